This is an optimization exercise on Yosys and OpenROAD, whose aim is small area and a short achievable clock period, not a production implementation. Where RTL was checked, it was by simulation tests only, not by an equivalence proof against the original. Runs are listed by start time; runs that overlapped did not see each other's results, and the first one shown may already differ from the original design. Not every run is shown, and edits may drop behaviour that the tests do not exercise. Function not checked in runs 2 to 4, 6 to 9 and 21 to 23: the RTL went through the layout flow alone.

--- flow/run.sh ---
#!/bin/bash
# synth_recipe.tcl (not shown) runs the flow's synth.tcl, then flattens the netlist and writes it again
# the make line also repeats each setting of config.mk as NAME=value (left out here)
make -C /OpenROAD-flow-scripts/flow DESIGN_CONFIG=/design/flow/config.mk WORK_HOME=/design/flow/orfs CLKGATE_MAP_FILE= SYNTH_SCRIPT=/design/flow/synth_recipe.tcl finish
--- flow/config.mk ---
export PLATFORM = sky130hd
export DESIGN_NAME = qrs
export DESIGN_NICKNAME = qrs
export VERILOG_FILES = /design/flow/design.v
export SDC_FILE = /design/flow/constraint.sdc
export NUM_CORES = 4
export LEC_CHECK = 0
export CAP_MARGIN = 20
export CORE_MARGIN = 2
export CORE_UTILIZATION = 40
export SLEW_MARGIN = 20
--- flow/constraint.sdc ---
create_clock -name core_clock -period 25.0 [get_ports {clk}]
set_input_delay 5.0000 -clock core_clock [delete_from_list [all_inputs] [get_ports {clk}]]
set_output_delay 5.0000 -clock core_clock [all_outputs]
set_load 0.01 [all_outputs]
--- flow/design.v ---
module dfl(clk,reset,up_out,d1
    );
input clk,reset;
input [15:0] up_out;
output reg [15:0] d1;
always @(posedge clk,posedge reset)
begin
if(reset)
begin
    d1<=0;
end
else 
begin
  d1<=up_out;
end	 
end
endmodule
module dflo(clk,reset,low,d13
    );
input clk,reset;
input [15:0] low;
output reg [15:0] d13;
always @(posedge clk,posedge reset)
begin
if(reset)
begin
    d13<=0;
end
else 
begin
  d13<=low;
end	 
end
endmodule
module dfh(clk,reset,low_out,d15
    );
input clk,reset;
input [15:0] low_out;
output reg [15:0] d15;
always @(posedge clk,posedge reset)
begin
if(reset)
begin
    d15<=0;
end
else 
begin
  d15<=low_out;
end	 
end
endmodule
module dfho(clk,reset,high,d47
    );
input clk,reset;
input [15:0] high;
output reg [15:0] d47;
always @(posedge clk,posedge reset)
begin
if(reset)
begin
    d47<=0;
end
else 
begin
  d47<=high;
end	 
end
endmodule
module dfd(clk,reset,high_out,d48
    );
input clk,reset;
input [15:0] high_out;
output reg [15:0] d48;
always @(posedge clk,posedge reset)
begin
if(reset)
begin
    d48<=0;
end
else 
begin
  d48<=high_out;
end	 
end
endmodule
module dfa(clk,reset,sqr_out,d52
    );
input clk,reset;
input [15:0] sqr_out;
output reg [15:0] d52;
always @(posedge clk,posedge reset)
begin
if(reset)
begin
    d52<=0;
end
else 
begin
  d52<=sqr_out;
end	 
end
endmodule
module qrs(
input clk,
input reset,
input signed [15:0] data_in,
output  signed [15:0] up,
output  signed [15:0] low,
output  signed [15:0] low_out,
output  signed [15:0] high,
output  signed [15:0] high_out,
output  signed [15:0] deri_out,
output  signed [15:0] sqr_out,
output  signed [15:0] avg_out,
output  signed [15:0] data_out
    );
reg signed [15:0] up_out;
wire [15:0] d1,d2,d3,d4,d5,d6,d7,d8,d9,d10,d11,d12,d13,d14,d15,d16,d17,d18,d19,d20,d21,d22,d23,d24,d25,d26,d27,d28,d29,d30,d31,d32,d33 ,d34,d35,d36,d37,d38,d39,d40,d41,d42,d43,d44,d45,d46,d47,d48,d49,d50,d51,d52,d53;
reg signed [15:0] down_out;
reg signed [15:0] data_wait;
reg i;
always @ (posedge clk, posedge reset) 
begin 
	if(reset)
	begin
          up_out <= 16'd0;
          i <= 1'b0;
	end
	else
	begin
       if (i==1'b0) 
		  begin
           up_out <= data_in;
			  i <= 1'b1;
        end
       else 
		  begin
          up_out <= 24'd0;
          i <= 1'b0;
        end
	 end
end
assign up = up_out; 
dfl A1(clk,reset,up_out,d1);
dfl A2(clk,reset,d1,d2);
dfl A3(clk,reset,d2,d3);
dfl A4(clk,reset,d3,d4);
dfl A5(clk,reset,d4,d5);
dfl A6(clk,reset,d5,d6);
dfl A7(clk,reset,d6,d7);
dfl A8(clk,reset,d7,d8);
dfl A9(clk,reset,d8,d9);
dfl A10(clk,reset,d9,d10);
dfl A11(clk,reset,d10,d11);
dfl A12(clk,reset,d11,d12);
 assign low=( up_out-(2*d6)+ d12 )/32;
dflo B1(clk,reset,low,d13);
dflo B2(clk,reset,d13,d14);
assign low_out=( ( up_out-(2*d6)+d12 )/32 )+(2*d13)-d14;
dfh A15(clk,reset,low_out,d15);
dfh A16(clk,reset,d15,d16);
dfh A17(clk,reset,d16,d17);
dfh A18(clk,reset,d17,d18);
dfh A19(clk,reset,d18,d19);
dfh A20(clk,reset,d19,d20);
dfh A21(clk,reset,d20,d21);
dfh A22(clk,reset,d21,d22);
dfh A23(clk,reset,d22,d23);
dfh A24(clk,reset,d23,d24);
dfh A25(clk,reset,d24,d25);
dfh A26(clk,reset,d25,d26);
dfh A27(clk,reset,d26,d27);
dfh A28(clk,reset,d27,d28);
dfh A29(clk,reset,d28,d29);
dfh A30(clk,reset,d29,d30);
dfh A31(clk,reset,d30,d31);
dfh A32(clk,reset,d31,d32);
dfh A33(clk,reset,d32,d33);
dfh A34(clk,reset,d33,d34);
dfh A35(clk,reset,d34,d35);
dfh A36(clk,reset,d35,d36);
dfh A37(clk,reset,d36,d37);
dfh A38(clk,reset,d37,d38);
dfh A39(clk,reset,d38,d39);
dfh A40(clk,reset,d39,d40);
dfh A41(clk,reset,d40,d41);
dfh A42(clk,reset,d41,d42);
dfh A43(clk,reset,d42,d43);
dfh A44(clk,reset,d43,d44);
dfh A45(clk,reset,d44,d45);
dfh A46(clk,reset,d45,d46);
 assign high=(low_out)-(d46);
dfho B3(clk,reset,high,d47);
assign high_out=(low_out)-(d46)+(d47);
dfd A47(clk,reset,high_out,d48);
dfd A48(clk,reset,d48,d49);
dfd A49(clk,reset,d49,d50);
dfd A50(clk,reset,d50,d51);
assign deri_out=( (2*high_out)+d48-d50-(2*d51) )/8;
assign sqr_out=( (deri_out)*(deri_out) );
dfa A51(clk,reset,sqr_out,d52);
dfa A52(clk,reset,d52,d53);
assign avg_out=( (sqr_out)+d52+d53 )/3;
reg j;
always @ (posedge clk, posedge reset)
begin
 if (reset)
		  begin
           down_out <= 16'd0;
           data_wait <= 16'd0;
           j <= 1'b0;
        end
 else if (j==1'b0) 
		  begin
           down_out <= avg_out;
			  j <= 1'b1;
        end
   else 
		 begin
         data_wait<= avg_out;
          j <= 1'b0;
       end     
end
assign data_out = down_out;
endmodule
==> flow_summary_export.csv, run 1 <==
group,metric,value,unit
drt,wl,57890,µm
synth,synthDistinctLibCells,89,
clock_network,cts_made_buffers,87,
clock_network,clockBufferDepth,3,
placed_design,routabilityCongestion,0.8284,
synth,synth_top_family_by_area,"adder cells",
clock_network,clk_pin_slew,0.06,ns
placed_design,buffer_ports.inserted,160,
grt,grt_usage,13.99,%
finish,fillers,7068,
floorplanning,dieHeight,293.1,µm
drt,drtIter0Drc,927,
setup_path,criticalPathCategory,"flop to primary output",
synth,synthMuxAreaShare,0.6776,%
setup_path,arrival,19.02,ns
clock_network,cts_max_level,3,
synth,async_flop_share,100.0,%
synth,ys.flop_type,"dfrtp_1",
synth,yosysTopAreaCell,"dfrtp_1",
synth,synth_seq_area_share,65.89,%
timing,relSlewSlack,29.23,%
grt,antenna_found_initial,0,
timing,finalSetupViolCount,0,
synth,synth_adder_area_share,14.20,%
setup_path,slowest_delay,0.57,ns
finish,syn_to_final_growth,20.18,%
setup_path,r2r_start,"up_out[2]",
synth,synth.top_cell.area_share,65.89,%
synth,synth-simple-area-share,4.766,%
synth,ys_seq_elements,880,
synth,ys_warn_count,7,
grt,grt_pass1_vias,19040,
synth,synth_compound_area_share,6.361,%
clock_network,root_buffer,"clkbuf_16",
drt,ant_nets,0,
timing,worst_slack,0.9839,ns
synth,syn_area,0.03342,mm²
timing,fin_skew,0.05256,ns
timing,drv_slew,0,
synth,syn_inst,2395,
floorplanning,die-area,0.08588,mm²
drt,drc_errors,0,
timing,worst_pin_slew,1.054,ns
finish,drive_gt1_share,10.95,%
synth,synthXorXnorAreaFrac,3.036,%
synth,synth.most_common_cell,"dfrtp_1",
setup_path,worstRegToRegCells,74,
hold_path,hold_class,"flop to flop",
clock_network,cts_tree,"done",
finish,nets,2986,
placed_design,dpl.hpwl,39660,µm
floorplanning,pin_count,162,
timing,fin_setup_tns,0,ns
clock_network,postCtsHoldBufs,0,
timing,period_minus_slack,24.02,ns
setup_path,cp-start-kind,"flop",
timing,grt_setup_unrepaired,"true",
setup_path,critical_path.endpoint_type,"primary output",
clock_network,numClockSinks,880,
setup_path,ff2ff_setup_slack,6.64,ns
hold_path,hold_depth,0,
setup_path,cp_slowest_cell,"fa_1",
floorplanning,rows,106,
flow_run,max_cap_viol_count,0,
synth,syn_area_per_cell,13.95,µm²
clock_network,clkLatencyLatePin,0.64,ns
drt,wl_per_cell,15.15,µm
timing,min_period_over_period,96.06,%
synth,synthTopCellsByCount,"dfrtp_1 (880), inv_1 (412), ha_1 (169)",
synth,synth-edff-count,0,
drt,dr.pass1.iters,8,
outcome,outcome,"no timing/DRC/antenna violations",
hold_path,hold_path_startpoint,"A2.d1[12]",
timing,final_hold_viol_count,0,
setup_path,cp_max_fo,20,
floorplanning,start_util,40.19,%
timing,max_freq,0.04164,GHz
placed_design,post-place-ws,-0.6126,ns
floorplanning,die_w,293.1,µm
drt,num_vias,17690,
synth,synth.area.top_cells,"dfrtp_1 (66%), fa_1 (7.8%), ha_1 (6.3%)",
grt,grt_pass1_wl,96760,µm
drt,via_per_inst,4.630,
grt,grt_max_degree,193,
setup_path,cp_data_required_time,20.00,ns
grt,grt_overflow,0,
hold_path,hold_end,"A3.d1[12]",
floorplanning,core_area,0.08316,mm²
setup_path,reg2reg_to,"down_out[0]",
## per-layer routing
metal / vias up / wire (µm) / track usage, %
met5: - / 0 / 0
met1: 8997 / 26180 / 18.75
li1: 8127 / - / -
met3: 132 / 2813 / 2.844
met2: 434 / 27080 / 22.67
met4: 0 / 1814 / 5.153
## worst max-delay path by stage
| stage | slack, ns | start | to | depth (start not counted) |
|---|---|---|---|---|
| floorplan | 2.69 | up_out[1] | avg_out[0] | 79 |
| global placement | -0.03 | up_out[1] | avg_out[0] | 75 |
| detailed placement | -0.61 | A6.d1[1] | avg_out[0] | 74 |
| CTS | 0.08 | up_out[1] | avg_out[0] | 74 |
| global route | -0.16 | up_out[1] | avg_out[0] | 76 |
| finish | 0.98 | up_out[2] | avg_out[0] | 75 |
## final cells by class
cell class | count | area (µm²) | share of cell area [%]
Sequential cell | 880 | 22020 | 54.83
Multi-Input combinational cell | 1080 | 10260 | 25.55
Clock buffer | 125 | 2520 | 6.274
Timing Repair Buffer | 203 | 1962 | 4.885
Inverter | 416 | 1565 | 3.897
Tap cell | 1080 | 1351 | 3.364
Clock inverter | 36 | 479.2 | 1.193
Antenna cell | 1 | 2.502 | 0.006231
## layout by cell type (no fill, tap or decap), types with 23 or more instances in the layout
master / n
a21o_1: 29
a21oi_1: 63
buf_4: 39
clkbuf_16: 87
clkdlybuf4s50_1: 158
dfrtp_1: 880
fa_1: 131
ha_1: 167
inv_1: 410
nand2_1: 91
nor2_1: 108
nor2b_1: 28
nor3_1: 23
o21ai_0: 48
o21bai_1: 28
xnor2_1: 61
xor2_1: 24
## worst max-delay path: cells and delay by family, from the launching register on
| kind | cells | cell delay [ns] |
|---|---|---|
| simple gates | 13 | 2.24 |
| compound gates | 26 | 5.58 |
| mux | 1 | 0.30 |
| flops | 1 | 0.42 |
| fa+ha+maj | 18 | 7.53 |
| xor+xnor | 5 | 1.15 |
| buf+inv | 12 | 1.19 |
## stage by stage
step | cells | hold slack (ns) | cell area [µm²] | utilization (%)
2_1_floorplan | 2396 | 0.3312 | 33430 | -
3_3_place_gp | 3633 | 0.3313 | 36420 | 43.79
3_5_place_dp | 3633 | 0.3347 | 36420 | 43.79
4_1_cts | 3802 | 0.3053 | 39690 | 47.72
5_1_grt | 3820 | 0.3222 | 40160 | 48.30
6_report | 3821 | 0.3093 | 40160 | 48.30
## timing repair
action / in CTS / in global routing
setup endpoints to repair: 5 / 5
pin swaps: 3 / 20
cloned: 2 / 1
gates resized for setup: 31 / 73
setup buffers: 6 / 17
## logic make-up after synthesis
kind of cell | after synthesis
AOI/OAI and AO/OA | 301
adders and majority gates | 301
xor gates and xnor gates | 115
buffers and inverters | 439
other | 1
and+or+nand+nor | 337
muxes | 21
DFF | 880
Power of run 1 is not shown: default switching activity piles up to over one toggle a cycle in this logic, so the estimate is an artifact.
==> run 2: changes to the inputs <==
==> flow/design.v (replaced) <==
module qrs(
input clk,
input reset,
input signed [15:0] data_in,
output  signed [15:0] up,
output  signed [15:0] low,
output  signed [15:0] low_out,
output  signed [15:0] high,
output  signed [15:0] high_out,
output  signed [15:0] deri_out,
output  signed [15:0] sqr_out,
output  signed [15:0] avg_out,
output  signed [15:0] data_out
    );
integer t;
reg ph;
reg [4:0] cnt;               
always @(posedge clk, posedge reset)
  if (reset) begin
    ph <= 1'b0;
    cnt <= 5'd0;
  end else begin
    ph <= ~ph;
    if (!ph && !cnt[4]) cnt <= cnt + 5'd1;
  end
reg [15:0] up_r;
always @(posedge clk, posedge reset)
  if (reset) up_r <= 16'd0;
  else up_r <= ph ? 16'd0 : data_in;
assign up = up_r;
reg [7:0] xq [0:10];
always @(posedge clk) begin
  xq[0] <= ph ? up_r[15:8] : data_in[7:0];
  for (t = 1; t < 11; t = t + 1) xq[t] <= xq[t-1];
end
reg [6:0] lq [0:30];
reg [6:0] laux;
wire [12:0] lnew;
always @(posedge clk, posedge reset)
  if (reset) begin
    lq[0] <= 7'd0;
    lq[1] <= 7'd0;
    lq[2] <= 7'd0;
  end else begin
    lq[0] <= ph ? laux : {1'b0, lnew[12:7]};
    lq[1] <= lq[0];
    lq[2] <= lq[1];
  end
always @(posedge clk) begin
  laux <= lnew[6:0];
  for (t = 3; t < 31; t = t + 1) lq[t] <= lq[t-1];
end
reg signed [13:0] m0, m1;    
reg [15:0] h1, h2, h3;       
wire [15:0] m0x = {{2{m0[13]}}, m0};
wire [15:0] m1x = {{2{m1[13]}}, m1};
wire [15:0] hsum, hdif, h3m;
wire co_hs, co_hd, co_h3;
ks_add #(16) a_hsum(.a(m0x), .b(m1x), .ci(1'b0), .s(hsum), .co(co_hs));    
ks_add #(16) a_hdif(.a(m0x), .b(~m1x), .ci(1'b1), .s(hdif), .co(co_hd));   
wire [15:0] h3s, h3y;
csa3 #(16) c_h3(.a({m0x[14:0], 1'b0}), .b(m0x), .c(~m1x), .s(h3s), .y(h3y));
ks_add #(16) a_h3m(.a(h3s), .b({h3y[14:0], 1'b1}), .ci(1'b0), .s(h3m), .co(co_h3));  
wire v3 = (cnt >= 5'd3);
wire v6 = (cnt >= 5'd6);
wire v16 = cnt[4];
wire [15:0] mx3 = v3 ? {xq[3], xq[4]} : 16'd0;
wire [15:0] mx6 = v6 ? {xq[9], xq[10]} : 16'd0;
wire [12:0] ml16 = v16 ? {lq[30][5:0], lq[29]} : 13'd0;
wire [17:0] cc;
wire co_cc;
rc_add #(18) a_cc(.a({2'b0, mx6}), .b(~{1'b0, mx3, 1'b0}), .ci(1'b1), .s(cc), .co(co_cc));
wire [14:0] md;
wire co_md;
rc_add #(15) a_md(.a({m0[13], m0}), .b(~{{2{ml16[12]}}, ml16}), .ci(1'b1), .s(md), .co(co_md));
wire [20:0] c2a;
wire co_c2;
assign c2a[4:0] = cc[4:0];
rc_add #(16) a_c2(.a({{3{cc[17]}}, cc[17:5]}), .b({md[14], md}), .ci(1'b0), .s(c2a[20:5]), .co(co_c2));
wire [18:0] es, ey, ea;
wire co_ea;
csa3 #(19) c_ea(.a({3'b0, h3m}), .b(~{3'b0, h1}), .c(~{2'b0, h2, 1'b0}), .s(es), .y(ey));
rc_add #(19) a_ea(.a(es), .b({ey[17:0], 1'b1}), .ci(1'b1), .s(ea), .co(co_ea));
wire [22:0] ka;
wire co_ka;
assign ka[4:0] = c2a[4:0];
rc_add #(18) a_ka(.a({2'b0, c2a[20:5]}), .b(ea[18:1]), .ci(1'b0), .s(ka[22:5]), .co(co_ka));
wire [6:0] kahi1;
wire co_k1;
rc_add #(7) a_k1(.a(ka[22:16]), .b(7'd0), .ci(1'b1), .s(kahi1), .co(co_k1));
reg [17:0] cc_r;
reg [12:0] ml16_r;
reg [15:0] klo_r;
reg [6:0] khi_r, khi1_r;
reg c2hi_r;                  
reg [15:0] c2lo_r;           
always @(posedge clk) begin
  cc_r <= cc;
  ml16_r <= ml16;
  klo_r <= ka[15:0];
  khi_r <= ka[22:16];
  khi1_r <= kahi1;
  c2hi_r <= &c2a[20:16];
  c2lo_r <= c2a[15:0];
end
wire [15:0] sl;
wire co_sl;
ks_add #(16) a_sl(.a(data_in), .b(cc_r[15:0]), .ci(1'b0), .s(sl), .co(co_sl));
assign lnew = {cc_r[17] ^ (cc_r[16] & co_sl), cc_r[16] ^ co_sl, sl[15:5]};
wire [13:0] mnew;
wire co_mn;
ks_add #(14) a_mn(.a({lnew[12], lnew}), .b(~{ml16_r[12], ml16_r}), .ci(1'b1), .s(mnew), .co(co_mn));
wire [15:0] sk;
wire co_sk;
ks_add #(16) a_sk(.a(data_in), .b(klo_r), .ci(1'b0), .s(sk), .co(co_sk));
wire [15:0] sc;
wire co_sc;
ks_add #(16) a_sc(.a(data_in), .b(c2lo_r), .ci(1'b0), .s(sc), .co(co_sc));
wire c21 = co_sc & c2hi_r;
wire [6:0] khi = co_sk ? khi1_r : khi_r;
wire [15:0] dna = {khi[6:5] - {1'b0, c21}, khi[4:0], sk[15:7]};
wire [18:0] t1s, t1y, t2s, t2y, tb;
wire co_tb;
csa3 #(19) c_t1(.a({2'b0, h3m, 1'b0}), .b({3'b0, hsum}), .c(~{3'b0, h2}), .s(t1s), .y(t1y));
csa3 #(19) c_t2(.a(t1s), .b({t1y[17:0], 1'b1}), .c(~{2'b0, h3, 1'b0}), .s(t2s), .y(t2y));
ks_add #(19) a_tb(.a(t2s), .b({t2y[17:0], 1'b1}), .ci(1'b0), .s(tb), .co(co_tb));
wire [15:0] dnb = tb[18:3];
wire [15:0] dn = ph ? dnb : dna;
wire [15:0] sn;
sq16 u_sq(.d(dn), .q(sn));
always @(posedge clk, posedge reset)
  if (reset) begin
    m0 <= 14'd0;
    m1 <= 14'd0;
  end else if (!ph) begin
    m0 <= mnew;
    m1 <= m0;
  end
wire [12:0] lA  = {lq[0][5:0], laux};
wire [12:0] lA1 = {lq[2][5:0], lq[1]};
wire [12:0] lB  = {lq[1][5:0], lq[0]};
wire [13:0] lod;
wire co_lo;
ks_add #(14) a_lo(.a({lA[12], lA}), .b(~{lA1[12], lA1}), .ci(1'b1), .s(lod), .co(co_lo));
assign low = ph ? {{3{lA[12]}}, lA} : 16'd0;
assign low_out = ph ? {{2{lod[13]}}, lod} : {{2{lB[12]}}, lB, 1'b0};
assign high = ph ? hdif : {m0x[14:0], 1'b0};
wire [15:0] hcur = ph ? hsum : h3m;
assign high_out = hcur;
always @(posedge clk, posedge reset)
  if (reset) begin
    h1 <= 16'd0; h2 <= 16'd0; h3 <= 16'd0;
  end else begin
    h1 <= hcur; h2 <= h1; h3 <= h2;
  end
reg [15:0] deri_r, sqr_r, s1;
reg [16:0] pp;               
wire [16:0] ppn;
wire co_pp;
rc_add #(17) a_pp(.a({1'b0, sqr_r}), .b({1'b0, s1}), .ci(1'b0), .s(ppn), .co(co_pp));
always @(posedge clk, posedge reset)
  if (reset) begin
    deri_r <= 16'd0; sqr_r <= 16'd0; s1 <= 16'd0; pp <= 17'd0;
  end else begin
    deri_r <= dn; sqr_r <= sn; s1 <= sqr_r; pp <= ppn;
  end
assign deri_out = deri_r;
assign sqr_out = sqr_r;
wire [17:0] ysum, avg;
wire co_y;
ks_add #(18) a_y(.a({2'b0, sqr_r}), .b({1'b0, pp}), .ci(1'b0), .s(ysum), .co(co_y));
div3_18 u_div(.y(ysum), .q(avg));
assign avg_out = avg[15:0];
reg [15:0] dout;
always @(posedge clk, posedge reset)
  if (reset) dout <= 16'd0;
  else if (!ph) dout <= avg[15:0];
assign data_out = dout;
endmodule
module ks_add #(parameter N = 16) (input [N-1:0] a, input [N-1:0] b, input ci, output [N-1:0] s, output co);
  localparam L = $clog2(N);
  wire [N-1:0] g [0:L];
  wire [N-1:0] p [0:L];
  genvar i, l;
  generate
    for (i = 0; i < N; i = i + 1) begin : pg
      if (i == 0) begin : b0
        assign g[0][0] = (a[0] & b[0]) | ((a[0] ^ b[0]) & ci);
      end else begin : bi
        assign g[0][i] = a[i] & b[i];
      end
      assign p[0][i] = a[i] ^ b[i];
    end
    for (l = 0; l < L; l = l + 1) begin : lv
      for (i = 0; i < N; i = i + 1) begin : nd
        if (i >= (1 << l)) begin : m
          assign g[l+1][i] = g[l][i] | (p[l][i] & g[l][i - (1 << l)]);
          assign p[l+1][i] = p[l][i] & p[l][i - (1 << l)];
        end else begin : k
          assign g[l+1][i] = g[l][i];
          assign p[l+1][i] = p[l][i];
        end
      end
    end
    assign s[0] = p[0][0] ^ ci;
    for (i = 1; i < N; i = i + 1) begin : sm
      assign s[i] = p[0][i] ^ g[L][i-1];
    end
  endgenerate
  assign co = g[L][N-1];
endmodule
module rc_add #(parameter N = 16) (input [N-1:0] a, input [N-1:0] b, input ci, output [N-1:0] s, output co);
  wire [N:0] c;
  assign c[0] = ci;
  genvar i;
  generate for (i = 0; i < N; i = i + 1) begin : fa
    assign s[i] = a[i] ^ b[i] ^ c[i];
    assign c[i+1] = (a[i] & b[i]) | (a[i] & c[i]) | (b[i] & c[i]);
  end endgenerate
  assign co = c[N];
endmodule
module csa3 #(parameter N = 16) (input [N-1:0] a, input [N-1:0] b, input [N-1:0] c, output [N-1:0] s, output [N-1:0] y);
  assign s = a ^ b ^ c;
  assign y = (a & b) | (a & c) | (b & c);
endmodule
module div3_18(input [17:0] y, output [17:0] q);
  wire [9:0] r1, r0;
  assign r1[9] = 1'b0;
  assign r0[9] = 1'b0;
  genvar i;
  generate for (i = 8; i >= 0; i = i - 1) begin : st
    wire d1 = y[2*i+1], d0 = y[2*i];
    wire a1 = r1[i+1], a0 = r0[i+1];
    assign q[2*i+1] = a1 | (a0 & d1);
    assign q[2*i]   = (~a1 & ~a0 & d1 & d0) | (a0 & ~d1) | (a1 & (d1 | d0));
    assign r1[i] = (~a1 & ~a0 & d1 & ~d0) | (a0 & ~d1 & d0) | (a1 & (d1 ~^ d0));
    assign r0[i] = (~a1 & ~a0 & ~d1 & d0) | (a0 & (d1 ~^ d0)) | (a1 & d1 & ~d0);
  end endgenerate
endmodule
module sq16(input [15:0] d, output [15:0] q);
  wire sq_1 = d[0] & d[1];
  wire sq_2 = d[0] & d[2];
  wire sq_3 = d[0] & d[3];
  wire sq_4 = d[0] & d[4];
  wire sq_5 = d[0] & d[5];
  wire sq_6 = d[0] & d[6];
  wire sq_7 = d[0] & d[7];
  wire sq_8 = d[0] & d[8];
  wire sq_9 = d[0] & d[9];
  wire sq_10 = d[0] & d[10];
  wire sq_11 = d[0] & d[11];
  wire sq_12 = d[0] & d[12];
  wire sq_13 = d[0] & d[13];
  wire sq_14 = d[0] & d[14];
  wire sq_15 = d[1] & d[2];
  wire sq_16 = d[1] & d[3];
  wire sq_17 = d[1] & d[4];
  wire sq_18 = d[1] & d[5];
  wire sq_19 = d[1] & d[6];
  wire sq_20 = d[1] & d[7];
  wire sq_21 = d[1] & d[8];
  wire sq_22 = d[1] & d[9];
  wire sq_23 = d[1] & d[10];
  wire sq_24 = d[1] & d[11];
  wire sq_25 = d[1] & d[12];
  wire sq_26 = d[1] & d[13];
  wire sq_27 = d[2] & d[3];
  wire sq_28 = d[2] & d[4];
  wire sq_29 = d[2] & d[5];
  wire sq_30 = d[2] & d[6];
  wire sq_31 = d[2] & d[7];
  wire sq_32 = d[2] & d[8];
  wire sq_33 = d[2] & d[9];
  wire sq_34 = d[2] & d[10];
  wire sq_35 = d[2] & d[11];
  wire sq_36 = d[2] & d[12];
  wire sq_37 = d[3] & d[4];
  wire sq_38 = d[3] & d[5];
  wire sq_39 = d[3] & d[6];
  wire sq_40 = d[3] & d[7];
  wire sq_41 = d[3] & d[8];
  wire sq_42 = d[3] & d[9];
  wire sq_43 = d[3] & d[10];
  wire sq_44 = d[3] & d[11];
  wire sq_45 = d[4] & d[5];
  wire sq_46 = d[4] & d[6];
  wire sq_47 = d[4] & d[7];
  wire sq_48 = d[4] & d[8];
  wire sq_49 = d[4] & d[9];
  wire sq_50 = d[4] & d[10];
  wire sq_51 = d[5] & d[6];
  wire sq_52 = d[5] & d[7];
  wire sq_53 = d[5] & d[8];
  wire sq_54 = d[5] & d[9];
  wire sq_55 = d[6] & d[7];
  wire sq_56 = d[6] & d[8];
  wire sq_57 = sq_3 ^ sq_15 ^ d[2];
  wire sq_58 = (sq_3 & sq_15) | (sq_3 & d[2]) | (sq_15 & d[2]);
  wire sq_59 = sq_4 ^ sq_16;
  wire sq_60 = sq_4 & sq_16;
  wire sq_61 = sq_5 ^ sq_17 ^ sq_27;
  wire sq_62 = (sq_5 & sq_17) | (sq_5 & sq_27) | (sq_17 & sq_27);
  wire sq_63 = sq_6 ^ sq_18 ^ sq_28;
  wire sq_64 = (sq_6 & sq_18) | (sq_6 & sq_28) | (sq_18 & sq_28);
  wire sq_65 = sq_7 ^ sq_19 ^ sq_29;
  wire sq_66 = (sq_7 & sq_19) | (sq_7 & sq_29) | (sq_19 & sq_29);
  wire sq_67 = sq_37 ^ d[4];
  wire sq_68 = sq_37 & d[4];
  wire sq_69 = sq_8 ^ sq_20 ^ sq_30;
  wire sq_70 = (sq_8 & sq_20) | (sq_8 & sq_30) | (sq_20 & sq_30);
  wire sq_71 = sq_9 ^ sq_21 ^ sq_31;
  wire sq_72 = (sq_9 & sq_21) | (sq_9 & sq_31) | (sq_21 & sq_31);
  wire sq_73 = sq_39 ^ sq_45 ^ d[5];
  wire sq_74 = (sq_39 & sq_45) | (sq_39 & d[5]) | (sq_45 & d[5]);
  wire sq_75 = sq_10 ^ sq_22 ^ sq_32;
  wire sq_76 = (sq_10 & sq_22) | (sq_10 & sq_32) | (sq_22 & sq_32);
  wire sq_77 = sq_40 ^ sq_46;
  wire sq_78 = sq_40 & sq_46;
  wire sq_79 = sq_11 ^ sq_23 ^ sq_33;
  wire sq_80 = (sq_11 & sq_23) | (sq_11 & sq_33) | (sq_23 & sq_33);
  wire sq_81 = sq_41 ^ sq_47 ^ sq_51;
  wire sq_82 = (sq_41 & sq_47) | (sq_41 & sq_51) | (sq_47 & sq_51);
  wire sq_83 = sq_12 ^ sq_24 ^ sq_34;
  wire sq_84 = (sq_12 & sq_24) | (sq_12 & sq_34) | (sq_24 & sq_34);
  wire sq_85 = sq_42 ^ sq_48 ^ sq_52;
  wire sq_86 = (sq_42 & sq_48) | (sq_42 & sq_52) | (sq_48 & sq_52);
  wire sq_87 = sq_13 ^ sq_25 ^ sq_35;
  wire sq_88 = (sq_13 & sq_25) | (sq_13 & sq_35) | (sq_25 & sq_35);
  wire sq_89 = sq_43 ^ sq_49 ^ sq_53;
  wire sq_90 = (sq_43 & sq_49) | (sq_43 & sq_53) | (sq_49 & sq_53);
  wire sq_91 = sq_55 ^ d[7];
  wire sq_92 = sq_55 & d[7];
  wire sq_93 = sq_14 ^ sq_26 ^ sq_36;
  wire sq_94 = sq_44 ^ sq_50 ^ sq_54;
  wire sq_95 = sq_60 ^ sq_61 ^ d[3];
  wire sq_96 = (sq_60 & sq_61) | (sq_60 & d[3]) | (sq_61 & d[3]);
  wire sq_97 = sq_62 ^ sq_63;
  wire sq_98 = sq_62 & sq_63;
  wire sq_99 = sq_64 ^ sq_65 ^ sq_67;
  wire sq_100 = (sq_64 & sq_65) | (sq_64 & sq_67) | (sq_65 & sq_67);
  wire sq_101 = sq_66 ^ sq_68 ^ sq_69;
  wire sq_102 = (sq_66 & sq_68) | (sq_66 & sq_69) | (sq_68 & sq_69);
  wire sq_103 = sq_70 ^ sq_71 ^ sq_73;
  wire sq_104 = (sq_70 & sq_71) | (sq_70 & sq_73) | (sq_71 & sq_73);
  wire sq_105 = sq_72 ^ sq_74 ^ sq_75;
  wire sq_106 = (sq_72 & sq_74) | (sq_72 & sq_75) | (sq_74 & sq_75);
  wire sq_107 = sq_76 ^ sq_78 ^ sq_79;
  wire sq_108 = (sq_76 & sq_78) | (sq_76 & sq_79) | (sq_78 & sq_79);
  wire sq_109 = sq_81 ^ d[6];
  wire sq_110 = sq_81 & d[6];
  wire sq_111 = sq_80 ^ sq_82 ^ sq_83;
  wire sq_112 = (sq_80 & sq_82) | (sq_80 & sq_83) | (sq_82 & sq_83);
  wire sq_113 = sq_84 ^ sq_86 ^ sq_87;
  wire sq_114 = (sq_84 & sq_86) | (sq_84 & sq_87) | (sq_86 & sq_87);
  wire sq_115 = sq_89 ^ sq_91;
  wire sq_116 = sq_89 & sq_91;
  wire sq_117 = sq_88 ^ sq_90 ^ sq_92;
  wire sq_118 = sq_93 ^ sq_94 ^ sq_56;
  wire sq_119 = sq_100 ^ sq_101 ^ sq_38;
  wire sq_120 = (sq_100 & sq_101) | (sq_100 & sq_38) | (sq_101 & sq_38);
  wire sq_121 = sq_102 ^ sq_103;
  wire sq_122 = sq_102 & sq_103;
  wire sq_123 = sq_104 ^ sq_105 ^ sq_77;
  wire sq_124 = (sq_104 & sq_105) | (sq_104 & sq_77) | (sq_105 & sq_77);
  wire sq_125 = sq_106 ^ sq_107 ^ sq_109;
  wire sq_126 = (sq_106 & sq_107) | (sq_106 & sq_109) | (sq_107 & sq_109);
  wire sq_127 = sq_108 ^ sq_110 ^ sq_111;
  wire sq_128 = (sq_108 & sq_110) | (sq_108 & sq_111) | (sq_110 & sq_111);
  wire sq_129 = sq_112 ^ sq_113 ^ sq_115;
  wire sq_130 = (sq_112 & sq_113) | (sq_112 & sq_115) | (sq_113 & sq_115);
  wire sq_131 = sq_114 ^ sq_116 ^ sq_117;
  wire sq_132 = sq_126 ^ sq_127 ^ sq_85;
  wire sq_133 = (sq_126 & sq_127) | (sq_126 & sq_85) | (sq_127 & sq_85);
  wire sq_134 = sq_128 ^ sq_129;
  wire sq_135 = sq_128 & sq_129;
  wire sq_136 = sq_130 ^ sq_131 ^ sq_118;
  wire [15:0] sq_ra = {sq_135, sq_133, sq_132, sq_124, sq_122, sq_120, sq_119, sq_98, sq_96, sq_95, sq_58, sq_57, sq_2, sq_1, 1'b0, d[0]};
  wire [15:0] sq_rb = {sq_136, sq_134, 1'b0, sq_125, sq_123, sq_121, 1'b0, sq_99, sq_97, 1'b0, sq_59, 1'b0, 1'b0, d[1], 1'b0, 1'b0};
  wire sq_co;
  ks_add #(.N(16)) sq_add(.a(sq_ra), .b(sq_rb), .ci(1'b0), .s(q), .co(sq_co));
endmodule
==> run 2 against run 1 <==
  * Highest routed layer unchanged
  * Fmax grew 99%
  * Synthesized cell count is 4.1% lower
  * Non-clock buffer count down 36
  * Largest cell class is now multi-input combinational cells
==> flow_summary_export.csv, run 2 <==
group,metric,value,unit
outcome,outcome,"no timing/DRC/antenna violations",
drt,drtIter0Drc,778,
clock_network,clk_pin_slew,0.06,ns
drt,ant_nets,0,
timing,period_minus_slack,12.09,ns
clock_network,cts_tree,"done",
timing,drv_slew,0,
setup_path,cp_slowest_cell,"nor3_4",
drt,drc_errors,0,
grt,grt_usage,17.48,%
setup_path,cp_data_required_time,20.00,ns
synth,yosysTopAreaCell,"dfxtp_1",
timing,max_freq,0.08271,GHz
synth,syn_area_per_cell,11.21,µm²
timing,relSlewSlack,36.68,%
setup_path,ff2ff_setup_slack,13.74,ns
timing,final_hold_viol_count,0,
synth,synth.most_common_cell,"dfxtp_1",
drt,wl_per_cell,16.99,µm
synth,synthTopCellsByCount,"dfxtp_1 (358), inv_1 (319), dfrtp_1 (197)",
finish,top_register,"lq",
timing,fin_setup_tns,0,ns
setup_path,crit_top_cell,"ha_1",
placed_design,routabilityCongestion,0.8617,
floorplanning,dieHeight,257.8,µm
synth,ys_seq_elements,555,
clock_network,numClockSinks,555,
synth,syn_area,0.02576,mm²
finish,drive_gt1_share,6.622,%
floorplanning,die_w,257.8,µm
synth,syn_inst,2297,
grt,grt_pass1_vias,17310,
synth,synth_seq_area_share,46.96,%
synth,synth.area.top_cells,"dfxtp_1 (28%), dfrtp_1 (19%), fa_1 (13%)",
floorplanning,die-area,0.06645,mm²
setup_path,cp_max_fo,19,
grt,grt_overflow,0,
clock_network,clockBufferDepth,3,
finish,nets,2848,
synth,async_flop_share,35.50,%
drt,wl,57380,µm
synth,synth.top_cell.area_share,27.82,%
grt,antenna_found_initial,0,
placed_design,buffer_ports.inserted,160,
setup_path,worst-path-buf-inv,3,
placed_design,dpl.hpwl,43870,µm
finish,fillers,5833,
finish,largest_reg_flops,216,
clock_network,post_cts_buffers,0,
finish,layout_commonest_cell,"dfxtp_1",
setup_path,criticalPathCategory,"flop to primary output",
synth,ys_warn_count,7,
setup_path,critical_path.endpoint_type,"primary output",
setup_path,slowest_delay,0.54,ns
drt,dr.pass1.iters,4,
floorplanning,start_util,40.18,%
timing,finalSetupViolCount,0,
timing,grt_setup_unrepaired,"false",
synth,synth-edff-count,0,
grt,grt_max_degree,87,
clock_network,cts-resized-gates,0,
clock_network,postCtsHoldBufs,0,
timing,min_period_over_period,48.36,%
floorplanning,rows,93,
flow_run,max_cap_viol_count,0,
finish,biggestRegsByFlops,"lq x216, xq x88, pp x17",
synth,ys.flop_type,"dfxtp_1",
floorplanning,core_area,0.06412,mm²
setup_path,crit_family,"compound AO/OA/AOI/OAI gates",
floorplanning,pin_count,162,
setup_path,arrival,7.09,ns
finish,final_cell_mix,"dfxtp_1 (358), inv_1 (317), dfrtp_1 (196)",
hold_path,hold_class,"flop to flop",
clock_network,root_buffer,"clkbuf_16",
drt,num_vias,16300,
drt,via_per_inst,4.826,
timing,worst_pin_slew,0.9498,ns
finish,syn_to_final_growth,17.58,%
synth,synthDistinctLibCells,88,
setup_path,cp-start-kind,"flop",
timing,fin_skew,0.07417,ns
clock_network,cts_made_buffers,57,
grt,grt_pass1_wl,91800,µm
clock_network,cts_max_level,2,
clock_network,clkLatencyLatePin,0.65,ns
==> run 2: cell count changes in the layout (fill, tap and decap cells not counted), sizes merged, moves of 16 or more <==
cell	previous run	this run
clkbuf	125	80
nor2	117	100
and2	15	47
dfrtp	880	197
a21oi	74	106
inv	412	325
a21o	29	56
nand2	92	140
fa	131	171
a21boi	21	5
dfxtp	0	358
o21ai	58	115
buf	43	7
==> run 2: worst paths after layout <==
kind / cells after the start / start / to
max: 25 / deri_r[0] / avg_out[0]
min: 0 / lq[13][0] / lq[14][0]
max reg2reg: 33 / cnt[1] / khi1_r[6]
min reg2reg: 0 / lq[13][0] / lq[14][0]
max in group asynchronous: 3 / reset / s1[8]
min in group asynchronous: 2 / reset / h2[14]
==> run 2: cell families after synthesis <==
| family | Yosys count | share of synthesized area [%] |
|---|---|---|
| fa+ha+maj | 358 | 22.34 |
| compound gates | 432 | 11.19 |
| other cells | 1 | 0.01456 |
| flops | 555 | 46.96 |
| buf+inv | 369 | 5.600 |
| xor+xnor | 121 | 4.167 |
| simple gates | 417 | 7.854 |
| mux | 44 | 1.870 |
==> run 2: through the flow <==
step                      instance area (µm²)  hold slack (ns)  utilization, %  std cells  setup WS, ns
final                                   30290           0.3211           47.24       3378         12.91
after global routing                    30290           0.3240           47.24       3377         12.24
after CTS                               30290           0.3246           47.24       3377         12.79
after detailed placement                28260           0.3121           44.07       3271         12.59
after global placement                  28260           0.3102           44.07       3271         12.67
after floorplan                         25760           0.3096               -       2297         13.87
==> run 2: layout make-up <==
type                    instances  area [µm²]  area share [%]
flip-flops and latches        555       12100           39.95
clock inverters                26       404.1           1.334
diodes                          1       2.502        0.008262
inverters                     321        1212           4.003
well taps                     855        1070           3.532
multi-input cells            1373       12220           40.35
repair buffers                167        1654           5.461
clock buffers                  80        1625           5.366
==> run 2: layer usage <==
layer | global-route usage (%) | wire, µm
met1 | 21.86 | 24960
met2 | 29.79 | 27620
met5 | 0 | 0
met3 | 3.278 | 2551
met4 | 7.097 | 2241
Power of run 2 is left out for the same reason.
==> run 3: changes to the inputs <==
==> flow/flow/run.sh (new file) <==
#!/bin/bash
# Standard layout, with plain buf_1 cells as the port buffers and a clock tree
# of clkbuf_4 cells without dummy loads. Everything else is standard.sh.
set -euo pipefail
export BUFFER_PORTS_ARGS="-buffer_cell sky130_fd_sc_hd__buf_1"
export CTS_ARGS="-sink_clustering_enable -repair_clock_nets -dont_use_dummy_load -buf_list sky130_fd_sc_hd__clkbuf_4"
bash standard.sh finish > standard_flow.log 2>&1
==> flow/standard.sh (new file) <==
#!/bin/bash
# synth_recipe.tcl (not shown) runs the flow's synth.tcl, then flattens the netlist and writes it again
# the make line also repeats each setting of config.mk as NAME=value (left out here)
make -C /OpenROAD-flow-scripts/flow DESIGN_CONFIG=/design/flow/config.mk WORK_HOME=/design/flow/orfs CLKGATE_MAP_FILE= SYNTH_SCRIPT=/design/flow/synth_recipe.tcl "${@:-finish}"
removed: flow/run.sh
==> run 3 against run 2 <==
  * Register-to-register slack better by 0.04 ns
  * Count of clock-buffer cells in the layout is 66 higher
  * Sequential share of layout area is 2.7 points higher
  * Wire length is 0.55% higher
  * Still clean on timing, DRC and antenna
  * Worst hold slack worse by 0.047 ns
  * Worst setup slack worse by 0.047 ns
  * Area after synthesis stayed put
  * Critical path depth stayed put
==> flow_summary_export.csv, run 3 <==
group,metric,value,unit
outcome,outcome,"no timing/DRC/antenna violations",
finish,drive_gt1_share,8.733,%
synth,synthTopCellsByCount,"dfxtp_1 (358), inv_1 (319), dfrtp_1 (197)",
synth,ys_seq_elements,555,
synth,synth.area.top_cells,"dfxtp_1 (28%), dfrtp_1 (19%), fa_1 (13%)",
synth,syn_area_per_cell,11.21,µm²
synth,yosysTopAreaCell,"dfxtp_1",
timing,period_minus_slack,12.14,ns
grt,grt_max_degree,93,
setup_path,cp_slowest_cell,"nor3_4",
flow_run,max_cap_viol_count,0,
synth,async_flop_share,35.50,%
timing,worst_pin_slew,0.9479,ns
clock_network,numClockSinks,555,
floorplanning,die_w,257.8,µm
drt,num_vias,16580,
timing,max_freq,0.08239,GHz
hold_path,hold_depth,0,
synth,synth.top_cell.area_share,27.82,%
grt,grt.busiest_layer,"met2",
setup_path,reg2reg_to,"khi1_r[6]",
hold_path,hold_end,"lq[8][1]",
synth,synth.most_common_cell,"dfxtp_1",
grt,grt_usage,18.02,%
finish,layout_commonest_cell,"dfxtp_1",
grt,grt_overflow,0,
clock_network,cts_tree,"done",
placed_design,place_inst,3274,
finish,largest_reg_flops,216,
timing,final_hold_viol_count,0,
finish,syn_to_final_growth,10.18,%
setup_path,ff2ff_setup_slack,13.78,ns
floorplanning,pin_count,162,
grt,use_met1,21.49,%
hold_path,hold_path_startpoint,"lq[7][1]",
synth,synth_seq_area_share,46.96,%
timing,drv_slew,0,
timing,relSlewSlack,36.81,%
drt,ant_nets,0,
setup_path,critical_path.endpoint_type,"primary output",
grt,antenna_found_initial,5,
finish,biggestRegsByFlops,"lq x216, xq x88, pp x17",
setup_path,arrival,7.14,ns
clock_network,cts_max_level,4,
clock_network,cts_made_buffers,146,
synth,synthDistinctLibCells,88,
finish,fin_util,44.27,%
floorplanning,core_area,0.06412,mm²
synth,syn_area,0.02576,mm²
drt,drc_errors,0,
clock_network,postCtsHoldBufs,0,
finish,nets,2940,
setup_path,cp_data_required_time,20.00,ns
drt,drtIter0Drc,757,
drt,wl,57700,µm
finish,top_register,"lq",
setup_path,r2r_start,"cnt[1]",
setup_path,crit_top_cell,"ha_1",
synth,synth-edff-count,0,
finish,final_cell_mix,"dfxtp_1 (358), inv_1 (317), dfrtp_1 (196)",
finish,fillers,6033,
clock_network,clk_pin_slew,0.07,ns
setup_path,cp_max_fo,19,
setup_path,worstRegToRegCells,33,
drt,wl_per_cell,16.86,µm
synth,ys.flop_type,"dfxtp_1",
clock_network,root_buffer,"clkbuf_4",
placed_design,dpl.hpwl,43660,µm
clock_network,cts-resized-gates,0,
timing,finalSetupViolCount,0,
drt,dr.pass1.iters,5,
hold_path,hold_class,"flop to flop",
setup_path,slowest_delay,0.56,ns
synth,syn_inst,2297,
placed_design,buffer_ports.inserted,160,
floorplanning,die-area,0.06645,mm²
setup_path,crit_path_start,"deri_r[0]",
setup_path,criticalPathCategory,"flop to primary output",
placed_design,placed_area,0.02728,mm²
clock_network,clkLatencyLatePin,0.95,ns
timing,min_period_over_period,48.55,%
floorplanning,start_util,40.18,%
placed_design,routabilityCongestion,0.8444,
floorplanning,rows,93,
finish,finalInstanceArea,0.02838,mm²
finish,stdcell_count,3423,
timing,fin_skew,0.09521,ns
timing,fin_setup_tns,0,ns
synth,ys_warn_count,7,
grt,met3_usage,4.868,%
grt,grt_pass1_vias,18060,
clock_network,clockBufferDepth,3,
grt,met2_usage,30.32,%
grt,grt_pass1_wl,93380,µm
setup_path,cp-start-kind,"flop",
floorplanning,dieHeight,257.8,µm
timing,grt_setup_unrepaired,"false",
drt,via_per_inst,4.843,
clock_network,post_cts_buffers,0,
[run 3: cell counts after synthesis]
Identical to the previous run, type by type.
[run 3: critical path, delay by kind of cell (launching register included)]
family / cells / cell delay [ns]
simple gates: 5 / 1.46
xor+xnor: 1 / 0.23
mux: 1 / 0.34
flops: 1 / 0.46
compound gates: 12 / 2.55
buf+inv: 3 / 0.36
fa+ha+maj: 3 / 0.81
[run 3: cell type report]
class / instances / area, µm² / area share (%)
flip-flops and latches: 555 / 12100 / 42.63
diodes: 3 / 7.507 / 0.02645
multi-input cells: 1373 / 12220 / 43.06
well taps: 855 / 1070 / 3.769
repair buffers: 170 / 675.6 / 2.381
clock buffers: 146 / 1096 / 3.862
inverters: 321 / 1212 / 4.272
[run 3: through the flow]
step	worst slack (ns)	hold slack (ns)
3_5_place_dp	12.95	0.3121
3_3_place_gp	12.99	0.3104
6_report	12.86	0.2745
5_1_grt	12.21	0.2440
4_1_cts	12.80	0.2587
2_1_floorplan	13.87	0.3096
[run 3: layer usage]
metal	vias to the layer above	share of wire [%]
met5	-	0.012
met4	2	3.5
met3	111	5.2
met2	358	48
met1	8056	43
li1	8050	-
[run 3: worst max-delay path by stage]
stage,to,cells after the start
2_1_floorplan,sqr_r[15],26
3_3_place_gp,sqr_r[15],27
3_5_place_dp,sqr_r[15],27
4_1_cts,avg_out[0],25
5_1_grt,avg_out[0],25
6_report,avg_out[0],25
[run 3: kinds of logic after synthesis]
kind of cell               Yosys count  synth area share, %
DFF                                555                46.96
muxes                               44                1.870
xor gates and xnor gates           121                4.167
AOI/OAI and AO/OA                  432                11.19
other                                1              0.01456
adders and majority gates          358                22.34
buffers and inverters              369                5.600
and+or+nand+nor                    417                7.854
Power of run 3 is left out for the same reason.
==> run 4: changes to the inputs <==
==> flow/flow/run.sh (replaced) <==
#!/bin/bash
# Standard layout, with plain buf_2 cells as the port buffers and a clock tree
# of clkbuf_8 cells without dummy loads. Everything else is standard.sh.
set -euo pipefail
export BUFFER_PORTS_ARGS="-buffer_cell sky130_fd_sc_hd__buf_2"
export CTS_ARGS="-sink_clustering_enable -repair_clock_nets -dont_use_dummy_load -buf_list sky130_fd_sc_hd__clkbuf_8"
bash standard.sh finish > standard_flow.log 2>&1
==> run 4 against run 3 <==
  * Wire length shrank 0.85%
  * Clock skew increased by 0.011 ns
  * Final cell count shrank 1.7%
  * Non-clock buffer count is 4 lower
  * Utilization increased by 0.54 points
  * Sequential share of layout area fell by 0.52 points
  * Register-to-register slack is essentially flat
  * Global-route usage decreased by 0.47 points
  * Die area did not move
  * Worst hold slack better by 0.0082 ns
  * Fmax up 3.5%
  * Critical endpoint unchanged
  * Largest cell class unchanged
==> flow_summary_export.csv, run 4 <==
group,metric,value,unit
outcome,outcome,"no timing/DRC/antenna violations",
setup_path,ff2ff_setup_slack,13.78,ns
grt,grt_pass1_vias,17330,
synth,synth_top_family_by_area,"adder cells",
timing,fin_setup_tns,0,ns
synth,ys.flop_type,"dfxtp_1",
finish,final_cell_mix,"dfxtp_1 (358), inv_1 (317), dfrtp_1 (196)",
setup_path,crit_path_start,"deri_r[0]",
synth,synth-simple-area-share,7.854,%
placed_design,routabilityCongestion,0.8548,
clock_network,clkLatencyLatePin,0.68,ns
finish,largest_reg_flops,216,
finish,finalInstanceArea,0.02873,mm²
setup_path,cp-start-kind,"flop",
grt,antenna_found_initial,2,
clock_network,cts_made_buffers,93,
synth,synthMuxAreaShare,1.870,%
drt,wl,57210,µm
clock_network,numClockSinks,555,
synth,synth_seq_area_share,46.96,%
grt,grt_usage,17.54,%
timing,min_period_over_period,46.91,%
clock_network,clk_pin_slew,0.05,ns
synth,synth_compound_area_share,11.19,%
timing,worst_pin_slew,0.9602,ns
timing,fin_skew,0.1065,ns
drt,dr.pass1.iters,5,
placed_design,dpl.hpwl,43840,µm
synth,synth-edff-count,0,
setup_path,arrival,6.73,ns
clock_network,root_buffer,"clkbuf_8",
synth,synth_adder_area_share,22.34,%
setup_path,cp_max_fo,19,
clock_network,post_cts_buffers,0,
drt,wl_per_cell,17.01,µm
hold_path,hold_class,"flop to flop",
drt,drtIter0Drc,673,
timing,drv_slew,0,
finish,multi_input_area,0.01222,mm²
finish,fin_util,44.81,%
grt,grt_pass1_wl,91500,µm
synth,synth.most_common_cell,"dfxtp_1",
synth,async_flop_share,35.50,%
synth,syn_area_per_cell,11.21,µm²
clock_network,postCtsHoldBufs,0,
finish,layout_commonest_cell,"dfxtp_1",
flow_run,max_cap_viol_count,0,
clock_network,cts_tree,"done",
finish,drive_gt1_share,13.04,%
setup_path,worstRegToRegCells,33,
timing,relSlewSlack,35.69,%
floorplanning,start_util,40.18,%
clock_network,cts_max_level,3,
floorplanning,rows,93,
clock_network,cts-resized-gates,0,
synth,syn_inst,2297,
setup_path,cp-endpoint,"avg_out[0]",
grt,grt_max_degree,88,
synth,synth.area.top_cells,"dfxtp_1 (28%), dfrtp_1 (19%), fa_1 (13%)",
synth,syn_area,0.02576,mm²
finish,top_register,"lq",
drt,via_per_inst,4.838,
synth,synth.top_cell.area_share,27.82,%
timing,finalSetupViolCount,0,
setup_path,criticalPathCategory,"flop to primary output",
finish,fillers,5962,
finish,seqCellArea,0.01210,mm²
setup_path,reg2reg_to,"khi1_r[6]",
timing,max_freq,0.08526,GHz
drt,drc_errors,0,
clock_network,clockBufferDepth,3,
setup_path,r2r_start,"cnt[1]",
floorplanning,pin_count,162,
floorplanning,die-area,0.06645,mm²
synth,synthDistinctLibCells,88,
drt,num_vias,16280,
floorplanning,die_w,257.8,µm
setup_path,cp_data_required_time,20.00,ns
synth,synthXorXnorAreaFrac,4.167,%
drt,ant_nets,0,
finish,syn_to_final_growth,11.54,%
timing,period_minus_slack,11.73,ns
timing,grt_setup_unrepaired,"false",
setup_path,critical_path.endpoint_type,"primary output",
floorplanning,dieHeight,257.8,µm
placed_design,placed_area,0.02745,mm²
finish,nets,2883,
floorplanning,core_area,0.06412,mm²
placed_design,buffer_ports.inserted,160,
grt,grt_overflow,0,
synth,ys_seq_elements,555,
synth,yosysTopAreaCell,"dfxtp_1",
timing,final_hold_viol_count,0,
finish,biggestRegsByFlops,"lq x216, xq x88, pp x17",
synth,ys_warn_count,7,
synth,synthTopCellsByCount,"dfxtp_1 (358), inv_1 (319), dfrtp_1 (197)",
## run 4: cell count changes in the layout (fill, tap and decap cells not counted), sizes merged
cell / previous run / this run
buf: 170 / 166
clkbuf: 146 / 93
diode: 3 / 1
## run 4: through the flow
step,setup WS [ns],hold WS [ns],instances
3_5_place_dp,12.91,0.3121,3270
3_3_place_gp,13.02,0.3110,3270
2_1_floorplan,13.87,0.3096,2297
6_report,13.27,0.2827,3364
5_1_grt,12.72,0.2814,3363
4_1_cts,13.21,0.2817,3363
## run 4: routing by layer
layer	vias to the layer above	GRT usage [%]	part of all wire [%]
met5	-	0	0
met4	0	6.647	3.3
met3	104	3.985	4.5
met2	300	30.24	49
met1	7966	21.40	43
li1	7906	-	-
## run 4: kinds of logic after synthesis
kind of cell,count (synthesis)
DFF,555
AOI/OAI and AO/OA,432
and+or+nand+nor,417
buffers and inverters,369
adders and majority gates,358
xor gates and xnor gates,121
muxes,44
other,1
## run 4: cell type report
class                      count  area share [%]
timing repair buffer         166           2.944
antenna                        1        0.008710
clock buffer                  93           4.455
sequential                   555           42.12
multi-input combinational   1373           42.53
inverter                     321           4.220
tap                          855           3.723
## run 4: worst max-delay path: stages (launching register included)
cell	delay (ns)
dfrtp_1	0.45
ha_1	0.24
ha_1	0.24
a211oi_1	0.34
o21ai_1	0.23
a21oi_2	0.30
a21oi_1	0.11
a21oi_1	0.16
o21bai_1	0.08
xor2_1	0.21
inv_1	0.08
ha_1	0.32
inv_1	0.13
a2111oi_4	0.06
nor3_4	0.56
o21ai_0	0.27
nor4b_4	0.23
o31ai_2	0.39
nand3_1	0.29
o21ai_0	0.22
and3_1	0.31
o211ai_2	0.14
o21ai_2	0.18
mux2_4	0.34
nand2_1	0.06
buf_2	0.13
## run 4: how the worst min path moves through the flow
stage / cells after the start / slack, ns / to / startpoint
floorplan: 0 / 0.31 / lq[10][0] / lq[9][0]
global placement: 0 / 0.31 / xq[8][6] / xq[7][6]
detailed placement: 0 / 0.31 / lq[20][0] / lq[19][0]
CTS: 0 / 0.28 / lq[29][3] / lq[28][3]
global route: 0 / 0.28 / lq[29][3] / lq[28][3]
finish: 0 / 0.28 / lq[29][3] / lq[28][3]
Power of run 4 is left out for the same reason.
==> run 5: changes to the inputs <==
--- a/flow/design.v
+++ b/flow/design.v
@@ -179,5 +179,5 @@
 endmodule
 module ks_add #(parameter N = 16) (input [N-1:0] a, input [N-1:0] b, input ci, output [N-1:0] s, output co);
-  localparam L = $clog2(N);
+  localparam L = (N <= 2) ? 1 : (N <= 4) ? 2 : (N <= 8) ? 3 : (N <= 16) ? 4 : (N <= 32) ? 5 : 6;
   wire [N-1:0] g [0:L];
   wire [N-1:0] p [0:L];
==> run 5 against run 4 <==
  * Final cell count unchanged
  * Utilization stayed put
  * Die area unchanged
  * Largest cell class unchanged
  * Cell area unchanged
  * Count of clock-buffer cells in the layout did not move
  * Wire length stayed put
  * Non-clock buffer count is the same
  * Worst setup slack unchanged
  * Clock skew unchanged
  * Sequential share of layout area unchanged
  * Critical path type unchanged
  * Critical path depth unchanged
==> flow_summary_export.csv, run 5 <==
group,metric,value,unit
setup_path,crit_path_start,"deri_r[0]",
finish,largest_reg_flops,216,
clock_network,root_buffer,"clkbuf_8",
finish,syn_to_final_growth,11.54,%
floorplanning,core_area,0.06412,mm²
synth,async_flop_share,35.50,%
synth,yosysTopAreaCell,"dfxtp_1",
hold_path,hold_class,"flop to flop",
drt,drtIter0Drc,673,
synth,synthDistinctLibCells,88,
setup_path,arrival,6.73,ns
clock_network,clk_pin_slew,0.05,ns
outcome,outcome,"no timing/DRC/antenna violations",
timing,min_period_over_period,46.91,%
finish,biggestRegsByFlops,"lq x216, xq x88, pp x17",
grt,grt_pass1_vias,17330,
grt,grt_max_degree,88,
synth,synthTopCellsByCount,"dfxtp_1 (358), inv_1 (319), dfrtp_1 (197)",
drt,num_vias,16280,
floorplanning,start_util,40.18,%
timing,fin_setup_tns,0,ns
setup_path,crit_family,"compound AO/OA/AOI/OAI gates",
drt,drc_errors,0,
grt,grt_overflow,0,
grt,grt_usage,17.54,%
floorplanning,dieHeight,257.8,µm
finish,drive_gt1_share,13.04,%
drt,wl,57210,µm
synth,ys_seq_elements,555,
clock_network,cts_made_buffers,93,
flow_run,max_cap_viol_count,0,
timing,final_hold_viol_count,0,
placed_design,buffer_ports.inserted,160,
setup_path,cp_max_fo,19,
finish,nets,2883,
synth,ys.flop_type,"dfxtp_1",
synth,syn_inst,2297,
drt,via_per_inst,4.838,
finish,top_register,"lq",
clock_network,post_cts_buffers,0,
synth,synth_seq_area_share,46.96,%
floorplanning,rows,93,
synth,synth-edff-count,0,
timing,worst_pin_slew,0.9602,ns
placed_design,routabilityCongestion,0.8548,
drt,wl_met1,24760,µm
clock_network,clockBufferDepth,3,
drt,route.met3.wl,2568,µm
placed_design,place_inst,3270,
setup_path,cp_slowest_cell,"nor3_4",
synth,syn_area_per_cell,11.21,µm²
finish,stdcell_count,3364,
timing,grt_setup_unrepaired,"false",
setup_path,slowest_delay,0.56,ns
clock_network,postCtsHoldBufs,0,
timing,max_freq,0.08526,GHz
synth,synth.top_cell.area_share,27.82,%
clock_network,cts_max_level,3,
grt,grt_pass1_wl,91500,µm
timing,fin_skew,0.1065,ns
synth,synth.area.top_cells,"dfxtp_1 (28%), dfrtp_1 (19%), fa_1 (13%)",
setup_path,criticalPathCategory,"flop to primary output",
clock_network,clkLatencyLatePin,0.68,ns
drt,wl_per_cell,17.01,µm
setup_path,cp-start-kind,"flop",
placed_design,dpl.hpwl,43840,µm
grt,antenna_found_initial,2,
clock_network,numClockSinks,555,
timing,period_minus_slack,11.73,ns
finish,layout_commonest_cell,"dfxtp_1",
drt,dr.pass1.iters,5,
floorplanning,pin_count,162,
setup_path,crit_top_cell,"ha_1",
synth,ys_warn_count,7,
clock_network,cts-resized-gates,0,
setup_path,critical_path.endpoint_type,"primary output",
drt,dr.max_layer_used,"met4",
drt,wl_met2,28020,µm
timing,finalSetupViolCount,0,
timing,holdWs,0.2827,ns
finish,final_cell_mix,"dfxtp_1 (358), inv_1 (317), dfrtp_1 (196)",
drt,ant_nets,0,
setup_path,r2r_start,"cnt[1]",
floorplanning,die_w,257.8,µm
setup_path,worst-path-buf-inv,3,
synth,synth.most_common_cell,"dfxtp_1",
setup_path,cp_data_required_time,20.00,ns
synth,syn_area,0.02576,mm²
clock_network,cts_tree,"done",
timing,drv_slew,0,
timing,relSlewSlack,35.69,%
floorplanning,die-area,0.06645,mm²
hold_path,hold_path_startpoint,"lq[28][3]",
-- run 5: cell counts after synthesis --
No cell type changed its count.
-- run 5: kinds of logic after synthesis --
kind of cell    after synthesis  synth area share (%)
xor+xnor                    121                 4.167
simple gates                417                 7.854
flops                       555                 46.96
compound gates              432                 11.19
other cells                   1               0.01456
fa+ha+maj                   358                 22.34
mux                          44                 1.870
buf+inv                     369                 5.600
-- run 5: metrics by stage --
step           cell area, µm²  utilization (%)  setup WS, ns
2_1_floorplan           25760                -         13.87
3_3_place_gp            27450            42.81         13.02
3_5_place_dp            27450            42.81         12.91
4_1_cts                 28730            44.81         13.21
5_1_grt                 28730            44.81         12.72
6_report                28730            44.81         13.27
-- run 5: area by class of cell --
| class | instances | area, µm² |
|---|---|---|
| diodes | 1 | 2.502 |
| clock buffers | 93 | 1280 |
| fillers | 5962 | 35380 |
| inverters | 321 | 1212 |
| multi-input cells | 1373 | 12220 |
| flip-flops and latches | 555 | 12100 |
| well taps | 855 | 1070 |
| repair buffers | 166 | 845.8 |
-- run 5: final timing paths --
path                               to  slack [ns]  depth (start not counted)
min                         lq[29][3]        0.28                          0
min reg2reg                 lq[29][3]        0.28                          0
max reg2reg                 khi1_r[6]       13.78                         33
max in group asynchronous       s1[8]       19.17                          3
min in group asynchronous  deri_r[15]        4.42                          2
max                        avg_out[0]       13.27                         25
-- run 5: worst register-to-register path: cells and delay by family (launching register included) --
family | cells | cell delay [ns]
flops | 1 | 0.43
compound gates | 2 | 0.43
xor+xnor | 1 | 0.13
simple gates | 2 | 0.61
buf+inv | 4 | 0.27
fa+ha+maj | 24 | 9.22
-- run 5: routing by layer --
metal / global-route usage [%] / up-vias
li1: - / 7906
met1: 21.40 / 7966
met2: 30.24 / 300
met3: 3.985 / 104
met4: 6.647 / 0
met5: 0 / -
Power of run 5 is left out for the same reason.
==> run 6: changes to the inputs <==
--- a/flow/design.v
+++ b/flow/design.v
@@ -70,5 +70,5 @@
 wire [17:0] cc;
 wire co_cc;
-rc_add #(18) a_cc(.a({2'b0, mx6}), .b(~{1'b0, mx3, 1'b0}), .ci(1'b1), .s(cc), .co(co_cc));
+ks_add #(18) a_cc(.a({2'b0, mx6}), .b(~{1'b0, mx3, 1'b0}), .ci(1'b1), .s(cc), .co(co_cc));
 wire [14:0] md;
 wire co_md;
@@ -81,16 +81,13 @@
 wire co_ea;
 csa3 #(19) c_ea(.a({3'b0, h3m}), .b(~{3'b0, h1}), .c(~{2'b0, h2, 1'b0}), .s(es), .y(ey));
-rc_add #(19) a_ea(.a(es), .b({ey[17:0], 1'b1}), .ci(1'b1), .s(ea), .co(co_ea));
+ks_add #(19) a_ea(.a(es), .b({ey[17:0], 1'b1}), .ci(1'b1), .s(ea), .co(co_ea));
 wire [22:0] ka;
 wire co_ka;
 assign ka[4:0] = c2a[4:0];
 rc_add #(18) a_ka(.a({2'b0, c2a[20:5]}), .b(ea[18:1]), .ci(1'b0), .s(ka[22:5]), .co(co_ka));
-wire [6:0] kahi1;
-wire co_k1;
-rc_add #(7) a_k1(.a(ka[22:16]), .b(7'd0), .ci(1'b1), .s(kahi1), .co(co_k1));
 reg [17:0] cc_r;
 reg [12:0] ml16_r;
 reg [15:0] klo_r;
-reg [6:0] khi_r, khi1_r;
+reg [6:0] khi_r;
 reg c2hi_r;                  
 reg [15:0] c2lo_r;           
@@ -100,5 +97,4 @@
   klo_r <= ka[15:0];
   khi_r <= ka[22:16];
-  khi1_r <= kahi1;
   c2hi_r <= &c2a[20:16];
   c2lo_r <= c2a[15:0];
@@ -118,5 +114,6 @@
 ks_add #(16) a_sc(.a(data_in), .b(c2lo_r), .ci(1'b0), .s(sc), .co(co_sc));
 wire c21 = co_sc & c2hi_r;
-wire [6:0] khi = co_sk ? khi1_r : khi_r;
+wire [6:0] khi1 = khi_r + 7'd1;
+wire [6:0] khi = co_sk ? khi1 : khi_r;
 wire [15:0] dna = {khi[6:5] - {1'b0, c21}, khi[4:0], sk[15:7]};
 wire [18:0] t1s, t1y, t2s, t2y, tb;
@@ -167,8 +164,6 @@
 assign deri_out = deri_r;
 assign sqr_out = sqr_r;
-wire [17:0] ysum, avg;
-wire co_y;
-ks_add #(18) a_y(.a({2'b0, sqr_r}), .b({1'b0, pp}), .ci(1'b0), .s(ysum), .co(co_y));
-div3_18 u_div(.y(ysum), .q(avg));
+wire [15:0] avg;
+avg3 u_avg(.a(sqr_r), .b(pp), .q(avg));
 assign avg_out = avg[15:0];
 reg [15:0] dout;
@@ -224,16 +219,59 @@
   assign y = (a & b) | (a & c) | (b & c);
 endmodule
-module div3_18(input [17:0] y, output [17:0] q);
-  wire [9:0] r1, r0;
-  assign r1[9] = 1'b0;
-  assign r0[9] = 1'b0;
-  genvar i;
-  generate for (i = 8; i >= 0; i = i - 1) begin : st
+module m3add(input [1:0] x, input [1:0] y, output [1:0] z);
+  assign z[0] = (~x[1] & ~x[0] & y[0]) | (x[0] & ~y[1] & ~y[0]) | (x[1] & y[1]);
+  assign z[1] = (~x[1] & ~x[0] & y[1]) | (x[0] & y[0]) | (x[1] & ~y[1] & ~y[0]);
+endmodule
+module avg3(input [15:0] a, input [16:0] b, output [15:0] q);
+  wire [17:0] aa = {2'b0, a};
+  wire [17:0] bb = {1'b0, b};
+  wire [17:0] g [0:5];
+  wire [17:0] p [0:5];
+  assign g[0] = aa & bb;
+  assign p[0] = aa ^ bb;
+  genvar i, l;
+  generate
+    for (l = 0; l < 5; l = l + 1) begin : lv
+      for (i = 0; i < 18; i = i + 1) begin : nd
+        if (i >= (1 << l)) begin : m
+          assign g[l+1][i] = g[l][i] | (p[l][i] & g[l][i - (1 << l)]);
+          assign p[l+1][i] = p[l][i] & p[l][i - (1 << l)];
+        end else begin : k
+          assign g[l+1][i] = g[l][i];
+          assign p[l+1][i] = p[l][i];
+        end
+      end
+    end
+  endgenerate
+  wire [17:0] cy = g[5];                      
+  wire [17:0] y = p[0] ^ {cy[16:0], 1'b0};    
+  wire [1:0] e [0:8];
+  generate for (i = 0; i < 9; i = i + 1) begin : dg
+    wire [1:0] ad = aa[2*i +: 2];
+    wire [1:0] bd = bb[2*i +: 2];
+    m3add u(.x({ad[1] & ~ad[0], ad[0] & ~ad[1]}), .y({bd[1] & ~bd[0], bd[0] & ~bd[1]}), .z(e[i]));
+  end endgenerate
+  wire [1:0] s [0:4][0:8];
+  generate
+    for (i = 0; i < 9; i = i + 1) begin : s0
+      assign s[0][i] = e[i];
+    end
+    for (l = 0; l < 4; l = l + 1) begin : sl
+      for (i = 0; i < 9; i = i + 1) begin : sn
+        if ((((8 - i) >> l) & 1) && (((8 - i) >> l) << l) >= 1) begin : m
+          m3add u(.x(s[l][i]), .y(s[l][8 - ((((8 - i) >> l) << l) - 1)]), .z(s[l+1][i]));
+        end else begin : k
+          assign s[l+1][i] = s[l][i];
+        end
+      end
+    end
+  endgenerate
+  generate for (i = 0; i < 8; i = i + 1) begin : qd
+    wire [1:0] rs = s[4][i+1];
+    wire c = cy[2*i+1];
+    wire [1:0] r = c ? {rs[0], ~rs[1] & ~rs[0]} : rs;
     wire d1 = y[2*i+1], d0 = y[2*i];
-    wire a1 = r1[i+1], a0 = r0[i+1];
-    assign q[2*i+1] = a1 | (a0 & d1);
-    assign q[2*i]   = (~a1 & ~a0 & d1 & d0) | (a0 & ~d1) | (a1 & (d1 | d0));
-    assign r1[i] = (~a1 & ~a0 & d1 & ~d0) | (a0 & ~d1 & d0) | (a1 & (d1 ~^ d0));
-    assign r0[i] = (~a1 & ~a0 & ~d1 & d0) | (a0 & (d1 ~^ d0)) | (a1 & d1 & ~d0);
+    assign q[2*i+1] = r[1] | (r[0] & d1);
+    assign q[2*i]   = (~r[1] & ~r[0] & d1 & d0) | (r[0] & ~d1) | (r[1] & (d1 | d0));
   end endgenerate
 endmodule
==> flow/flow/run.sh (replaced) <==
#!/bin/bash
# Standard layout (standard.sh), with plain buf_2 cells as the port
# buffers and a clock tree of clkbuf_8 cells without dummy loads.
set -euo pipefail
export BUFFER_PORTS_ARGS="-buffer_cell sky130_fd_sc_hd__buf_2"
export CTS_ARGS="-sink_clustering_enable -repair_clock_nets -dont_use_dummy_load -buf_list sky130_fd_sc_hd__clkbuf_8"
bash standard.sh finish > standard_flow.log 2>&1
--- a/flow/config.mk
+++ b/flow/config.mk
@@ -6,4 +6,5 @@
 export NUM_CORES = 4
 export LEC_CHECK = 0
+export ABC_AREA = 1
 export CAP_MARGIN = 20
 export CORE_MARGIN = 2
==> run 6 against run 5 <==
  * Via count rose by 27%
  * Clock skew fell by 0.019 ns
  * Critical path depth up 6
  * First-iteration DRC count up 55%
  * Critical path type is now input port to flop
  * Critical endpoint is now sqr_r[15]
  * Highest routed layer unchanged
==> flow_summary_export.csv, run 6 <==
group,metric,value,unit
floorplanning,die-area,0.07287,mm²
hold_path,hold_depth,0,
clock_network,cts-resized-gates,0,
synth,syn_area_per_cell,8.735,µm²
hold_path,hold_path_startpoint,"xq[8][7]",
hold_path,hold_end,"xq[9][7]",
drt,via_per_inst,4.718,
synth,synth_top_family_by_area,"adder cells",
synth,async_flop_share,35.95,%
placed_design,routabilityCongestion,0.9032,
clock_network,clockBufferDepth,3,
drt,num_vias,20710,
finish,top_register,"lq",
clock_network,postCtsHoldBufs,0,
setup_path,crit_top_cell,"nand2_1",
synth,synth_compound_area_share,8.734,%
floorplanning,start_util,40.40,%
setup_path,slowest_delay,0.54,ns
setup_path,criticalPathCategory,"input port to flop",
floorplanning,rows,97,
synth,ys_seq_elements,548,
floorplanning,die_w,270.0,µm
timing,worst_pin_slew,0.9368,ns
drt,ant_nets,0,
timing,grt_setup_unrepaired,"false",
grt,grt_overflow,0,
synth,synth_adder_area_share,19.69,%
drt,drtIter0Drc,1041,
clock_network,numClockSinks,548,
placed_design,dpl.hpwl,50800,µm
synth,ys.flop_type,"dfxtp_1",
synth,syn_inst,3239,
floorplanning,pin_count,162,
drt,wl,64770,µm
finish,final_cell_mix,"nand2_1 (680), inv_1 (557), dfxtp_1 (351)",
setup_path,arrival,9.99,ns
clock_network,clk_pin_slew,0.06,ns
timing,fin_skew,0.08752,ns
finish,largest_reg_flops,216,
synth,synthXorXnorAreaFrac,3.684,%
drt,drc_errors,0,
grt,grt_pass1_vias,20280,
clock_network,root_buffer,"clkbuf_8",
synth,syn_area,0.02829,mm²
synth,synth-edff-count,0,
synth,synthTopCellsByCount,"nand2_1 (680), inv_1 (558), dfxtp_1 (351)",
setup_path,cp_data_required_time,25.53,ns
setup_path,worstRegToRegCells,35,
synth,synthMuxAreaShare,0.03980,%
finish,drive_gt1_share,9.600,%
setup_path,critical_path.endpoint_type,"flop",
grt,grt_max_degree,95,
synth,ys_warn_count,8,
grt,grt_pass1_wl,104700,µm
timing,relSlewSlack,37.55,%
setup_path,reg2reg_to,"khi_r[5]",
grt,grt_usage,17.99,%
placed_design,buffer_ports.inserted,160,
outcome,outcome,"no timing/DRC/antenna violations",
clock_network,cts_max_level,3,
grt,antenna_found_initial,0,
timing,finalSetupViolCount,0,
hold_path,hold_class,"flop to flop",
timing,drv_slew,0,
timing,period_minus_slack,9.459,ns
setup_path,cp_slowest_cell,"fa_1",
timing,min_period_over_period,37.84,%
clock_network,clkLatencyLatePin,0.69,ns
finish,nets,3828,
synth,synth.area.top_cells,"dfxtp_1 (25%), dfrtp_1 (17%), fa_1 (10%)",
setup_path,ff2ff_setup_slack,15.99,ns
flow_run,max_cap_viol_count,0,
timing,fin_setup_tns,0,ns
setup_path,cp-start-kind,"input port",
setup_path,r2r_start,"cnt[4]",
floorplanning,dieHeight,270.0,µm
timing,max_freq,0.1057,GHz
synth,synth.most_common_cell,"nand2_1",
clock_network,cts_tree,"done",
synth,synthDistinctLibCells,57,
setup_path,cp_max_fo,9,
timing,final_hold_viol_count,0,
floorplanning,core_area,0.07003,mm²
drt,wl_per_cell,14.76,µm
drt,dr.pass1.iters,5,
finish,fillers,6875,
clock_network,post_cts_buffers,0,
synth,synth.top_cell.area_share,24.84,%
synth,synth-simple-area-share,17.15,%
clock_network,cts_made_buffers,93,
finish,biggestRegsByFlops,"lq x216, xq x88, pp x17",
synth,yosysTopAreaCell,"dfxtp_1",
finish,syn_to_final_growth,10.92,%
synth,synth_seq_area_share,42.26,%
finish,layout_commonest_cell,"nand2_1",
run 6: cell families (layout without fill, tap and decap cells):
kind of cell | Yosys count | in the layout
flip-flops | 548 | 548
multiplexers | 1 | 1
AND/OR/NAND/NOR | 1152 | 1152
XOR/XNOR | 119 | 119
AO/OA/AOI/OAI | 434 | 434
adder cells (fa/ha/maj) | 360 | 360
other | 1 | 2
buffers and inverters | 624 | 833
run 6: how the worst max path moves through the flow:
stage	start	end	slack, ns
3_5_place_dp	data_in[4]	sqr_r[15]	14.85
5_1_grt	data_in[4]	sqr_r[15]	15.17
2_1_floorplan	reset	cnt[0]	14.63
6_report	data_in[4]	sqr_r[15]	15.54
4_1_cts	data_in[4]	sqr_r[15]	15.56
3_3_place_gp	data_in[4]	sqr_r[15]	14.89
run 6: metrics by stage:
step	setup slack (ns)	instances	area, µm²	utilization, %	hold slack [ns]
floorplan	14.63	3239	28290	-	0.3096
global placement	14.89	4295	30100	42.98	0.3099
detailed placement	14.85	4295	30100	42.98	0.3121
CTS	15.56	4388	31380	44.81	0.2610
global route	15.17	4388	31380	44.81	0.2833
finish	15.54	4389	31380	44.81	0.2623
run 6: routing by layer:
metal,up-vias,track usage (%),part of all wire (%)
li1,10570,-,-
met1,9629,24.04,47
met2,398,29.62,46
met3,112,2.916,3.7
met4,0,6.096,3.1
met5,-,0,0
run 6: cell type report:
class	count	area, µm²	area share (%)
inverters	574	2165	6.898
multi-input cells	2067	13950	44.46
clock buffers	93	1280	4.079
repair buffers	166	845.8	2.695
diodes	1	2.502	0.007974
well taps	940	1176	3.748
flip-flops and latches	548	11960	38.11
run 6: worst max-delay path: cells and delay by family:
family	cells	cell delay, ns
xor gates and xnor gates	1	0.14
adders and majority gates	5	1.86
and+or+nand+nor	15	1.14
AOI/OAI and AO/OA	5	1.21
buffers and inverters	5	0.64
Power of run 6 is left out for the same reason.
==> run 7: changes to the inputs <==
==> flow/flow/run.sh (replaced) <==
#!/bin/bash
# Standard layout (standard.sh), with plain buf_2 cells as the port
# buffers and a clock tree of clkbuf_16 cells in sink clusters of up to 20,
# without dummy loads.
set -euo pipefail
export BUFFER_PORTS_ARGS="-buffer_cell sky130_fd_sc_hd__buf_2"
export CTS_ARGS="-sink_clustering_enable -repair_clock_nets -dont_use_dummy_load -buf_list sky130_fd_sc_hd__clkbuf_16 -sink_clustering_size 20 -sink_clustering_max_diameter 80"
bash standard.sh finish > standard_flow.log 2>&1
==> run 7 against run 6 <==
  * Count of clock-buffer cells in the layout decreased by 54
  * Die area unchanged
  * Final cell count decreased by 1.2%
  * Sequential share of layout area increased by 0.37 points
  * Via count decreased by 1.1%
  * Worst setup slack got worse by 0.076 ns
  * Area after synthesis unchanged
  * Global-route usage decreased by 0.26 points
  * Flip-flop and latch count unchanged
  * Still clean on timing, DRC and antenna
  * Cell area decreased by 0.97%
  * Highest routed layer unchanged
==> flow_summary_export.csv, run 7 <==
group,metric,value,unit
outcome,outcome,"no timing/DRC/antenna violations",
setup_path,crit_top_cell,"nand2_1",
timing,grt_setup_unrepaired,"false",
floorplanning,dieHeight,270.0,µm
setup_path,cp-start-kind,"input port",
drt,wl,64190,µm
synth,async_flop_share,35.95,%
synth,ys_seq_elements,548,
drt,drc_errors,0,
setup_path,critical_path.endpoint_type,"flop",
floorplanning,die-area,0.07287,mm²
setup_path,ff2ff_setup_slack,16.04,ns
finish,largest_reg_flops,216,
timing,fin_skew,0.07786,ns
finish,syn_to_final_growth,9.844,%
clock_network,post_cts_buffers,0,
clock_network,clockBufferDepth,3,
clock_network,clk_pin_slew,0.08,ns
synth,syn_area,0.02829,mm²
synth,synth-edff-count,0,
clock_network,cts_tree,"done",
setup_path,arrival,9.99,ns
drt,num_vias,20470,
synth,synthTopCellsByCount,"nand2_1 (680), inv_1 (558), dfxtp_1 (351)",
placed_design,routabilityCongestion,0.9032,
setup_path,slowest_delay,0.54,ns
grt,grt_pass1_vias,19860,
clock_network,postCtsHoldBufs,0,
drt,wl_per_cell,14.81,µm
synth,yosysTopAreaCell,"dfxtp_1",
synth,synthDistinctLibCells,57,
grt,grt_usage,17.72,%
finish,layout_commonest_cell,"nand2_1",
placed_design,dpl.hpwl,50800,µm
clock_network,cts-resized-gates,0,
timing,drv_slew,0,
clock_network,numClockSinks,548,
drt,dr.pass1.iters,5,
timing,fin_setup_tns,0,ns
timing,final_hold_viol_count,0,
clock_network,cts_max_level,2,
synth,synth_seq_area_share,42.26,%
placed_design,buffer_ports.inserted,160,
flow_run,max_cap_viol_count,0,
grt,antenna_found_initial,0,
synth,ys.flop_type,"dfxtp_1",
timing,finalSetupViolCount,0,
floorplanning,start_util,40.40,%
drt,via_per_inst,4.723,
timing,worst_pin_slew,0.9169,ns
synth,ys_warn_count,8,
timing,period_minus_slack,9.535,ns
hold_path,hold_class,"flop to flop",
setup_path,cp_max_fo,9,
grt,grt_overflow,0,
synth,synth.area.top_cells,"dfxtp_1 (25%), dfrtp_1 (17%), fa_1 (10%)",
synth,synth.top_cell.area_share,24.84,%
timing,min_period_over_period,38.14,%
finish,top_register,"lq",
drt,ant_nets,0,
finish,nets,3774,
clock_network,root_buffer,"clkbuf_16",
floorplanning,rows,97,
clock_network,cts_made_buffers,39,
synth,synth.most_common_cell,"nand2_1",
synth,syn_inst,3239,
setup_path,cp_slowest_cell,"fa_1",
timing,max_freq,0.1049,GHz
timing,relSlewSlack,38.87,%
synth,syn_area_per_cell,8.735,µm²
finish,drive_gt1_share,8.161,%
setup_path,cp_data_required_time,25.45,ns
grt,grt_pass1_wl,103500,µm
floorplanning,pin_count,162,
grt,grt_max_degree,95,
clock_network,clkLatencyLatePin,0.60,ns
floorplanning,core_area,0.07003,mm²
setup_path,criticalPathCategory,"input port to flop",
drt,drtIter0Drc,1055,
finish,fin_util,44.38,%
floorplanning,die_w,270.0,µm
finish,final_cell_mix,"nand2_1 (680), inv_1 (557), dfxtp_1 (351)",
finish,biggestRegsByFlops,"lq x216, xq x88, pp x17",
[run 7: cell counts after synthesis]
No cell type changed its count.
[run 7: final timing paths]
path | start | end | depth (start not counted)
max in group asynchronous | reset | ph | 3
min reg2reg | lq[17][5] | lq[18][5] | 0
max | data_in[4] | sqr_r[15] | 31
min | lq[17][5] | lq[18][5] | 0
max reg2reg | cnt[4] | khi_r[5] | 35
min in group asynchronous | reset | dout[12] | 2
[run 7: kinds of logic after synthesis]
logic type	after synthesis	share of synthesized area (%)
buffers and inverters	624	8.425
AND/OR/NAND/NOR	1152	17.15
adder cells (fa/ha/maj)	360	19.69
XOR/XNOR	119	3.684
multiplexers	1	0.03980
flip-flops	548	42.26
other	1	0.01325
AO/OA/AOI/OAI	434	8.734
[run 7: cell type report]
type | count | area, µm²
clock buffer | 39 | 975.9
multi-input combinational | 2067 | 13950
tap | 940 | 1176
sequential | 548 | 11960
antenna | 1 | 2.502
inverter | 574 | 2165
fill | 6864 | 38950
timing repair buffer | 166 | 845.8
[run 7: layer usage]
metal  vias to the layer above  global-route usage [%]  share of wire, %
met2                       378                   29.49                46
met4                         0                   5.541               2.9
met3                        82                   2.151               3.6
met1                      9544                   24.07                48
li1                      10470                       -                 -
met5                         -                       0                 0
[run 7: worst max-delay path, delay by kind of cell]
family	cells	cell delay (ns)
xor gates and xnor gates	1	0.14
and+or+nand+nor	15	1.14
AOI/OAI and AO/OA	5	1.20
buffers and inverters	5	0.64
adders and majority gates	5	1.86
[run 7: stage by stage]
step	std cells	hold WS, ns	cell area (µm²)	worst slack, ns
final	4335	0.2848	31080	15.46
after global routing	4334	0.2782	31070	15.06
after CTS	4334	0.2808	31070	15.46
after detailed placement	4295	0.3121	30100	14.85
after global placement	4295	0.3099	30100	14.89
after floorplan	3239	0.3096	28290	14.63
Power of run 7 is left out for the same reason.
==> run 8: changes to the inputs <==
--- a/flow/design.v
+++ b/flow/design.v
@@ -57,6 +57,6 @@
 wire [15:0] hsum, hdif, h3m;
 wire co_hs, co_hd, co_h3;
-ks_add #(16) a_hsum(.a(m0x), .b(m1x), .ci(1'b0), .s(hsum), .co(co_hs));    
-ks_add #(16) a_hdif(.a(m0x), .b(~m1x), .ci(1'b1), .s(hdif), .co(co_hd));   
+sk_add #(16) a_hsum(.a(m0x), .b(m1x), .ci(1'b0), .s(hsum), .co(co_hs));    
+sk_add #(16) a_hdif(.a(m0x), .b(~m1x), .ci(1'b1), .s(hdif), .co(co_hd));   
 wire [15:0] h3s, h3y;
 csa3 #(16) c_h3(.a({m0x[14:0], 1'b0}), .b(m0x), .c(~m1x), .s(h3s), .y(h3y));
@@ -85,11 +85,9 @@
 wire co_ka;
 assign ka[4:0] = c2a[4:0];
-rc_add #(18) a_ka(.a({2'b0, c2a[20:5]}), .b(ea[18:1]), .ci(1'b0), .s(ka[22:5]), .co(co_ka));
+rc_add #(18) a_ka(.a({{2{c2a[20]}}, c2a[20:5]}), .b(ea[18:1]), .ci(1'b0), .s(ka[22:5]), .co(co_ka));
 reg [17:0] cc_r;
 reg [12:0] ml16_r;
 reg [15:0] klo_r;
 reg [6:0] khi_r;
-reg c2hi_r;                  
-reg [15:0] c2lo_r;           
 always @(posedge clk) begin
   cc_r <= cc;
@@ -97,6 +95,4 @@
   klo_r <= ka[15:0];
   khi_r <= ka[22:16];
-  c2hi_r <= &c2a[20:16];
-  c2lo_r <= c2a[15:0];
 end
 wire [15:0] sl;
@@ -110,11 +106,11 @@
 wire co_sk;
 ks_add #(16) a_sk(.a(data_in), .b(klo_r), .ci(1'b0), .s(sk), .co(co_sk));
-wire [15:0] sc;
-wire co_sc;
-ks_add #(16) a_sc(.a(data_in), .b(c2lo_r), .ci(1'b0), .s(sc), .co(co_sc));
-wire c21 = co_sc & c2hi_r;
+wire [14:0] hna;
+wire co_hna;
+ks_add #(15) a_hna(.a({mnew[13], mnew}), .b({m0[13], m0}), .ci(1'b0), .s(hna), .co(co_hna));
+wire sa = ~ph & hna[14];
 wire [6:0] khi1 = khi_r + 7'd1;
 wire [6:0] khi = co_sk ? khi1 : khi_r;
-wire [15:0] dna = {khi[6:5] - {1'b0, c21}, khi[4:0], sk[15:7]};
+wire [15:0] dna = {khi[6:0], sk[15:7]};
 wire [18:0] t1s, t1y, t2s, t2y, tb;
 wire co_tb;
@@ -123,7 +119,9 @@
 ks_add #(19) a_tb(.a(t2s), .b({t2y[17:0], 1'b1}), .ci(1'b0), .s(tb), .co(co_tb));
 wire [15:0] dnb = tb[18:3];
-wire [15:0] dn = ph ? dnb : dna;
-wire [15:0] sn;
-sq16 u_sq(.d(dn), .q(sn));
+wire [15:0] dn0 = ph ? dnb : dna;
+wire [15:0] dn = {dn0[15:14] + {1'b0, sa}, dn0[13:0]};
+wire [15:0] sn0, sn;
+sq16 u_sq(.d(dn0), .q(sn0));
+assign sn = {sn0[15] ^ (sa & dn0[0]), sn0[14:0]};
 always @(posedge clk, posedge reset)
   if (reset) begin
@@ -139,5 +137,5 @@
 wire [13:0] lod;
 wire co_lo;
-ks_add #(14) a_lo(.a({lA[12], lA}), .b(~{lA1[12], lA1}), .ci(1'b1), .s(lod), .co(co_lo));
+sk_add #(14) a_lo(.a({lA[12], lA}), .b(~{lA1[12], lA1}), .ci(1'b1), .s(lod), .co(co_lo));
 assign low = ph ? {{3{lA[12]}}, lA} : 16'd0;
 assign low_out = ph ? {{2{lod[13]}}, lod} : {{2{lB[12]}}, lB, 1'b0};
@@ -194,4 +192,36 @@
         end else begin : k
           assign g[l+1][i] = g[l][i];
+          assign p[l+1][i] = p[l][i];
+        end
+      end
+    end
+    assign s[0] = p[0][0] ^ ci;
+    for (i = 1; i < N; i = i + 1) begin : sm
+      assign s[i] = p[0][i] ^ g[L][i-1];
+    end
+  endgenerate
+  assign co = g[L][N-1];
+endmodule
+module sk_add #(parameter N = 16) (input [N-1:0] a, input [N-1:0] b, input ci, output [N-1:0] s, output co);
+  localparam L = (N <= 2) ? 1 : (N <= 4) ? 2 : (N <= 8) ? 3 : (N <= 16) ? 4 : (N <= 32) ? 5 : 6;
+  wire [N-1:0] g [0:L];
+  wire [N-1:0] p [0:L];
+  genvar i, l;
+  generate
+    for (i = 0; i < N; i = i + 1) begin : pg
+      if (i == 0) begin : b0
+        assign g[0][0] = (a[0] & b[0]) | ((a[0] ^ b[0]) & ci);
+      end else begin : bi
+        assign g[0][i] = a[i] & b[i];
+      end
+      assign p[0][i] = a[i] ^ b[i];
+    end
+    for (l = 0; l < L; l = l + 1) begin : lv
+      for (i = 0; i < N; i = i + 1) begin : nd
+        if ((i >> l) & 1) begin : m
+          assign g[l+1][i] = g[l][i] | (p[l][i] & g[l][((i >> l) << l) - 1]);
+          assign p[l+1][i] = p[l][i] & p[l][((i >> l) << l) - 1];
+        end else begin : k
+          assign g[l+1][i] = g[l][i];
           assign p[l+1][i] = p[l][i];
         end
==> run 8 against run 7 <==
  * Cell area shrank 2.7%
  * First-iteration DRC count shrank 15%
  * Utilization shrank 0.13 points
  * Worst setup slack lost 0.52 ns
  * Critical path type is now flop to flop
==> flow_summary_export.csv, run 8 <==
group,metric,value,unit
outcome,outcome,"no timing/DRC/antenna violations",
clock_network,cts_tree,"done",
setup_path,cp_max_fo,16,
setup_path,arrival,10.50,ns
drt,num_vias,19170,
floorplanning,die-area,0.07096,mm²
floorplanning,rows,96,
drt,dr.pass1.iters,5,
placed_design,routabilityCongestion,0.8695,
setup_path,cp_slowest_cell,"dfrtp_1",
clock_network,clkLatencyLatePin,0.58,ns
timing,min_period_over_period,40.23,%
grt,grt_pass1_wl,97920,µm
grt,grt_overflow,0,
setup_path,cp-start-kind,"flop",
timing,period_minus_slack,10.06,ns
setup_path,critical_path.endpoint_type,"flop",
finish,final_cell_mix,"nand2_1 (633), inv_1 (577), dfxtp_1 (339)",
hold_path,hold_class,"flop to flop",
timing,final_hold_viol_count,0,
drt,wl,60490,µm
synth,synthDistinctLibCells,62,
clock_network,cts-resized-gates,0,
drt,drtIter0Drc,898,
drt,via_per_inst,4.657,
drt,wl_per_cell,14.70,µm
timing,fin_setup_tns,0,ns
drt,route.met3.wl,2226,µm
clock_network,numClockSinks,536,
grt,grt_max_degree,83,
timing,fin_skew,0.07065,ns
grt,grt_pass1_vias,18960,
timing,worst_pin_slew,0.9430,ns
synth,yosysTopAreaCell,"dfxtp_1",
finish,drive_gt1_share,8.537,%
setup_path,worst-path-buf-inv,2,
clock_network,cts_max_level,2,
drt,dr.max_layer_used,"met4",
synth,synth-edff-count,0,
setup_path,r2r_start,"cnt[4]",
finish,syn_to_final_growth,9.828,%
finish,biggestRegsByFlops,"lq x216, xq x88, pp x17",
placed_design,dpl.hpwl,47920,µm
timing,drv_slew,0,
synth,synth.top_cell.area_share,24.64,%
drt,wl_met2,28680,µm
grt,antenna_found_initial,0,
floorplanning,pin_count,162,
clock_network,postCtsHoldBufs,0,
clock_network,cts_made_buffers,38,
synth,ys_warn_count,11,
finish,fillers,6646,
clock_network,clockBufferDepth,3,
synth,synth.most_common_cell,"nand2_1",
synth,ys_seq_elements,536,
clock_network,clk_pin_slew,0.08,ns
synth,async_flop_share,36.75,%
setup_path,crit_path_start,"cnt[4]",
synth,syn_area_per_cell,8.961,µm²
drt,ant_nets,0,
synth,synth.area.top_cells,"dfxtp_1 (25%), dfrtp_1 (18%), fa_1 (11%)",
setup_path,cp_data_required_time,25.44,ns
floorplanning,dieHeight,266.4,µm
finish,largest_reg_flops,216,
finish,nets,3621,
floorplanning,core_area,0.06835,mm²
hold_path,hold_path_startpoint,"xq[7][5]",
setup_path,crit_top_cell,"fa_1",
floorplanning,die_w,266.4,µm
floorplanning,start_util,40.29,%
flow_run,max_cap_viol_count,0,
synth,ys.flop_type,"dfxtp_1",
finish,layout_commonest_cell,"nand2_1",
finish,top_register,"lq",
timing,finalSetupViolCount,0,
setup_path,criticalPathCategory,"flop to flop",
synth,syn_inst,3073,
grt,grt_usage,17.40,%
clock_network,root_buffer,"clkbuf_16",
placed_design,buffer_ports.inserted,160,
drt,wl_met1,28260,µm
drt,drc_errors,0,
synth,synth_seq_area_share,42.55,%
setup_path,crit_family,"adder cells",
clock_network,post_cts_buffers,0,
timing,grt_setup_unrepaired,"false",
timing,max_freq,0.09942,GHz
timing,relSlewSlack,37.13,%
setup_path,slowest_delay,0.58,ns
synth,synthTopCellsByCount,"nand2_1 (633), inv_1 (578), dfxtp_1 (339)",
synth,syn_area,0.02754,mm²
run 8: cell count changes after synthesis, moves of 8 or more:
| cell | change |
|---|---|
| nand3_1 | -25 |
| nand2_1 | -47 |
| xor2_1 | +9 |
| fa_1 | +11 |
| clkbuf_1 | -8 |
| dfxtp_1 | -12 |
| inv_1 | +20 |
| a21oi_1 | -33 |
| nand2_2 | +9 |
| nor2_1 | -48 |
run 8: logic make-up after synthesis:
group,Yosys count,synth area share [%]
AND/OR/NAND/NOR,1032,15.91
buffers and inverters,629,8.737
AO/OA/AOI/OAI,379,7.774
adder cells (fa/ha/maj),368,20.89
flip-flops,536,42.55
other,1,0.01362
XOR/XNOR,128,4.126
run 8: worst paths after layout:
path / to / slack [ns] / depth (start not counted)
max: khi_r[6] / 14.94 / 32
min: xq[8][5] / 0.30 / 0
max reg2reg: khi_r[6] / 14.94 / 32
min reg2reg: xq[8][5] / 0.30 / 0
max in group asynchronous: ph / 18.28 / 4
min in group asynchronous: up_r[6] / 4.47 / 2
run 8: layout make-up:
class	instances	area (µm²)	share of cell area, %
diodes	1	2.502	0.008274
clock buffers	38	950.9	3.144
inverters	585	2206	7.294
multi-input cells	1908	13420	44.36
flip-flops and latches	536	11720	38.75
well taps	882	1104	3.649
repair buffers	166	845.8	2.797
run 8: metal layers:
layer	vias up	track usage (%)
met2	265	30.29
met1	8970	22.75
met4	0	4.373
li1	9860	-
met3	73	2.417
met5	-	0
run 8: stage by stage:
stage | cell area, µm² | hold slack, ns | util, % | std cells | setup WS (ns)
after floorplan | 27540 | 0.3096 | - | 3073 | 14.63
after CTS | 30240 | 0.3100 | 44.25 | 4115 | 14.95
final | 30240 | 0.3028 | 44.25 | 4116 | 14.94
after detailed placement | 29290 | 0.3121 | 42.86 | 4077 | 14.59
after global placement | 29290 | 0.3102 | 42.86 | 4077 | 14.66
after global routing | 30240 | 0.3157 | 44.25 | 4115 | 14.41
Power of run 8 is left out for the same reason.
==> run 9: changes to the inputs <==
==> flow/flow/run.sh (replaced) <==
#!/bin/bash
# Standard layout (standard.sh), with plain buf_2 cells as the port
# buffers, a clock tree of clkbuf_16 cells in sink clusters of up to 20
# without dummy loads, and timing repair asked to leave 16 ns of setup slack.
set -euo pipefail
export BUFFER_PORTS_ARGS="-buffer_cell sky130_fd_sc_hd__buf_2"
export CTS_ARGS="-sink_clustering_enable -repair_clock_nets -dont_use_dummy_load -buf_list sky130_fd_sc_hd__clkbuf_16 -sink_clustering_size 20 -sink_clustering_max_diameter 80"
bash standard.sh SETUP_SLACK_MARGIN=16 finish > standard_flow.log 2>&1
==> run 9 against run 8 <==
  * Still clean on timing, DRC and antenna
  * Cell area up 6.2%
  * Worst hold slack better by 0.0024 ns
  * Clock skew up 0.034 ns
  * Worst setup slack better by 0.92 ns
  * Utilization up 2.7 points
  * Non-clock buffer count up 78
  * First-iteration DRC count down 13%
==> flow_summary_export.csv, run 9 <==
group,metric,value,unit
clock_network,clkLatencyLatePin,0.59,ns
synth,async_flop_share,36.75,%
synth,synthDistinctLibCells,62,
synth,syn_inst,3073,
finish,nets,3699,
setup_path,cp_max_fo,3,
floorplanning,rows,96,
setup_path,ff2ff_setup_slack,16.12,ns
floorplanning,die-area,0.07096,mm²
clock_network,clk_pin_slew,0.07,ns
setup_path,crit_top_cell,"nand2_2",
timing,min_period_over_period,36.55,%
timing,period_minus_slack,9.138,ns
finish,biggestRegsByFlops,"lq x216, xq x88, pp x17",
grt,grt_pass1_vias,19550,
clock_network,cts_made_buffers,38,
synth,synth.top_cell.area_share,24.64,%
setup_path,crit_family,"simple AND/OR/NAND/NOR gates",
clock_network,cts_max_level,2,
floorplanning,start_util,40.29,%
timing,max_freq,0.1094,GHz
drt,ant_nets,0,
placed_design,routabilityCongestion,0.8966,
timing,worst_pin_slew,0.8048,ns
setup_path,critical_path.endpoint_type,"flop",
clock_network,postCtsHoldBufs,0,
timing,drv_slew,0,
synth,ys_warn_count,11,
finish,syn_to_final_growth,16.62,%
setup_path,arrival,9.59,ns
setup_path,criticalPathCategory,"input port to flop",
synth,synth.most_common_cell,"nand2_1",
grt,grt_max_degree,81,
finish,fillers,6531,
finish,final_cell_mix,"nand2_1 (583), inv_1 (553), dfxtp_1 (339)",
clock_network,cts_tree,"done",
floorplanning,pin_count,162,
setup_path,cp_data_required_time,25.45,ns
setup_path,slowest_delay,0.30,ns
synth,ys.flop_type,"dfxtp_1",
grt,antenna_found_initial,1,
drt,drc_errors,0,
timing,relSlewSlack,46.35,%
synth,synth-edff-count,0,
clock_network,clockBufferDepth,3,
floorplanning,core_area,0.06835,mm²
synth,synth.area.top_cells,"dfxtp_1 (25%), dfrtp_1 (18%), fa_1 (11%)",
synth,synth_seq_area_share,42.55,%
finish,diodes,0,
synth,syn_area,0.02754,mm²
finish,top_register,"lq",
timing,fin_skew,0.1044,ns
floorplanning,dieHeight,266.4,µm
floorplanning,die_w,266.4,µm
clock_network,root_buffer,"clkbuf_16",
drt,via_per_inst,4.682,
placed_design,dpl.hpwl,49190,µm
finish,largest_reg_flops,216,
finish,layout_commonest_cell,"nand2_1",
timing,grt_setup_unrepaired,"true",
outcome,outcome,"no timing/DRC/antenna violations",
placed_design,buffer_ports.inserted,160,
grt,grt_pass1_wl,102300,µm
finish,drive_gt1_share,17.34,%
drt,drtIter0Drc,783,
grt,grt_usage,18.26,%
timing,final_hold_viol_count,0,
setup_path,cp-start-kind,"input port",
synth,synthTopCellsByCount,"nand2_1 (633), inv_1 (578), dfxtp_1 (339)",
setup_path,cp_slowest_cell,"ha_1",
drt,num_vias,19630,
drt,wl,64170,µm
flow_run,max_cap_viol_count,0,
synth,ys_seq_elements,536,
timing,finalSetupViolCount,0,
timing,fin_setup_tns,0,ns
synth,syn_area_per_cell,8.961,µm²
drt,wl_per_cell,15.30,µm
grt,grt_overflow,0,
setup_path,worst-path-buf-inv,3,
synth,yosysTopAreaCell,"dfxtp_1",
drt,dr.pass1.iters,5,
hold_path,hold_class,"flop to flop",
clock_network,numClockSinks,536,
-- run 9: path summary, 6_finish.rpt --
| check | depth (start not counted) | endpoint | startpoint |
|---|---|---|---|
| setup / recovery | 39 | sqr_r[15] | data_in[1] |
| hold / removal | 0 | lq[24][4] | lq[23][4] |
| setup reg to reg | 35 | khi_r[6] | cnt[0] |
| hold reg to reg | 0 | lq[24][4] | lq[23][4] |
| max in group asynchronous | 4 | h3[14] | reset |
| min in group asynchronous | 2 | up_r[4] | reset |
-- run 9: what timing repair did --
item                       CTS  global route
pin swaps                   53            98
buffers inserted            39            37
setup endpoints to repair   22            24
resized for setup          106           142
-- run 9: stage by stage --
stage,utilization [%],cell area [µm²],instances,hold WS [ns],setup WS [ns]
after floorplan,-,27860,3073,0.3096,15.83
final,46.99,32110,4193,0.3052,15.86
after detailed placement,43.33,29620,4079,0.3121,14.70
after global routing,46.99,32110,4193,0.3116,15.62
after global placement,43.33,29620,4079,0.3099,14.81
after CTS,45.79,31300,4156,0.3061,15.84
-- run 9: routing by layer --
layer,part of all wire [%],GRT usage [%]
met5,0.020,0
met2,48,31.51
met4,2.7,5.557
met3,3.4,2.380
met1,46,23.84
-- run 9: logic make-up after synthesis --
| family | synth area share, % |
|---|---|
| DFF | 42.55 |
| other | 0.01362 |
| adders and majority gates | 20.89 |
| AOI/OAI and AO/OA | 7.774 |
| and+or+nand+nor | 15.91 |
| buffers and inverters | 8.737 |
| xor gates and xnor gates | 4.126 |
-- run 9: layout make-up --
type	instances	area, µm²	area share (%)
timing repair buffer	244	1483	4.617
clock buffer	38	950.9	2.961
tap	882	1104	3.436
inverter	585	2213	6.892
sequential	536	11730	36.53
multi-input combinational	1908	14630	45.56
Power of run 9 is left out for the same reason.
==> run 10: changes to the inputs <==
--- a/flow/design.v
+++ b/flow/design.v
@@ -85,9 +85,11 @@
 wire co_ka;
 assign ka[4:0] = c2a[4:0];
-rc_add #(18) a_ka(.a({{2{c2a[20]}}, c2a[20:5]}), .b(ea[18:1]), .ci(1'b0), .s(ka[22:5]), .co(co_ka));
+rc_add #(18) a_ka(.a({2'b0, c2a[20:5]}), .b(ea[18:1]), .ci(1'b0), .s(ka[22:5]), .co(co_ka));
 reg [17:0] cc_r;
 reg [12:0] ml16_r;
 reg [15:0] klo_r;
 reg [6:0] khi_r;
+reg c2hi_r;                  
+reg [15:0] c2lo_r;           
 always @(posedge clk) begin
   cc_r <= cc;
@@ -95,4 +97,6 @@
   klo_r <= ka[15:0];
   khi_r <= ka[22:16];
+  c2hi_r <= &c2a[20:16];
+  c2lo_r <= c2a[15:0];
 end
 wire [15:0] sl;
@@ -106,11 +110,11 @@
 wire co_sk;
 ks_add #(16) a_sk(.a(data_in), .b(klo_r), .ci(1'b0), .s(sk), .co(co_sk));
-wire [14:0] hna;
-wire co_hna;
-ks_add #(15) a_hna(.a({mnew[13], mnew}), .b({m0[13], m0}), .ci(1'b0), .s(hna), .co(co_hna));
-wire sa = ~ph & hna[14];
+wire [15:0] sc;
+wire co_sc;
+ks_add #(16) a_sc(.a(data_in), .b(c2lo_r), .ci(1'b0), .s(sc), .co(co_sc));
+wire c21 = co_sc & c2hi_r;
 wire [6:0] khi1 = khi_r + 7'd1;
 wire [6:0] khi = co_sk ? khi1 : khi_r;
-wire [15:0] dna = {khi[6:0], sk[15:7]};
+wire [15:0] dna = {khi[6:5] - {1'b0, c21}, khi[4:0], sk[15:7]};
 wire [18:0] t1s, t1y, t2s, t2y, tb;
 wire co_tb;
@@ -119,9 +123,7 @@
 ks_add #(19) a_tb(.a(t2s), .b({t2y[17:0], 1'b1}), .ci(1'b0), .s(tb), .co(co_tb));
 wire [15:0] dnb = tb[18:3];
-wire [15:0] dn0 = ph ? dnb : dna;
-wire [15:0] dn = {dn0[15:14] + {1'b0, sa}, dn0[13:0]};
-wire [15:0] sn0, sn;
-sq16 u_sq(.d(dn0), .q(sn0));
-assign sn = {sn0[15] ^ (sa & dn0[0]), sn0[14:0]};
+wire [15:0] dn = ph ? dnb : dna;
+wire [15:0] sn;
+sq16 u_sq(.d(dn), .q(sn));
 always @(posedge clk, posedge reset)
   if (reset) begin
==> flow/flow/run.sh (replaced) <==
#!/bin/bash
# Standard layout (standard.sh), with plain buf_2 cells as the port
# buffers and a clock tree of clkbuf_16 cells in sink clusters of up to 20,
# without dummy loads.
set -euo pipefail
export BUFFER_PORTS_ARGS="-buffer_cell sky130_fd_sc_hd__buf_2"
export CTS_ARGS="-sink_clustering_enable -repair_clock_nets -dont_use_dummy_load -buf_list sky130_fd_sc_hd__clkbuf_16 -sink_clustering_size 20 -sink_clustering_max_diameter 80"
bash standard.sh finish > standard_flow.log 2>&1
==> run 10 against run 9 <==
  * Still clean on timing, DRC and antenna
  * Clock skew fell by 0.017 ns
  * Non-clock buffer count shrank 78
  * Critical path depth fell by 14
  * Utilization fell by 2.3 points
==> flow_summary_export.csv, run 10 <==
group,metric,value,unit
grt,grt_pass1_vias,19090,
finish,biggestRegsByFlops,"lq x216, xq x88, pp x17",
drt,wl,61860,µm
clock_network,cts_max_level,2,
setup_path,cp_data_required_time,25.42,ns
drt,dr.pass1.iters,5,
timing,grt_setup_unrepaired,"false",
timing,min_period_over_period,38.73,%
floorplanning,core_area,0.06859,mm²
timing,max_freq,0.1033,GHz
hold_path,hold_end,"xq[3][7]",
synth,synth.top_cell.area_share,25.32,%
finish,nets,3673,
floorplanning,die-area,0.07151,mm²
grt,grt_usage,17.84,%
finish,largest_reg_flops,216,
clock_network,root_buffer,"clkbuf_16",
placed_design,routabilityCongestion,0.8622,
drt,via_per_inst,4.592,
setup_path,reg2reg_to,"khi_r[5]",
floorplanning,rows,96,
timing,fin_setup_tns,0,ns
finish,final_cell_mix,"nand2_1 (670), inv_1 (575), dfxtp_1 (351)",
drt,drc_errors,0,
synth,ys_seq_elements,548,
synth,synth-edff-count,0,
drt,drtIter0Drc,934,
setup_path,critical_path.endpoint_type,"flop",
hold_path,hold_class,"flop to flop",
synth,syn_inst,3123,
grt,grt_pass1_wl,100300,µm
synth,synth_compound_area_share,7.452,%
synth,synthTopCellsByCount,"nand2_1 (670), inv_1 (577), dfxtp_1 (351)",
clock_network,cts_made_buffers,42,
clock_network,postCtsHoldBufs,0,
floorplanning,pin_count,162,
setup_path,worstRegToRegCells,34,
placed_design,dpl.hpwl,48880,µm
floorplanning,die_w,267.4,µm
synth,syn_area_per_cell,8.887,µm²
synth,synthXorXnorAreaFrac,3.345,%
timing,drv_slew,0,
clock_network,cts_tree,"done",
setup_path,cp_max_fo,11,
hold_path,hold_path_startpoint,"xq[2][7]",
flow_run,max_cap_viol_count,0,
hold_path,hold_depth,0,
floorplanning,dieHeight,267.4,µm
setup_path,r2r_start,"cnt[4]",
timing,worst_pin_slew,1.002,ns
grt,grt_overflow,0,
synth,synth_seq_area_share,43.08,%
synth,synth_adder_area_share,20.54,%
synth,async_flop_share,35.95,%
finish,layout_commonest_cell,"nand2_1",
clock_network,clockBufferDepth,3,
synth,synth.most_common_cell,"nand2_1",
drt,ant_nets,0,
finish,drive_gt1_share,8.668,%
timing,fin_skew,0.08756,ns
setup_path,arrival,10.10,ns
finish,top_register,"lq",
finish,syn_to_final_growth,10.36,%
clock_network,cts-resized-gates,0,
grt,antenna_found_initial,0,
synth,synth_top_family_by_area,"adder cells",
timing,final_hold_viol_count,0,
grt,grt_max_degree,75,
synth,synthMuxAreaShare,0,%
finish,fillers,6677,
clock_network,numClockSinks,548,
outcome,outcome,"no timing/DRC/antenna violations",
clock_network,post_cts_buffers,0,
synth,syn_area,0.02775,mm²
drt,num_vias,19370,
timing,period_minus_slack,9.683,ns
drt,wl_per_cell,14.66,µm
clock_network,clkLatencyLatePin,0.60,ns
setup_path,criticalPathCategory,"input port to flop",
setup_path,cp-start-kind,"input port",
synth,ys_warn_count,10,
floorplanning,start_util,40.46,%
synth,synthDistinctLibCells,55,
timing,relSlewSlack,33.22,%
synth,yosysTopAreaCell,"dfxtp_1",
setup_path,ff2ff_setup_slack,16.02,ns
clock_network,clk_pin_slew,0.08,ns
finish,diodes,0,
synth,synth-simple-area-share,16.82,%
synth,synth.area.top_cells,"dfxtp_1 (25%), dfrtp_1 (18%), fa_1 (11%)",
synth,ys.flop_type,"dfxtp_1",
placed_design,buffer_ports.inserted,160,
timing,finalSetupViolCount,0,
==> run 10: final cells by class <==
cell class	instances	area, µm²	share of cell area, %
repair buffers	166	845.8	2.761
clock buffers	42	1051	3.431
well taps	931	1165	3.803
multi-input cells	1939	13370	43.65
flip-flops and latches	548	11960	39.05
inverters	593	2238	7.308
==> run 10: worst max-delay path by stage <==
stage / startpoint / to / slack, ns / depth (start not counted)
final: data_in[3] / sqr_r[15] / 15.32 / 25
after global routing: data_in[3] / sqr_r[15] / 14.86 / 25
after detailed placement: data_in[3] / sqr_r[15] / 14.71 / 25
after global placement: data_in[3] / sqr_r[15] / 14.81 / 25
after CTS: data_in[3] / sqr_r[15] / 15.27 / 25
after floorplan: reset / cnt[0] / 14.63 / 1
==> run 10: metal layers <==
| metal | global-route usage, % | wire length (µm) | vias to the layer above |
|---|---|---|---|
| met4 | 5.147 | 1557 | 0 |
| met3 | 2.437 | 2226 | 77 |
| met5 | 0 | 0 | - |
| li1 | - | - | 9998 |
| met1 | 24.29 | 29490 | 9039 |
| met2 | 29.63 | 28580 | 259 |
==> run 10: cells by family (layout without fill, tap and decap cells) <==
family,count (synthesis),count (layout)
and+or+nand+nor,1098,1098
buffers and inverters,636,801
DFF,548,548
AOI/OAI and AO/OA,369,369
adders and majority gates,365,365
xor gates and xnor gates,106,106
other,1,1
==> run 10: through the flow <==
| stage | hold WS [ns] | cell area [µm²] | std cells | worst slack [ns] | util (%) |
|---|---|---|---|---|---|
| floorplan | 0.3096 | 27750 | 3123 | 14.63 | - |
| global placement | 0.3096 | 29580 | 4177 | 14.81 | 43.13 |
| detailed placement | 0.3121 | 29580 | 4177 | 14.71 | 43.13 |
| CTS | 0.3046 | 30630 | 4219 | 15.27 | 44.66 |
| global route | 0.3052 | 30630 | 4219 | 14.86 | 44.66 |
| finish | 0.3034 | 30630 | 4219 | 15.32 | 44.66 |
==> run 10: critical path: stages <==
cell	delay, ns
buf_2	0.12
ha_1	0.32
a21oi_1	0.21
nand2_1	0.10
nand2_1	0.06
nand2_1	0.14
nand2_1	0.10
nand2_1	0.05
o22ai_1	0.76
inv_1	0.35
a21oi_1	0.27
fa_1	0.46
fa_1	0.49
inv_1	0.05
fa_1	0.49
inv_1	0.04
ha_1	0.32
nand2_1	0.09
inv_1	0.05
a31oi_1	0.15
nand2_1	0.10
a31oi_1	0.18
inv_1	0.06
nand3_1	0.08
nand2_1	0.05
Power of run 10 is left out for the same reason.
==> run 11: changes to the inputs <==
==> flow/flow/run.sh (replaced) <==
#!/bin/bash
# Standard layout (standard.sh), with plain buf_2 cells as the port
# buffers, a clock tree of clkbuf_16 cells in sink clusters of up to 20
# without dummy loads, and timing repair asked to leave 16 ns of setup slack.
set -euo pipefail
export BUFFER_PORTS_ARGS="-buffer_cell sky130_fd_sc_hd__buf_2"
export CTS_ARGS="-sink_clustering_enable -repair_clock_nets -dont_use_dummy_load -buf_list sky130_fd_sc_hd__clkbuf_16 -sink_clustering_size 20 -sink_clustering_max_diameter 80"
bash standard.sh SETUP_SLACK_MARGIN=16 finish > standard_flow.log 2>&1
==> run 11 against run 10 <==
  * Still clean on timing, DRC and antenna
  * Count of clock-buffer cells in the layout decreased by 1
  * Final cell count increased by 1.1%
  * Global-route usage decreased by 0.13 points
  * Register-to-register slack improved by 0.41 ns
  * Critical path type unchanged
  * Highest routed layer unchanged
==> flow_summary_export.csv, run 11 <==
group,metric,value,unit
hold_path,hold_path_startpoint,"xq[6][6]",
timing,drv_slew,0,
clock_network,cts_tree,"done",
setup_path,r2r_start,"m1[1]",
finish,fin_util,46.08,%
setup_path,crit_top_cell,"nand2_2",
synth,synth-edff-count,0,
floorplanning,start_util,40.46,%
timing,worst_slack,16.13,ns
hold_path,hold_end,"xq[7][6]",
floorplanning,dieHeight,267.4,µm
timing,final_hold_viol_count,0,
drt,dr.pass1.iters,5,
hold_path,hold_depth,0,
finish,seqCellArea,0.01197,mm²
finish,drive_gt1_share,13.33,%
synth,ys_seq_elements,548,
clock_network,numClockSinks,548,
synth,syn_area,0.02775,mm²
clock_network,clkLatencyLatePin,0.60,ns
synth,async_flop_share,35.95,%
finish,finalInstanceArea,0.03160,mm²
synth,syn_area_per_cell,8.887,µm²
placed_design,routabilityCongestion,0.8725,
setup_path,criticalPathCategory,"input port to flop",
setup_path,critical_path.endpoint_type,"flop",
clock_network,cts_made_buffers,41,
synth,ys.flop_type,"dfxtp_1",
setup_path,cp-start-kind,"input port",
finish,syn_to_final_growth,13.87,%
finish,multi_input_area,0.01399,mm²
setup_path,cp_max_fo,5,
timing,relSlewSlack,36.91,%
hold_path,hold_class,"flop to flop",
drt,num_vias,19590,
timing,max_freq,0.1127,GHz
finish,biggestRegsByFlops,"lq x216, xq x88, pp x17",
finish,largest_reg_flops,216,
placed_design,buffer_ports.inserted,160,
placed_design,post-place-ws,14.72,ns
finish,final_cell_mix,"nand2_1 (645), inv_1 (562), dfxtp_1 (351)",
clock_network,cts_max_level,2,
setup_path,ff2ff_setup_slack,16.43,ns
finish,nets,3717,
drt,wl_per_cell,14.61,µm
floorplanning,die_w,267.4,µm
setup_path,worstRegToRegCells,33,
synth,synth.top_cell.area_share,25.32,%
synth,synth.area.top_cells,"dfxtp_1 (25%), dfrtp_1 (18%), fa_1 (11%)",
setup_path,reg2reg_to,"khi_r[5]",
synth,yosysTopAreaCell,"dfxtp_1",
floorplanning,rows,96,
timing,fin_setup_tns,0,ns
drt,drtIter0Drc,901,
drt,via_per_inst,4.593,
clock_network,clockBufferDepth,3,
timing,finalSetupViolCount,0,
synth,synth_seq_area_share,43.08,%
finish,layout_commonest_cell,"nand2_1",
timing,worst_pin_slew,0.9464,ns
drt,ant_nets,0,
timing,fin_skew,0.07223,ns
synth,ys_warn_count,10,
finish,fillers,6586,
placed_design,placed_area,0.02969,mm²
synth,synth.most_common_cell,"nand2_1",
synth,synthTopCellsByCount,"nand2_1 (670), inv_1 (577), dfxtp_1 (351)",
grt,grt_usage,17.71,%
floorplanning,pin_count,162,
synth,synthDistinctLibCells,55,
grt,grt_max_degree,71,
grt,grt_overflow,0,
flow_run,max_cap_viol_count,0,
placed_design,dpl.hpwl,48580,µm
floorplanning,die-area,0.07151,mm²
grt,grt_pass1_vias,19110,
clock_network,clk_pin_slew,0.08,ns
drt,wl,62310,µm
synth,syn_inst,3123,
timing,period_minus_slack,8.872,ns
outcome,outcome,"no timing/DRC/antenna violations",
finish,top_register,"lq",
setup_path,arrival,9.32,ns
setup_path,cp_slowest_cell,"fa_1",
floorplanning,core_area,0.06859,mm²
timing,grt_setup_unrepaired,"true",
clock_network,postCtsHoldBufs,0,
setup_path,slowest_delay,0.48,ns
grt,grt_pass1_wl,99840,µm
drt,drc_errors,0,
setup_path,cp_data_required_time,25.44,ns
grt,antenna_found_initial,1,
clock_network,root_buffer,"clkbuf_16",
timing,min_period_over_period,35.49,%
==> run 11: cell counts after synthesis <==
Identical to the previous run, type by type.
==> run 11: layout make-up <==
class                   count  area share [%]
diodes                      1        0.007919
clock buffers              41           3.247
inverters                 593           7.135
multi-input cells        1939           44.26
flip-flops and latches    548           37.88
well taps                 931           3.686
repair buffers            211           3.777
==> run 11: metrics by stage <==
| step | std cells | hold WS, ns |
|---|---|---|
| after global routing | 4263 | 0.2984 |
| after floorplan | 3123 | 0.3096 |
| after detailed placement | 4178 | 0.3121 |
| after CTS | 4236 | 0.2824 |
| after global placement | 4178 | 0.3100 |
| final | 4264 | 0.2820 |
==> run 11: critical path, delay by kind of cell <==
family,cells,cell delay (ns)
and+or+nand+nor,18,1.48
AOI/OAI and AO/OA,4,0.55
buffers and inverters,5,0.35
adders and majority gates,5,1.93
==> run 11: per-layer routing <==
| layer | global-route usage [%] | wire [µm] | vias to the layer above | part of all wire [%] |
|---|---|---|---|---|
| met5 | 0 | 0 | - | 0 |
| met1 | 23.89 | 29470 | 9116 | 47 |
| met3 | 2.243 | 2368 | 82 | 3.8 |
| li1 | - | - | 10080 | - |
| met2 | 29.82 | 28950 | 312 | 46 |
| met4 | 5.087 | 1517 | 0 | 2.4 |
==> run 11: timing repair <==
action / 4_1_cts / 5_1_grt
endpoints found under the setup margin: 11 / 17
pin swaps: 6 / 35
buffers inserted: 17 / 27
gates resized for setup: 35 / 106
==> run 11: worst max-delay path by stage <==
stage | start | to | cells after the start
global route | data_in[1] | sqr_r[15] | 32
floorplan | data_in[1] | sqr_r[15] | 32
CTS | m0[7] | high_out[14] | 21
finish | data_in[1] | sqr_r[15] | 32
global placement | data_in[6] | sqr_r[15] | 25
detailed placement | data_in[1] | sqr_r[15] | 27
==> run 11: cell families (layout without fill, tap and decap cells) <==
group	count (synthesis)	in the layout	share of synthesized area, %
and+or+nand+nor	1098	1098	16.82
xor gates and xnor gates	106	106	3.345
other	1	2	0.01351
AOI/OAI and AO/OA	369	369	7.452
adders and majority gates	365	365	20.54
DFF	548	548	43.08
buffers and inverters	636	845	8.746
Power of run 11 is left out for the same reason.
==> run 12: changes to the inputs <==
==> flow/flow/run.sh (replaced) <==
#!/bin/bash
# Standard layout (standard.sh), with plain buf_2 cells as the port
# buffers, a clock tree of clkbuf_16 cells in sink clusters of up to 20
# without dummy loads, and timing repair asked to leave 17 ns of setup slack.
set -euo pipefail
export BUFFER_PORTS_ARGS="-buffer_cell sky130_fd_sc_hd__buf_2"
export CTS_ARGS="-sink_clustering_enable -repair_clock_nets -dont_use_dummy_load -buf_list sky130_fd_sc_hd__clkbuf_16 -sink_clustering_size 20 -sink_clustering_max_diameter 80"
bash standard.sh SETUP_SLACK_MARGIN=17 finish > standard_flow.log 2>&1
==> run 12 against run 11 <==
  * Critical path type unchanged
  * Highest routed layer unchanged
  * First-iteration DRC count increased by 19%
  * Via count increased by 8.0%
  * Critical endpoint unchanged
  * Sequential share of layout area down 4.5 points
  * Largest cell class unchanged
  * Clock skew is 0.014 ns higher
  * Count of clock-buffer cells in the layout is 1 higher
  * Synthesized cell count stayed put
==> flow_summary_export.csv, run 12 <==
group,metric,value,unit
outcome,outcome,"no timing/DRC/antenna violations",
timing,relSlewSlack,40.57,%
synth,synth_adder_area_share,20.54,%
clock_network,cts_made_buffers,42,
finish,top_register,"lq",
synth,synthTopCellsByCount,"nand2_1 (670), inv_1 (577), dfxtp_1 (351)",
synth,ys_warn_count,10,
finish,drive_gt1_share,30.90,%
grt,grt_usage,18.92,%
floorplanning,die-area,0.07151,mm²
setup_path,crit_top_cell,"nand2_1",
clock_network,clkLatencyLatePin,0.61,ns
drt,via_per_inst,4.708,
timing,final_hold_viol_count,0,
synth,synth_top_family_by_area,"adder cells",
finish,syn_to_final_growth,29.66,%
setup_path,critical_path.endpoint_type,"flop",
setup_path,cp_data_required_time,25.47,ns
floorplanning,rows,96,
floorplanning,die_w,267.4,µm
synth,synthDistinctLibCells,55,
synth,ys.flop_type,"dfxtp_1",
floorplanning,pin_count,162,
synth,synthMuxAreaShare,0,%
clock_network,cts_tree,"done",
finish,final_cell_mix,"nand2_1 (532), inv_1 (510), dfxtp_1 (350)",
setup_path,cp_slowest_cell,"fa_1",
drt,dr.pass1.iters,5,
synth,synth-simple-area-share,16.82,%
floorplanning,core_area,0.06859,mm²
grt,grt_pass1_vias,20560,
clock_network,clk_pin_slew,0.07,ns
synth,synth.most_common_cell,"nand2_1",
clock_network,root_buffer,"clkbuf_16",
synth,synth-edff-count,0,
synth,syn_area,0.02775,mm²
drt,drc_errors,0,
clock_network,clockBufferDepth,3,
drt,ant_nets,0,
hold_path,hold_class,"flop to flop",
drt,num_vias,21160,
grt,antenna_found_initial,1,
placed_design,routabilityCongestion,0.8634,
timing,worst_pin_slew,0.8821,ns
setup_path,criticalPathCategory,"input port to flop",
setup_path,arrival,9.28,ns
synth,synthXorXnorAreaFrac,3.345,%
synth,synth.area.top_cells,"dfxtp_1 (25%), dfrtp_1 (18%), fa_1 (11%)",
placed_design,buffer_ports.inserted,160,
placed_design,dpl.hpwl,48380,µm
timing,max_freq,0.1135,GHz
finish,fillers,6102,
clock_network,numClockSinks,548,
synth,synth.top_cell.area_share,25.32,%
drt,wl,70480,µm
flow_run,max_cap_viol_count,0,
drt,wl_per_cell,15.68,µm
clock_network,cts_max_level,2,
timing,fin_setup_tns,0,ns
clock_network,postCtsHoldBufs,0,
floorplanning,start_util,40.46,%
finish,diodes,0,
timing,drv_slew,0,
grt,grt_pass1_wl,107100,µm
finish,multi_input_area,0.01615,mm²
grt,grt_overflow,0,
setup_path,slowest_delay,0.53,ns
synth,synth_seq_area_share,43.08,%
synth,synth_compound_area_share,7.452,%
timing,grt_setup_unrepaired,"true",
synth,syn_area_per_cell,8.887,µm²
floorplanning,dieHeight,267.4,µm
timing,period_minus_slack,8.814,ns
timing,finalSetupViolCount,0,
finish,nets,3948,
timing,fin_skew,0.08671,ns
drt,drtIter0Drc,1074,
setup_path,cp-start-kind,"input port",
synth,ys_seq_elements,548,
timing,min_period_over_period,35.26,%
synth,syn_inst,3123,
grt,grt_max_degree,134,
finish,layout_commonest_cell,"nand2_1",
finish,largest_reg_flops,216,
finish,seqCellArea,0.01200,mm²
setup_path,cp_max_fo,10,
synth,yosysTopAreaCell,"dfxtp_1",
synth,async_flop_share,35.95,%
finish,biggestRegsByFlops,"lq x216, xq x88, pp x17",
[run 12: cells by family after synthesis]
logic type / after synthesis
XOR/XNOR: 106
adder cells (fa/ha/maj): 365
AO/OA/AOI/OAI: 369
buffers and inverters: 636
AND/OR/NAND/NOR: 1098
flip-flops: 548
other: 1
[run 12: routing by layer]
metal,vias to the layer above,share of wire (%),GRT usage [%]
met3,114,3.8,2.409
met4,0,2.8,5.223
met2,419,49,32.48
li1,10540,-,-
met1,10090,45,25.07
met5,-,0,0
[run 12: final timing paths]
check	start	endpoint	slack (ns)	cells past startpoint
worst min register to register	lq[10][1]	lq[11][1]	0.29	0
max in group asynchronous	reset	ph	19.19	4
worst max-delay path	data_in[4]	sqr_r[15]	16.19	26
min in group asynchronous	reset	cnt[1]	4.58	3
worst min-delay path	lq[10][1]	lq[11][1]	0.29	0
worst max register to register	m0[3]	sqr_r[15]	16.66	45
[run 12: per-stage QoR]
stage          util (%)  cells  hold WS [ns]  setup WS, ns  cell area [µm²]
2_1_floorplan         -   3123        0.3096         16.01            28060
3_5_place_dp      43.58   4177        0.3121         14.68            29890
6_report          52.46   4494        0.2903         16.19            35980
3_3_place_gp      43.58   4177        0.3097         14.84            29890
5_1_grt           52.46   4494        0.2915         15.92            35980
4_1_cts           49.27   4404        0.2920         16.31            33790
[run 12: layout make-up]
type	count	share of cell area (%)
clock buffers	42	2.921
inverters	593	6.349
multi-input cells	1940	44.87
flip-flops and latches	548	33.35
well taps	931	3.237
repair buffers	440	9.274
[run 12: timing repair]
action	CTS	global route
gates cloned	1	0
resized for setup	403	380
endpoints found under the hold margin	0	0
buffers inserted	184	89
pin swaps	147	223
endpoints found under the setup margin	71	69
[run 12: critical path, delay by kind of cell]
family | cells | cell delay, ns
buffers and inverters | 6 | 0.52
adders and majority gates | 5 | 2.04
and+or+nand+nor | 10 | 1.11
AOI/OAI and AO/OA | 5 | 0.61
Power of run 12 is left out for the same reason.
==> run 13: changes to the inputs <==
==> flow/flow/run.sh (replaced) <==
#!/bin/bash
# Standard layout (standard.sh), with plain buf_2 cells as the port
# buffers, a clock tree of clkbuf_16 cells in sink clusters of up to 30
# without dummy loads, and timing repair asked to leave 16 ns of setup slack.
set -euo pipefail
export BUFFER_PORTS_ARGS="-buffer_cell sky130_fd_sc_hd__buf_2"
export CTS_ARGS="-sink_clustering_enable -repair_clock_nets -dont_use_dummy_load -buf_list sky130_fd_sc_hd__clkbuf_16 -sink_clustering_size 30 -sink_clustering_max_diameter 100"
bash standard.sh SETUP_SLACK_MARGIN=16 finish > standard_flow.log 2>&1
==> run 13 against run 12 <==
  * Wire length shrank 12%
  * Utilization decreased by 6.8 points
  * Final cell count decreased by 5.4%
  * Still clean on timing, DRC and antenna
  * Synthesized cell count unchanged
  * Cell area decreased by 13%
  * Clock skew increased by 0.040 ns
  * Register-to-register slack lost 0.25 ns
  * Non-clock buffer count fell by 229
  * Count of clock-buffer cells in the layout shrank 14
  * Sequential share of layout area increased by 4.9 points
==> flow_summary_export.csv, run 13 <==
group,metric,value,unit
synth,syn_area,0.02775,mm²
synth,synth-edff-count,0,
synth,synthTopCellsByCount,"nand2_1 (670), inv_1 (577), dfxtp_1 (351)",
finish,layout_commonest_cell,"nand2_1",
finish,final_cell_mix,"nand2_1 (638), inv_1 (559), dfxtp_1 (351)",
floorplanning,pin_count,162,
setup_path,r2r_start,"m0[2]",
setup_path,cp_max_fo,5,
drt,via_per_inst,4.594,
drt,num_vias,19530,
finish,stdcell_count,4251,
drt,drc_errors,0,
timing,grt_setup_unrepaired,"true",
setup_path,crit_path_start,"data_in[9]",
synth,yosysTopAreaCell,"dfxtp_1",
floorplanning,dieHeight,267.4,µm
finish,top_register,"lq",
finish,nets,3704,
outcome,outcome,"no timing/DRC/antenna violations",
clock_network,root_buffer,"clkbuf_16",
grt,grt_max_degree,71,
hold_path,hold_class,"flop to flop",
floorplanning,die-area,0.07151,mm²
setup_path,cp_data_required_time,25.45,ns
clock_network,clkLatencyLatePin,0.64,ns
timing,worst_pin_slew,0.9578,ns
floorplanning,start_util,40.46,%
drt,drtIter0Drc,956,
setup_path,criticalPathCategory,"input port to flop",
finish,largest_reg_flops,216,
synth,ys_warn_count,10,
clock_network,cts_made_buffers,28,
synth,syn_area_per_cell,8.887,µm²
placed_design,buffer_ports.inserted,160,
clock_network,clockBufferDepth,3,
drt,dr.pass1.iters,5,
timing,holdWs,0.2731,ns
synth,ys_seq_elements,548,
grt,grt_usage,17.48,%
finish,drive_gt1_share,13.29,%
timing,relSlewSlack,36.15,%
timing,min_period_over_period,35.61,%
flow_run,max_cap_viol_count,0,
synth,ys.flop_type,"dfxtp_1",
drt,wl,61970,µm
setup_path,cp-start-kind,"input port",
synth,async_flop_share,35.95,%
synth,synth_seq_area_share,43.08,%
floorplanning,core_area,0.06859,mm²
finish,syn_to_final_growth,12.73,%
floorplanning,rows,96,
timing,drv_slew,0,
drt,ant_nets,0,
setup_path,reg2reg_to,"khi_r[5]",
grt,grt_pass1_wl,99350,µm
timing,fin_setup_tns,0,ns
drt,wl_per_cell,14.58,µm
setup_path,ff2ff_setup_slack,16.41,ns
placed_design,place_inst,4178,
synth,synth.most_common_cell,"nand2_1",
setup_path,arrival,9.35,ns
setup_path,worstRegToRegCells,34,
synth,syn_inst,3123,
clock_network,postCtsHoldBufs,0,
synth,synth.area.top_cells,"dfxtp_1 (25%), dfrtp_1 (18%), fa_1 (11%)",
finish,fillers,6624,
placed_design,routabilityCongestion,0.8725,
timing,period_minus_slack,8.903,ns
grt,grt_overflow,0,
clock_network,cts_max_level,1,
setup_path,cp-endpoint,"sqr_r[15]",
grt,antenna_found_initial,1,
timing,fin_skew,0.1265,ns
synth,synthDistinctLibCells,55,
placed_design,dpl.hpwl,48580,µm
floorplanning,die_w,267.4,µm
clock_network,clk_pin_slew,0.10,ns
clock_network,cts_tree,"done",
setup_path,critical_path.endpoint_type,"flop",
timing,finalSetupViolCount,0,
finish,biggestRegsByFlops,"lq x216, xq x88, pp x17",
clock_network,numClockSinks,548,
timing,final_hold_viol_count,0,
synth,synth.top_cell.area_share,25.32,%
timing,max_freq,0.1123,GHz
grt,grt_pass1_vias,18990,
## run 13: timing repair
| item | CTS | global route |
|---|---|---|
| resized for setup | 41 | 108 |
| setup buffers | 20 | 24 |
| pin swaps | 5 | 44 |
| endpoints found under the setup margin | 11 | 19 |
## run 13: area by class of cell
type | instances | area (µm²) | share of cell area, %
Multi-Input combinational cell | 1939 | 14000 | 44.74
Sequential cell | 548 | 11970 | 38.26
Inverter | 593 | 2253 | 7.203
Timing Repair Buffer | 211 | 1196 | 3.823
Tap cell | 931 | 1165 | 3.723
Clock buffer | 28 | 700.7 | 2.240
Antenna cell | 1 | 2.502 | 0.007998
## run 13: critical path: stages
cell	delay, ns
buf_2	0.15
ha_4	0.27
a21oi_2	0.21
o21ai_2	0.12
a21oi_4	0.26
buf_4	0.18
nand3_1	0.10
nand3_2	0.11
nand2_4	0.08
inv_2	0.10
nor2_4	0.04
fa_1	0.49
fa_2	0.53
inv_1	0.05
fa_2	0.52
inv_1	0.04
ha_1	0.33
nand2_1	0.09
inv_1	0.05
a31oi_1	0.16
nand2_1	0.11
a31oi_2	0.17
inv_1	0.06
nand3_1	0.07
nand2_1	0.06
## run 13: cell families after synthesis
group | after synthesis | synth area share, %
and+or+nand+nor | 1098 | 16.82
buffers and inverters | 636 | 8.746
DFF | 548 | 43.08
AOI/OAI and AO/OA | 369 | 7.452
adders and majority gates | 365 | 20.54
xor gates and xnor gates | 106 | 3.345
other | 1 | 0.01351
## run 13: worst min path at each step
stage / from / cells past startpoint / endpoint
3_5_place_dp: lq[6][3] / 0 / lq[7][3]
3_3_place_gp: lq[23][2] / 0 / lq[24][2]
4_1_cts: lq[17][6] / 0 / lq[18][6]
5_1_grt: lq[9][6] / 0 / lq[10][6]
2_1_floorplan: lq[9][0] / 0 / lq[10][0]
6_report: lq[17][6] / 0 / lq[18][6]
## run 13: per-stage QoR
stage	util (%)	setup slack, ns	cell area [µm²]
4_1_cts	44.71	15.95	30660
6_report	45.62	16.10	31290
5_1_grt	45.61	15.77	31280
3_3_place_gp	43.29	14.85	29690
2_1_floorplan	-	15.96	27860
3_5_place_dp	43.29	14.72	29690
## run 13: layer usage
metal	GRT usage, %	up-vias	routed length [µm]
met4	3.416	0	1325
li1	-	10050	-
met3	1.912	66	2099
met5	0	-	0
met1	23.97	9131	29710
met2	29.94	284	28830
Power of run 13 is left out for the same reason.
==> run 14: changes to the inputs <==
==> flow/flow/run.sh (replaced) <==
#!/bin/bash
# Standard layout (standard.sh), with plain buf_2 cells as the port
# buffers, a clock tree of clkbuf_16 cells in sink clusters of up to 20
# without dummy loads, and timing repair asked to leave 16.3 ns of setup slack.
set -euo pipefail
export BUFFER_PORTS_ARGS="-buffer_cell sky130_fd_sc_hd__buf_2"
export CTS_ARGS="-sink_clustering_enable -repair_clock_nets -dont_use_dummy_load -buf_list sky130_fd_sc_hd__clkbuf_16 -sink_clustering_size 20 -sink_clustering_max_diameter 80"
bash standard.sh SETUP_SLACK_MARGIN=16.3 finish > standard_flow.log 2>&1
==> run 14 against run 13 <==
  * Die area unchanged
  * First-iteration DRC count down 2.7%
  * Non-clock buffer count up 57
  * Largest cell class unchanged
  * Worst hold slack improved by 0.031 ns
  * Area after synthesis unchanged
  * Count of clock-buffer cells in the layout increased by 14
  * Sequential share of layout area decreased by 1.6 points
  * Wire length rose by 4.4%
  * Utilization is 2.1 points higher
==> flow_summary_export.csv, run 14 <==
group,metric,value,unit
setup_path,criticalPathCategory,"input port to flop",
clock_network,cts_tree,"done",
setup_path,worstRegToRegCells,34,
finish,final_cell_mix,"nand2_1 (607), inv_1 (545), dfxtp_1 (351)",
setup_path,cp_max_fo,5,
clock_network,cts_made_buffers,42,
setup_path,arrival,9.26,ns
floorplanning,start_util,40.46,%
timing,final_hold_viol_count,0,
grt,grt_usage,17.98,%
synth,ys_warn_count,10,
setup_path,slowest_delay,0.49,ns
clock_network,clk_pin_slew,0.08,ns
setup_path,critical_path.endpoint_type,"flop",
setup_path,cp_data_required_time,25.45,ns
drt,via_per_inst,4.628,
drt,ant_nets,0,
timing,period_minus_slack,8.812,ns
timing,worst_pin_slew,1.034,ns
hold_path,hold_class,"flop to flop",
finish,drive_gt1_share,18.54,%
clock_network,root_buffer,"clkbuf_16",
synth,synthDistinctLibCells,55,
finish,diodes,0,
synth,syn_area_per_cell,8.887,µm²
grt,antenna_found_initial,2,
synth,async_flop_share,35.95,%
placed_design,place_inst,4179,
floorplanning,dieHeight,267.4,µm
timing,finalSetupViolCount,0,
clock_network,numClockSinks,548,
clock_network,cts_max_level,2,
timing,min_period_over_period,35.25,%
synth,syn_area,0.02775,mm²
floorplanning,rows,96,
synth,ys_seq_elements,548,
drt,wl,64690,µm
floorplanning,pin_count,162,
grt,grt_max_degree,70,
floorplanning,die_w,267.4,µm
timing,drv_slew,0,
floorplanning,die-area,0.07151,mm²
placed_design,routabilityCongestion,0.8816,
synth,synth.top_cell.area_share,25.32,%
finish,stdcell_count,4323,
synth,synth_seq_area_share,43.08,%
setup_path,cp_slowest_cell,"fa_1",
outcome,outcome,"no timing/DRC/antenna violations",
finish,fillers,6589,
finish,top_register,"lq",
synth,synth.area.top_cells,"dfxtp_1 (25%), dfrtp_1 (18%), fa_1 (11%)",
synth,synthTopCellsByCount,"nand2_1 (670), inv_1 (577), dfxtp_1 (351)",
floorplanning,core_area,0.06859,mm²
clock_network,postCtsHoldBufs,0,
grt,grt_pass1_vias,19480,
synth,synth-edff-count,0,
timing,relSlewSlack,31.04,%
grt,grt_pass1_wl,101200,µm
synth,synth.most_common_cell,"nand2_1",
clock_network,clockBufferDepth,3,
placed_design,dpl.hpwl,48980,µm
placed_design,buffer_ports.inserted,160,
finish,largest_reg_flops,216,
finish,biggestRegsByFlops,"lq x216, xq x88, pp x17",
timing,fin_skew,0.06562,ns
timing,grt_setup_unrepaired,"true",
hold_path,hold_depth,0,
flow_run,max_cap_viol_count,0,
setup_path,cp-start-kind,"input port",
synth,syn_inst,3123,
drt,drtIter0Drc,930,
grt,grt_overflow,0,
finish,syn_to_final_growth,17.90,%
timing,fin_setup_tns,0,ns
drt,num_vias,20010,
synth,yosysTopAreaCell,"dfxtp_1",
drt,wl_per_cell,14.96,µm
synth,ys.flop_type,"dfxtp_1",
drt,drc_errors,0,
timing,holdWs,0.3038,ns
drt,dr.pass1.iters,7,
finish,layout_commonest_cell,"nand2_1",
clock_network,clkLatencyLatePin,0.60,ns
timing,max_freq,0.1135,GHz
finish,nets,3777,
setup_path,crit_top_cell,"nand2_2",
[run 14: cell count changes in the layout (fill, tap and decap cells not counted), moves of 12 or more]
cell,before,now
buf_4,50,108
nand2_1,638,607
nand2_2,50,75
ha_1,192,173
ha_4,20,36
inv_2,25,40
clkbuf_16,28,42
inv_1,559,545
buf_2,158,145
o21ai_0,128,116
[run 14: cells by family after synthesis]
logic type                 count (synthesis)  share of synthesized area [%]
adders and majority gates                365                          20.54
DFF                                      548                          43.08
and+or+nand+nor                         1098                          16.82
other                                      1                        0.01351
AOI/OAI and AO/OA                        369                          7.452
buffers and inverters                    636                          8.746
xor gates and xnor gates                 106                          3.345
[run 14: area by class of cell]
type | count | area, µm² | share of cell area (%)
clock buffers | 42 | 1051 | 3.212
inverters | 593 | 2251 | 6.879
multi-input cells | 1941 | 14550 | 44.47
flip-flops and latches | 548 | 11980 | 36.62
well taps | 931 | 1165 | 3.560
repair buffers | 268 | 1723 | 5.265
[run 14: repair_timing]
item / 4_1_cts / 5_1_grt
gates cloned: 0 / 2
endpoints found under the hold margin: 0 / 0
setup endpoints to repair: 23 / 45
pin swaps: 34 / 97
buffers inserted: 45 / 55
resized for setup: 100 / 201
[run 14: worst max-delay path, delay by kind of cell]
kind	cells	cell delay, ns
AO/OA/AOI/OAI	4	0.55
adder cells (fa/ha/maj)	5	1.99
buffers and inverters	5	0.36
AND/OR/NAND/NOR	16	1.37
[run 14: worst paths after layout]
kind                                  from   endpoint  slack (ns)
worst max-delay path            data_in[7]  sqr_r[15]       16.19
worst min-delay path              xq[0][6]   xq[1][6]        0.30
worst max register to register       m0[1]   khi_r[5]       16.66
worst min register to register    xq[0][6]   xq[1][6]        0.30
max in group asynchronous            reset      h1[4]       18.39
min in group asynchronous            reset   up_r[10]        4.58
[run 14: stage by stage]
step / util [%] / worst slack (ns) / instance area [µm²]
after detailed placement: 43.49 / 15.20 / 29830
after global routing: 47.71 / 15.94 / 32720
final: 47.71 / 16.19 / 32720
after CTS: 46.06 / 16.20 / 31590
after floorplan: - / 16.01 / 28000
after global placement: 43.49 / 15.24 / 29830
[run 14: metal layers]
metal / GRT usage (%) / wire, µm
met2: 30.45 / 30390
met1: 23.91 / 30160
met4: 5.254 / 1634
met3: 2.510 / 2508
met5: 0 / 8
Power of run 14 is left out for the same reason.
==> run 15: changes to the inputs <==
==> flow/flow/run.sh (replaced) <==
#!/bin/bash
# Standard layout (standard.sh), with plain buf_2 cells as the port
# buffers, a clock tree of clkbuf_16 cells in sink clusters of up to 20
# without dummy loads, and timing repair asked to leave 16 ns of setup slack.
set -euo pipefail
export BUFFER_PORTS_ARGS="-buffer_cell sky130_fd_sc_hd__buf_2"
export CTS_ARGS="-sink_clustering_enable -repair_clock_nets -dont_use_dummy_load -buf_list sky130_fd_sc_hd__clkbuf_16 -sink_clustering_size 20 -sink_clustering_max_diameter 80"
bash standard.sh SETUP_SLACK_MARGIN=16 finish > standard_flow.log 2>&1
--- a/flow/config.mk
+++ b/flow/config.mk
@@ -9,4 +9,5 @@
 export CAP_MARGIN = 20
 export CORE_MARGIN = 2
-export CORE_UTILIZATION = 40
+export CORE_UTILIZATION = 55
+export PLACE_DENSITY = 0.7
 export SLEW_MARGIN = 20
==> run 15 against run 14 <==
  * Wire length fell by 2.0%
  * Final cell count fell by 7.3%
  * First-iteration DRC count rose by 14%
  * Flip-flop and latch count did not move
  * Utilization is 15 points higher
  * Still clean
  * Count of clock-buffer cells in the layout decreased by 4
  * Largest cell class unchanged
  * Critical path depth is 1 higher
==> flow_summary_export.csv, run 15 <==
group,metric,value,unit
outcome,outcome,"no timing/DRC/antenna violations",
hold_path,hold_class,"flop to flop",
synth,synth.most_common_cell,"nand2_1",
clock_network,clk_pin_slew,0.08,ns
synth,ys.flop_type,"dfxtp_1",
synth,synth_adder_area_share,20.54,%
timing,finalSetupViolCount,0,
floorplanning,pin_count,162,
timing,fin_skew,0.1081,ns
floorplanning,start_util,55.54,%
synth,async_flop_share,35.95,%
timing,holdWs,0.2849,ns
synth,synth-simple-area-share,16.82,%
finish,diodes,0,
setup_path,criticalPathCategory,"input port to flop",
synth,synth.area.top_cells,"dfxtp_1 (25%), dfrtp_1 (18%), fa_1 (11%)",
floorplanning,die_w,228.6,µm
setup_path,slowest_delay,0.49,ns
synth,synth-edff-count,0,
timing,min_period_over_period,35.53,%
setup_path,cp_max_fo,5,
synth,yosysTopAreaCell,"dfxtp_1",
finish,drive_gt1_share,13.89,%
setup_path,cp-endpoint,"sqr_r[15]",
synth,ys_seq_elements,548,
timing,fin_setup_tns,0,ns
setup_path,crit_path_start,"data_in[5]",
grt,grt_pass1_wl,102600,µm
setup_path,cp-start-kind,"input port",
setup_path,critical_path.endpoint_type,"flop",
floorplanning,core_area,0.04997,mm²
timing,drv_slew,0,
synth,synthTopCellsByCount,"nand2_1 (670), inv_1 (577), dfxtp_1 (351)",
drt,drtIter0Drc,1063,
drt,via_per_inst,5.095,
finish,nets,3719,
synth,syn_inst,3123,
finish,syn_to_final_growth,13.02,%
placed_design,routabilityCongestion,0.9061,
synth,synthMuxAreaShare,0,%
floorplanning,die-area,0.05227,mm²
setup_path,r2r_start,"cnt[4]",
synth,synthDistinctLibCells,55,
setup_path,arrival,9.30,ns
timing,grt_setup_unrepaired,"true",
synth,syn_area,0.02775,mm²
setup_path,cp_data_required_time,25.41,ns
grt,antenna_found_initial,0,
finish,top_register,"lq",
setup_path,crit_top_cell,"nand2_2",
synth,syn_area_per_cell,8.887,µm²
drt,wl,63400,µm
synth,synth_top_family_by_area,"adder cells",
clock_network,clkLatencyLatePin,0.59,ns
finish,largest_reg_flops,216,
timing,final_hold_viol_count,0,
synth,ys_warn_count,10,
timing,max_freq,0.1126,GHz
placed_design,place_inst,3920,
setup_path,worstRegToRegCells,35,
clock_network,clockBufferDepth,3,
flow_run,max_cap_viol_count,0,
drt,wl_per_cell,15.83,µm
clock_network,cts_tree,"done",
finish,fillers,4270,
placed_design,dpl.hpwl,49070,µm
setup_path,cp_slowest_cell,"fa_1",
drt,dr.pass1.iters,5,
drt,ant_nets,0,
clock_network,cts_max_level,2,
finish,biggestRegsByFlops,"lq x216, xq x88, pp x17",
drt,num_vias,20410,
synth,synth_compound_area_share,7.452,%
synth,synth.top_cell.area_share,25.32,%
grt,grt_max_degree,88,
timing,period_minus_slack,8.883,ns
setup_path,reg2reg_to,"khi_r[6]",
drt,drc_errors,0,
grt,grt_overflow,0,
clock_network,root_buffer,"clkbuf_16",
finish,layout_commonest_cell,"nand2_1",
finish,final_cell_mix,"nand2_1 (628), inv_1 (565), dfxtp_1 (351)",
finish,stdcell_count,4006,
setup_path,ff2ff_setup_slack,16.45,ns
clock_network,cts_made_buffers,38,
grt,grt_pass1_vias,20480,
clock_network,numClockSinks,548,
synth,synthXorXnorAreaFrac,3.345,%
timing,worst_pin_slew,0.9517,ns
grt,grt_usage,24.42,%
synth,synth_seq_area_share,43.08,%
floorplanning,dieHeight,228.6,µm
floorplanning,rows,82,
timing,relSlewSlack,36.55,%
placed_design,buffer_ports.inserted,160,
## run 15: routing by layer
| layer | track usage [%] | vias up | share of wire [%] | routed length, µm |
|---|---|---|---|---|
| met2 | 41.81 | 424 | 48 | 30440 |
| met5 | 0 | - | 0 | 0 |
| met1 | 31.88 | 9795 | 45 | 28310 |
| met4 | 9.191 | 0 | 3.8 | 2389 |
| met3 | 2.882 | 121 | 3.6 | 2264 |
| li1 | - | 10070 | - | - |
## run 15: per-stage QoR
step,utilization [%],cell area [µm²],setup slack (ns)
2_1_floorplan,-,27860,15.96
3_3_place_gp,58.79,29370,15.10
3_5_place_dp,58.79,29370,15.08
4_1_cts,61.11,30530,16.00
5_1_grt,62.78,31370,15.91
6_report,62.78,31370,16.12
## run 15: worst max-delay path, delay by kind of cell
| family | cells | cell delay (ns) |
|---|---|---|
| fa+ha+maj | 5 | 1.91 |
| simple gates | 16 | 1.32 |
| compound gates | 5 | 0.74 |
| buf+inv | 5 | 0.32 |
## run 15: logic make-up (layout without fill, tap and decap cells)
group           Yosys count  count (layout)
fa+ha+maj               365             365
other cells               1               1
simple gates           1098            1098
xor+xnor                106             106
flops                   548             548
compound gates          369             369
buf+inv                 636             847
## run 15: final cells by class
class	count	area, µm²	share of cell area, %
Inverter	593	2260	7.204
Sequential cell	548	11970	38.17
Clock buffer	38	950.9	3.032
Tap cell	672	840.8	2.681
Multi-Input combinational cell	1939	14060	44.83
Timing Repair Buffer	216	1281	4.085
## run 15: what timing repair did
item	in CTS	in global routing
pin swaps	12	50
gates cloned	0	0
setup buffers	9	39
resized for setup	38	142
hold buffers	0	0
endpoints found under the setup margin	10	24
## run 15: worst min-delay path by stage
stage               from        end  slack [ns]  cells past startpoint
2_1_floorplan   lq[9][0]  lq[10][0]        0.31                      0
5_1_grt        lq[16][5]  lq[17][5]        0.28                      0
3_3_place_gp    xq[0][6]   xq[1][6]        0.31                      0
3_5_place_dp   lq[21][2]  lq[22][2]        0.31                      0
6_report       lq[16][5]  lq[17][5]        0.28                      0
4_1_cts        lq[16][5]  lq[17][5]        0.29                      0
Power of run 15 is left out for the same reason.
==> run 16: changes to the inputs <==
--- a/flow/design.v
+++ b/flow/design.v
@@ -25,8 +25,7 @@
   end
 reg [15:0] up_r;
-always @(posedge clk, posedge reset)
-  if (reset) up_r <= 16'd0;
-  else up_r <= ph ? 16'd0 : data_in;
-assign up = up_r;
+always @(posedge clk)
+  up_r <= data_in;
+assign up = ph ? up_r : 16'd0;
 reg [7:0] xq [0:10];
 always @(posedge clk) begin
@@ -61,5 +60,5 @@
 wire [15:0] h3s, h3y;
 csa3 #(16) c_h3(.a({m0x[14:0], 1'b0}), .b(m0x), .c(~m1x), .s(h3s), .y(h3y));
-ks_add #(16) a_h3m(.a(h3s), .b({h3y[14:0], 1'b1}), .ci(1'b0), .s(h3m), .co(co_h3));  
+sk_add #(16) a_h3m(.a(h3s), .b({h3y[14:0], 1'b1}), .ci(1'b0), .s(h3m), .co(co_h3));  
 wire v3 = (cnt >= 5'd3);
 wire v6 = (cnt >= 5'd6);
@@ -70,5 +69,5 @@
 wire [17:0] cc;
 wire co_cc;
-ks_add #(18) a_cc(.a({2'b0, mx6}), .b(~{1'b0, mx3, 1'b0}), .ci(1'b1), .s(cc), .co(co_cc));
+sk_add #(18) a_cc(.a({2'b0, mx6}), .b(~{1'b0, mx3, 1'b0}), .ci(1'b1), .s(cc), .co(co_cc));
 wire [14:0] md;
 wire co_md;
@@ -81,5 +80,5 @@
 wire co_ea;
 csa3 #(19) c_ea(.a({3'b0, h3m}), .b(~{3'b0, h1}), .c(~{2'b0, h2, 1'b0}), .s(es), .y(ey));
-ks_add #(19) a_ea(.a(es), .b({ey[17:0], 1'b1}), .ci(1'b1), .s(ea), .co(co_ea));
+sk_add #(19) a_ea(.a(es), .b({ey[17:0], 1'b1}), .ci(1'b1), .s(ea), .co(co_ea));
 wire [22:0] ka;
 wire co_ka;
@@ -106,5 +105,5 @@
 wire [13:0] mnew;
 wire co_mn;
-ks_add #(14) a_mn(.a({lnew[12], lnew}), .b(~{ml16_r[12], ml16_r}), .ci(1'b1), .s(mnew), .co(co_mn));
+sk_add #(14) a_mn(.a({lnew[12], lnew}), .b(~{ml16_r[12], ml16_r}), .ci(1'b1), .s(mnew), .co(co_mn));
 wire [15:0] sk;
 wire co_sk;
@@ -121,5 +120,5 @@
 csa3 #(19) c_t1(.a({2'b0, h3m, 1'b0}), .b({3'b0, hsum}), .c(~{3'b0, h2}), .s(t1s), .y(t1y));
 csa3 #(19) c_t2(.a(t1s), .b({t1y[17:0], 1'b1}), .c(~{2'b0, h3, 1'b0}), .s(t2s), .y(t2y));
-ks_add #(19) a_tb(.a(t2s), .b({t2y[17:0], 1'b1}), .ci(1'b0), .s(tb), .co(co_tb));
+sk_add #(19) a_tb(.a(t2s), .b({t2y[17:0], 1'b1}), .ci(1'b0), .s(tb), .co(co_tb));
 wire [15:0] dnb = tb[18:3];
 wire [15:0] dn = ph ? dnb : dna;
--- a/flow/config.mk
+++ b/flow/config.mk
@@ -9,5 +9,4 @@
 export CAP_MARGIN = 20
 export CORE_MARGIN = 2
-export CORE_UTILIZATION = 55
-export PLACE_DENSITY = 0.7
+export CORE_UTILIZATION = 40
 export SLEW_MARGIN = 20
==> run 16 against run 15 <==
  * Register-to-register slack got worse by 0.09 ns
  * Cell area is 2.5% lower
  * Worst setup slack got worse by 0.079 ns
  * Count of clock-buffer cells in the layout unchanged
  * Wire length shrank 7.3%
  * Global-route usage is 7.1 points lower
==> flow_summary_export.csv, run 16 <==
group,metric,value,unit
finish,finalInstanceArea,0.03059,mm²
synth,synth_compound_area_share,6.251,%
synth,synthMuxAreaShare,0,%
placed_design,dpl.hpwl,45320,µm
synth,syn_inst,2872,
timing,period_minus_slack,8.963,ns
synth,async_flop_share,33.03,%
floorplanning,die-area,0.06889,mm²
finish,multi_input_area,0.01329,mm²
synth,synth-simple-area-share,15.44,%
floorplanning,pin_count,162,
floorplanning,start_util,40.50,%
hold_path,hold_class,"flop to flop",
setup_path,critical_path.endpoint_type,"flop",
synth,synth_top_family_by_area,"adder cells",
drt,ant_nets,0,
grt,grt_max_degree,157,
drt,route.met3.wl,2191,µm
drt,wl_met1,27360,µm
outcome,outcome,"no timing/DRC/antenna violations",
clock_network,cts_made_buffers,38,
placed_design,routabilityCongestion,0.8440,
floorplanning,rows,94,
flow_run,max_cap_viol_count,0,
setup_path,cp-start-kind,"input port",
grt,grt_usage,17.29,%
clock_network,clockBufferDepth,3,
drt,via_per_inst,4.586,
timing,fin_skew,0.08437,ns
synth,synthXorXnorAreaFrac,3.245,%
synth,synth-edff-count,0,
placed_design,buffer_ports.inserted,160,
synth,ys_seq_elements,548,
setup_path,arrival,9.41,ns
timing,min_period_over_period,35.85,%
finish,drive_gt1_share,15.16,%
drt,dr.max_layer_used,"met4",
clock_network,cts_tree,"done",
timing,final_hold_viol_count,0,
synth,synth.top_cell.area_share,27.49,%
timing,grt_setup_unrepaired,"true",
synth,yosysTopAreaCell,"dfxtp_1",
setup_path,cp_max_fo,5,
clock_network,cts_max_level,2,
clock_network,clk_pin_slew,0.07,ns
timing,fin_setup_tns,0,ns
synth,synth_seq_area_share,44.44,%
drt,wl_per_cell,14.86,µm
finish,syn_to_final_growth,14.49,%
finish,fillers,6284,
drt,dr.pass1.iters,6,
clock_network,numClockSinks,548,
floorplanning,dieHeight,262.5,µm
synth,synthDistinctLibCells,57,
timing,max_freq,0.1116,GHz
finish,diodes,0,
finish,top_register,"lq",
clock_network,root_buffer,"clkbuf_16",
synth,ys_warn_count,9,
grt,grt_pass1_vias,17800,
drt,wl_met2,27380,µm
timing,drv_slew,0,
finish,nets,3490,
grt,antenna_found_initial,0,
drt,drtIter0Drc,769,
synth,synthTopCellsByCount,"nand2_1 (626), inv_1 (524), dfxtp_1 (367)",
synth,synth.area.top_cells,"dfxtp_1 (27%), dfrtp_1 (17%), fa_1 (12%)",
synth,syn_area_per_cell,9.304,µm²
floorplanning,die_w,262.5,µm
drt,drc_errors,0,
timing,worst_pin_slew,0.9655,ns
timing,finalSetupViolCount,0,
setup_path,criticalPathCategory,"input port to flop",
synth,syn_area,0.02672,mm²
finish,layout_commonest_cell,"nand2_1",
floorplanning,core_area,0.06598,mm²
drt,num_vias,18150,
setup_path,ff2ff_setup_slack,16.36,ns
drt,wl,58780,µm
finish,biggestRegsByFlops,"lq x216, xq x88, pp x17",
grt,grt_pass1_wl,94840,µm
setup_path,cp_data_required_time,25.45,ns
timing,relSlewSlack,35.63,%
placed_design,placed_area,0.02859,mm²
grt,grt_overflow,0,
finish,largest_reg_flops,216,
finish,seqCellArea,0.01189,mm²
synth,synth_adder_area_share,22.32,%
clock_network,postCtsHoldBufs,0,
finish,final_cell_mix,"nand2_1 (589), inv_1 (510), dfxtp_1 (367)",
synth,synth.most_common_cell,"nand2_1",
clock_network,clkLatencyLatePin,0.59,ns
synth,ys.flop_type,"dfxtp_1",
[run 16: cell types whose count changed in the layout (fill, tap and decap cells not counted), moves of 10 or more]
cell	delta
nand3_1	-24
nand2_1	-39
dfxtp_1	+16
dfrtp_1	-16
nand2_2	-16
a21oi_1	-57
o21ai_0	-32
xor2_1	-10
inv_1	-55
fa_1	+12
nor2_1	-33
[run 16: worst paths after layout]
path | from | cells past startpoint | endpoint
min in group asynchronous | reset | 2 | ph
min | lq[18][0] | 0 | lq[19][0]
max in group asynchronous | reset | 3 | deri_r[15]
max reg2reg | m1[1] | 43 | sqr_r[15]
min reg2reg | lq[18][0] | 0 | lq[19][0]
max | data_in[9] | 26 | sqr_r[15]
[run 16: per-layer routing]
metal | up-vias | GRT usage [%]
li1 | 9253 | -
met2 | 272 | 28.97
met4 | 0 | 5.669
met1 | 8539 | 22.99
met5 | - | 0
met3 | 81 | 2.558
[run 16: area by class of cell]
cell class              count  share of cell area (%)
multi-input cells        1745                   43.44
inverters                 541                   6.723
repair buffers            221                   4.331
clock buffers              38                   3.108
well taps                 864                   3.533
flip-flops and latches    548                   38.87
[run 16: kinds of logic after synthesis]
logic type / count (synthesis)
flops: 548
other cells: 1
simple gates: 981
compound gates: 287
fa+ha+maj: 377
buf+inv: 579
xor+xnor: 99
[run 16: worst max-delay path, cell delays in order]
cell      delay [ns]
buf_2           0.16
ha_4            0.24
a21o_1          0.20
nor2_1          0.17
nand3_2         0.11
nand2_2         0.08
nand2_1         0.06
a21o_1          0.19
a21oi_2         0.13
o21ai_2         0.10
nand2_2         0.13
nand2_1         0.08
fa_1            0.48
inv_1           0.05
fa_1            0.48
inv_1           0.06
fa_1            0.49
inv_1           0.06
ha_4            0.24
a21oi_2         0.19
o21ai_0         0.11
nor2_1          0.14
o21ai_2         0.09
a21o_1          0.17
nand3b_1        0.15
nand2_1         0.05
[run 16: what timing repair did]
item                                    4_1_cts  5_1_grt
endpoints found under the setup margin       18       27
gates cloned                                  0        0
buffers inserted                             15       41
gates resized for setup                      50      122
pin swaps                                     8       49
[run 16: metrics by stage]
stage / utilization [%] / hold slack, ns / worst slack, ns / cells
final: 46.37 / 0.3125 / 16.04 / 3957
after global routing: 46.37 / 0.3171 / 15.82 / 3957
after CTS: 45.18 / 0.3156 / 15.97 / 3916
after detailed placement: 43.33 / 0.3121 / 15.12 / 3863
after floorplan: - / 0.3096 / 16.00 / 2872
after global placement: 43.33 / 0.3095 / 15.14 / 3863
Power of run 16 is left out for the same reason.
==> run 17: changes to the inputs <==
==> flow/flow/run.sh (replaced) <==
#!/bin/bash
# Standard layout (standard.sh), with plain buf_2 cells as the port
# buffers, a clock tree of clkbuf_16 cells in sink clusters of up to 20
# without dummy loads, and timing repair asked to leave 15.0 ns of setup slack.
set -euo pipefail
export BUFFER_PORTS_ARGS="-buffer_cell sky130_fd_sc_hd__buf_2"
export CTS_ARGS="-sink_clustering_enable -repair_clock_nets -dont_use_dummy_load -buf_list sky130_fd_sc_hd__clkbuf_16 -sink_clustering_size 20 -sink_clustering_max_diameter 80"
bash standard.sh SETUP_SLACK_MARGIN=15.0 finish > standard_flow.log 2>&1
==> run 17 against run 16 <==
  * Still clean on timing, DRC and antenna
  * Die area unchanged
  * Worst setup slack got worse by 0.61 ns
  * Non-clock buffer count decreased by 55
  * First-iteration DRC count increased by 4.4%
  * Via count decreased by 2.0%
  * Worst hold slack got worse by 0.0047 ns
  * Fmax decreased by 6.3%
  * Register-to-register slack got worse by 0.68 ns
  * Cell area decreased by 3.8%
  * Wire length decreased by 2.8%
  * Clock skew decreased by 0.015 ns
  * Synthesized cell count unchanged
  * Critical path type unchanged
  * Largest cell class unchanged
  * Highest routed layer unchanged
==> flow_summary_export.csv, run 17 <==
group,metric,value,unit
drt,via_per_inst,4.556,
setup_path,cp_max_fo,7,
hold_path,hold_path_startpoint,"lq[24][4]",
drt,wl_met1,26970,µm
drt,route.met3.wl,1917,µm
synth,synthDistinctLibCells,57,
timing,worst_pin_slew,0.8687,ns
drt,ant_nets,0,
setup_path,reg2reg_to,"khi_r[5]",
clock_network,clkLatencyLatePin,0.57,ns
grt,antenna_found_initial,2,
synth,synth.top_cell.area_share,27.49,%
grt,grt_pass1_wl,93540,µm
flow_run,max_cap_viol_count,0,
setup_path,arrival,9.97,ns
synth,synth.most_common_cell,"nand2_1",
synth,synth_seq_area_share,44.44,%
clock_network,numClockSinks,548,
drt,dr.pass1.iters,5,
drt,dr.max_layer_used,"met4",
timing,drv_slew,0,
finish,largest_reg_flops,216,
placed_design,routabilityCongestion,0.8760,
finish,fillers,6386,
clock_network,clockBufferDepth,3,
finish,drive_gt1_share,9.447,%
timing,fin_skew,0.06934,ns
setup_path,criticalPathCategory,"input port to flop",
synth,synthTopCellsByCount,"nand2_1 (626), inv_1 (524), dfxtp_1 (367)",
timing,fin_setup_tns,0,ns
synth,synth-edff-count,0,
finish,syn_to_final_growth,10.16,%
hold_path,hold_end,"lq[25][4]",
hold_path,hold_depth,0,
grt,grt_usage,16.99,%
placed_design,buffer_ports.inserted,160,
floorplanning,rows,94,
synth,ys_seq_elements,548,
floorplanning,dieHeight,262.5,µm
clock_network,cts_max_level,2,
outcome,outcome,"no timing/DRC/antenna violations",
floorplanning,die_w,262.5,µm
setup_path,critical_path.endpoint_type,"flop",
timing,min_period_over_period,38.28,%
setup_path,cp-start-kind,"input port",
synth,syn_inst,2872,
finish,top_register,"lq",
drt,wl,57120,µm
placed_design,dpl.hpwl,45040,µm
synth,yosysTopAreaCell,"dfxtp_1",
synth,syn_area_per_cell,9.304,µm²
timing,final_hold_viol_count,0,
clock_network,postCtsHoldBufs,0,
timing,holdWs,0.3078,ns
synth,async_flop_share,33.03,%
synth,ys.flop_type,"dfxtp_1",
timing,finalSetupViolCount,0,
clock_network,clk_pin_slew,0.09,ns
floorplanning,die-area,0.06889,mm²
setup_path,worstRegToRegCells,35,
setup_path,r2r_start,"cnt[4]",
timing,max_freq,0.1045,GHz
floorplanning,start_util,40.50,%
drt,wl_per_cell,14.63,µm
drt,drtIter0Drc,803,
finish,biggestRegsByFlops,"lq x216, xq x88, pp x17",
drt,wl_met2,26490,µm
clock_network,post_cts_buffers,0,
finish,nets,3435,
hold_path,hold_class,"flop to flop",
clock_network,cts_made_buffers,38,
finish,layout_commonest_cell,"nand2_1",
clock_network,root_buffer,"clkbuf_16",
floorplanning,pin_count,162,
clock_network,cts_tree,"done",
synth,synth.area.top_cells,"dfxtp_1 (27%), dfrtp_1 (17%), fa_1 (12%)",
timing,period_minus_slack,9.570,ns
timing,relSlewSlack,42.09,%
drt,drc_errors,0,
setup_path,cp_data_required_time,25.40,ns
floorplanning,core_area,0.06598,mm²
finish,final_cell_mix,"nand2_1 (626), inv_1 (522), dfxtp_1 (367)",
synth,syn_area,0.02672,mm²
grt,grt_overflow,0,
grt,grt_pass1_vias,17580,
drt,num_vias,17780,
grt,grt_max_degree,89,
setup_path,ff2ff_setup_slack,15.68,ns
synth,ys_warn_count,9,
timing,grt_setup_unrepaired,"false",
## run 17: cell counts after synthesis
Identical to the previous run, type by type.
## run 17: worst max-delay path, cell delays in order
cell and delay [ns]:
buf_2 0.14, ha_1 0.33, a21oi_1 0.21, o21ai_0 0.13, nand2_1 0.09, nand3_1 0.11, nand2_1 0.11, nand2_1 0.08
a21o_1 0.17, o21ai_0 0.38, nand2_1 0.29, inv_1 0.20, nor2_1 0.08, fa_1 0.57, fa_1 0.43, fa_1 0.42
ha_1 0.37, nand2_1 0.07, inv_1 0.07, nand3_1 0.08, o21ai_0 0.32, a21o_1 0.17, nand3b_1 0.10, nand2_1 0.05
## run 17: worst max path at each step
stage,to,cells past startpoint,from,slack (ns)
after floorplan,cnt[0],1,reset,15.08
after global routing,sqr_r[15],24,data_in[5],15.05
after detailed placement,sqr_r[15],24,data_in[6],14.76
after CTS,sqr_r[15],24,data_in[6],15.32
after global placement,sqr_r[15],24,data_in[6],14.80
final,sqr_r[15],24,data_in[5],15.43
## run 17: per-layer routing
metal,vias to the layer above,GRT usage [%]
li1,9150,-
met1,8286,22.70
met2,267,28.56
met3,79,2.343
met4,0,5.421
met5,-,0
## run 17: cells by family after synthesis
logic type,count (synthesis),synth area share (%)
AO/OA/AOI/OAI,287,6.251
buffers and inverters,579,8.292
XOR/XNOR,99,3.245
AND/OR/NAND/NOR,981,15.44
adder cells (fa/ha/maj),377,22.32
other,1,0.01403
flip-flops,548,44.44
## run 17: per-stage QoR
stage	cell area, µm²	utilization, %	instances	setup WS (ns)
after floorplan	26720	-	2872	15.08
after global placement	28480	43.17	3864	14.80
after detailed placement	28480	43.17	3864	14.76
after CTS	29430	44.61	3902	15.32
after global routing	29430	44.61	3902	15.05
final	29440	44.61	3903	15.43
## run 17: what timing repair did
action                     4_1_cts  5_1_grt
setup endpoints to repair        0        2
gates resized for setup          0        2
hold endpoints to repair         0        0
## run 17: final cells by class
class	instances	area, µm²	share of cell area [%]
multi-input cells	1745	12630	42.90
diodes	1	2.502	0.008501
inverters	541	2046	6.949
flip-flops and latches	548	11880	40.36
well taps	864	1081	3.672
repair buffers	166	845.8	2.873
clock buffers	38	950.9	3.230
Power of run 17 is left out for the same reason.
==> run 18: changes to the inputs <==
==> flow/flow/run.sh (replaced) <==
#!/bin/bash
# Standard layout (standard.sh), with plain buf_2 cells as the port
# buffers, a clock tree of clkbuf_16 cells in sink clusters of up to 20
# without dummy loads, and timing repair asked to leave 15.4 ns of setup slack.
set -euo pipefail
export BUFFER_PORTS_ARGS="-buffer_cell sky130_fd_sc_hd__buf_2"
export CTS_ARGS="-sink_clustering_enable -repair_clock_nets -dont_use_dummy_load -buf_list sky130_fd_sc_hd__clkbuf_16 -sink_clustering_size 20 -sink_clustering_max_diameter 80"
bash standard.sh SETUP_SLACK_MARGIN=15.4 finish > standard_flow.log 2>&1
==> run 18 against run 17 <==
  * Utilization grew 0.25 points
  * Via count grew 0.57%
  * Count of clock-buffer cells in the layout grew 1
  * Wire length grew 1.1%
  * Critical path type unchanged
==> flow_summary_export.csv, run 18 <==
group,metric,value,unit
placed_design,place_inst,3865,
hold_path,hold_path_startpoint,"lq[17][1]",
clock_network,cts_tree,"done",
finish,fillers,6343,
placed_design,post-place-ws,14.73,ns
timing,drv_slew,0,
timing,finalSetupViolCount,0,
grt,grt_overflow,0,
synth,syn_area_per_cell,9.304,µm²
timing,fin_skew,0.08487,ns
synth,synthXorXnorAreaFrac,3.245,%
clock_network,clk_pin_slew,0.07,ns
placed_design,buffer_ports.inserted,160,
grt,antenna_found_initial,2,
finish,stdcell_count,3913,
finish,top_register,"lq",
synth,ys.flop_type,"dfxtp_1",
synth,synthDistinctLibCells,57,
timing,grt_setup_unrepaired,"false",
clock_network,cts_made_buffers,39,
drt,dr.pass1.iters,5,
placed_design,dpl.hpwl,45230,µm
floorplanning,die-area,0.06889,mm²
floorplanning,rows,94,
timing,max_freq,0.1082,GHz
outcome,outcome,"no timing/DRC/antenna violations",
synth,async_flop_share,33.03,%
synth,synth.area.top_cells,"dfxtp_1 (27%), dfrtp_1 (17%), fa_1 (12%)",
finish,biggestRegsByFlops,"lq x216, xq x88, pp x17",
drt,drc_errors,0,
setup_path,crit_family,"adder cells",
timing,worst_slack,15.76,ns
timing,min_period_over_period,36.97,%
drt,num_vias,17880,
setup_path,cp_slowest_cell,"fa_1",
synth,synth_top_family_by_area,"adder cells",
synth,syn_inst,2872,
grt,grt_pass1_wl,93460,µm
setup_path,r2r_start,"m0[0]",
floorplanning,pin_count,162,
finish,final_cell_mix,"nand2_1 (621), inv_1 (519), dfxtp_1 (367)",
timing,relSlewSlack,33.37,%
setup_path,arrival,9.70,ns
clock_network,numClockSinks,548,
setup_path,path_cells,"buf_2 > ha_1 > a21oi_1 > o21ai_1 > inv_1 > a21boi_0 > o21ai_1 > nand2_2 > clkinv_1 > nand2_1 > fa_1 > inv_1 > fa_1 > inv_1 > fa_1 > inv_1 > ha_1 > a21oi_2 > o21ai_0 > nor2_1 > o21ai_1 > a21o_1 > nand3b_1 > nand2_1",
floorplanning,dieHeight,262.5,µm
finish,nets,3446,
setup_path,cp_max_fo,10,
finish,drive_gt1_share,10.40,%
clock_network,clockBufferDepth,3,
finish,syn_to_final_growth,10.79,%
setup_path,cp-start-kind,"input port",
synth,synth_adder_area_share,22.32,%
finish,diodes,0,
setup_path,reg2reg_to,"sqr_r[15]",
grt,grt_max_degree,163,
floorplanning,core_area,0.06598,mm²
setup_path,cp_data_required_time,25.46,ns
synth,synthMuxAreaShare,0,%
timing,fin_setup_tns,0,ns
clock_network,root_buffer,"clkbuf_16",
drt,wl,57750,µm
synth,syn_area,0.02672,mm²
clock_network,clkLatencyLatePin,0.60,ns
synth,synth-simple-area-share,15.44,%
setup_path,critical_path.endpoint_type,"flop",
setup_path,worst-path-buf-inv,6,
drt,wl_per_cell,14.76,µm
drt,drtIter0Drc,843,
hold_path,hold_depth,0,
setup_path,worstRegToRegCells,44,
timing,period_minus_slack,9.243,ns
synth,yosysTopAreaCell,"dfxtp_1",
synth,ys_seq_elements,548,
finish,layout_commonest_cell,"nand2_1",
synth,ys_warn_count,9,
clock_network,postCtsHoldBufs,0,
synth,synth.top_cell.area_share,27.49,%
clock_network,cts_max_level,2,
finish,largest_reg_flops,216,
drt,ant_nets,0,
setup_path,crit_top_cell,"inv_1",
timing,worst_pin_slew,0.9994,ns
finish,fin_util,44.87,%
setup_path,slowest_delay,0.54,ns
grt,grt_pass1_vias,17650,
drt,via_per_inst,4.570,
setup_path,ff2ff_setup_slack,16.09,ns
hold_path,hold_end,"lq[18][1]",
synth,synth.most_common_cell,"nand2_1",
setup_path,criticalPathCategory,"input port to flop",
placed_design,routabilityCongestion,0.8823,
floorplanning,die_w,262.5,µm
synth,synthTopCellsByCount,"nand2_1 (626), inv_1 (524), dfxtp_1 (367)",
synth,synth-edff-count,0,
floorplanning,start_util,40.50,%
synth,synth_compound_area_share,6.251,%
flow_run,max_cap_viol_count,0,
synth,synth_seq_area_share,44.44,%
grt,grt_usage,17.09,%
hold_path,hold_class,"flop to flop",
timing,final_hold_viol_count,0,
-- run 18: layout make-up --
class | count | area (µm²) | share of cell area [%]
multi-input cells | 1745 | 12670 | 42.81
clock buffers | 39 | 975.9 | 3.297
inverters | 541 | 2053 | 6.935
flip-flops and latches | 548 | 11890 | 40.15
well taps | 864 | 1081 | 3.652
repair buffers | 176 | 933.4 | 3.153
-- run 18: what timing repair did --
| action | in CTS | in global routing |
|---|---|---|
| pin swaps | 0 | 1 |
| setup buffers | 0 | 9 |
| endpoints found under the setup margin | 2 | 7 |
| resized for setup | 2 | 25 |
-- run 18: cells by family after synthesis --
family                   Yosys count
flip-flops                       548
adder cells (fa/ha/maj)          377
XOR/XNOR                          99
other                              1
buffers and inverters            579
AO/OA/AOI/OAI                    287
AND/OR/NAND/NOR                  981
-- run 18: worst max path at each step --
stage / start / end / slack, ns / cells past startpoint
finish: data_in[6] / sqr_r[15] / 15.76 / 24
global route: data_in[7] / sqr_r[15] / 15.40 / 27
CTS: data_in[5] / sqr_r[15] / 15.45 / 24
detailed placement: data_in[6] / sqr_r[15] / 14.73 / 24
global placement: data_in[6] / sqr_r[15] / 14.71 / 24
floorplan: data_in[9] / sqr_r[15] / 15.77 / 25
-- run 18: per-layer routing --
layer  part of all wire [%]  track usage (%)
met4                    3.5            6.384
met5                      0                0
met2                     46            28.52
met3                    3.4            2.399
met1                     47            22.61
-- run 18: stage by stage --
step,hold slack [ns],area [µm²]
final,0.2762,29600
after global routing,0.2746,29600
after CTS,0.2739,29480
after detailed placement,0.3121,28500
after global placement,0.3097,28500
after floorplan,0.3096,26730
Power of run 18 is left out for the same reason.
==> run 19: changes to the inputs <==
==> flow/flow/run.sh (replaced) <==
#!/bin/bash
# Standard layout (standard.sh), with plain buf_2 cells as the port
# buffers, a clock tree of clkbuf_16 cells in sink clusters of up to 20
# without dummy loads, and timing repair asked to leave 15.7 ns of setup slack.
set -euo pipefail
export BUFFER_PORTS_ARGS="-buffer_cell sky130_fd_sc_hd__buf_2"
export CTS_ARGS="-sink_clustering_enable -repair_clock_nets -dont_use_dummy_load -buf_list sky130_fd_sc_hd__clkbuf_16 -sink_clustering_size 20 -sink_clustering_max_diameter 80"
bash standard.sh SETUP_SLACK_MARGIN=15.7 finish > standard_flow.log 2>&1
==> run 19 against run 18 <==
  * Global-route usage about the same
  * Register-to-register slack improved by 0.17 ns
  * Clock skew about the same
  * Synthesized cell count unchanged
  * First-iteration DRC count fell by 5.5%
  * Count of clock-buffer cells in the layout unchanged
  * Non-clock buffer count grew 8
  * Wire length is 0.43% higher
  * Utilization is 0.36 points higher
  * Critical path depth unchanged
  * Critical path type unchanged
==> flow_summary_export.csv, run 19 <==
group,metric,value,unit
timing,drv_slew,0,
floorplanning,dieHeight,262.5,µm
synth,synthXorXnorAreaFrac,3.245,%
finish,finalInstanceArea,0.02984,mm²
finish,diodes,0,
finish,fin_util,45.23,%
floorplanning,core_area,0.06598,mm²
placed_design,buffer_ports.inserted,160,
floorplanning,die-area,0.06889,mm²
synth,synth_compound_area_share,6.251,%
synth,ys_seq_elements,548,
synth,synth_top_family_by_area,"adder cells",
drt,wl,58000,µm
finish,drive_gt1_share,11.97,%
hold_path,hold_class,"flop to flop",
drt,num_vias,17900,
timing,relSlewSlack,33.39,%
clock_network,cts_max_level,2,
grt,antenna_found_initial,2,
finish,largest_reg_flops,216,
setup_path,cp_max_fo,10,
floorplanning,pin_count,162,
timing,period_minus_slack,9.041,ns
floorplanning,rows,94,
finish,nets,3454,
synth,synth.most_common_cell,"nand2_1",
synth,synthTopCellsByCount,"nand2_1 (626), inv_1 (524), dfxtp_1 (367)",
floorplanning,die_w,262.5,µm
drt,drtIter0Drc,797,
clock_network,numClockSinks,548,
timing,grt_setup_unrepaired,"true",
setup_path,cp-start-kind,"input port",
grt,grt_pass1_vias,17700,
timing,worst_pin_slew,0.9992,ns
synth,syn_inst,2872,
synth,synth_adder_area_share,22.32,%
clock_network,cts_tree,"done",
timing,max_freq,0.1106,GHz
flow_run,max_cap_viol_count,0,
placed_design,placed_area,0.02850,mm²
drt,wl_per_cell,14.79,µm
synth,syn_area_per_cell,9.304,µm²
drt,via_per_inst,4.564,
setup_path,worst-path-buf-inv,6,
drt,drc_errors,0,
synth,synth-edff-count,0,
setup_path,cp_slowest_cell,"fa_1",
synth,synthDistinctLibCells,57,
synth,yosysTopAreaCell,"dfxtp_1",
finish,fillers,6342,
setup_path,slowest_delay,0.53,ns
finish,final_cell_mix,"nand2_1 (607), inv_1 (514), dfxtp_1 (367)",
setup_path,crit_top_cell,"inv_1",
timing,min_period_over_period,36.16,%
synth,ys.flop_type,"dfxtp_1",
floorplanning,start_util,40.50,%
synth,synth_seq_area_share,44.44,%
drt,ant_nets,0,
setup_path,critical_path.endpoint_type,"flop",
clock_network,clockBufferDepth,3,
drt,dr.pass1.iters,5,
finish,seqCellArea,0.01189,mm²
setup_path,crit_family,"adder cells",
grt,grt_usage,17.10,%
placed_design,routabilityCongestion,0.8823,
timing,finalSetupViolCount,0,
placed_design,dpl.hpwl,45230,µm
timing,fin_skew,0.08447,ns
grt,grt_overflow,0,
setup_path,criticalPathCategory,"input port to flop",
timing,final_hold_viol_count,0,
clock_network,clk_pin_slew,0.07,ns
synth,synth.top_cell.area_share,27.49,%
synth,syn_area,0.02672,mm²
synth,async_flop_share,33.03,%
timing,fin_setup_tns,0,ns
synth,synthMuxAreaShare,0,%
grt,grt_pass1_wl,93510,µm
synth,synth-simple-area-share,15.44,%
setup_path,arrival,9.50,ns
finish,top_register,"lq",
grt,grt_max_degree,163,
finish,layout_commonest_cell,"nand2_1",
synth,ys_warn_count,9,
clock_network,cts_made_buffers,39,
clock_network,clkLatencyLatePin,0.59,ns
finish,biggestRegsByFlops,"lq x216, xq x88, pp x17",
setup_path,path_cells,"buf_2 > ha_1 > a21oi_1 > o21ai_1 > inv_1 > a21boi_0 > o21ai_2 > nand2_4 > clkinvlp_4 > nand2_1 > fa_1 > inv_1 > fa_1 > inv_1 > fa_1 > inv_1 > ha_2 > a21oi_2 > o21ai_0 > nor2_1 > o21ai_2 > a21o_1 > nand3b_1 > nand2_1",
setup_path,cp_data_required_time,25.46,ns
finish,multi_input_area,0.01285,mm²
clock_network,root_buffer,"clkbuf_16",
synth,synth.area.top_cells,"dfxtp_1 (27%), dfrtp_1 (17%), fa_1 (12%)",
finish,syn_to_final_growth,11.67,%
outcome,outcome,"no timing/DRC/antenna violations",
[run 19: cell types whose count changed in the layout (fill, tap and decap cells not counted), sizes merged]
cell,change
buf,+8
[run 19: path summary, 6_finish.rpt]
| path | to | start | cells after the start | slack (ns) |
|---|---|---|---|---|
| min in group asynchronous | ph | reset | 2 | 4.51 |
| worst max-delay path | sqr_r[15] | data_in[6] | 24 | 15.96 |
| worst max register to register | sqr_r[15] | m1[1] | 43 | 16.26 |
| worst min register to register | lq[18][1] | lq[17][1] | 0 | 0.28 |
| worst min-delay path | lq[18][1] | lq[17][1] | 0 | 0.28 |
| max in group asynchronous | m1[1] | reset | 3 | 19.17 |
[run 19: logic make-up (layout without fill, tap and decap cells)]
family,Yosys count,in the layout
adders and majority gates,377,377
and+or+nand+nor,981,981
xor gates and xnor gates,99,99
AOI/OAI and AO/OA,287,287
buffers and inverters,579,764
DFF,548,548
other,1,1
[run 19: layout make-up]
| type | count | share of cell area, % |
|---|---|---|
| Tap cell | 864 | 3.623 |
| Timing Repair Buffer | 184 | 3.329 |
| Sequential cell | 548 | 39.83 |
| Inverter | 541 | 6.893 |
| Clock buffer | 39 | 3.271 |
| Multi-Input combinational cell | 1745 | 43.05 |
[run 19: worst register-to-register path, delay by kind of cell, from the launching register on]
| family | cells | cell delay [ns] |
|---|---|---|
| AOI/OAI and AO/OA | 7 | 1.13 |
| DFF | 1 | 0.45 |
| buffers and inverters | 5 | 0.30 |
| adders and majority gates | 11 | 4.99 |
| and+or+nand+nor | 20 | 1.80 |
[run 19: timing repair]
item                                    4_1_cts  5_1_grt
resized for setup                            13       63
buffers inserted                              2       15
hold buffers                                  0        0
pin swaps                                     0       11
endpoints found under the setup margin       11       13
[run 19: layer usage]
metal  vias to the layer above  wire (µm)  global-route usage [%]
li1                       9196          -                       -
met1                      8308      26910                   22.58
met2                       301      27070                   28.66
met3                        92       2109                   2.399
met4                         0       1904                   6.213
met5                         -          0                       0
[run 19: metrics by stage]
stage,hold WS (ns),setup slack (ns),std cells
6_report,0.2762,15.96,3921
5_1_grt,0.2746,15.65,3921
4_1_cts,0.2739,15.65,3906
3_5_place_dp,0.3121,14.73,3865
3_3_place_gp,0.3097,14.71,3865
2_1_floorplan,0.3096,15.77,2872
Power of run 19 is left out for the same reason.
==> run 20: changes to the inputs <==
==> flow/flow/run.sh (replaced) <==
#!/bin/bash
# Standard layout (standard.sh), with plain buf_2 cells as the port
# buffers, a clock tree of clkbuf_16 cells in sink clusters of up to 25
# without dummy loads, and timing repair asked to leave 15.7 ns of setup slack.
set -euo pipefail
export BUFFER_PORTS_ARGS="-buffer_cell sky130_fd_sc_hd__buf_2"
export CTS_ARGS="-sink_clustering_enable -repair_clock_nets -dont_use_dummy_load -buf_list sky130_fd_sc_hd__clkbuf_16 -sink_clustering_size 25 -sink_clustering_max_diameter 90"
bash standard.sh SETUP_SLACK_MARGIN=15.7 finish > standard_flow.log 2>&1
==> run 20 against run 19 <==
  * Still clean
  * Die area stayed put
  * Wire length shrank 0.25%
  * First-iteration DRC count decreased by 2.4%
==> flow_summary_export.csv, run 20 <==
group,metric,value,unit
setup_path,cp_slowest_cell,"fa_1",
finish,nets,3443,
timing,holdWs,0.2944,ns
clock_network,postCtsHoldBufs,0,
hold_path,hold_depth,0,
setup_path,cp_max_fo,9,
drt,dr.pass1.iters,5,
placed_design,routabilityCongestion,0.8823,
timing,fin_skew,0.06972,ns
synth,syn_inst,2872,
setup_path,worstRegToRegCells,43,
drt,drc_errors,0,
floorplanning,die-area,0.06889,mm²
timing,relSlewSlack,32.23,%
clock_network,cts_max_level,2,
setup_path,slowest_delay,0.49,ns
placed_design,post-place-ws,14.73,ns
clock_network,root_buffer,"clkbuf_16",
timing,final_hold_viol_count,0,
synth,synthTopCellsByCount,"nand2_1 (626), inv_1 (524), dfxtp_1 (367)",
drt,num_vias,17840,
synth,synth.top_cell.area_share,27.49,%
floorplanning,start_util,40.50,%
synth,ys_seq_elements,548,
grt,grt_overflow,0,
finish,layout_commonest_cell,"nand2_1",
finish,drive_gt1_share,11.52,%
setup_path,reg2reg_to,"sqr_r[15]",
outcome,outcome,"no timing/DRC/antenna violations",
synth,synthDistinctLibCells,57,
setup_path,worst-path-buf-inv,7,
grt,grt_pass1_vias,17620,
placed_design,buffer_ports.inserted,160,
setup_path,crit_cells,26,
setup_path,crit_family,"adder cells",
timing,fin_setup_tns,0,ns
synth,synth.most_common_cell,"nand2_1",
drt,wl_per_cell,14.80,µm
timing,worst_pin_slew,1.017,ns
clock_network,clkLatencyLatePin,0.57,ns
timing,period_minus_slack,9.030,ns
grt,antenna_found_initial,2,
flow_run,max_cap_viol_count,0,
clock_network,clockBufferDepth,3,
floorplanning,rows,94,
finish,largest_reg_flops,216,
floorplanning,die_w,262.5,µm
timing,max_freq,0.1107,GHz
timing,grt_setup_unrepaired,"true",
finish,final_cell_mix,"nand2_1 (607), inv_1 (515), dfxtp_1 (367)",
grt,grt_usage,17.03,%
hold_path,hold_class,"flop to flop",
floorplanning,dieHeight,262.5,µm
floorplanning,core_area,0.06598,mm²
synth,syn_area_per_cell,9.304,µm²
hold_path,hold_end,"xq[6][3]",
timing,min_period_over_period,36.12,%
clock_network,numClockSinks,548,
timing,finalSetupViolCount,0,
drt,drtIter0Drc,778,
finish,syn_to_final_growth,10.98,%
setup_path,crit_path_start,"data_in[6]",
clock_network,clk_pin_slew,0.09,ns
finish,diodes,0,
setup_path,ff2ff_setup_slack,16.27,ns
drt,via_per_inst,4.563,
setup_path,r2r_start,"m1[1]",
finish,top_register,"lq",
synth,yosysTopAreaCell,"dfxtp_1",
clock_network,cts_made_buffers,34,
setup_path,criticalPathCategory,"input port to flop",
synth,async_flop_share,33.03,%
floorplanning,pin_count,162,
setup_path,critical_path.endpoint_type,"flop",
finish,finalInstanceArea,0.02965,mm²
setup_path,cp_data_required_time,25.48,ns
synth,synth-edff-count,0,
setup_path,crit_top_cell,"nand2_1",
drt,ant_nets,0,
synth,syn_area,0.02672,mm²
hold_path,hold_path_startpoint,"xq[5][3]",
setup_path,arrival,9.51,ns
synth,synth.area.top_cells,"dfxtp_1 (27%), dfrtp_1 (17%), fa_1 (12%)",
drt,wl,57850,µm
finish,biggestRegsByFlops,"lq x216, xq x88, pp x17",
synth,synth_seq_area_share,44.44,%
placed_design,dpl.hpwl,45230,µm
synth,ys.flop_type,"dfxtp_1",
synth,ys_warn_count,9,
grt,grt_max_degree,163,
setup_path,cp-start-kind,"input port",
timing,drv_slew,0,
timing,worst_slack,15.97,ns
grt,grt_pass1_wl,93230,µm
clock_network,cts_tree,"done",
placed_design,placed_area,0.02850,mm²
==> run 20: changes by cell type in the layout (fill, tap and decap cells not counted), sizes merged <==
cell / change
buf: -6
clkbuf: -5
==> run 20: through the flow <==
| step | std cells | utilization (%) |
|---|---|---|
| 6_report | 3910 | 44.94 |
| 5_1_grt | 3910 | 44.94 |
| 4_1_cts | 3900 | 44.56 |
| 3_5_place_dp | 3865 | 43.19 |
| 3_3_place_gp | 3865 | 43.19 |
| 2_1_floorplan | 2872 | - |
==> run 20: final cells by class <==
type	count	area (µm²)
fill	6371	36330
multi-input combinational	1745	12830
sequential	548	11890
inverter	541	2054
tap	864	1081
timing repair buffer	178	948.4
clock buffer	34	850.8
==> run 20: cells by family (layout without fill, tap and decap cells) <==
logic type	after synthesis	after routing	synth area share, %
xor gates and xnor gates	99	99	3.245
AOI/OAI and AO/OA	287	287	6.251
DFF	548	548	44.44
buffers and inverters	579	753	8.292
and+or+nand+nor	981	981	15.44
adders and majority gates	377	377	22.32
other	1	1	0.01403
==> run 20: what timing repair did <==
action | 4_1_cts | 5_1_grt
setup buffers | 1 | 10
gates resized for setup | 16 | 54
endpoints found under the setup margin | 9 | 10
pin swaps | 0 | 5
==> run 20: worst max path at each step <==
stage	endpoint
global route	sqr_r[15]
CTS	sqr_r[15]
floorplan	sqr_r[15]
global placement	sqr_r[15]
detailed placement	sqr_r[15]
finish	sqr_r[15]
==> run 20: routing by layer <==
layer / up-vias / routed length, µm / track usage [%]
met5: - / 0 / 0
met4: 0 / 1903 / 5.949
met3: 85 / 1707 / 2.230
met2: 235 / 26920 / 28.72
met1: 8352 / 27320 / 22.55
li1: 9168 / - / -
Power of run 20 is left out for the same reason.
==> run 21: changes to the inputs <==
--- a/flow/design.v
+++ b/flow/design.v
@@ -37,16 +37,9 @@
 wire [12:0] lnew;
 always @(posedge clk, posedge reset)
-  if (reset) begin
-    lq[0] <= 7'd0;
-    lq[1] <= 7'd0;
-    lq[2] <= 7'd0;
-  end else begin
-    lq[0] <= ph ? laux : {1'b0, lnew[12:7]};
-    lq[1] <= lq[0];
-    lq[2] <= lq[1];
-  end
+  if (reset) lq[0] <= 7'd0;
+  else lq[0] <= ph ? laux : {1'b0, lnew[12:7]};
 always @(posedge clk) begin
   laux <= lnew[6:0];
-  for (t = 3; t < 31; t = t + 1) lq[t] <= lq[t-1];
+  for (t = 1; t < 31; t = t + 1) lq[t] <= lq[t-1];
 end
 reg signed [13:0] m0, m1;    
@@ -157,8 +150,9 @@
 always @(posedge clk, posedge reset)
   if (reset) begin
-    deri_r <= 16'd0; sqr_r <= 16'd0; s1 <= 16'd0; pp <= 17'd0;
+    deri_r <= 16'd0; sqr_r <= 16'd0; pp <= 17'd0;
   end else begin
-    deri_r <= dn; sqr_r <= sn; s1 <= sqr_r; pp <= ppn;
+    deri_r <= dn; sqr_r <= sn; pp <= ppn;
   end
+always @(posedge clk) s1 <= sqr_r;
 assign deri_out = deri_r;
 assign sqr_out = sqr_r;
@@ -167,7 +161,6 @@
 assign avg_out = avg[15:0];
 reg [15:0] dout;
-always @(posedge clk, posedge reset)
-  if (reset) dout <= 16'd0;
-  else if (!ph) dout <= avg[15:0];
+always @(posedge clk)
+  if (!ph) dout <= avg[15:0];      
 assign data_out = dout;
 endmodule
==> flow/flow/run.sh (replaced) <==
#!/bin/bash
# Standard layout (standard.sh), with plain buf_2 cells as the port
# buffers, a clock tree of clkbuf_16 cells in sink clusters of up to 20
# without dummy loads, and timing repair asked to leave 15.7 ns of setup slack.
set -euo pipefail
export BUFFER_PORTS_ARGS="-buffer_cell sky130_fd_sc_hd__buf_2"
export CTS_ARGS="-sink_clustering_enable -repair_clock_nets -dont_use_dummy_load -buf_list sky130_fd_sc_hd__clkbuf_16 -sink_clustering_size 20 -sink_clustering_max_diameter 80"
bash standard.sh SETUP_SLACK_MARGIN=15.7 finish > standard_flow.log 2>&1
==> run 21 against run 20 <==
  * Flip-flop and latch count did not move
  * Via count fell by 0.67%
  * Critical endpoint unchanged
  * Die area fell by 0.29%
  * Area after synthesis fell by 0.30%
  * Final cell count fell by 0.66%
  * Utilization rose by 0.067 points
  * Wire length fell by 2.8%
  * First-iteration DRC count rose by 14%
==> flow_summary_export.csv, run 21 <==
group,metric,value,unit
floorplanning,rows,94,
drt,drtIter0Drc,885,
finish,layout_commonest_cell,"nand2_1",
drt,wl_met2,25720,µm
clock_network,postCtsHoldBufs,0,
hold_path,hold_depth,0,
synth,ys_seq_elements,548,
timing,grt_setup_unrepaired,"false",
clock_network,root_buffer,"clkbuf_16",
outcome,outcome,"no timing/DRC/antenna violations",
clock_network,cts_max_level,2,
grt,grt_usage,16.98,%
placed_design,routabilityCongestion,0.8344,
floorplanning,start_util,40.45,%
clock_network,clk_pin_slew,0.07,ns
synth,ys_warn_count,9,
drt,ant_nets,0,
clock_network,clkLatencyLatePin,0.59,ns
finish,nets,3417,
floorplanning,pin_count,162,
finish,largest_reg_flops,216,
timing,max_freq,0.1105,GHz
drt,route.met3.wl,2621,µm
timing,finalSetupViolCount,0,
synth,async_flop_share,24.82,%
synth,synth_adder_area_share,22.38,%
clock_network,clockBufferDepth,3,
setup_path,cp_max_fo,6,
synth,synthTopCellsByCount,"nand2_1 (568), inv_1 (522), dfxtp_1 (396)",
synth,synth.top_cell.area_share,29.76,%
flow_run,max_cap_viol_count,0,
setup_path,criticalPathCategory,"input port to flop",
floorplanning,die-area,0.06869,mm²
grt,grt_pass1_vias,17520,
clock_network,cts_tree,"done",
drt,via_per_inst,4.563,
floorplanning,dieHeight,262.1,µm
timing,relSlewSlack,34.76,%
clock_network,numClockSinks,548,
placed_design,dpl.hpwl,43720,µm
setup_path,cp-start-kind,"input port",
synth,synthXorXnorAreaFrac,3.255,%
synth,synth_compound_area_share,6.288,%
synth,synth.most_common_cell,"nand2_1",
placed_design,place_inst,3834,
grt,antenna_found_initial,0,
setup_path,cp_data_required_time,25.42,ns
finish,stdcell_count,3884,
finish,drive_gt1_share,11.95,%
finish,diodes,0,
timing,fin_skew,0.07435,ns
timing,worst_pin_slew,0.9786,ns
finish,biggestRegsByFlops,"lq x216, xq x88, pp x17",
drt,dr.max_layer_used,"met4",
finish,top_register,"lq",
synth,synth.area.top_cells,"dfxtp_1 (30%), dfrtp_1 (13%), fa_1 (12%)",
setup_path,worstRegToRegCells,36,
synth,synthMuxAreaShare,0,%
synth,ys.flop_type,"dfxtp_1",
drt,drc_errors,0,
hold_path,hold_class,"flop to flop",
grt,grt_max_degree,79,
finish,multi_input_area,0.01276,mm²
placed_design,buffer_ports.inserted,160,
floorplanning,die_w,262.1,µm
synth,syn_area,0.02664,mm²
grt,grt_overflow,0,
synth,synth-simple-area-share,15.28,%
setup_path,critical_path.endpoint_type,"flop",
setup_path,ff2ff_setup_slack,16.29,ns
finish,seqCellArea,0.01182,mm²
grt,grt_pass1_wl,91830,µm
timing,drv_slew,0,
synth,synthDistinctLibCells,66,
synth,syn_inst,2842,
synth,synth_seq_area_share,44.33,%
synth,yosysTopAreaCell,"dfxtp_1",
drt,wl_met1,26370,µm
finish,syn_to_final_growth,11.28,%
timing,fin_setup_tns,0,ns
synth,syn_area_per_cell,9.374,µm²
synth,synth_top_family_by_area,"adder cells",
timing,final_hold_viol_count,0,
drt,num_vias,17720,
drt,dr.pass1.iters,6,
drt,wl_per_cell,14.47,µm
drt,wl,56210,µm
floorplanning,core_area,0.06586,mm²
clock_network,cts_made_buffers,39,
timing,min_period_over_period,36.21,%
timing,period_minus_slack,9.053,ns
finish,final_cell_mix,"nand2_1 (560), inv_1 (515), dfxtp_1 (396)",
finish,fillers,6398,
synth,synth-edff-count,16,
setup_path,arrival,9.47,ns
==> run 21: final timing paths <==
| kind | from | end |
|---|---|---|
| max | data_in[11] | sqr_r[15] |
| min | xq[5][4] | xq[6][4] |
| max reg2reg | cnt[4] | khi_r[6] |
| min reg2reg | xq[5][4] | xq[6][4] |
| max in group asynchronous | reset | m0[0] |
| min in group asynchronous | reset | cnt[1] |
==> run 21: area by class of cell <==
cell class	instances	area share [%]
inverters	549	7.044
multi-input cells	1709	43.06
repair buffers	175	3.089
clock buffers	39	3.292
flip-flops and latches	548	39.87
well taps	864	3.647
==> run 21: metrics by stage <==
stage / cell area (µm²) / setup slack [ns] / util [%] / hold WS (ns)
floorplan: 26640 / 15.97 / - / 0.3096
global placement: 28390 / 15.19 / 43.10 / 0.3099
detailed placement: 28390 / 15.20 / 43.10 / 0.3121
CTS: 29370 / 15.72 / 44.60 / 0.3109
global route: 29650 / 15.68 / 45.01 / 0.3088
finish: 29650 / 15.95 / 45.01 / 0.3089
==> run 21: kinds of logic (layout without fill, tap and decap cells) <==
logic type / after synthesis / in the layout
compound gates: 286 / 286
xor+xnor: 99 / 99
fa+ha+maj: 377 / 377
buf+inv: 585 / 763
flops: 548 / 548
other cells: 1 / 1
simple gates: 946 / 946
==> run 21: repair_timing <==
item	CTS	global route
gates cloned	0	0
pin swaps	0	5
resized for setup	5	52
setup endpoints to repair	6	15
setup buffers	0	11
==> run 21: layer usage <==
layer,up-vias,GRT usage (%)
li1,9139,-
met1,8225,23.00
met2,282,27.81
met3,75,2.932
met4,0,5.116
met5,-,0
==> run 21: critical path, stage by stage <==
cell	delay, ns
buf_2	0.15
ha_1	0.39
a21oi_2	0.23
o21ai_4	0.11
a21oi_4	0.26
nand2_4	0.10
nand2_1	0.08
nand3_2	0.10
nand2_2	0.17
nand2_1	0.10
fa_1	0.54
inv_1	0.05
fa_1	0.47
inv_1	0.05
fa_1	0.49
inv_1	0.04
ha_1	0.34
a21oi_2	0.20
o2111ai_1	0.17
a21oi_1	0.23
inv_1	0.06
nand3_1	0.08
nand2_1	0.05
Power of run 21 is left out for the same reason.
==> run 22: changes to the inputs <==
==> flow/flow/run.sh (replaced) <==
#!/bin/bash
# Standard layout (standard.sh), with plain buf_2 cells as the port
# buffers, a clock tree of clkbuf_16 cells in sink clusters of up to 25
# without dummy loads, and timing repair asked to leave 15.7 ns of setup slack.
set -euo pipefail
export BUFFER_PORTS_ARGS="-buffer_cell sky130_fd_sc_hd__buf_2"
export CTS_ARGS="-sink_clustering_enable -repair_clock_nets -dont_use_dummy_load -buf_list sky130_fd_sc_hd__clkbuf_16 -sink_clustering_size 25 -sink_clustering_max_diameter 90"
bash standard.sh SETUP_SLACK_MARGIN=15.7 finish > standard_flow.log 2>&1
==> run 22 against run 21 <==
  * Critical path depth shrank 8
  * Synthesized cell count did not move
  * Utilization down 0.18 points
  * Critical path type is now flop to primary output
  * Wire length down 0.29%
  * Worst setup slack improved by 0.0095 ns
  * Non-clock buffer count unchanged
  * Register-to-register slack about the same
  * Flip-flop and latch count did not move
  * Global-route usage about the same
  * Area after synthesis unchanged
  * Largest cell class unchanged
  * Count of clock-buffer cells in the layout decreased by 4
  * Still clean on timing, DRC and antenna
==> flow_summary_export.csv, run 22 <==
group,metric,value,unit
synth,yosysTopAreaCell,"dfxtp_1",
floorplanning,pin_count,162,
clock_network,root_buffer,"clkbuf_16",
synth,ys.flop_type,"dfxtp_1",
timing,final_hold_viol_count,0,
finish,seqCellArea,0.01182,mm²
timing,fin_setup_tns,0,ns
synth,synth-edff-count,16,
timing,worst_pin_slew,0.9845,ns
timing,min_period_over_period,36.17,%
floorplanning,rows,94,
floorplanning,die_w,262.1,µm
synth,syn_inst,2842,
placed_design,routabilityCongestion,0.8344,
outcome,outcome,"no timing/DRC/antenna violations",
clock_network,clockBufferDepth,3,
finish,nets,3413,
drt,ant_nets,0,
timing,period_minus_slack,9.044,ns
grt,grt_pass1_vias,17490,
timing,max_freq,0.1106,GHz
grt,grt_max_degree,79,
synth,synth.area.top_cells,"dfxtp_1 (30%), dfrtp_1 (13%), fa_1 (12%)",
floorplanning,die-area,0.06869,mm²
drt,wl_per_cell,14.44,µm
drt,drc_errors,0,
synth,syn_area_per_cell,9.374,µm²
drt,dr.pass1.iters,7,
timing,fin_skew,0.08518,ns
grt,grt_usage,16.96,%
drt,wl,56040,µm
setup_path,arrival,4.04,ns
clock_network,clk_pin_slew,0.09,ns
finish,multi_input_area,0.01275,mm²
hold_path,hold_depth,0,
floorplanning,dieHeight,262.1,µm
setup_path,r2r_start,"cnt[4]",
finish,final_cell_mix,"nand2_1 (560), inv_1 (515), dfxtp_1 (396)",
drt,drtIter0Drc,887,
synth,synthTopCellsByCount,"nand2_1 (568), inv_1 (522), dfxtp_1 (396)",
finish,biggestRegsByFlops,"lq x216, xq x88, pp x17",
grt,antenna_found_initial,0,
timing,finalSetupViolCount,0,
placed_design,dpl.hpwl,43720,µm
grt,grt_overflow,0,
clock_network,clkLatencyLatePin,0.59,ns
timing,drv_slew,0,
setup_path,ff2ff_setup_slack,16.30,ns
synth,synth.top_cell.area_share,29.76,%
finish,fillers,6405,
setup_path,cp_max_fo,5,
synth,ys_seq_elements,548,
clock_network,cts_max_level,2,
placed_design,buffer_ports.inserted,160,
drt,num_vias,17630,
finish,top_register,"lq",
grt,grt_pass1_wl,91800,µm
setup_path,critical_path.endpoint_type,"primary output",
hold_path,hold_path_startpoint,"xq[6][7]",
timing,relSlewSlack,34.36,%
setup_path,reg2reg_to,"khi_r[6]",
hold_path,hold_end,"xq[7][7]",
synth,synth_seq_area_share,44.33,%
setup_path,criticalPathCategory,"flop to primary output",
synth,async_flop_share,24.82,%
clock_network,postCtsHoldBufs,0,
hold_path,hold_class,"flop to flop",
finish,layout_commonest_cell,"nand2_1",
synth,synthDistinctLibCells,66,
floorplanning,core_area,0.06586,mm²
timing,grt_setup_unrepaired,"false",
drt,via_per_inst,4.545,
finish,diodes,0,
clock_network,numClockSinks,548,
synth,syn_area,0.02664,mm²
synth,synth.most_common_cell,"nand2_1",
clock_network,cts_made_buffers,35,
flow_run,max_cap_viol_count,0,
floorplanning,start_util,40.45,%
setup_path,cp_data_required_time,20.00,ns
setup_path,worstRegToRegCells,36,
clock_network,cts_tree,"done",
finish,drive_gt1_share,11.74,%
finish,syn_to_final_growth,10.83,%
finish,largest_reg_flops,216,
setup_path,cp-start-kind,"flop",
setup_path,crit_path_start,"m0[0]",
synth,ys_warn_count,9,
run 22: changes by cell type in the layout (fill, tap and decap cells not counted):
cell	change
a21oi_1	+1
nor2_1	+1
nor2_2	-1
o21ai_1	-1
ha_1	+1
ha_4	-1
clkbuf_16	-4
a21oi_2	-1
o21ai_0	+1
run 22: worst max-delay path, stage by stage (launching register included):
cell	delay [ns]
dfrtp_2	0.42
inv_1	0.12
fa_1	0.51
inv_1	0.05
fa_1	0.41
inv_1	0.09
nor2_1	0.06
a211oi_2	0.23
o21ai_1	0.12
a21o_1	0.19
nand2_1	0.06
nand2_1	0.10
inv_1	0.09
fa_1	0.48
o21ai_1	0.34
buf_2	0.20
run 22: cell families (layout without fill, tap and decap cells):
kind of cell,after synthesis,after routing,share of synthesized area [%]
simple gates,946,946,15.28
other cells,1,1,0.01408
xor+xnor,99,99,3.255
flops,548,548,44.33
compound gates,286,286,6.288
buf+inv,585,759,8.444
fa+ha+maj,377,377,22.38
run 22: final cells by class:
cell class	count	area share, %
clock buffer	35	2.966
inverter	549	7.072
multi-input combinational	1709	43.17
sequential	548	40.03
tap	864	3.661
timing repair buffer	175	3.102
run 22: worst max-delay path by stage:
| stage | end | slack [ns] | depth (start not counted) |
|---|---|---|---|
| finish | high_out[8] | 15.96 | 15 |
| global route | sqr_r[15] | 15.69 | 26 |
| CTS | high_out[11] | 15.73 | 19 |
| detailed placement | sqr_r[15] | 15.20 | 24 |
| global placement | sqr_r[15] | 15.19 | 24 |
| floorplan | sqr_r[15] | 15.97 | 25 |
run 22: repair_timing:
item,4_1_cts,5_1_grt
endpoints found under the hold margin,0,0
setup buffers,0,11
pin swaps,0,5
gates cloned,0,0
resized for setup,5,48
setup endpoints to repair,6,15
run 22: through the flow:
stage / std cells / worst slack, ns / area (µm²) / hold WS (ns) / util [%]
3_5_place_dp: 3834 / 15.20 / 28390 / 0.3121 / 43.10
5_1_grt: 3880 / 15.69 / 29530 / 0.3071 / 44.83
6_report: 3880 / 15.96 / 29530 / 0.3052 / 44.83
2_1_floorplan: 2842 / 15.97 / 26640 / 0.3096 / -
4_1_cts: 3869 / 15.73 / 29270 / 0.3127 / 44.45
3_3_place_gp: 3834 / 15.19 / 28390 / 0.3099 / 43.10
run 22: metal layers:
metal	up-vias	share of wire [%]	global-route usage [%]
li1	9125	-	-
met1	8171	47	22.95
met2	262	46	27.89
met3	75	4.4	2.932
met4	0	2.5	4.959
met5	-	0	0
Power of run 22 is left out for the same reason.
==> run 23: changes to the inputs <==
--- a/flow/design.v
+++ b/flow/design.v
@@ -139,8 +139,9 @@
 always @(posedge clk, posedge reset)
   if (reset) begin
-    h1 <= 16'd0; h2 <= 16'd0; h3 <= 16'd0;
+    h1 <= 16'd0; h2 <= 16'd0;
   end else begin
-    h1 <= hcur; h2 <= h1; h3 <= h2;
+    h1 <= hcur; h2 <= h1;
   end
+always @(posedge clk) h3 <= h2;
 reg [15:0] deri_r, sqr_r, s1;
 reg [16:0] pp;               
==> run 23 against run 22 <==
  * Count of clock-buffer cells in the layout did not move
  * Area after synthesis down 0.30%
  * Worst setup slack worse by 0.013 ns
  * Wire length hardly changed
  * Register-to-register slack lost 0.14 ns
  * Fmax decreased by 0.14%
  * Global-route usage down 0.062 points
  * Flip-flop and latch count is the same
  * Utilization shrank 0.085 points
  * Final cell count increased by 0.15%
  * Cell area decreased by 0.37%
==> flow_summary_export.csv, run 23 <==
group,metric,value,unit
grt,grt_max_degree,87,
timing,fin_skew,0.09540,ns
floorplanning,start_util,40.40,%
hold_path,hold_class,"flop to flop",
drt,route.met3.wl,2348,µm
flow_run,max_cap_viol_count,0,
floorplanning,rows,94,
floorplanning,pin_count,162,
synth,synth_seq_area_share,44.17,%
synth,synthDistinctLibCells,66,
drt,via_per_inst,4.530,
finish,fillers,6320,
clock_network,clkLatencyLatePin,0.60,ns
synth,syn_area,0.02656,mm²
placed_design,dpl.hpwl,43960,µm
floorplanning,die-area,0.06848,mm²
floorplanning,die_w,261.7,µm
synth,syn_inst,2842,
drt,dr.max_layer_used,"met4",
drt,drtIter0Drc,741,
timing,finalSetupViolCount,0,
setup_path,cp_max_fo,7,
clock_network,root_buffer,"clkbuf_16",
synth,ys_seq_elements,548,
drt,wl_met1,26120,µm
synth,synth.top_cell.area_share,31.05,%
timing,max_freq,0.1104,GHz
synth,async_flop_share,21.90,%
grt,grt_pass1_vias,17570,
finish,biggestRegsByFlops,"lq x216, xq x88, pp x17",
placed_design,routabilityCongestion,0.8716,
setup_path,arrival,9.48,ns
finish,nets,3419,
floorplanning,core_area,0.06575,mm²
synth,synth-edff-count,16,
clock_network,clk_pin_slew,0.09,ns
setup_path,cp_data_required_time,25.42,ns
timing,period_minus_slack,9.057,ns
grt,antenna_found_initial,1,
synth,yosysTopAreaCell,"dfxtp_1",
synth,synthTopCellsByCount,"nand2_1 (568), inv_1 (522), dfxtp_1 (412)",
outcome,outcome,"no timing/DRC/antenna violations",
clock_network,cts_made_buffers,35,
setup_path,critical_path.endpoint_type,"flop",
timing,grt_setup_unrepaired,"true",
drt,wl_met2,26310,µm
synth,synth.area.top_cells,"dfxtp_1 (31%), fa_1 (13%), dfrtp_1 (11%)",
timing,min_period_over_period,36.23,%
grt,grt_usage,16.90,%
floorplanning,dieHeight,261.7,µm
timing,final_hold_viol_count,0,
timing,worst_pin_slew,0.9673,ns
clock_network,cts_tree,"done",
synth,syn_area_per_cell,9.346,µm²
clock_network,postCtsHoldBufs,0,
timing,drv_slew,0,
finish,largest_reg_flops,216,
finish,layout_commonest_cell,"nand2_1",
setup_path,cp-start-kind,"input port",
grt,grt_pass1_wl,91600,µm
drt,wl_per_cell,14.42,µm
synth,ys.flop_type,"dfxtp_1",
finish,top_register,"lq",
drt,ant_nets,0,
timing,relSlewSlack,35.51,%
finish,syn_to_final_growth,10.75,%
setup_path,criticalPathCategory,"input port to flop",
finish,final_cell_mix,"nand2_1 (562), inv_1 (516), dfxtp_1 (412)",
drt,drc_errors,0,
clock_network,clockBufferDepth,3,
timing,fin_setup_tns,0,ns
finish,drive_gt1_share,11.48,%
placed_design,buffer_ports.inserted,160,
grt,grt_overflow,0,
drt,wl,56040,µm
drt,num_vias,17600,
drt,dr.pass1.iters,5,
clock_network,numClockSinks,548,
clock_network,cts_max_level,2,
finish,diodes,0,
synth,synth.most_common_cell,"nand2_1",
synth,ys_warn_count,9,
[run 23: cell families after synthesis]
logic type | count (synthesis) | synth area share, %
buf+inv | 585 | 8.470
xor+xnor | 99 | 3.264
simple gates | 946 | 15.33
other cells | 1 | 0.01412
flops | 548 | 44.17
fa+ha+maj | 377 | 22.45
compound gates | 286 | 6.307
[run 23: routing by layer]
| metal | GRT usage (%) | vias up |
|---|---|---|
| met5 | 0 | - |
| met4 | 4.609 | 0 |
| met3 | 2.913 | 66 |
| met2 | 28.91 | 229 |
| met1 | 22.07 | 8172 |
| li1 | - | 9136 |
[run 23: layout make-up]
type | instances | area (µm²) | share of cell area, %
clock buffers | 35 | 875.8 | 2.977
inverters | 549 | 2090 | 7.103
multi-input cells | 1709 | 12670 | 43.07
flip-flops and latches | 548 | 11740 | 39.91
well taps | 864 | 1081 | 3.675
repair buffers | 181 | 960.9 | 3.266
[run 23: stage by stage]
step / hold slack, ns / instance area (µm²) / setup WS, ns / util (%) / instances
after detailed placement: 0.3121 / 28310 / 15.24 / 43.07 / 3835
after floorplan: 0.3096 / 26560 / 15.97 / - / 2842
after global routing: 0.2940 / 29420 / 15.60 / 44.75 / 3886
final: 0.2921 / 29420 / 15.94 / 44.75 / 3886
after global placement: 0.3096 / 28310 / 15.28 / 43.07 / 3835
after CTS: 0.2937 / 29220 / 15.72 / 44.44 / 3870
[run 23: final timing paths]
| check | cells past startpoint | slack [ns] | end | from |
|---|---|---|---|---|
| max in group asynchronous | 3 | 19.13 | h2[15] | reset |
| max reg2reg | 39 | 16.16 | sqr_r[15] | m0[1] |
| min in group asynchronous | 2 | 4.53 | deri_r[8] | reset |
| min reg2reg | 0 | 0.29 | xq[8][6] | xq[7][6] |
| min | 0 | 0.29 | xq[8][6] | xq[7][6] |
| max | 23 | 15.94 | sqr_r[15] | data_in[9] |
[run 23: worst max-delay path, stage by stage]
cell	delay, ns
buf_2	0.14
ha_1	0.36
a21oi_1	0.28
o21ai_2	0.12
a21oi_4	0.27
nand2_4	0.11
nand2_1	0.08
nand3_2	0.09
nand2_2	0.16
nand2_1	0.10
fa_1	0.54
inv_1	0.05
fa_1	0.47
inv_1	0.05
fa_1	0.49
inv_1	0.04
ha_1	0.34
a21oi_2	0.20
o2111ai_1	0.18
a21oi_1	0.21
inv_1	0.06
nand3_1	0.08
nand2_1	0.05
[run 23: what timing repair did]
| action | CTS | global route |
|---|---|---|
| gates resized for setup | 5 | 30 |
| pin swaps | 0 | 4 |
| endpoints found under the setup margin | 5 | 14 |
| buffers inserted | 0 | 16 |
Power of run 23 is left out for the same reason.
==> run 24: changes to the inputs <==
--- a/flow/design.v
+++ b/flow/design.v
@@ -33,13 +33,22 @@
   for (t = 1; t < 11; t = t + 1) xq[t] <= xq[t-1];
 end
-reg [6:0] lq [0:30];
+reg [5:0] lq [0:30];
+reg lb0;                     
+reg [14:1] lbq;              
+wire [14:0] lb = {lbq, lb0};
 reg [6:0] laux;
 wire [12:0] lnew;
 always @(posedge clk, posedge reset)
-  if (reset) lq[0] <= 7'd0;
-  else lq[0] <= ph ? laux : {1'b0, lnew[12:7]};
+  if (reset) begin
+    lq[0] <= 6'd0;
+    lb0 <= 1'b0;
+  end else begin
+    lq[0] <= ph ? laux[5:0] : lnew[12:7];
+    if (ph) lb0 <= laux[6];
+  end
 always @(posedge clk) begin
   laux <= lnew[6:0];
   for (t = 1; t < 31; t = t + 1) lq[t] <= lq[t-1];
+  if (ph) lbq <= lb[13:0];
 end
 reg signed [13:0] m0, m1;    
@@ -59,5 +68,5 @@
 wire [15:0] mx3 = v3 ? {xq[3], xq[4]} : 16'd0;
 wire [15:0] mx6 = v6 ? {xq[9], xq[10]} : 16'd0;
-wire [12:0] ml16 = v16 ? {lq[30][5:0], lq[29]} : 13'd0;
+wire [12:0] ml16 = v16 ? {lq[30], lb[14], lq[29]} : 13'd0;
 wire [17:0] cc;
 wire co_cc;
@@ -126,7 +135,7 @@
     m1 <= m0;
   end
-wire [12:0] lA  = {lq[0][5:0], laux};
-wire [12:0] lA1 = {lq[2][5:0], lq[1]};
-wire [12:0] lB  = {lq[1][5:0], lq[0]};
+wire [12:0] lA  = {lq[0], laux};
+wire [12:0] lA1 = {lq[2], lb[0], lq[1]};
+wire [12:0] lB  = {lq[1], lb[0], lq[0]};
 wire [13:0] lod;
 wire co_lo;
==> run 24 against run 23 <==
  * Area after synthesis down 0.75%
  * Largest cell class unchanged
  * Worst setup slack worse by 0.0055 ns
  * Via count decreased by 0.53%
  * Die area down 0.74%
  * Utilization grew 0.12 points
  * Flip-flop and latch count fell by 15
  * Still clean
  * Sequential share of layout area decreased by 0.51 points
  * Wire length rose by 0.26%
  * Cell area about the same
  * Count of clock-buffer cells in the layout is 1 lower
  * Non-clock buffer count shrank 8
==> flow_summary_export.csv, run 24 <==
group,metric,value,unit
outcome,outcome,"no timing/DRC/antenna violations",
placed_design,dpl.hpwl,43990,µm
drt,via_per_inst,4.554,
synth,synth-edff-count,30,
drt,wl,56190,µm
clock_network,root_buffer,"clkbuf_16",
setup_path,cp-start-kind,"input port",
clock_network,clockBufferDepth,3,
timing,fin_setup_tns,0,ns
timing,worst_pin_slew,0.8269,ns
timing,drv_slew,0,
drt,drtIter0Drc,773,
floorplanning,start_util,40.24,%
drt,num_vias,17510,
timing,finalSetupViolCount,0,
synth,async_flop_share,22.51,%
timing,relSlewSlack,44.87,%
grt,grt_pass1_wl,91200,µm
timing,fin_skew,0.05502,ns
clock_network,cts_made_buffers,34,
finish,syn_to_final_growth,11.49,%
setup_path,cp_max_fo,7,
grt,grt_pass1_vias,17360,
floorplanning,core_area,0.06551,mm²
floorplanning,rows,94,
drt,drc_errors,0,
clock_network,clk_pin_slew,0.09,ns
setup_path,arrival,9.49,ns
clock_network,cts_max_level,2,
synth,synth_seq_area_share,43.89,%
grt,antenna_found_initial,1,
finish,drive_gt1_share,12.08,%
synth,ys_seq_elements,533,
setup_path,cp_slowest_cell,"fa_1",
finish,largest_reg_flops,186,
drt,ant_nets,0,
synth,synthDistinctLibCells,62,
drt,wl_per_cell,14.61,µm
timing,period_minus_slack,9.062,ns
setup_path,cp_data_required_time,25.43,ns
synth,synth.area.top_cells,"dfxtp_1 (29%), fa_1 (13%), dfrtp_1 (11%)",
setup_path,slowest_delay,0.55,ns
drt,dr.pass1.iters,5,
finish,biggestRegsByFlops,"lq x186, xq x88, pp x17",
synth,synthTopCellsByCount,"nand2_1 (571), inv_1 (534), dfxtp_1 (383)",
floorplanning,dieHeight,260.7,µm
synth,ys.flop_type,"dfxtp_1",
synth,ys_warn_count,9,
synth,syn_inst,2809,
clock_network,cts_tree,"done",
hold_path,hold_class,"flop to flop",
clock_network,postCtsHoldBufs,0,
floorplanning,die_w,260.7,µm
finish,final_cell_mix,"nand2_1 (564), inv_1 (530), dfxtp_1 (383)",
finish,diodes,0,
synth,syn_area,0.02636,mm²
finish,top_register,"lq",
synth,syn_area_per_cell,9.385,µm²
timing,max_freq,0.1103,GHz
flow_run,max_cap_viol_count,0,
synth,yosysTopAreaCell,"dfxtp_1",
setup_path,criticalPathCategory,"input port to flop",
synth,synth.top_cell.area_share,29.09,%
synth,synth.most_common_cell,"nand2_1",
placed_design,routabilityCongestion,0.8571,
grt,grt_max_degree,90,
setup_path,critical_path.endpoint_type,"flop",
timing,final_hold_viol_count,0,
setup_path,crit_top_cell,"inv_1",
finish,layout_commonest_cell,"nand2_1",
setup_path,ff2ff_setup_slack,16.18,ns
timing,grt_setup_unrepaired,"true",
placed_design,buffer_ports.inserted,160,
setup_path,worst-path-buf-inv,6,
floorplanning,pin_count,162,
grt,grt_overflow,0,
setup_path,crit_family,"adder cells",
finish,nets,3378,
grt,grt_usage,17.03,%
floorplanning,die-area,0.06797,mm²
timing,min_period_over_period,36.25,%
clock_network,numClockSinks,533,
clock_network,clkLatencyLatePin,0.57,ns
## run 24: cell count changes after synthesis, moves of 5 or more
cell	delta
a21oi_1	-16
dfxtp_1	-29
edfxtp_1	+14
inv_1	+12
inv_2	-6
nand2_2	+5
nand3_2	+5
nand3b_1	-6
nor2_1	-7
nor2_2	-7
o21ai_0	-8
xnor2_1	+6
## run 24: worst paths after layout
| check | from | to | depth (start not counted) |
|---|---|---|---|
| setup / recovery | data_in[9] | sqr_r[15] | 25 |
| hold / removal | xq[7][3] | xq[8][3] | 0 |
| setup reg to reg | cnt[4] | khi_r[6] | 35 |
| hold reg to reg | xq[7][3] | xq[8][3] | 0 |
| max in group asynchronous | reset | m0[0] | 4 |
| min in group asynchronous | reset | cnt[0] | 2 |
## run 24: cell families after synthesis
logic type      share of synthesized area, %
fa+ha+maj                              22.62
simple gates                           15.61
xor+xnor                               3.356
buf+inv                                8.577
compound gates                         5.933
other cells                          0.01423
flops                                  43.89
## run 24: metrics by stage
stage	utilization [%]	instance area [µm²]	instances	hold slack (ns)	setup WS, ns
floorplan	-	26360	2809	0.3096	15.71
finish	44.86	29390	3845	0.2884	15.94
global route	44.86	29390	3845	0.3071	15.67
detailed placement	42.92	28120	3803	0.3121	15.05
CTS	44.30	29020	3840	0.2919	15.71
global placement	42.92	28120	3803	0.3102	15.08
## run 24: routing by layer
layer | GRT usage (%) | vias up | part of all wire [%]
met2 | 28.94 | 274 | 47
met5 | 0 | - | 0
met4 | 4.857 | 0 | 2.7
li1 | - | 9004 | -
met1 | 22.65 | 8163 | 46
met3 | 2.341 | 69 | 3.8
## run 24: cell type report
cell class,count,area [µm²]
Tap cell,864,1081
Inverter,555,2107
Fill cell,6330,36120
Sequential cell,533,11580
Multi-Input combinational cell,1686,12860
Clock buffer,34,850.8
Timing Repair Buffer,173,913.4
## run 24: timing repair
item                       in CTS  in global routing
pin swaps                       2                  9
gates resized for setup         6                 60
setup endpoints to repair       4                 14
hold endpoints to repair        0                  0
cloned                          0                  0
setup buffers                   3                  4
## run 24: worst register-to-register path, delay by kind of cell (launching register included)
kind | cells | cell delay [ns]
and+or+nand+nor | 6 | 1.18
buffers and inverters | 7 | 0.59
DFF | 1 | 0.35
xor gates and xnor gates | 2 | 0.32
AOI/OAI and AO/OA | 1 | 0.14
adders and majority gates | 19 | 6.18
Power of run 24 is left out for the same reason.
==> run 25: changes to the inputs <==
--- a/flow/flow/run.sh
+++ b/flow/flow/run.sh
@@ -6,3 +6,3 @@
 export BUFFER_PORTS_ARGS="-buffer_cell sky130_fd_sc_hd__buf_2"
 export CTS_ARGS="-sink_clustering_enable -repair_clock_nets -dont_use_dummy_load -buf_list sky130_fd_sc_hd__clkbuf_16 -sink_clustering_size 25 -sink_clustering_max_diameter 90"
-bash standard.sh SETUP_SLACK_MARGIN=15.7 finish > standard_flow.log 2>&1
+bash standard.sh SETUP_SLACK_MARGIN=15.9 finish > standard_flow.log 2>&1
==> run 25 against run 24 <==
  * Synthesized cell count is the same
  * Critical endpoint unchanged
  * Fmax grew 1.2%
  * Via count is essentially flat
  * Area after synthesis is the same
  * Utilization grew 0.51 points
==> flow_summary_export.csv, run 25 <==
group,metric,value,unit
synth,yosysTopAreaCell,"dfxtp_1",
synth,syn_inst,2809,
clock_network,cts_max_level,2,
synth,synth-edff-count,30,
synth,async_flop_share,22.51,%
drt,route.met3.wl,2000,µm
synth,synth.top_cell.area_share,29.09,%
synth,synth_seq_area_share,43.89,%
placed_design,dpl.hpwl,43270,µm
timing,final_hold_viol_count,0,
synth,syn_area,0.02636,mm²
synth,synthTopCellsByCount,"nand2_1 (571), inv_1 (534), dfxtp_1 (383)",
synth,ys_seq_elements,533,
setup_path,worst-path-buf-inv,6,
clock_network,cts_tree,"done",
grt,grt_usage,16.76,%
drt,via_per_inst,4.526,
synth,synthDistinctLibCells,62,
setup_path,crit_family,"adder cells",
drt,wl_per_cell,14.34,µm
finish,drive_gt1_share,13.42,%
drt,wl,55440,µm
drt,ant_nets,0,
grt,grt_pass1_wl,89580,µm
finish,top_register,"lq",
finish,stdcell_count,3866,
setup_path,cp_data_required_time,25.45,ns
setup_path,cp_max_fo,6,
setup_path,crit_top_cell,"nand2_2",
synth,syn_area_per_cell,9.385,µm²
placed_design,place_inst,3802,
timing,drv_slew,0,
synth,ys_warn_count,9,
timing,worst_pin_slew,0.8226,ns
finish,syn_to_final_growth,12.75,%
grt,antenna_found_initial,0,
hold_path,hold_class,"flop to flop",
setup_path,slowest_delay,0.48,ns
clock_network,clkLatencyLatePin,0.59,ns
finish,final_cell_mix,"nand2_1 (556), inv_1 (526), dfxtp_1 (383)",
timing,period_minus_slack,8.953,ns
timing,min_period_over_period,35.81,%
synth,ys.flop_type,"dfxtp_1",
floorplanning,start_util,40.24,%
timing,relSlewSlack,45.16,%
floorplanning,pin_count,162,
grt,grt_pass1_vias,17280,
setup_path,criticalPathCategory,"input port to flop",
setup_path,critical_path.endpoint_type,"flop",
placed_design,routabilityCongestion,0.8612,
grt,grt_max_degree,90,
drt,wl_met1,26270,µm
drt,num_vias,17500,
grt,grt_overflow,0,
placed_design,buffer_ports.inserted,160,
timing,grt_setup_unrepaired,"true",
finish,biggestRegsByFlops,"lq x186, xq x88, pp x17",
clock_network,cts_made_buffers,35,
setup_path,arrival,9.40,ns
drt,wl_met2,25480,µm
clock_network,clockBufferDepth,3,
drt,dr.pass1.iters,4,
setup_path,cp-start-kind,"input port",
drt,drtIter0Drc,777,
finish,layout_commonest_cell,"nand2_1",
floorplanning,dieHeight,260.7,µm
clock_network,numClockSinks,533,
timing,fin_skew,0.07741,ns
floorplanning,die-area,0.06797,mm²
setup_path,cp_slowest_cell,"fa_1",
synth,synth.most_common_cell,"nand2_1",
timing,fin_setup_tns,0,ns
timing,finalSetupViolCount,0,
drt,dr.max_layer_used,"met4",
drt,drc_errors,0,
finish,largest_reg_flops,186,
floorplanning,rows,94,
clock_network,clk_pin_slew,0.09,ns
outcome,outcome,"no timing/DRC/antenna violations",
floorplanning,die_w,260.7,µm
synth,synth.area.top_cells,"dfxtp_1 (29%), fa_1 (13%), dfrtp_1 (11%)",
finish,diodes,0,
clock_network,postCtsHoldBufs,0,
flow_run,max_cap_viol_count,0,
finish,nets,3399,
floorplanning,core_area,0.06551,mm²
timing,max_freq,0.1117,GHz
clock_network,root_buffer,"clkbuf_16",
## run 25: per-stage QoR
| stage | hold slack [ns] | cell area, µm² | util (%) | worst slack (ns) |
|---|---|---|---|---|
| after floorplan | 0.3096 | 26460 | - | 15.91 |
| after global placement | 0.3096 | 28210 | 43.07 | 15.35 |
| after detailed placement | 0.3121 | 28210 | 43.07 | 15.26 |
| after CTS | 0.3055 | 29150 | 44.50 | 15.83 |
| after global routing | 0.3061 | 29720 | 45.37 | 15.84 |
| final | 0.3044 | 29720 | 45.37 | 16.05 |
## run 25: per-layer routing
layer,global-route usage [%],vias to the layer above
met1,22.30,8108
met3,2.360,88
li1,-,9037
met2,28.28,265
met4,5.095,0
met5,0,-
## run 25: kinds of logic after synthesis
kind of cell	after synthesis	share of synthesized area, %
AOI/OAI and AO/OA	264	5.933
xor gates and xnor gates	101	3.356
adders and majority gates	377	22.62
buffers and inverters	590	8.577
DFF	533	43.89
other	1	0.01423
and+or+nand+nor	943	15.61
## run 25: area by class of cell
type / instances / area (µm²)
clock buffer: 35 / 875.8
fill: 6337 / 35790
timing repair buffer: 193 / 1066
tap: 864 / 1081
inverter: 555 / 2113
multi-input combinational: 1686 / 13010
sequential: 533 / 11580
## run 25: worst paths after layout
path                       startpoint        end  slack (ns)  cells after the start
setup / recovery           data_in[6]  sqr_r[15]       16.05                     30
setup reg to reg               cnt[0]   khi_r[6]       16.42                     36
min in group asynchronous       reset      h1[0]        4.54                      2
max in group asynchronous       reset         ph       19.15                      3
hold reg to reg              xq[6][4]   xq[7][4]        0.30                      0
hold / removal               xq[6][4]   xq[7][4]        0.30                      0
## run 25: repair_timing
item	in CTS	in global routing
endpoints found under the setup margin	12	19
pin swaps	1	28
setup buffers	3	26
gates resized for setup	9	83
Power of run 25 is left out for the same reason.
==> run 26: changes to the inputs <==
--- a/flow/flow/run.sh
+++ b/flow/flow/run.sh
@@ -2,5 +2,5 @@
 # Standard layout (standard.sh), with plain buf_2 cells as the port
 # buffers, a clock tree of clkbuf_16 cells in sink clusters of up to 25
-# without dummy loads, and timing repair asked to leave 15.7 ns of setup slack.
+# without dummy loads, and timing repair asked to leave 15.9 ns of setup slack.
 set -euo pipefail
 export BUFFER_PORTS_ARGS="-buffer_cell sky130_fd_sc_hd__buf_2"
==> run 26 against run 25 <==
  * Wire length unchanged
  * Critical path depth stayed put
  * Die area did not move
  * Synthesized cell count stayed put
  * Worst setup slack unchanged
  * Cell area stayed put
  * Highest routed layer unchanged
  * First-iteration DRC count unchanged
==> flow_summary_export.csv, run 26 <==
group,metric,value,unit
outcome,outcome,"no timing/DRC/antenna violations",
synth,ys.flop_type,"dfxtp_1",
floorplanning,pin_count,162,
finish,diodes,0,
drt,wl,55440,µm
floorplanning,dieHeight,260.7,µm
floorplanning,die_w,260.7,µm
setup_path,slowest_delay,0.48,ns
timing,fin_skew,0.07741,ns
floorplanning,rows,94,
clock_network,clk_pin_slew,0.09,ns
drt,dr.pass1.iters,4,
synth,yosysTopAreaCell,"dfxtp_1",
setup_path,cp_slowest_cell,"fa_1",
grt,grt_pass1_vias,17280,
synth,synthTopCellsByCount,"nand2_1 (571), inv_1 (534), dfxtp_1 (383)",
synth,ys_warn_count,9,
grt,grt_overflow,0,
drt,ant_nets,0,
hold_path,hold_class,"flop to flop",
synth,ys_seq_elements,533,
timing,max_freq,0.1117,GHz
setup_path,cp_max_fo,6,
timing,drv_slew,0,
clock_network,clockBufferDepth,3,
clock_network,numClockSinks,533,
setup_path,arrival,9.40,ns
timing,holdWs,0.3044,ns
floorplanning,start_util,40.24,%
finish,layout_commonest_cell,"nand2_1",
setup_path,critical_path.endpoint_type,"flop",
timing,fin_setup_tns,0,ns
setup_path,crit_top_cell,"nand2_2",
placed_design,dpl.hpwl,43270,µm
synth,synth-edff-count,30,
setup_path,cp-start-kind,"input port",
timing,final_hold_viol_count,0,
floorplanning,core_area,0.06551,mm²
synth,synth.top_cell.area_share,29.09,%
finish,biggestRegsByFlops,"lq x186, xq x88, pp x17",
clock_network,cts_made_buffers,35,
drt,via_per_inst,4.526,
finish,final_cell_mix,"nand2_1 (556), inv_1 (526), dfxtp_1 (383)",
drt,num_vias,17500,
finish,seqCellArea,0.01158,mm²
grt,antenna_found_initial,0,
finish,stdcell_count,3866,
synth,async_flop_share,22.51,%
placed_design,buffer_ports.inserted,160,
clock_network,cts_max_level,2,
finish,multi_input_area,0.01301,mm²
timing,period_minus_slack,8.953,ns
finish,fillers,6337,
timing,min_period_over_period,35.81,%
timing,grt_setup_unrepaired,"true",
synth,syn_area,0.02636,mm²
synth,synth.most_common_cell,"nand2_1",
finish,top_register,"lq",
setup_path,criticalPathCategory,"input port to flop",
synth,synthDistinctLibCells,62,
finish,fin_util,45.37,%
timing,finalSetupViolCount,0,
grt,grt_pass1_wl,89580,µm
grt,grt_max_degree,90,
placed_design,routabilityCongestion,0.8612,
floorplanning,die-area,0.06797,mm²
clock_network,clkLatencyLatePin,0.59,ns
finish,drive_gt1_share,13.42,%
drt,drtIter0Drc,777,
finish,largest_reg_flops,186,
synth,syn_area_per_cell,9.385,µm²
synth,synth.area.top_cells,"dfxtp_1 (29%), fa_1 (13%), dfrtp_1 (11%)",
timing,relSlewSlack,45.16,%
finish,syn_to_final_growth,12.75,%
timing,worst_pin_slew,0.8226,ns
finish,nets,3399,
synth,synth_seq_area_share,43.89,%
drt,wl_per_cell,14.34,µm
clock_network,postCtsHoldBufs,0,
clock_network,root_buffer,"clkbuf_16",
flow_run,max_cap_viol_count,0,
grt,grt_usage,16.76,%
drt,drc_errors,0,
placed_design,place_inst,3802,
setup_path,cp_data_required_time,25.45,ns
clock_network,cts_tree,"done",
synth,syn_inst,2809,
==> run 26: cell counts after synthesis <==
No cell type changed its count.
==> run 26: cells by family (layout without fill, tap and decap cells) <==
| group | after synthesis | in the layout | share of synthesized area, % |
|---|---|---|---|
| AND/OR/NAND/NOR | 943 | 943 | 15.61 |
| buffers and inverters | 590 | 783 | 8.577 |
| flip-flops | 533 | 533 | 43.89 |
| adder cells (fa/ha/maj) | 377 | 377 | 22.62 |
| AO/OA/AOI/OAI | 264 | 264 | 5.933 |
| XOR/XNOR | 101 | 101 | 3.356 |
| other | 1 | 1 | 0.01423 |
==> run 26: worst paths after layout <==
check / startpoint / endpoint / slack (ns) / cells after the start
max: data_in[6] / sqr_r[15] / 16.05 / 30
min: xq[6][4] / xq[7][4] / 0.30 / 0
max reg2reg: cnt[0] / khi_r[6] / 16.42 / 36
min reg2reg: xq[6][4] / xq[7][4] / 0.30 / 0
max in group asynchronous: reset / ph / 19.15 / 3
min in group asynchronous: reset / h1[0] / 4.54 / 2
==> run 26: layer usage <==
| metal | vias to the layer above | routed length, µm | global-route usage (%) |
|---|---|---|---|
| li1 | 9037 | - | - |
| met1 | 8108 | 26270 | 22.30 |
| met2 | 265 | 25480 | 28.28 |
| met3 | 88 | 2000 | 2.360 |
| met4 | 0 | 1682 | 5.095 |
| met5 | - | 0 | 0 |
==> run 26: per-stage QoR <==
step           area [µm²]  setup WS, ns
5_1_grt             29720         15.84
4_1_cts             29150         15.83
2_1_floorplan       26460         15.91
3_5_place_dp        28210         15.26
3_3_place_gp        28210         15.35
6_report            29720         16.05
==> run 26: critical path: cells and delay by family <==
kind	cells	cell delay, ns
adders and majority gates	5	1.99
and+or+nand+nor	15	1.28
AOI/OAI and AO/OA	4	0.70
buffers and inverters	6	0.42
==> run 26: final cells by class <==
class                   count  share of cell area (%)
multi-input cells        1686                   43.76
flip-flops and latches    533                   38.96
inverters                 555                   7.110
well taps                 864                   3.637
repair buffers            193                   3.587
clock buffers              35                   2.947
==> run 26: what timing repair did <==
| item | in CTS | in global routing |
|---|---|---|
| pin swaps | 1 | 28 |
| gates resized for setup | 9 | 83 |
| setup endpoints to repair | 12 | 19 |
| buffers inserted | 3 | 26 |
| cloned | 0 | 0 |
Power of run 26 is left out for the same reason.
==> run 27: changes to the inputs <==
==> flow/flow/run.sh (replaced) <==
#!/bin/bash
# Standard layout (standard.sh), with plain buf_1 cells as the port
# buffers, a clock tree of clkbuf_16 cells in sink clusters of up to 25
# without dummy loads, and timing repair asked to leave 16.1 ns of setup slack.
set -euo pipefail
export BUFFER_PORTS_ARGS="-buffer_cell sky130_fd_sc_hd__buf_1"
export CTS_ARGS="-sink_clustering_enable -repair_clock_nets -dont_use_dummy_load -buf_list sky130_fd_sc_hd__clkbuf_16 -sink_clustering_size 25 -sink_clustering_max_diameter 90"
bash standard.sh SETUP_SLACK_MARGIN=16.1 finish > standard_flow.log 2>&1
==> run 27 against run 26 <==
  * Worst setup slack improved by 0.0092 ns
  * Synthesized cell count did not move
  * Area after synthesis unchanged
  * Critical path depth is 1 lower
  * Via count grew 0.71%
==> flow_summary_export.csv, run 27 <==
group,metric,value,unit
setup_path,criticalPathCategory,"input port to flop",
drt,drc_errors,0,
synth,syn_area,0.02636,mm²
timing,grt_setup_unrepaired,"true",
grt,antenna_found_initial,1,
grt,grt_pass1_vias,17490,
floorplanning,die-area,0.06797,mm²
synth,ys_warn_count,9,
drt,drtIter0Drc,774,
synth,synth.most_common_cell,"nand2_1",
timing,worst_pin_slew,0.8446,ns
drt,dr.pass1.iters,7,
setup_path,critical_path.endpoint_type,"flop",
setup_path,cp-start-kind,"input port",
timing,period_minus_slack,8.943,ns
synth,ys_seq_elements,533,
floorplanning,start_util,40.24,%
clock_network,cts_max_level,2,
synth,ys.flop_type,"dfxtp_1",
drt,via_per_inst,4.538,
clock_network,clockBufferDepth,3,
finish,diodes,0,
hold_path,hold_path_startpoint,"xq[1][5]",
floorplanning,rows,94,
finish,fillers,6392,
synth,synth.area.top_cells,"dfxtp_1 (29%), fa_1 (13%), dfrtp_1 (11%)",
finish,biggestRegsByFlops,"lq x186, xq x88, pp x17",
finish,seqCellArea,0.01159,mm²
grt,grt_pass1_wl,90020,µm
timing,finalSetupViolCount,0,
clock_network,cts_tree,"done",
drt,ant_nets,0,
timing,fin_skew,0.07332,ns
timing,max_freq,0.1118,GHz
finish,multi_input_area,0.01321,mm²
clock_network,numClockSinks,533,
finish,layout_commonest_cell,"nand2_1",
setup_path,cp_data_required_time,25.43,ns
outcome,outcome,"no timing/DRC/antenna violations",
synth,synth.top_cell.area_share,29.09,%
finish,drive_gt1_share,10.83,%
grt,grt_overflow,0,
floorplanning,pin_count,162,
synth,synth_seq_area_share,43.89,%
synth,synth-edff-count,30,
grt,grt_max_degree,77,
setup_path,cp_slowest_cell,"fa_1",
timing,relSlewSlack,43.70,%
setup_path,crit_top_cell,"nand2_2",
setup_path,worst-path-buf-inv,7,
clock_network,postCtsHoldBufs,0,
synth,synthTopCellsByCount,"nand2_1 (571), inv_1 (534), dfxtp_1 (383)",
finish,syn_to_final_growth,13.41,%
placed_design,dpl.hpwl,43460,µm
placed_design,routabilityCongestion,0.8578,
placed_design,buffer_ports.inserted,160,
synth,synthDistinctLibCells,62,
finish,top_register,"lq",
timing,fin_setup_tns,0,ns
clock_network,clkLatencyLatePin,0.59,ns
clock_network,root_buffer,"clkbuf_16",
drt,wl,56260,µm
clock_network,cts_made_buffers,34,
floorplanning,core_area,0.06551,mm²
drt,wl_per_cell,14.49,µm
setup_path,arrival,9.37,ns
setup_path,r2r_start,"cnt[4]",
timing,min_period_over_period,35.77,%
finish,final_cell_mix,"nand2_1 (543), inv_1 (522), dfxtp_1 (383)",
flow_run,max_cap_viol_count,0,
setup_path,cp_max_fo,6,
drt,num_vias,17620,
clock_network,clk_pin_slew,0.09,ns
setup_path,slowest_delay,0.50,ns
finish,nets,3416,
timing,drv_slew,0,
floorplanning,dieHeight,260.7,µm
synth,syn_area_per_cell,9.385,µm²
setup_path,crit_path_start,"data_in[9]",
hold_path,hold_class,"flop to flop",
floorplanning,die_w,260.7,µm
timing,final_hold_viol_count,0,
synth,syn_inst,2809,
setup_path,crit_family,"adder cells",
grt,grt_usage,16.76,%
synth,async_flop_share,22.51,%
synth,yosysTopAreaCell,"dfxtp_1",
finish,largest_reg_flops,186,
-- run 27: worst paths after layout --
check,depth (start not counted),end,slack [ns]
worst max-delay path,29,sqr_r[15],16.06
worst min-delay path,0,xq[2][5],0.30
worst max register to register,27,khi_r[6],16.39
worst min register to register,0,xq[2][5],0.30
max in group asynchronous,3,ph,19.06
min in group asynchronous,2,pp[6],4.57
-- run 27: metal layers --
metal	vias up	routed length (µm)	GRT usage (%)
li1	9063	-	-
met3	55	2217	2.613
met5	-	0	0
met4	0	1066	4.016
met2	236	26560	28.93
met1	8268	26410	22.02
-- run 27: cells by family after synthesis --
kind of cell               synth area share [%]
xor gates and xnor gates                  3.356
other                                   0.01423
buffers and inverters                     8.577
DFF                                       43.89
adders and majority gates                 22.62
AOI/OAI and AO/OA                         5.933
and+or+nand+nor                           15.61
-- run 27: timing repair --
action,in CTS,in global routing
gates resized for setup,61,105
setup endpoints to repair,15,26
pin swaps,17,30
setup buffers,14,31
endpoints found under the hold margin,0,0
cloned,0,1
-- run 27: cell type report --
type                            instances  share of cell area (%)
Clock buffer                           34                   2.846
Timing Repair Buffer                  210                   3.524
Multi-Input combinational cell       1687                   44.19
Inverter                              555                   7.068
Sequential cell                       533                   38.76
Tap cell                              864                   3.616
-- run 27: stage by stage --
| stage | util [%] | setup WS, ns | cell area (µm²) | hold WS, ns | instances |
|---|---|---|---|---|---|
| CTS | 44.69 | 16.10 | 29280 | 0.3065 | 3851 |
| global route | 45.64 | 15.84 | 29900 | 0.3145 | 3883 |
| floorplan | - | 15.94 | 26580 | 0.3096 | 2809 |
| detailed placement | 42.96 | 15.07 | 28140 | 0.3121 | 3803 |
| global placement | 42.96 | 15.15 | 28140 | 0.3105 | 3803 |
| finish | 45.64 | 16.06 | 29900 | 0.2959 | 3883 |
Power of run 27 is left out for the same reason.
==> run 28: changes to the inputs <==
==> flow/flow/run.sh (replaced) <==
#!/bin/bash
# Standard layout (standard.sh), with plain buf_1 cells as the port
# buffers, a clock tree of clkbuf_16 cells in sink clusters of up to 25
# without dummy loads, and timing repair asked to leave 15.9 ns of setup slack.
set -euo pipefail
export BUFFER_PORTS_ARGS="-buffer_cell sky130_fd_sc_hd__buf_1"
export CTS_ARGS="-sink_clustering_enable -repair_clock_nets -dont_use_dummy_load -buf_list sky130_fd_sc_hd__clkbuf_16 -sink_clustering_size 25 -sink_clustering_max_diameter 90"
bash standard.sh SETUP_SLACK_MARGIN=15.9 finish > standard_flow.log 2>&1
==> run 28 against run 27 <==
  * Die area unchanged
  * First-iteration DRC count up 6.6%
  * Cell area down 1.5%
  * Utilization down 0.69 points
  * Still clean on timing, DRC and antenna
  * Worst setup slack worse by 0.0066 ns
  * Global-route usage down 0.16 points
  * Area after synthesis unchanged
==> flow_summary_export.csv, run 28 <==
group,metric,value,unit
finish,seqCellArea,0.01158,mm²
setup_path,ff2ff_setup_slack,16.33,ns
placed_design,buffer_ports.inserted,160,
floorplanning,rows,94,
grt,grt_max_degree,90,
finish,syn_to_final_growth,11.70,%
synth,synthTopCellsByCount,"nand2_1 (571), inv_1 (534), dfxtp_1 (383)",
timing,min_period_over_period,35.80,%
floorplanning,pin_count,162,
setup_path,arrival,9.40,ns
setup_path,crit_top_cell,"nand2_1",
finish,multi_input_area,0.01301,mm²
drt,wl_per_cell,14.32,µm
timing,period_minus_slack,8.950,ns
finish,biggestRegsByFlops,"lq x186, xq x88, pp x17",
hold_path,hold_path_startpoint,"xq[8][7]",
finish,final_cell_mix,"nand2_1 (561), inv_1 (525), dfxtp_1 (383)",
floorplanning,start_util,40.24,%
timing,final_hold_viol_count,0,
synth,synth.most_common_cell,"nand2_1",
timing,fin_skew,0.08248,ns
synth,ys.flop_type,"dfxtp_1",
grt,use_met1,21.90,%
synth,synthDistinctLibCells,62,
timing,grt_setup_unrepaired,"true",
timing,drv_slew,0,
setup_path,criticalPathCategory,"input port to flop",
finish,top_register,"lq",
setup_path,cp_slowest_cell,"fa_1",
grt,met2_usage,28.35,%
clock_network,clk_pin_slew,0.09,ns
grt,grt.busiest_layer,"met2",
setup_path,worst-path-buf-inv,6,
floorplanning,dieHeight,260.7,µm
setup_path,slowest_delay,0.49,ns
timing,fin_setup_tns,0,ns
synth,synth.area.top_cells,"dfxtp_1 (29%), fa_1 (13%), dfrtp_1 (11%)",
finish,drive_gt1_share,8.942,%
drt,dr.pass1.iters,7,
setup_path,crit_path_start,"data_in[5]",
clock_network,clockBufferDepth,3,
floorplanning,core_area,0.06551,mm²
finish,diodes,0,
timing,worst_slack,16.05,ns
setup_path,r2r_start,"m0[1]",
placed_design,post-place-ws,15.14,ns
setup_path,cp-start-kind,"input port",
drt,drtIter0Drc,825,
flow_run,max_cap_viol_count,0,
finish,nets,3394,
synth,synth_seq_area_share,43.89,%
setup_path,cp_max_fo,6,
synth,ys_warn_count,9,
placed_design,routabilityCongestion,0.8409,
drt,via_per_inst,4.556,
synth,synth.top_cell.area_share,29.09,%
timing,max_freq,0.1117,GHz
setup_path,crit_cells,31,
grt,grt_pass1_vias,17450,
synth,yosysTopAreaCell,"dfxtp_1",
drt,ant_nets,0,
clock_network,postCtsHoldBufs,0,
grt,grt_pass1_wl,90060,µm
synth,syn_area_per_cell,9.385,µm²
clock_network,root_buffer,"clkbuf_16",
timing,worst_pin_slew,0.9218,ns
grt,grt_overflow,0,
setup_path,critical_path.endpoint_type,"flop",
placed_design,dpl.hpwl,43300,µm
clock_network,cts_tree,"done",
drt,drc_errors,0,
drt,wl,55290,µm
outcome,outcome,"no timing/DRC/antenna violations",
clock_network,cts_max_level,1,
clock_network,cts_made_buffers,31,
timing,finalSetupViolCount,0,
synth,synth-edff-count,30,
synth,syn_inst,2809,
finish,layout_commonest_cell,"nand2_1",
drt,num_vias,17590,
synth,async_flop_share,22.51,%
clock_network,clkLatencyLatePin,0.62,ns
setup_path,cp_data_required_time,25.45,ns
grt,met3_usage,2.710,%
grt,antenna_found_initial,0,
hold_path,hold_class,"flop to flop",
timing,holdWs,0.2806,ns
synth,ys_seq_elements,533,
finish,largest_reg_flops,186,
hold_path,hold_depth,0,
clock_network,numClockSinks,533,
grt,grt_usage,16.60,%
setup_path,worstRegToRegCells,42,
finish,fillers,6304,
floorplanning,die-area,0.06797,mm²
floorplanning,die_w,260.7,µm
synth,syn_area,0.02636,mm²
timing,relSlewSlack,38.55,%
setup_path,crit_family,"adder cells",
run 28: cell count changes in the layout (fill, tap and decap cells not counted), moves of 5 or more:
cell      before  now
fa_2           8    0
ha_4          21   16
buf_6          5    0
nand2_4       13    8
buf_4         52   34
clkbuf_2       1    6
fa_1         158  166
ha_1         190  195
nand2_1      543  561
nand2_2       49   36
run 28: per-stage QoR:
step | util, % | std cells | instance area [µm²]
global placement | 42.76 | 3802 | 28010
floorplan | - | 2809 | 26460
finish | 44.95 | 3861 | 29450
global route | 44.95 | 3861 | 29450
CTS | 44.17 | 3841 | 28940
detailed placement | 42.76 | 3802 | 28010
run 28: layout make-up:
cell class / instances / share of cell area (%)
Clock buffer: 31 / 2.634
Inverter: 555 / 7.181
Multi-Input combinational cell: 1686 / 44.19
Sequential cell: 533 / 39.34
Tap cell: 864 / 3.671
Timing Repair Buffer: 192 / 2.979
run 28: what timing repair did:
action | CTS | global route
gates resized for setup | 27 | 93
pin swaps | 2 | 21
endpoints found under the setup margin | 13 | 20
setup buffers | 8 | 20
run 28: worst paths after layout:
check | endpoint
max in group asynchronous | ph
worst min-delay path | xq[9][7]
worst max register to register | sqr_r[15]
worst max-delay path | sqr_r[15]
min in group asynchronous | lq[0][1]
worst min register to register | xq[9][7]
run 28: metal layers:
metal	vias to the layer above	routed length, µm
met5	-	0
met4	0	1595
met3	78	2358
met2	259	25620
met1	8222	25710
li1	9032	-
run 28: logic make-up after synthesis:
logic type | after synthesis | share of synthesized area (%)
and+or+nand+nor | 943 | 15.61
buffers and inverters | 590 | 8.577
DFF | 533 | 43.89
adders and majority gates | 377 | 22.62
AOI/OAI and AO/OA | 264 | 5.933
xor gates and xnor gates | 101 | 3.356
other | 1 | 0.01423
Power of run 28 is left out for the same reason.
==> run 29: changes to the inputs <==
==> flow/flow/run.sh (replaced) <==
#!/bin/bash
# Standard layout (standard.sh), with plain buf_1 cells as the port
# buffers, a clock tree of clkbuf_16 cells in sink clusters of up to 30
# without dummy loads, and timing repair asked to leave 15.9 ns of setup slack.
set -euo pipefail
export BUFFER_PORTS_ARGS="-buffer_cell sky130_fd_sc_hd__buf_1"
export CTS_ARGS="-sink_clustering_enable -repair_clock_nets -dont_use_dummy_load -buf_list sky130_fd_sc_hd__clkbuf_16 -sink_clustering_size 30 -sink_clustering_max_diameter 100"
bash standard.sh SETUP_SLACK_MARGIN=15.9 finish > standard_flow.log 2>&1
==> run 29 against run 28 <==
  * Clock skew is 0.0053 ns higher
  * Worst setup slack worse by 0.0071 ns
  * Count of clock-buffer cells in the layout is 4 lower
  * Wire length is 0.27% lower
  * Cell area is 0.47% lower
  * Critical endpoint unchanged
  * Still clean on timing, DRC and antenna
==> flow_summary_export.csv, run 29 <==
group,metric,value,unit
outcome,outcome,"no timing/DRC/antenna violations",
timing,max_freq,0.1116,GHz
placed_design,dpl.hpwl,43300,µm
setup_path,cp_data_required_time,25.46,ns
grt,grt_pass1_wl,89830,µm
hold_path,hold_depth,0,
timing,worst_pin_slew,0.9120,ns
floorplanning,dieHeight,260.7,µm
clock_network,numClockSinks,533,
clock_network,cts_made_buffers,27,
drt,ant_nets,0,
clock_network,clk_pin_slew,0.11,ns
placed_design,buffer_ports.inserted,160,
timing,fin_setup_tns,0,ns
placed_design,placed_area,0.02801,mm²
clock_network,clockBufferDepth,3,
synth,synth-edff-count,30,
synth,ys_seq_elements,533,
floorplanning,die-area,0.06797,mm²
synth,syn_area_per_cell,9.385,µm²
synth,ys.flop_type,"dfxtp_1",
setup_path,ff2ff_setup_slack,16.35,ns
setup_path,cp-start-kind,"input port",
drt,drc_errors,0,
drt,via_per_inst,4.557,
clock_network,postCtsHoldBufs,0,
floorplanning,pin_count,162,
drt,num_vias,17550,
setup_path,critical_path.endpoint_type,"flop",
setup_path,cp_slowest_cell,"fa_1",
finish,syn_to_final_growth,11.17,%
setup_path,worst-path-buf-inv,6,
flow_run,max_cap_viol_count,0,
setup_path,arrival,9.41,ns
synth,synth.most_common_cell,"nand2_1",
setup_path,crit_cells,31,
timing,finalSetupViolCount,0,
timing,period_minus_slack,8.957,ns
timing,min_period_over_period,35.83,%
finish,layout_commonest_cell,"nand2_1",
timing,relSlewSlack,39.20,%
synth,syn_inst,2809,
finish,largest_reg_flops,186,
timing,fin_skew,0.08775,ns
synth,syn_area,0.02636,mm²
synth,synthDistinctLibCells,62,
synth,async_flop_share,22.51,%
placed_design,place_inst,3802,
floorplanning,start_util,40.24,%
synth,synth.top_cell.area_share,29.09,%
finish,diodes,0,
clock_network,clkLatencyLatePin,0.62,ns
timing,grt_setup_unrepaired,"true",
floorplanning,die_w,260.7,µm
grt,grt_max_degree,90,
clock_network,cts_tree,"done",
setup_path,reg2reg_to,"khi_r[6]",
synth,yosysTopAreaCell,"dfxtp_1",
hold_path,hold_path_startpoint,"xq[5][0]",
finish,drive_gt1_share,8.501,%
floorplanning,rows,94,
setup_path,slowest_delay,0.49,ns
grt,grt.busiest_layer,"met2",
floorplanning,core_area,0.06551,mm²
grt,antenna_found_initial,0,
setup_path,criticalPathCategory,"input port to flop",
grt,grt_overflow,0,
clock_network,root_buffer,"clkbuf_16",
finish,stdcell_count,3852,
setup_path,crit_top_cell,"nand2_1",
grt,grt_usage,16.55,%
grt,met2_usage,28.18,%
drt,dr.pass1.iters,7,
finish,top_register,"lq",
grt,use_met1,21.92,%
finish,fin_util,44.74,%
timing,drv_slew,0,
hold_path,hold_end,"xq[6][0]",
grt,grt_pass1_vias,17440,
setup_path,r2r_start,"cnt[4]",
finish,biggestRegsByFlops,"lq x186, xq x88, pp x17",
finish,final_cell_mix,"nand2_1 (559), inv_1 (527), dfxtp_1 (383)",
grt,met3_usage,2.593,%
finish,nets,3385,
drt,wl_per_cell,14.31,µm
drt,wl,55140,µm
hold_path,hold_class,"flop to flop",
setup_path,crit_family,"adder cells",
finish,finalInstanceArea,0.02931,mm²
setup_path,worstRegToRegCells,37,
finish,fillers,6334,
timing,final_hold_viol_count,0,
synth,ys_warn_count,9,
synth,synth_seq_area_share,43.89,%
placed_design,routabilityCongestion,0.8409,
setup_path,cp_max_fo,6,
clock_network,cts_max_level,1,
drt,drtIter0Drc,726,
synth,synthTopCellsByCount,"nand2_1 (571), inv_1 (534), dfxtp_1 (383)",
synth,synth.area.top_cells,"dfxtp_1 (29%), fa_1 (13%), dfrtp_1 (11%)",
[run 29: cell counts after synthesis]
No cell type changed its count.
[run 29: final cells by class]
class,instances,area (µm²),share of cell area (%)
Tap cell,864,1081,3.689
Inverter,555,2115,7.215
Multi-Input combinational cell,1686,13020,44.41
Clock buffer,27,675.6,2.305
Sequential cell,533,11580,39.52
Timing Repair Buffer,187,839.6,2.865
[run 29: logic make-up after synthesis]
| logic type | after synthesis | synth area share, % |
|---|---|---|
| other cells | 1 | 0.01423 |
| xor+xnor | 101 | 3.356 |
| compound gates | 264 | 5.933 |
| fa+ha+maj | 377 | 22.62 |
| simple gates | 943 | 15.61 |
| flops | 533 | 43.89 |
| buf+inv | 590 | 8.577 |
[run 29: worst max-delay path by stage]
stage / slack, ns / from / to
floorplan: 15.91 / data_in[12] / sqr_r[14]
global placement: 15.14 / data_in[5] / sqr_r[15]
detailed placement: 15.14 / data_in[5] / sqr_r[15]
CTS: 15.82 / m1[1] / high_out[15]
global route: 15.81 / data_in[5] / sqr_r[15]
finish: 16.04 / data_in[5] / sqr_r[15]
[run 29: metal layers]
metal  vias to the layer above  wire length [µm]
met3                        69              2233
met5                         -                 0
met1                      8221             25800
met2                       241             25520
met4                         0              1587
li1                       9021                 -
[run 29: stage by stage]
stage	setup WS [ns]	hold slack (ns)
floorplan	15.91	0.3096
global placement	15.14	0.3099
detailed placement	15.14	0.3121
CTS	15.82	0.2785
global route	15.81	0.2949
finish	16.04	0.2887
[run 29: what timing repair did]
action,4_1_cts,5_1_grt
setup endpoints to repair,13,21
setup buffers,8,15
resized for setup,26,89
pin swaps,2,18
Power of run 29 is left out for the same reason.
==> run 30: changes to the inputs <==
--- a/flow/config.mk
+++ b/flow/config.mk
@@ -9,4 +9,4 @@
 export CAP_MARGIN = 20
 export CORE_MARGIN = 2
-export CORE_UTILIZATION = 40
+export CORE_UTILIZATION = 50
 export SLEW_MARGIN = 20
==> run 30 against run 29 <==
  * Cell area is 0.84% lower
  * Area after synthesis did not move
  * Clock skew fell by 0.025 ns
  * Register-to-register slack about the same
  * Sequential share of layout area increased by 0.34 points
  * Flip-flop and latch count stayed put
  * Die area shrank 20%
  * Synthesized cell count stayed put
  * Non-clock buffer count is 10 higher
  * Count of clock-buffer cells in the layout shrank 2
  * First-iteration DRC count up 15%
  * Critical path depth down 8
  * Largest cell class unchanged
==> flow_summary_export.csv, run 30 <==
group,metric,value,unit
setup_path,worstRegToRegCells,42,
synth,synthTopCellsByCount,"nand2_1 (571), inv_1 (534), dfxtp_1 (383)",
outcome,outcome,"no timing/DRC/antenna violations",
synth,async_flop_share,22.51,%
timing,grt_setup_unrepaired,"true",
placed_design,routabilityCongestion,0.8559,
grt,antenna_found_initial,0,
hold_path,hold_path_startpoint,"xq[6][0]",
floorplanning,rows,84,
timing,fin_skew,0.06322,ns
floorplanning,die_w,233.6,µm
synth,synth-edff-count,30,
grt,grt_overflow,0,
synth,ys.flop_type,"dfxtp_1",
drt,wl,56420,µm
finish,final_cell_mix,"nand2_1 (558), inv_1 (527), dfxtp_1 (383)",
floorplanning,dieHeight,233.6,µm
setup_path,ff2ff_setup_slack,16.35,ns
hold_path,hold_depth,0,
finish,nets,3393,
drt,num_vias,17870,
synth,yosysTopAreaCell,"dfxtp_1",
clock_network,numClockSinks,533,
timing,final_hold_viol_count,0,
clock_network,clk_pin_slew,0.11,ns
drt,drtIter0Drc,836,
setup_path,cp_data_required_time,25.45,ns
finish,largest_reg_flops,186,
synth,ys_seq_elements,533,
timing,worst_pin_slew,0.7694,ns
hold_path,hold_class,"flop to flop",
synth,synth.area.top_cells,"dfxtp_1 (29%), fa_1 (13%), dfrtp_1 (11%)",
hold_path,hold_end,"xq[7][0]",
clock_network,root_buffer,"clkbuf_16",
flow_run,max_cap_viol_count,0,
setup_path,critical_path.endpoint_type,"flop",
timing,finalSetupViolCount,0,
synth,synth.top_cell.area_share,29.09,%
finish,diodes,0,
setup_path,cp_max_fo,6,
setup_path,reg2reg_to,"sqr_r[15]",
grt,grt_usage,21.07,%
synth,syn_area,0.02636,mm²
grt,grt_pass1_vias,17980,
drt,ant_nets,0,
setup_path,r2r_start,"m0[2]",
clock_network,cts_tree,"done",
grt,grt_pass1_wl,91020,µm
setup_path,criticalPathCategory,"input port to flop",
finish,drive_gt1_share,8.445,%
finish,top_register,"lq",
drt,wl_per_cell,15.32,µm
drt,via_per_inst,4.851,
timing,fin_setup_tns,0,ns
timing,period_minus_slack,8.910,ns
timing,drv_slew,0,
floorplanning,core_area,0.05234,mm²
placed_design,buffer_ports.inserted,160,
clock_network,cts_made_buffers,25,
timing,max_freq,0.1122,GHz
setup_path,cp-start-kind,"input port",
floorplanning,start_util,50.37,%
synth,ys_warn_count,9,
finish,biggestRegsByFlops,"lq x186, xq x88, pp x17",
floorplanning,die-area,0.05458,mm²
timing,relSlewSlack,48.71,%
finish,syn_to_final_growth,10.24,%
placed_design,dpl.hpwl,44410,µm
synth,synth.most_common_cell,"nand2_1",
grt,grt_max_degree,77,
synth,syn_inst,2809,
synth,syn_area_per_cell,9.385,µm²
floorplanning,pin_count,162,
timing,holdWs,0.3186,ns
clock_network,clkLatencyLatePin,0.60,ns
synth,synth_seq_area_share,43.89,%
setup_path,arrival,9.36,ns
drt,dr.pass1.iters,5,
timing,min_period_over_period,35.64,%
finish,fin_util,55.52,%
clock_network,clockBufferDepth,3,
clock_network,cts_max_level,1,
finish,layout_commonest_cell,"nand2_1",
synth,synthDistinctLibCells,62,
drt,drc_errors,0,
## run 30: cell types whose count changed in the layout (fill, tap and decap cells not counted), sizes merged
cell	before	now
buf	179	190
clkbuf	35	32
inv	551	552
clkinvlp	2	1
## run 30: repair_timing
item,CTS,global route
pin swaps,4,26
hold buffers,0,0
setup buffers,8,25
endpoints found under the setup margin,12,14
resized for setup,29,78
## run 30: through the flow
stage | cell area (µm²) | setup WS, ns | std cells
after global placement | 27790 | 15.14 | 3626
after detailed placement | 27790 | 15.13 | 3626
final | 29060 | 16.09 | 3684
after CTS | 28550 | 15.90 | 3659
after floorplan | 26460 | 15.91 | 2809
after global routing | 29060 | 15.81 | 3684
## run 30: critical path, cell delays in order
cell      delay, ns
buf_2          0.16
ha_4           0.31
nand2_1        0.11
nor4_4         0.34
nand2_4        0.13
nand2_4        0.12
nand2_1        0.06
nand3_1        0.11
nand2_2        0.08
inv_1          0.12
nand2_1        0.09
fa_1           0.49
fa_1           0.49
inv_1          0.05
fa_1           0.47
inv_1          0.05
fa_1           0.53
nor2_2         0.07
nand2_1        0.07
nor2_1         0.05
a221oi_2       0.17
o31ai_1        0.13
xor2_1         0.15
## run 30: kinds of logic (layout without fill, tap and decap cells)
family,count (synthesis),in the layout,share of synthesized area (%)
compound gates,264,264,5.933
flops,533,533,43.89
other cells,1,1,0.01423
simple gates,943,943,15.61
fa+ha+maj,377,377,22.62
xor+xnor,101,101,3.356
buf+inv,590,777,8.577
## run 30: worst max-delay path by stage
stage | start | cells after the start | to
final | data_in[14] | 23 | sqr_r[14]
after global routing | data_in[5] | 31 | sqr_r[15]
after CTS | m0[2] | 18 | high_out[15]
after detailed placement | data_in[5] | 31 | sqr_r[15]
after global placement | data_in[5] | 31 | sqr_r[15]
after floorplan | data_in[12] | 22 | sqr_r[14]
## run 30: layout make-up
| class | count | area, µm² |
|---|---|---|
| Clock buffer | 25 | 625.6 |
| Fill cell | 4766 | 23280 |
| Inverter | 555 | 2108 |
| Multi-Input combinational cell | 1686 | 12980 |
| Sequential cell | 533 | 11580 |
| Tap cell | 688 | 860.8 |
| Timing Repair Buffer | 197 | 905.9 |
## run 30: per-layer routing
metal / part of all wire [%] / GRT usage [%] / vias up
met4: 2.6 / 5.320 / 0
met3: 3.0 / 1.941 / 73
met1: 47 / 28.52 / 8524
met5: 0 / 0 / -
met2: 47 / 36.35 / 250
li1: - / - / 9025
Power of run 30 is left out for the same reason.

-- port drivers added, routing unchanged --
Ports are ideal in the flow. The routed layouts listed here were re-timed in OpenROAD. Step 1: set_driving_cell puts a clkbuf_16 on clk and a buf_2 on each other input, an assumption about the parent block. Step 2 moves the port delays by t, midway between the first and last clock arrival at a register: inputs arrive t later, outputs are due t later. That takes back most of the time a late clock gives input paths. Slacks: ideal ports / drivers / drivers and shift; pairs: ideal ports / drivers.
run | shift t [ns] | setup slack, ns | clock arrival spread, ns | worst register clock-pin slew, ns | worst data-port slew with drivers (ns)
run 1 | 0.685 | 0.984 / 0.923 / 1.609 | 0.071 / 0.071 | 0.07 / 0.07 | 0.04
run 2 | 0.672 | 12.910 / 12.851 / 12.605 | 0.078 / 0.077 | 0.07 / 0.07 | 0.05
run 3 | 0.958 | 12.863 / 12.806 / 12.925 | 0.102 / 0.103 | 0.07 / 0.07 | 0.03
run 4 | 0.681 | 13.272 / 13.218 / 12.848 | 0.107 / 0.107 | 0.06 / 0.06 | 0.04
run 5 | 0.681 | 13.272 / 13.218 / 12.848 | 0.107 / 0.107 | 0.06 / 0.06 | 0.04
run 6 | 0.702 | 15.541 / 15.551 / 14.850 | 0.094 / 0.093 | 0.07 / 0.07 | 0.09
run 7 | 0.609 | 15.465 / 15.465 / 14.856 | 0.094 / 0.094 | 0.08 / 0.08 | 0.09
run 8 | 0.605 | 14.942 / 14.942 / 14.522 | 0.077 / 0.077 | 0.08 / 0.08 | 0.07
run 9 | 0.601 | 15.862 / 15.877 / 15.276 | 0.107 / 0.106 | 0.09 / 0.09 | 0.06
run 10 | 0.619 | 15.317 / 15.358 / 14.739 | 0.096 / 0.096 | 0.09 / 0.09 | 0.07
run 11 | 0.612 | 16.128 / 16.166 / 15.554 | 0.092 / 0.092 | 0.09 / 0.09 | 0.07
run 12 | 0.625 | 16.186 / 16.143 / 15.598 | 0.088 / 0.087 | 0.09 / 0.09 | 0.08
run 13 | 0.641 | 16.097 / 16.056 / 15.461 | 0.131 / 0.131 | 0.12 / 0.12 | 0.06
run 14 | 0.615 | 16.188 / 16.208 / 15.593 | 0.097 / 0.097 | 0.08 / 0.08 | 0.07
run 15 | 0.598 | 16.117 / 16.094 / 15.504 | 0.109 / 0.108 | 0.09 / 0.09 | 0.10
run 16 | 0.605 | 16.037 / 16.003 / 15.463 | 0.088 / 0.087 | 0.09 / 0.09 | 0.08
run 17 | 0.591 | 15.430 / 15.465 / 14.874 | 0.080 / 0.080 | 0.09 / 0.09 | 0.11
run 18 | 0.615 | 15.757 / 15.799 / 15.184 | 0.086 / 0.086 | 0.09 / 0.09 | 0.12
run 19 | 0.613 | 15.960 / 15.951 / 15.357 | 0.085 / 0.085 | 0.09 / 0.09 | 0.11
run 20 | 0.600 | 15.970 / 15.955 / 15.411 | 0.079 / 0.079 | 0.10 / 0.10 | 0.11
run 21 | 0.615 | 15.947 / 15.903 / 15.376 | 0.075 / 0.075 | 0.09 / 0.09 | 0.03
run 22 | 0.609 | 15.956 / 15.896 / 15.404 | 0.085 / 0.086 | 0.10 / 0.10 | 0.03
run 23 | 0.610 | 15.943 / 15.914 / 15.378 | 0.100 / 0.101 | 0.10 / 0.10 | 0.04
run 24 | 0.595 | 15.938 / 15.979 / 15.385 | 0.079 / 0.079 | 0.10 / 0.10 | 0.06
run 25 | 0.610 | 16.048 / 16.057 / 15.476 | 0.080 / 0.080 | 0.09 / 0.09 | 0.04
run 26 | 0.610 | 16.048 / 16.057 / 15.476 | 0.080 / 0.080 | 0.09 / 0.09 | 0.04
run 27 | 0.597 | 16.057 / 16.077 / 15.480 | 0.101 / 0.101 | 0.10 / 0.10 | 0.07
run 28 | 0.648 | 16.050 / 16.046 / 15.445 | 0.090 / 0.091 | 0.10 / 0.10 | 0.03
run 29 | 0.633 | 16.043 / 16.061 / 15.454 | 0.109 / 0.109 | 0.11 / 0.11 | 0.03
run 30 | 0.624 | 16.091 / 16.095 / 15.489 | 0.066 / 0.066 | 0.11 / 0.11 | 0.07
After both steps every run listed still meets setup and hold. For run 6, which loses most, drivers alone change the setup slack by +0.010 ns; drivers and shift together by -0.691 ns.
